This is an optimization exercise on Yosys and OpenROAD, whose aim is small area, not a production implementation.
At most, simulation tests tie the RTL to the original design; equivalence was not proved.
The runs stand in the order in which they began. Some may have run side by side, so a run need not build on the results above it, and the first need not be the original design.
Not every run is shown, and edits may drop behaviour that the tests do not exercise.
For run 10, only the layout was checked, not whether the RTL still works.
No driver is modelled on the clock port, so clocking that relies on it looks cheaper here than on a real chip.
Power figures rest on the tool's default switching activity, not on a simulated workload.

**run.sh**
```bash
#!/bin/bash
# synth_recipe.tcl (not shown) runs the flow's synth.tcl, then flattens the netlist and writes it again
# the make line also repeats each setting of config.mk as NAME=value (left out here)
make -C /OpenROAD-flow-scripts/flow DESIGN_CONFIG=/design/flow/config.mk WORK_HOME=/design/flow/orfs CLKGATE_MAP_FILE= SYNTH_SCRIPT=/design/flow/synth_recipe.tcl finish
```
**config.mk**
```make
export PLATFORM = sky130hd
export DESIGN_NAME = top
export DESIGN_NICKNAME = top
export VERILOG_FILES = /design/flow/design.v
export SDC_FILE = /design/flow/constraint.sdc
export NUM_CORES = 4
export LEC_CHECK = 0
export CAP_MARGIN = 20
export CORE_MARGIN = 2
export CORE_UTILIZATION = 40
export SLEW_MARGIN = 20
```
**constraint.sdc**
```tcl
create_clock -name core_clock -period 10.0 [get_ports {CLK100MHZ}]
set_input_delay 2.0000 -clock core_clock [delete_from_list [all_inputs] [get_ports {CLK100MHZ}]]
set_output_delay 2.0000 -clock core_clock [all_outputs]
set_load 0.01 [all_outputs]
```
**design.v**
```verilog
`timescale 1ns / 1ps
module iclk_genr (
    input  wire CLK100MHZ,         
    input  wire rst,               
    output wire iclk_rise,         
    output wire iclk_fall          
);
    reg [4:0] counter;            
    always @(posedge CLK100MHZ) begin
        if (rst)
            counter <= 5'b0;
        else if (counter == 24)               
            counter <= 5'b0;
        else
            counter <= counter + 1;           
    end
    assign iclk_fall = (counter == 12);
    assign iclk_rise = (counter == 24);
endmodule
`timescale 1ns / 1ps
module spi_master (
    input  wire clk,              
    input  wire rst,              
    input  wire iclk_rise,        
    input  wire iclk_fall,        
    input  wire miso,             
    output wire sclk,             
    output reg  mosi,             
    output reg  cs,               
    output wire [14:0] acl_data   
);
    reg sclk_control;
    reg clk_counter;
    reg clk_reg;
    always @(posedge clk) begin
        if (rst) begin
            clk_counter <= 1'b0;
            clk_reg     <= 1'b1;
        end else if (iclk_rise) begin
            clk_counter <= clk_counter + 1;
            if (clk_counter == 1'b1)
                clk_reg <= ~clk_reg;     
        end
    end
    localparam [7:0] write_instr   = 8'h0A;     
    localparam [7:0] mode_reg_addr = 8'h2D;     
    localparam [7:0] mode_wr_data  = 8'h02;     
    localparam [7:0] read_instr    = 8'h0B;     
    localparam [7:0] x_LSB_addr    = 8'h0E;     
    reg [14:0] temp_DATA;                
    reg [15:0] X;                        
    reg [15:0] Y;                        
    reg [15:0] Z;                        
    reg [31:0] counter;                  
    wire latch_data;
    localparam [6:0] POWER_UP    = 7'h00,   
                     BEGIN_SPIW  = 7'h01,    
                     SEND_WCMD7  = 7'h02,    
                     SEND_WCMD6  = 7'h03,    
                     SEND_WCMD5  = 7'h04,    
                     SEND_WCMD4  = 7'h05,    
                     SEND_WCMD3  = 7'h06,    
                     SEND_WCMD2  = 7'h07,    
                     SEND_WCMD1  = 7'h08,    
                     SEND_WCMD0  = 7'h09,    
                     SEND_WADDR7 = 7'h0A,    
                     SEND_WADDR6 = 7'h0B,    
                     SEND_WADDR5 = 7'h0C,    
                     SEND_WADDR4 = 7'h0D,    
                     SEND_WADDR3 = 7'h0E,    
                     SEND_WADDR2 = 7'h0F,    
                     SEND_WADDR1 = 7'h10,    
                     SEND_WADDR0 = 7'h11,    
                     SEND_BYTE7  = 7'h12,    
                     SEND_BYTE6  = 7'h13,    
                     SEND_BYTE5  = 7'h14,    
                     SEND_BYTE4  = 7'h15,    
                     SEND_BYTE3  = 7'h16,    
                     SEND_BYTE2  = 7'h17,    
                     SEND_BYTE1  = 7'h18,    
                     SEND_BYTE0  = 7'h19,    
                     WAIT        = 7'h1A,    
                     BEGIN_SPIR  = 7'h1B,    
                     SEND_RCMD7  = 7'h1C,    
                     SEND_RCMD6  = 7'h1D,    
                     SEND_RCMD5  = 7'h1E,    
                     SEND_RCMD4  = 7'h1F,    
                     SEND_RCMD3  = 7'h20,    
                     SEND_RCMD2  = 7'h21,    
                     SEND_RCMD1  = 7'h22,    
                     SEND_RCMD0  = 7'h23,    
                     SEND_RADDR7 = 7'h24,    
                     SEND_RADDR6 = 7'h25,    
                     SEND_RADDR5 = 7'h26,    
                     SEND_RADDR4 = 7'h27,    
                     SEND_RADDR3 = 7'h28,    
                     SEND_RADDR2 = 7'h29,    
                     SEND_RADDR1 = 7'h2A,    
                     SEND_RADDR0 = 7'h2B,    
                     REC_XLSB7   = 7'h2C,    
                     REC_XLSB6   = 7'h2D,    
                     REC_XLSB5   = 7'h2E,    
                     REC_XLSB4   = 7'h2F,    
                     REC_XLSB3   = 7'h30,    
                     REC_XLSB2   = 7'h31,    
                     REC_XLSB1   = 7'h32,    
                     REC_XLSB0   = 7'h33,    
                     REC_XMSB7   = 7'h34,    
                     REC_XMSB6   = 7'h35,    
                     REC_XMSB5   = 7'h36,    
                     REC_XMSB4   = 7'h37,    
                     REC_XMSB3   = 7'h38,    
                     REC_XMSB2   = 7'h39,    
                     REC_XMSB1   = 7'h3A,    
                     REC_XMSB0   = 7'h3B,    
                     REC_YLSB7   = 7'h3C,    
                     REC_YLSB6   = 7'h3D,    
                     REC_YLSB5   = 7'h3E,    
                     REC_YLSB4   = 7'h3F,    
                     REC_YLSB3   = 7'h40,    
                     REC_YLSB2   = 7'h41,    
                     REC_YLSB1   = 7'h42,    
                     REC_YLSB0   = 7'h43,    
                     REC_YMSB7   = 7'h44,    
                     REC_YMSB6   = 7'h45,    
                     REC_YMSB5   = 7'h46,    
                     REC_YMSB4   = 7'h47,    
                     REC_YMSB3   = 7'h48,    
                     REC_YMSB2   = 7'h49,    
                     REC_YMSB1   = 7'h4A,    
                     REC_YMSB0   = 7'h4B,    
                     REC_ZLSB7   = 7'h4C,    
                     REC_ZLSB6   = 7'h4D,    
                     REC_ZLSB5   = 7'h4E,    
                     REC_ZLSB4   = 7'h4F,    
                     REC_ZLSB3   = 7'h50,    
                     REC_ZLSB2   = 7'h51,    
                     REC_ZLSB1   = 7'h52,    
                     REC_ZLSB0   = 7'h53,    
                     REC_ZMSB7   = 7'h54,    
                     REC_ZMSB6   = 7'h55,    
                     REC_ZMSB5   = 7'h56,    
                     REC_ZMSB4   = 7'h57,    
                     REC_ZMSB3   = 7'h58,    
                     REC_ZMSB2   = 7'h59,    
                     REC_ZMSB1   = 7'h5A,    
                     REC_ZMSB0   = 7'h5B,    
                     END_SPI     = 7'h5C;    
    reg [6:0] state_reg;                
    always @(posedge clk) begin
      if (rst) begin
        state_reg    <= POWER_UP;
        counter      <= 32'b0;
        cs           <= 1'b1;
        mosi         <= 1'b0;
        sclk_control <= 1'b0;
        X            <= 16'b0;
        Y            <= 16'b0;
        Z            <= 16'b0;
      end else if (iclk_rise) begin
        counter <= counter + 1;     
        case (state_reg)
            POWER_UP : begin
                if (counter == 32'd23999)     
                    state_reg <= BEGIN_SPIW;
            end
            BEGIN_SPIW : begin             
                if (counter == 32'd24001) begin
                    state_reg <= SEND_WCMD7;
                    cs <= 1'b0;               
                end
            end
            SEND_WCMD7 : begin             
                sclk_control <= 1'b1;       
                mosi <= write_instr[7];
                if (counter == 32'd24005)
                    state_reg <= SEND_WCMD6;
            end
            SEND_WCMD6 : begin             
                mosi <= write_instr[6];
                if (counter == 32'd24009)
                    state_reg <= SEND_WCMD5;
            end
            SEND_WCMD5 : begin             
                mosi <= write_instr[5];
                if (counter == 32'd24013)
                    state_reg <= SEND_WCMD4;
            end
            SEND_WCMD4 : begin             
                mosi <= write_instr[4];
                if (counter == 32'd24017)
                    state_reg <= SEND_WCMD3;
            end
            SEND_WCMD3 : begin             
                mosi <= write_instr[3];
                if (counter == 32'd24021)
                    state_reg <= SEND_WCMD2;
            end
            SEND_WCMD2 : begin             
                mosi <= write_instr[2];
                if (counter == 32'd24025)
                    state_reg <= SEND_WCMD1;
            end
            SEND_WCMD1 : begin             
                mosi <= write_instr[1];
                if (counter == 32'd24029)
                    state_reg <= SEND_WCMD0;
            end
            SEND_WCMD0 : begin             
                mosi <= write_instr[0];
                if (counter == 32'd24033)
                    state_reg <= SEND_WADDR7;
            end
            SEND_WADDR7 : begin            
                mosi <= mode_reg_addr[7];
                if (counter == 32'd24037)
                    state_reg <= SEND_WADDR6;
            end
            SEND_WADDR6 : begin            
                mosi <= mode_reg_addr[6];
                if (counter == 32'd24041)
                    state_reg <= SEND_WADDR5;
            end
            SEND_WADDR5 : begin            
                mosi <= mode_reg_addr[5];
                if (counter == 32'd24045)
                    state_reg <= SEND_WADDR4;
            end
            SEND_WADDR4 : begin            
                mosi <= mode_reg_addr[4];
                if (counter == 32'd24049)
                    state_reg <= SEND_WADDR3;
            end
            SEND_WADDR3 : begin            
                mosi <= mode_reg_addr[3];
                if (counter == 32'd24053)
                    state_reg <= SEND_WADDR2;
            end
            SEND_WADDR2 : begin            
                mosi <= mode_reg_addr[2];
                if (counter == 32'd24057)
                    state_reg <= SEND_WADDR1;
            end
            SEND_WADDR1 : begin            
                mosi <= mode_reg_addr[1];
                if (counter == 32'd24061)
                    state_reg <= SEND_WADDR0;
            end
            SEND_WADDR0 : begin            
                mosi <= mode_reg_addr[0];
                if (counter == 32'd24065)
                    state_reg <= SEND_BYTE7;
            end
            SEND_BYTE7 : begin             
                mosi <= mode_wr_data[7];
                if (counter == 32'd24069)
                    state_reg <= SEND_BYTE6;
            end
            SEND_BYTE6 : begin             
                mosi <= mode_wr_data[6];
                if (counter == 32'd24073)
                    state_reg <= SEND_BYTE5;
            end
            SEND_BYTE5 : begin             
                mosi <= mode_wr_data[5];
                if (counter == 32'd24077)
                    state_reg <= SEND_BYTE4;
            end
            SEND_BYTE4 : begin             
                mosi <= mode_wr_data[4];
                if (counter == 32'd24081)
                    state_reg <= SEND_BYTE3;
            end
            SEND_BYTE3 : begin             
                mosi <= mode_wr_data[3];
                if (counter == 32'd24085)
                    state_reg <= SEND_BYTE2;
            end
            SEND_BYTE2 : begin             
                mosi <= mode_wr_data[2];
                if (counter == 32'd24089)
                    state_reg <= SEND_BYTE1;
            end
            SEND_BYTE1 : begin             
                mosi <= mode_wr_data[1];
                if (counter == 32'd24093)
                    state_reg <= SEND_BYTE0;
            end
            SEND_BYTE0 : begin             
                mosi <= mode_wr_data[0];
                if (counter == 32'd24097) begin
                    state_reg <= WAIT;
                    counter   <= 32'd0;        
                    cs        <= 1'b1;         
                    sclk_control <= 1'b0;      
                end
            end
            WAIT : begin                    
                if (counter == 32'd160002) begin
                    counter   <= 32'd0;      
                    state_reg <= BEGIN_SPIR;
                end
            end
            BEGIN_SPIR : begin              
                if (counter == 32'd1) begin
                    state_reg    <= SEND_RCMD7;
                    cs           <= 1'b0;     
                    sclk_control <= 1'b1;     
                end
            end
            SEND_RCMD7 : begin              
                mosi <= read_instr[7];
                if (counter == 32'd4)
                    state_reg <= SEND_RCMD6;
            end
            SEND_RCMD6 : begin              
                mosi <= read_instr[6];
                if (counter == 32'd8)
                    state_reg <= SEND_RCMD5;
            end
            SEND_RCMD5 : begin              
                mosi <= read_instr[5];
                if (counter == 32'd12)
                    state_reg <= SEND_RCMD4;
            end
            SEND_RCMD4 : begin              
                mosi <= read_instr[4];
                if (counter == 32'd16)
                    state_reg <= SEND_RCMD3;
            end
            SEND_RCMD3 : begin              
                mosi <= read_instr[3];
                if (counter == 32'd20)
                    state_reg <= SEND_RCMD2;
            end
            SEND_RCMD2 : begin              
                mosi <= read_instr[2];
                if (counter == 32'd24)
                    state_reg <= SEND_RCMD1;
            end
            SEND_RCMD1 : begin              
                mosi <= read_instr[1];
                if (counter == 32'd28)
                    state_reg <= SEND_RCMD0;
            end
            SEND_RCMD0 : begin              
                mosi <= read_instr[0];
                if (counter == 32'd32)
                    state_reg <= SEND_RADDR7;
            end
            SEND_RADDR7 : begin             
                mosi <= x_LSB_addr[7];
                if (counter == 32'd36)
                    state_reg <= SEND_RADDR6;
            end
            SEND_RADDR6 : begin             
                mosi <= x_LSB_addr[6];
                if (counter == 32'd40)
                    state_reg <= SEND_RADDR5;
            end
            SEND_RADDR5 : begin             
                mosi <= x_LSB_addr[5];
                if (counter == 32'd44)
                    state_reg <= SEND_RADDR4;
            end
            SEND_RADDR4 : begin             
                mosi <= x_LSB_addr[4];
                if (counter == 32'd48)
                    state_reg <= SEND_RADDR3;
            end
            SEND_RADDR3 : begin             
                mosi <= x_LSB_addr[3];
                if (counter == 32'd52)
                    state_reg <= SEND_RADDR2;
            end
            SEND_RADDR2 : begin             
                mosi <= x_LSB_addr[2];
                if (counter == 32'd56)
                    state_reg <= SEND_RADDR1;
            end
            SEND_RADDR1 : begin             
                mosi <= x_LSB_addr[1];
                if (counter == 32'd60)
                    state_reg <= SEND_RADDR0;
            end
            SEND_RADDR0 : begin             
                mosi <= x_LSB_addr[0];
                if (counter == 32'd64)
                    state_reg <= REC_XLSB7;
            end
            REC_XLSB7 : begin               
                X[7] <= miso;
                if (counter == 32'd68)
                    state_reg <= REC_XLSB6;
            end
            REC_XLSB6 : begin               
                X[6] <= miso;
                if (counter == 32'd72)
                    state_reg <= REC_XLSB5;
            end
            REC_XLSB5 : begin               
                X[5] <= miso;
                if (counter == 32'd76)
                    state_reg <= REC_XLSB4;
            end
            REC_XLSB4 : begin               
                X[4] <= miso;
                if (counter == 32'd80)
                    state_reg <= REC_XLSB3;
            end
            REC_XLSB3 : begin               
                X[3] <= miso;
                if (counter == 32'd84)
                    state_reg <= REC_XLSB2;
            end
            REC_XLSB2 : begin               
                X[2] <= miso;
                if (counter == 32'd88)
                    state_reg <= REC_XLSB1;
            end
            REC_XLSB1 : begin               
                X[1] <= miso;
                if (counter == 32'd92)
                    state_reg <= REC_XLSB0;
            end
            REC_XLSB0 : begin               
                X[0] <= miso;
                if (counter == 32'd96)
                    state_reg <= REC_XMSB7;
            end
            REC_XMSB7 : begin               
                X[15] <= miso;
                if (counter == 32'd100)
                    state_reg <= REC_XMSB6;
            end
            REC_XMSB6 : begin               
                X[14] <= miso;
                if (counter == 32'd104)
                    state_reg <= REC_XMSB5;
            end
            REC_XMSB5 : begin               
                X[13] <= miso;
                if (counter == 32'd108)
                    state_reg <= REC_XMSB4;
            end
            REC_XMSB4 : begin               
                X[12] <= miso;
                if (counter == 32'd112)
                    state_reg <= REC_XMSB3;
            end
            REC_XMSB3 : begin               
                X[11] <= miso;
                if (counter == 32'd116)
                    state_reg <= REC_XMSB2;
            end
            REC_XMSB2 : begin               
                X[10] <= miso;
                if (counter == 32'd120)
                    state_reg <= REC_XMSB1;
            end
            REC_XMSB1 : begin               
                X[9] <= miso;
                if (counter == 32'd124)
                    state_reg <= REC_XMSB0;
            end
            REC_XMSB0 : begin               
                X[8] <= miso;
                if (counter == 32'd128)
                    state_reg <= REC_YLSB7;
            end
            REC_YLSB7 : begin               
                Y[7] <= miso;
                if (counter == 32'd132)
                    state_reg <= REC_YLSB6;
            end
            REC_YLSB6 : begin               
                Y[6] <= miso;
                if (counter == 32'd136)
                    state_reg <= REC_YLSB5;
            end
            REC_YLSB5 : begin               
                Y[5] <= miso;
                if (counter == 32'd140)
                    state_reg <= REC_YLSB4;
            end
            REC_YLSB4 : begin               
                Y[4] <= miso;
                if (counter == 32'd144)
                    state_reg <= REC_YLSB3;
            end
            REC_YLSB3 : begin               
                Y[3] <= miso;
                if (counter == 32'd148)
                    state_reg <= REC_YLSB2;
            end
            REC_YLSB2 : begin               
                Y[2] <= miso;
                if (counter == 32'd152)
                    state_reg <= REC_YLSB1;
            end
            REC_YLSB1 : begin               
                Y[1] <= miso;
                if (counter == 32'd156)
                    state_reg <= REC_YLSB0;
            end
            REC_YLSB0 : begin               
                Y[0] <= miso;
                if (counter == 32'd160)
                    state_reg <= REC_YMSB7;
            end
            REC_YMSB7 : begin               
                Y[15] <= miso;
                if (counter == 32'd164)
                    state_reg <= REC_YMSB6;
            end
            REC_YMSB6 : begin               
                Y[14] <= miso;
                if (counter == 32'd168)
                    state_reg <= REC_YMSB5;
            end
            REC_YMSB5 : begin               
                Y[13] <= miso;
                if (counter == 32'd172)
                    state_reg <= REC_YMSB4;
            end
            REC_YMSB4 : begin               
                Y[12] <= miso;
                if (counter == 32'd176)
                    state_reg <= REC_YMSB3;
            end
            REC_YMSB3 : begin               
                Y[11] <= miso;
                if (counter == 32'd180)
                    state_reg <= REC_YMSB2;
            end
            REC_YMSB2 : begin               
                Y[10] <= miso;
                if (counter == 32'd184)
                    state_reg <= REC_YMSB1;
            end
            REC_YMSB1 : begin               
                Y[9] <= miso;
                if (counter == 32'd188)
                    state_reg <= REC_YMSB0;
            end
            REC_YMSB0 : begin               
                Y[8] <= miso;
                if (counter == 32'd192)
                    state_reg <= REC_ZLSB7;
            end
            REC_ZLSB7 : begin               
                Z[7] <= miso;
                if (counter == 32'd196)
                    state_reg <= REC_ZLSB6;
            end
            REC_ZLSB6 : begin               
                Z[6] <= miso;
                if (counter == 32'd200)
                    state_reg <= REC_ZLSB5;
            end
            REC_ZLSB5 : begin               
                Z[5] <= miso;
                if (counter == 32'd204)
                    state_reg <= REC_ZLSB4;
            end
            REC_ZLSB4 : begin               
                Z[4] <= miso;
                if (counter == 32'd208)
                    state_reg <= REC_ZLSB3;
            end
            REC_ZLSB3 : begin               
                Z[3] <= miso;
                if (counter == 32'd212)
                    state_reg <= REC_ZLSB2;
            end
            REC_ZLSB2 : begin               
                Z[2] <= miso;
                if (counter == 32'd216)
                    state_reg <= REC_ZLSB1;
            end
            REC_ZLSB1 : begin               
                Z[1] <= miso;
                if (counter == 32'd220)
                    state_reg <= REC_ZLSB0;
            end
            REC_ZLSB0 : begin               
                Z[0] <= miso;
                if (counter == 32'd224)
                    state_reg <= REC_ZMSB7;
            end
            REC_ZMSB7 : begin               
                Z[15] <= miso;
                if (counter == 32'd228)
                    state_reg <= REC_ZMSB6;
            end
            REC_ZMSB6 : begin               
                Z[14] <= miso;
                if (counter == 32'd232)
                    state_reg <= REC_ZMSB5;
            end
            REC_ZMSB5 : begin               
                Z[13] <= miso;
                if (counter == 32'd236)
                    state_reg <= REC_ZMSB4;
            end
            REC_ZMSB4 : begin               
                Z[12] <= miso;
                if (counter == 32'd240)
                    state_reg <= REC_ZMSB3;
            end
            REC_ZMSB3 : begin               
                Z[11] <= miso;
                if (counter == 32'd244)
                    state_reg <= REC_ZMSB2;
            end
            REC_ZMSB2 : begin               
                Z[10] <= miso;
                if (counter == 32'd248)
                    state_reg <= REC_ZMSB1;
            end
            REC_ZMSB1 : begin               
                Z[9] <= miso;
                if (counter == 32'd252)
                    state_reg <= REC_ZMSB0;
            end
            REC_ZMSB0 : begin               
                Z[8] <= miso;
                if (counter == 32'd256) begin
                    cs           <= 1'b1;     
                    sclk_control <= 1'b0;     
                    state_reg    <= END_SPI;
                end
            end
            END_SPI : begin                 
                if (counter == 32'd40259) begin
                    counter   <= 32'd0;      
                    state_reg <= BEGIN_SPIR;  
                end
            end
        endcase
      end
    end
    always @(posedge clk)
        if (rst)
            temp_DATA <= 15'b0;
        else if (iclk_fall && latch_data) begin                     
            temp_DATA <= {X[11:7], Y[11:7], Z[11:7]};  
        end
    assign acl_data = temp_DATA;
    assign latch_data = ((state_reg == END_SPI) && (counter == 32'd258)) ? 1 : 0;
    assign sclk = (sclk_control) ? clk_reg : 0;
endmodule
`timescale 1ns / 1ps
module seg7_control (
    input  wire CLK100MHZ,          
    input  wire rst,                
    input  wire [14:0] acl_data,    
    output reg  [6:0] seg,          
    output reg  dp,                 
    output reg  [7:0] an            
);
    wire x_sign, y_sign, z_sign;
    assign x_sign = acl_data[14];     
    assign y_sign = acl_data[9];      
    assign z_sign = acl_data[4];      
    wire [3:0] x_data, y_data, z_data;
    assign x_data = acl_data[13:10];  
    assign y_data = acl_data[8:5];    
    assign z_data = acl_data[3:0];    
    wire [3:0] x_10, x_1, y_10, y_1, z_10, z_1;
    assign x_10 = x_data / 10;        
    assign x_1  = x_data % 10;        
    assign y_10 = y_data / 10;        
    assign y_1  = y_data % 10;        
    assign z_10 = z_data / 10;        
    assign z_1  = z_data % 10;        
    parameter ZERO  = 7'b000_0001;   
    parameter ONE   = 7'b100_1111;   
    parameter TWO   = 7'b001_0010;   
    parameter THREE = 7'b000_0110;   
    parameter FOUR  = 7'b100_1100;   
    parameter FIVE  = 7'b010_0100;   
    parameter SIX   = 7'b010_0000;   
    parameter SEVEN = 7'b000_1111;   
    parameter EIGHT = 7'b000_0000;   
    parameter NINE  = 7'b000_0100;   
    parameter NULL  = 7'b111_1111;   
    reg [2:0] anode_select;            
    reg [16:0] anode_timer;            
    always @(posedge CLK100MHZ) begin                
        if (rst) begin
            anode_timer  <= 0;
            anode_select <= 0;
        end
        else if (anode_timer == 99_999) begin              
            anode_timer  <= 0;                        
            anode_select <= anode_select + 1;
        end
        else
            anode_timer <= anode_timer + 1;
    end
    always @* begin
        case (anode_select) 
            3'b000 : an = 8'b1111_1110;   
            3'b001 : an = 8'b1111_1101;  
            3'b010 : an = 8'b1111_1011;  
            3'b011 : an = 8'b1111_0111;
            3'b100 : an = 8'b1110_1111;   
            3'b101 : an = 8'b1101_1111;  
            3'b110 : an = 8'b1011_1111;  
            3'b111 : an = 8'b0111_1111; 
        endcase
    end
    always @*
        case (anode_select)
            3'b000 : begin
                        if (z_sign)                   
                            dp = 1'b0;               
                        else
                            dp = 1'b1;               
                        case (z_1)                    
                            4'b0000 : seg = ZERO;
                            4'b0001 : seg = ONE;
                            4'b0010 : seg = TWO;
                            4'b0011 : seg = THREE;
                            4'b0100 : seg = FOUR;
                            4'b0101 : seg = FIVE;
                            4'b0110 : seg = SIX;
                            4'b0111 : seg = SEVEN;
                            4'b1000 : seg = EIGHT;
                            4'b1001 : seg = NINE;
                            default : seg = NULL;     
                        endcase
                    end
            3'b001 : begin  
                        dp = 1'b1;                   
                        case (z_10)                   
                            4'b0000 : seg = ZERO;
                            4'b0001 : seg = ONE;
                            4'b0010 : seg = TWO;
                            4'b0011 : seg = THREE;
                            4'b0100 : seg = FOUR;
                            4'b0101 : seg = FIVE;
                            4'b0110 : seg = SIX;
                            4'b0111 : seg = SEVEN;
                            4'b1000 : seg = EIGHT;
                            4'b1001 : seg = NINE;
                            default : seg = NULL;     
                        endcase
                    end
            3'b010 : begin                           
                        dp = 1'b1;
                        seg = NULL;     
                    end
            3'b011 : begin
                        if (y_sign)                   
                            dp = 1'b0;               
                        else
                            dp = 1'b1;               
                        case (y_1)                    
                            4'b0000 : seg = ZERO;
                            4'b0001 : seg = ONE;
                            4'b0010 : seg = TWO;
                            4'b0011 : seg = THREE;
                            4'b0100 : seg = FOUR;
                            4'b0101 : seg = FIVE;
                            4'b0110 : seg = SIX;
                            4'b0111 : seg = SEVEN;
                            4'b1000 : seg = EIGHT;
                            4'b1001 : seg = NINE;
                            default : seg = NULL;     
                        endcase
                    end
            3'b100 : begin
                        dp = 1'b1;                   
                        case (y_10)                   
                            4'b0000 : seg = ZERO;
                            4'b0001 : seg = ONE;
                            4'b0010 : seg = TWO;
                            4'b0011 : seg = THREE;
                            4'b0100 : seg = FOUR;
                            4'b0101 : seg = FIVE;
                            4'b0110 : seg = SIX;
                            4'b0111 : seg = SEVEN;
                            4'b1000 : seg = EIGHT;
                            4'b1001 : seg = NINE;
                            default : seg = NULL;     
                        endcase
                    end
            3'b101 : begin                           
                        dp = 1'b1;
                        seg = NULL;    
                    end
            3'b110 : begin 
                        if (x_sign)                   
                            dp = 1'b0;               
                        else
                            dp = 1'b1;               
                        case (x_1)                    
                            4'b0000 : seg = ZERO;
                            4'b0001 : seg = ONE;
                            4'b0010 : seg = TWO;
                            4'b0011 : seg = THREE;
                            4'b0100 : seg = FOUR;
                            4'b0101 : seg = FIVE;
                            4'b0110 : seg = SIX;
                            4'b0111 : seg = SEVEN;
                            4'b1000 : seg = EIGHT;
                            4'b1001 : seg = NINE;
                            default : seg = NULL;     
                        endcase
                    end
            3'b111 : begin
                        dp = 1'b1;                   
                        case (x_10)                   
                            4'b0000 : seg = ZERO;
                            4'b0001 : seg = ONE;
                            4'b0010 : seg = TWO;
                            4'b0011 : seg = THREE;
                            4'b0100 : seg = FOUR;
                            4'b0101 : seg = FIVE;
                            4'b0110 : seg = SIX;
                            4'b0111 : seg = SEVEN;
                            4'b1000 : seg = EIGHT;
                            4'b1001 : seg = NINE;
                            default : seg = NULL;     
                        endcase
                    end
        endcase 
endmodule
`timescale 1ns / 1ps
module top (
    input  wire CLK100MHZ,             
    input  wire CPU_RESETN,            
    input  wire ACL_MISO,              
    output wire ACL_MOSI,              
    output wire ACL_SCLK,              
    output wire ACL_CSN,               
    output wire [14:0] LED,            
    output wire [6:0] SEG,             
    output wire DP,                    
    output wire [7:0] AN               
);
    wire rst = ~CPU_RESETN;             
    wire iclk_rise, iclk_fall;          
    wire [14:0] acl_data;               
    iclk_genr clock_generation (
        .CLK100MHZ(CLK100MHZ),
        .rst(rst),
        .iclk_rise(iclk_rise),
        .iclk_fall(iclk_fall)
    );
    spi_master master (
        .clk(CLK100MHZ),
        .rst(rst),
        .iclk_rise(iclk_rise),
        .iclk_fall(iclk_fall),
        .miso(ACL_MISO),
        .sclk(ACL_SCLK),
        .mosi(ACL_MOSI),
        .cs(ACL_CSN),
        .acl_data(acl_data)
    );
    seg7_control display_control (
        .CLK100MHZ(CLK100MHZ),
        .rst(rst),
        .acl_data(acl_data),
        .seg(SEG),
        .dp(DP),
        .an(AN)
    );
    assign LED[14:10] = acl_data[14:10];     
    assign LED[9:5]   = acl_data[9:5];       
    assign LED[4:0]   = acl_data[4:0];       
endmodule
```
==> notes.md, run 1 <==
Bufs on Longest Clock Path 2; layout cells sized above 1 5.375%; origin of the worst setup path master.temp_DATA[6]; f_max 200.1 MHz; I/O pin count 37; top_reg_cell synth dfxtp_1; number of synthesized flops with an enable pin 0; Mapped Cells 1190; Synth area leaders dfxtp_1 25%, nor2_1 7.1%, ha_1 5.0%; All-Layer GR Usage 25.95%; # setup viols final 0; Pins Over Slew Limit 0; Synth async-reset ratio 0%; largest area contributor in the netlist dfxtp_1; maxcap violations 0; # hold bufs at CTS 0; Clock Skews 0.01349 ns; Post-DP HPWL 20980 um; most instantiated cells after synthesis 161 x nor2_1, 109 x nand2_1, 107 x dfxtp_1, 83 x a21oi_1, 72 x o21ai_0; vias in the first global route 8228; sequential area share after synthesis 25.05%; final hold viol count 0; PortBufs 36; via count 9093; min Tclk post-route 4.996 ns; Crit. End Element output port; initial core utilization 40.68%; RD Place Congestion 1.009; clk sinks 107; most common cell in the netlist nor2_1; antenna-violating nets left 0; average footprint of a synthesized cell 7.185 sq um; # H-tree levels 3; nets@finish 1204; Worst Setup Path Type reg -> out; DRT Wirelength 29810 um; FF-to-FF Start master.state_reg[3]; initial DRC count 1045; clock-pin slew on the worst setup and hold paths 0.07 ns; Synth Register Bits 107; Top delay family on crit path compound AO/OA/AOI/OAI gates; hold_sp master.X[11]; startpoint types flip-flop; worst skew pair latency 0.36 ns; Mapped Area 0.008551 sq mm; number of synthesis warnings 3; Critical Path Max Stage Delay 0.57 ns; CORE AREA 0.02102 sq mm; unrepaired setup endpoints after global routing no; area grow syn2layout 9.248%; Worst EP arrival 3.00 ns; CTS tree done; n_diodes 0; clock root cell clkbuf_16; worst-margin pin slew 1.136 ns; Congestion Overflow GR 0; Rows 53; post-CTS setup buffers 0; CTS buffer count 9; TNS Setup 0 ns; worst path bufs/invs 3; path category of the worst min-delay check reg -> reg; max reg flops 32; Final period util 49.96%; vias per cell 6.284; largest net degree at the start of global routing 71; die height 150.2 um; Largest regs master.counter (32), display_control.anode_timer (17), master.temp_DATA (15); Post-route DRC 0; Synth cell types 89; WL/cell 20.60 um; CP Cell Sequence inv_1, o21ai_0, inv_1, a31oi_1, o21ai_0, a41oi_1, clkdlybuf4s50_1; initial antenna violation count 0; status timing/DRC/antenna clean; die area 0.02256 sq mm; share of the synthesized area in the top cell type 25.05%; cts repair resizes 0; Die W 150.2 um; Slew HR 24.00%; Reg with most FFs master.counter; Synthesized Nets 1227; CP required 8.00 ns; first-pass GRT wire length 46010 um; Crit-path slowest cell clkdlybuf4s50_1; crit path max fanout 6; Pre-Repair DR Iteration Count 6
## kinds of logic (layout without fill, tap and decap cells)
family	after synthesis	count (layout)	synth area share [%]
AND/OR/NAND/NOR	553	553	33.95
adder cells (fa/ha/maj)	35	35	5.092
buffers and inverters	119	101	5.677
XOR/XNOR	53	53	5.429
multiplexers	21	21	2.473
AO/OA/AOI/OAI	302	302	22.33
flip-flops	107	107	25.05
## per-stage QoR
stage          hold WS [ns]  util (%)  instances  instance area, sq um  setup WS [ns]
2_1_floorplan        0.4176         -       1190                  8551          6.102
3_5_place_dp         0.4409     43.02       1431                  9044          5.439
6_report             0.4573     44.44       1447                  9341          5.004
5_1_grt              0.4734     44.44       1447                  9341          4.747
3_3_place_gp         0.4293     43.02       1431                  9044          5.516
4_1_cts              0.4602     44.44       1447                  9341          5.040
## worst reg2reg max path, cell delays in order, from the launching register on
cell and delay [ns]:
dfxtp_1 0.31, buf_4 0.45, nand4bb_1 0.67, a22o_1 0.39
a2111oi_1 0.49, a2111oi_0 0.25, a211oi_1 0.28, nand4_1 0.18
nor4_1 0.48, nand2_1 0.24, o311a_1 0.39
## layout by cell type, fill, tap and decap left out, types with 20 or more instances in the layout
master           count
nor2_1             161
nand2_1            109
dfxtp_1            105
a21oi_1             82
o21ai_0             72
nand3_1             65
clkdlybuf4s50_1     36
nor3_1              35
ha_1                34
xor2_1              33
inv_1               28
nand4_1             23
mux2i_1             20
a31oi_1             20
xnor2_1             20
buf_4               20
## metal layers
metal	global-route usage [%]	vias up	wire [um]
met5	0	-	0
met4	9.811	0	1062
met3	6.485	95	2766
met2	38.77	468	12820
met1	35.95	4243	13170
li1	-	4287	-
## final timing paths
check	to	slack (ns)	depth (start not counted)
min	master.X[11]	0.46	2
max	SEG[0]	5.00	7
min reg2reg	master.X[11]	0.46	2
max reg2reg	master.state_reg[0]	5.74	10
## layout make-up
type                            count  area [sq um]
Clock buffer                       10         229.0
Clock inverter                      6         68.82
Fill cell                        2142         11680
Inverter                           29         108.9
Multi-Input combinational cell    964          5936
Sequential cell                   107          2145
Tap cell                          275         344.1
Timing Repair Buffer               56         510.5
Power of run 1 is not shown: the default activity estimate is doubtful for this run.
==> inputs of run 2 (changes only) <==
==> design.v (replaced) <==
`timescale 1ns / 1ps
`timescale 1ns / 1ps
`timescale 1ns / 1ps
`timescale 1ns / 1ps
module top (
    input  wire CLK100MHZ,
    input  wire CPU_RESETN,
    input  wire ACL_MISO,
    output wire ACL_MOSI,
    output wire ACL_SCLK,
    output wire ACL_CSN,
    output wire [14:0] LED,
    output wire [6:0] SEG,
    output wire DP,
    output wire [7:0] AN
);
    wire rst = ~CPU_RESETN;
    reg [4:0]  c;
    reg [1:0]  q;
    reg [2:0]  l;
    reg [7:0]  h;
    reg [2:0]  sel;
    reg [10:0] v;
    reg [2:0]  lap;
    wire tick  = c[4] & c[3];                         
    wire fall  = c[3] & c[2] & ~c[1] & ~c[0];         
    wire q3    = tick & q[1] & q[0];
    wire l4    = q3 & l[2];                           
    wire hwrap = h[7] & h[6] & h[2] & h[1] & h[0];    
    wire vwrap = v[10] & v[9] & v[8] & v[7] & v[6] & v[4] & v[3] & v[2];  
    wire rd    = lap[2] & lap[0];                     
    wire wr    = ~lap[2] & ~lap[1] & lap[0];          
    always @(posedge CLK100MHZ) begin
        if (rst) begin
            c   <= 5'd0;
            q   <= 2'd0;
            l   <= 3'd0;
            h   <= 8'd0;
            sel <= 3'd0;
            v   <= 11'd861;
            lap <= 3'd0;
        end else begin
            c <= tick ? 5'd0 : c + 5'd1;
            if (tick) q <= q + 2'd1;
            if (q3) l <= l[2] ? 3'd0 : l + 3'd1;
            if (l4) begin
                h <= hwrap ? 8'd0 : h + 8'd1;
                if (hwrap) sel <= sel + 3'd1;
                v <= vwrap ? 11'd0 : v + 11'd1;
                if (vwrap && !rd) lap <= lap + 3'd1;
            end
        end
    end
    wire rwin = rd & (v[10:4] == 7'd0);
    wire wwin = wr & (v[10:3] == 8'd6);
    wire r_cs    = (v[1] & ~v[2]) | (v[2] & ~v[3]) | (~l[2] & ~v[1] & v[3]) | (~v[2] & v[3]) | (l[0] & v[0] & ~v[1]) | (~v[0] & ~v[1] & v[2]) | (l[2] & v[0] & ~v[2]) | (l[1] & v[0] & ~v[3]) | (~q[1] & ~v[1] & v[2]) | (q[0] & q[1] & v[0] & ~v[3]);
    wire r_mosi  = (~q[1] & ~l[0] & ~l[1] & ~l[2] & ~v[0] & ~v[1] & v[2] & ~v[3]) | (~q[0] & ~l[0] & ~l[1] & ~l[2] & ~v[0] & ~v[1] & v[2] & ~v[3]) | (q[0] & q[1] & l[2] & v[0] & ~v[2] & ~v[3]) | (~q[1] & ~l[0] & ~l[2] & ~v[0] & v[1] & ~v[2] & ~v[3]) | (~q[0] & ~l[0] & ~l[2] & ~v[0] & v[1] & ~v[2] & ~v[3]) | (q[0] & q[1] & l[0] & ~l[1] & ~v[0] & v[1] & ~v[2] & ~v[3]) | (l[2] & v[0] & v[1] & ~v[2] & ~v[3]) | (~q[0] & l[0] & l[1] & v[1] & ~v[2] & ~v[3]) | (l[0] & l[1] & v[0] & v[1] & ~v[2] & ~v[3]) | (q[0] & q[1] & ~l[0] & l[1] & v[1] & ~v[2] & ~v[3]) | (~q[1] & l[1] & ~v[0] & v[1] & ~v[2] & ~v[3]);
    wire r_samp  = (q[0] & ~q[1] & ~l[2] & v[0] & v[1] & v[2] & ~v[3]) | (q[0] & ~q[1] & ~v[0] & v[1] & ~v[2] & v[3]) | (q[0] & ~q[1] & l[0] & v[0] & ~v[1] & v[2] & v[3]) | (q[0] & ~q[1] & l[2] & v[0] & ~v[1] & v[2] & v[3]) | (q[0] & ~q[1] & ~l[0] & l[1] & ~v[0] & ~v[1] & v[2] & ~v[3]) | (q[0] & ~q[1] & l[1] & v[0] & ~v[1] & v[2] & v[3]) | (q[0] & ~q[1] & l[2] & ~v[0] & v[1] & v[2] & ~v[3]);
    wire r_latch = (q[0] & q[1] & l[2] & v[0] & ~v[1] & v[2] & v[3]);
    wire w_cs    = (v[0] & ~v[2]) | (v[1] & ~v[2]) | (l[0] & ~v[0] & ~v[1]) | (l[1] & ~v[0] & ~v[1]) | (l[2] & ~v[2]) | (q[1] & ~l[2] & ~v[0] & ~v[1]) | (~q[1] & ~v[0] & ~v[1] & v[2]);
    wire w_mosi  = (q[0] & q[1] & ~l[0] & l[1] & ~v[0] & ~v[1] & v[2]) | (~q[1] & l[0] & l[1] & ~v[0] & ~v[1] & v[2]) | (~q[0] & l[0] & l[1] & ~v[0] & ~v[1] & v[2]) | (q[0] & q[1] & l[2] & ~v[0] & ~v[1] & ~v[2]) | (~q[1] & ~l[0] & ~l[2] & v[0] & ~v[1] & ~v[2]) | (~q[0] & ~l[0] & ~l[2] & v[0] & ~v[1] & ~v[2]) | (~q[0] & l[0] & ~l[1] & v[1] & ~v[2]) | (q[0] & q[1] & ~l[0] & ~l[1] & ~l[2] & v[1] & ~v[2]) | (~q[1] & l[0] & ~l[1] & v[1] & ~v[2]) | (q[0] & q[1] & l[0] & ~l[1] & v[0] & ~v[1] & ~v[2]) | (~q[1] & l[2] & ~v[0] & v[1] & ~v[2]) | (~q[0] & l[2] & ~v[0] & v[1] & ~v[2]) | (l[0] & l[1] & ~v[0] & v[1] & ~v[2]) | (q[0] & q[1] & l[1] & ~v[0] & v[1] & ~v[2]);
    wire csl = (rwin & r_cs) | (wwin & w_cs);
    assign ACL_CSN  = ~csl;
    assign ACL_SCLK = csl & ~q[1];
    assign ACL_MOSI = (rwin & r_mosi) | (wwin & w_mosi);
    reg [14:0] sr;
    always @(posedge CLK100MHZ)
        if (tick & rwin & r_samp) sr <= {sr[13:0], ACL_MISO};
    reg [14:0] led;
    always @(posedge CLK100MHZ)
        if (rst)
            led <= 15'd0;
        else if (fall & rwin & r_latch)
            led <= {sr[13:10], sr[14], sr[8:5], sr[9], sr[3:0], sr[4]};
    assign LED = led;
    wire [3:0] nib = (sel[2:1] == 2'b00) ? led[3:0] :
                     (sel[2:1] == 2'b11) ? led[13:10] : led[8:5];
    wire sgn = (sel[2:1] == 2'b00) ? led[4] :
               (sel[2:1] == 2'b11) ? led[14] : led[9];
    wire tens  = (sel == 3'd1) | (sel == 3'd4) | (sel == 3'd7);
    wire blank = (sel == 3'd2) | (sel == 3'd5);
    wire ones  = (sel == 3'd0) | (sel == 3'd3) | (sel == 3'd6);
    wire [6:0] seg;
    assign seg[0] = (~nib[1] & ~nib[2] & ~nib[3]) | (nib[0] & nib[1] & nib[2] & ~nib[3]) | (nib[1] & ~nib[2] & nib[3]) | (tens);
    assign seg[1] = (nib[0] & ~nib[2] & ~nib[3] & ~tens) | (nib[1] & ~nib[2] & ~nib[3] & ~tens) | (nib[0] & nib[1] & ~nib[3] & ~tens) | (~nib[1] & nib[2] & nib[3]) | (nib[1] & nib[3] & tens) | (nib[0] & nib[1] & ~nib[2] & nib[3]);
    assign seg[2] = (nib[0] & ~tens) | (~nib[1] & nib[2] & ~nib[3] & ~tens) | (nib[1] & nib[2] & nib[3]) | (nib[1] & nib[3] & tens) | (nib[2] & nib[3] & tens);
    assign seg[3] = (nib[0] & ~nib[1] & ~nib[2] & ~nib[3] & ~tens) | (~nib[0] & ~nib[1] & nib[2] & ~nib[3] & ~tens) | (nib[0] & nib[1] & nib[2] & ~nib[3] & ~tens) | (nib[0] & nib[1] & ~nib[2] & nib[3]) | (~nib[0] & nib[1] & nib[2] & nib[3]) | (nib[1] & nib[3] & tens) | (nib[2] & nib[3] & tens);
    assign seg[4] = (~nib[0] & nib[1] & ~nib[2] & ~nib[3] & ~tens) | (~nib[0] & ~nib[1] & nib[2] & nib[3] & ~tens);
    assign seg[5] = (nib[0] & ~nib[1] & nib[2] & ~nib[3] & ~tens) | (~nib[0] & nib[1] & nib[2] & ~nib[3] & ~tens) | (nib[0] & nib[1] & nib[2] & nib[3] & ~tens);
    assign seg[6] = (nib[0] & ~nib[1] & ~nib[2] & ~nib[3] & ~tens) | (~nib[0] & ~nib[1] & nib[2] & ~nib[3] & ~tens) | (nib[0] & nib[1] & ~nib[2] & nib[3]) | (~nib[0] & nib[1] & nib[2] & nib[3]) | (nib[1] & nib[3] & tens) | (nib[2] & nib[3] & tens);
    assign SEG = blank ? 7'b111_1111 : seg;
    assign DP  = ~(ones & sgn);
    assign AN  = ~(8'd1 << sel);
endmodule
--- a/config.mk
+++ b/config.mk
@@ -6,4 +6,5 @@
 export NUM_CORES = 4
 export LEC_CHECK = 0
+export ABC_AREA = 1
 export CAP_MARGIN = 20
 export CORE_MARGIN = 2
==> run 2 against run 1 <==
  * Still clean
  * Setup slack better by 0.38 ns
  * Clock skew grew 0.0015 ns
  * Synthesized cell count decreased by 59%
  * Critical path depth increased by 3
  * Global-route usage shrank 8.1 points
  * Routed wire length shrank 72%
  * Fmax is 8.2% higher
  * Hold slack got worse by 0.011 ns
==> notes.md, run 2 <==
die area 0.009742 sq mm (-57%); worst skew pair latency 0.34 ns (-0.02 ns); most instantiated cells after synthesis 87 x nand2_1, 84 x nor2_1, 52 x inv_1, 50 x dfxtp_1, 38 x nand3_1; # setup viols final 0 (unchanged); number of synthesis warnings 1 (-2); share of the synthesized area in the top cell type 27.90% (+2.9 points); commonest non-fill, non-tap cell in the layout nand2_1; n_diodes 0 (unchanged); initial antenna violation count 0 (unchanged); die height 98.70 um (-34%); path category of the worst min-delay check reg -> reg; Synthesized Nets 501 (-59%); final core occ 48.18% (+3.7 points); largest area contributor in the netlist dfxtp_1; Die W 98.70 um (-34%); largest net degree at the start of global routing 37 (-48%); Synth area leaders dfxtp_1 28%, edfxtp_1 13%, nand2_1 9.1%; worst-margin pin slew 0.5124 ns (-0.6234 ns); CTS buffer count 9 (unchanged); Post-DP HPWL 6190 um (-70%); TNS Setup 0 ns (unchanged); clk sinks 65 (-39%); Bufs on Longest Clock Path 2 (unchanged); Worst Setup Path Type reg -> out; CP required 8.00 ns (about the same); area grow syn2layout 17.13%; PortBufs 36 (unchanged); CTS tree done; # hold bufs at CTS 0 (unchanged); first-pass GRT wire length 14420 um (-69%); clock-pin slew on the worst setup and hold paths 0.08 ns (about the same); sequential area share after synthesis 40.46% (+15 points); Congestion Overflow GR 0 (unchanged); unrepaired setup endpoints after global routing no; startpoint types flip-flop; clock root cell clkbuf_8; Cells after DPL 615 (-57%); Synth Register Bits 65 (-39%); via count 3267 (-64%); Mapped Area 0.003587 sq mm (-58%); f_max 216.5 MHz (+8.2%); maxcap violations 0 (unchanged); WL/cell 13.19 um (-36%); DRT Wirelength 8320 um (-72%); nets@finish 535 (-56%); All-Layer GR Usage 17.88% (-8.1 points); average footprint of a synthesized cell 7.412 sq um (+3.1%); initial DRC count 166 (-84%); layout cells sized above 1 8.795% (+3.4 points); post-CTS setup buffers 0 (unchanged); number of synthesized flops with an enable pin 15 (+15); Crit. End Element output port; Largest regs led (15), sr (15), v (11); Final period util 46.20% (-3.8 points); min Tclk post-route 4.620 ns (-0.3766 ns); antenna-violating nets left 0 (unchanged); Synth cell types 48 (-46%); crit path max fanout 8 (+2); cts repair resizes 0 (unchanged); top_reg_cell synth dfxtp_1; Post-route DRC 0 (unchanged); Worst EP arrival 2.62 ns (-0.38 ns); final setup margin 5.380 ns (+0.3766 ns); status timing/DRC/antenna clean; Rows 34 (-36%); Pins Over Slew Limit 0 (unchanged); # H-tree levels 3 (unchanged); Layout Cells excl Fill 631 (-56%); initial core utilization 41.13% (+0.46 points); RD Place Congestion 0.9385 (-7.0%); Mapped Cells 484 (-59%); vias in the first global route 3073 (-63%); final hold viol count 0 (unchanged); Synth async-reset ratio 0% (unchanged); I/O pin count 37 (unchanged); pre-CTS WS 5.747 ns (+0.3076 ns); CORE AREA 0.008721 sq mm (-59%); Pre-Repair DR Iteration Count 5 (-1); most common cell in the netlist nand2_1; vias per cell 5.177 (-18%); commonest cells after routing, fill and taps aside 87 x nand2_1, 84 x nor2_1, 52 x inv_1; Clock Skews 0.01503 ns (+0.001548 ns); Slew HR 65.80% (+42 points)
run 2: cell types whose count changed in the layout (fill, tap and decap cells not counted), sizes merged, moves of 26 or more:
cell / before / now
nor2: 161 / 89
a21oi: 84 / 20
dfxtp: 107 / 50
o21ai: 76 / 33
inv: 32 / 61
nor3: 37 / 8
xor2: 33 / 4
nand3: 65 / 39
run 2: final timing paths:
| check | start | endpoint | slack (ns) | depth (start not counted) |
|---|---|---|---|---|
| max | sel[1] | SEG[3] | 5.38 | 10 |
| min | sr[6] | sr[7] | 0.45 | 0 |
| max reg2reg | q[1] | led[5] | 8.00 | 7 |
| min reg2reg | sr[6] | sr[7] | 0.45 | 0 |
run 2: logic make-up after synthesis:
| logic type | count (synthesis) | synth area share [%] |
|---|---|---|
| AOI/OAI and AO/OA | 75 | 12.17 |
| xor gates and xnor gates | 6 | 1.465 |
| adders and majority gates | 14 | 4.883 |
| and+or+nand+nor | 248 | 31.84 |
| buffers and inverters | 76 | 9.173 |
| DFF | 65 | 40.46 |
run 2: critical path, cell delays in order (launching register included):
cell	delay (ns)
dfxtp_1	0.47
inv_2	0.10
ha_1	0.20
nand2_1	0.10
nand3_1	0.24
a21oi_1	0.32
nand3_1	0.13
nand2_1	0.08
nor2_1	0.05
nand3_1	0.07
clkdlybuf4s50_1	0.54
run 2: through the flow:
stage,hold WS (ns),instance area (sq um)
final,0.4459,4202
after global routing,0.4659,4202
after CTS,0.4507,4202
after floorplan,0.4208,3587
after detailed placement,0.4301,4000
after global placement,0.4246,4000
run 2: cell type report:
class | count | area (sq um)
tap | 108 | 135.1
inverter | 61 | 231.5
clock buffer | 9 | 123.9
multi-input combinational | 343 | 1807
clock inverter | 7 | 77.57
sequential | 65 | 1451
fill | 866 | 4519
timing repair buffer | 38 | 375.4
run 2: per-layer routing:
| layer | global-route usage, % | part of all wire (%) |
|---|---|---|
| met4 | 5.479 | 0.85 |
| met2 | 28.31 | 45 |
| met5 | 0 | 0 |
| met1 | 24.38 | 49 |
| met3 | 4.184 | 5.8 |
Power of run 2 is not shown: the default activity estimate is doubtful for this run.
==> inputs of run 3 (changes only) <==
--- a/design.v
+++ b/design.v
@@ -22,5 +22,5 @@
     reg [2:0]  sel;
     reg [10:0] v;
-    reg [2:0]  lap;
+    reg        rd;
     wire tick  = c[4] & c[3];                         
     wire fall  = c[3] & c[2] & ~c[1] & ~c[0];         
@@ -29,28 +29,32 @@
     wire hwrap = h[7] & h[6] & h[2] & h[1] & h[0];    
     wire vwrap = v[10] & v[9] & v[8] & v[7] & v[6] & v[4] & v[3] & v[2];  
-    wire rd    = lap[2] & lap[0];                     
-    wire wr    = ~lap[2] & ~lap[1] & lap[0];          
+    wire vlow  = (v[10:4] == 7'd0);
+    wire rdset = l4 & vlow & (v[3:0] == 4'd0) & sel[2] & sel[1] & ~sel[0];
+    wire wr    = ~rd & sel[2] & sel[1];
+    wire en_q   = tick;
+    wire en_l   = q3;
+    wire en_hv  = l4;
+    wire en_sel = l4 & hwrap;
+    wire clr_c  = tick;
+    wire clr_l  = q3 & l[2];
+    wire clr_h  = l4 & hwrap;
+    wire clr_v  = l4 & vwrap;
+    wire [5:0]  cy_c   = {cy_c[4:0] & c, 1'b1};
+    wire [2:0]  cy_q   = {cy_q[1:0] & q, en_q};
+    wire [3:0]  cy_l   = {cy_l[2:0] & l, en_l};
+    wire [8:0]  cy_h   = {cy_h[7:0] & h, en_hv};
+    wire [3:0]  cy_sel = {cy_sel[2:0] & sel, en_sel};
+    wire [11:0] cy_v   = {cy_v[10:0] & v, en_hv};
+    localparam [10:0] V0 = 11'd861;
     always @(posedge CLK100MHZ) begin
-        if (rst) begin
-            c   <= 5'd0;
-            q   <= 2'd0;
-            l   <= 3'd0;
-            h   <= 8'd0;
-            sel <= 3'd0;
-            v   <= 11'd861;
-            lap <= 3'd0;
-        end else begin
-            c <= tick ? 5'd0 : c + 5'd1;
-            if (tick) q <= q + 2'd1;
-            if (q3) l <= l[2] ? 3'd0 : l + 3'd1;
-            if (l4) begin
-                h <= hwrap ? 8'd0 : h + 8'd1;
-                if (hwrap) sel <= sel + 3'd1;
-                v <= vwrap ? 11'd0 : v + 11'd1;
-                if (vwrap && !rd) lap <= lap + 3'd1;
-            end
-        end
+        c   <= {5{~(rst | clr_c)}} & (c ^ cy_c[4:0]);
+        q   <= {2{~rst}} & (q ^ cy_q[1:0]);
+        l   <= {3{~(rst | clr_l)}} & (l ^ cy_l[2:0]);
+        h   <= {8{~(rst | clr_h)}} & (h ^ cy_h[7:0]);
+        sel <= {3{~rst}} & (sel ^ cy_sel[2:0]);
+        v   <= ({11{rst}} & V0) | ({11{~(rst | clr_v)}} & (v ^ cy_v[10:0]));
+        rd  <= ~rst & (rd | rdset);
     end
-    wire rwin = rd & (v[10:4] == 7'd0);
+    wire rwin = rd & vlow;
     wire wwin = wr & (v[10:3] == 8'd6);
     wire r_cs    = (v[1] & ~v[2]) | (v[2] & ~v[3]) | (~l[2] & ~v[1] & v[3]) | (~v[2] & v[3]) | (l[0] & v[0] & ~v[1]) | (~v[0] & ~v[1] & v[2]) | (l[2] & v[0] & ~v[2]) | (l[1] & v[0] & ~v[3]) | (~q[1] & ~v[1] & v[2]) | (q[0] & q[1] & v[0] & ~v[3]);
@@ -67,10 +71,10 @@
     always @(posedge CLK100MHZ)
         if (tick & rwin & r_samp) sr <= {sr[13:0], ACL_MISO};
+    wire ld   = ~rst & fall & rwin & r_latch;
+    wire hold = ~rst & ~(fall & rwin & r_latch);
     reg [14:0] led;
     always @(posedge CLK100MHZ)
-        if (rst)
-            led <= 15'd0;
-        else if (fall & rwin & r_latch)
-            led <= {sr[13:10], sr[14], sr[8:5], sr[9], sr[3:0], sr[4]};
+        led <= ({15{ld}} & {sr[13:10], sr[14], sr[8:5], sr[9], sr[3:0], sr[4]}) |
+               ({15{hold}} & led);
     assign LED = led;
     wire [3:0] nib = (sel[2:1] == 2'b00) ? led[3:0] :
@@ -81,12 +85,15 @@
     wire blank = (sel == 3'd2) | (sel == 3'd5);
     wire ones  = (sel == 3'd0) | (sel == 3'd3) | (sel == 3'd6);
+    wire ge10 = nib[3] & (nib[2] | nib[1]);
+    wire [3:0] d = tens ? {3'b000, ge10} :
+                   ge10 ? {1'b0, nib[2] & nib[1], ~nib[1], nib[0]} : nib;
     wire [6:0] seg;
-    assign seg[0] = (~nib[1] & ~nib[2] & ~nib[3]) | (nib[0] & nib[1] & nib[2] & ~nib[3]) | (nib[1] & ~nib[2] & nib[3]) | (tens);
-    assign seg[1] = (nib[0] & ~nib[2] & ~nib[3] & ~tens) | (nib[1] & ~nib[2] & ~nib[3] & ~tens) | (nib[0] & nib[1] & ~nib[3] & ~tens) | (~nib[1] & nib[2] & nib[3]) | (nib[1] & nib[3] & tens) | (nib[0] & nib[1] & ~nib[2] & nib[3]);
-    assign seg[2] = (nib[0] & ~tens) | (~nib[1] & nib[2] & ~nib[3] & ~tens) | (nib[1] & nib[2] & nib[3]) | (nib[1] & nib[3] & tens) | (nib[2] & nib[3] & tens);
-    assign seg[3] = (nib[0] & ~nib[1] & ~nib[2] & ~nib[3] & ~tens) | (~nib[0] & ~nib[1] & nib[2] & ~nib[3] & ~tens) | (nib[0] & nib[1] & nib[2] & ~nib[3] & ~tens) | (nib[0] & nib[1] & ~nib[2] & nib[3]) | (~nib[0] & nib[1] & nib[2] & nib[3]) | (nib[1] & nib[3] & tens) | (nib[2] & nib[3] & tens);
-    assign seg[4] = (~nib[0] & nib[1] & ~nib[2] & ~nib[3] & ~tens) | (~nib[0] & ~nib[1] & nib[2] & nib[3] & ~tens);
-    assign seg[5] = (nib[0] & ~nib[1] & nib[2] & ~nib[3] & ~tens) | (~nib[0] & nib[1] & nib[2] & ~nib[3] & ~tens) | (nib[0] & nib[1] & nib[2] & nib[3] & ~tens);
-    assign seg[6] = (nib[0] & ~nib[1] & ~nib[2] & ~nib[3] & ~tens) | (~nib[0] & ~nib[1] & nib[2] & ~nib[3] & ~tens) | (nib[0] & nib[1] & ~nib[2] & nib[3]) | (~nib[0] & nib[1] & nib[2] & nib[3]) | (nib[1] & nib[3] & tens) | (nib[2] & nib[3] & tens);
+    assign seg[0] = (~d[1] & ~d[2] & ~d[3]) | (d[0] & d[1] & d[2]);
+    assign seg[1] = (d[0] & ~d[2] & ~d[3]) | (d[1] & ~d[2]) | (d[0] & d[1]);
+    assign seg[2] = (d[0]) | (~d[1] & d[2]);
+    assign seg[3] = (d[0] & ~d[1] & ~d[2] & ~d[3]) | (~d[0] & ~d[1] & d[2]) | (d[0] & d[1] & d[2]);
+    assign seg[4] = (~d[0] & d[1] & ~d[2]);
+    assign seg[5] = (d[0] & ~d[1] & d[2]) | (~d[0] & d[1] & d[2]);
+    assign seg[6] = (d[0] & ~d[1] & ~d[2] & ~d[3]) | (~d[0] & ~d[1] & d[2]);
     assign SEG = blank ? 7'b111_1111 : seg;
     assign DP  = ~(ones & sgn);
==> flow/run.sh (new file) <==
#!/bin/bash
# Own layout flow: the standard flow, with three changes.
#  - Synthesis maps the logic with an area-only ABC script (flow/abc.script):
#    no gate up-sizing or buffering; the placer's repair adds what timing needs.
#  - Ports are buffered with buf_1 instead of a delay cell.
#  - CTS uses smaller clock buffers and no dummy loads.
# Every make step runs through standard.sh; each step's log is in
# orfs/logs/, and each call's whole output in this folder's *.log files.
set -euo pipefail
W=$(pwd)
rm -rf "$W/own_scripts"
cp -r "$FLOW_HOME/scripts" "$W/own_scripts"
cp "$W/flow/abc.script" "$W/own_scripts/abc_area.script"
cp "$W/flow/abc.script" "$W/own_scripts/abc_speed.script"
bash standard.sh "SCRIPTS_DIR=$W/own_scripts" synth > "$W/synth.log" 2>&1
bash standard.sh "SCRIPTS_DIR=$W/own_scripts" \
    "BUFFER_PORTS_ARGS=-buffer_cell sky130_fd_sc_hd__buf_1" \
    "CTS_ARGS=-sink_clustering_enable -repair_clock_nets -dont_use_dummy_load -buf_list sky130_fd_sc_hd__clkbuf_4 -root_buf sky130_fd_sc_hd__clkbuf_8" \
    finish > "$W/layout.log" 2>&1
==> flow/abc.script (new file) <==
strash
&get -n
&fraig -x
&put
scorr
dc2
dretime
strash
&get -n
&dch -f
&nf -a
&put
topo
==> standard.sh (new file) <==
#!/bin/bash
# synth_recipe.tcl (not shown) runs the flow's synth.tcl, then flattens the netlist and writes it again
# the make line also repeats each setting of config.mk as NAME=value (left out here)
make -C /OpenROAD-flow-scripts/flow DESIGN_CONFIG=/design/flow/config.mk WORK_HOME=/design/flow/orfs CLKGATE_MAP_FILE= SYNTH_SCRIPT=/design/flow/synth_recipe.tcl "${@:-finish}"
removed: run.sh
==> run 3 against run 2 <==
  * Fmax down 3.7%
  * Critical endpoint unchanged
  * Design area is 21% lower
  * Highest routed layer unchanged
  * Sequential share of layout area up 8.1 points
  * First-iteration DRC count is 37% lower
  * Hold slack got worse by 0.019 ns
  * Still clean on timing, DRC and antenna
  * Via count down 30%
  * Global-route usage is 1.8 points lower
  * Final cell count down 32%
==> notes.md, run 3 <==
hold_sp sr[12]; via count 2287 (-30%); Layout Cells excl Fill 432 (-32%); most instantiated cells after synthesis 48 x dfxtp_1, 33 x nand2_1, 25 x ha_1, 21 x and3_1, 16 x nor2_1; initial core utilization 40.67% (-0.46 points); clk sinks 63 (-3.1%); number of synthesis warnings 1 (unchanged); CTS tree done; PortBufs 36 (unchanged); antenna-violating nets left 0 (unchanged); clock root cell clkbuf_8; Bufs on Longest Clock Path 2 (unchanged); Mapped Cells 286 (-41%); Top delay family on crit path compound AO/OA/AOI/OAI gates; hold endpoint sr[13]; startpoint types flip-flop; hold slack 0.4268 ns (-0.01913 ns); average footprint of a synthesized cell 10.15 sq um (+37%); unrepaired setup endpoints after global routing no; WL/cell 13.76 um (+4.3%); min Tclk post-route 4.796 ns (+0.1765 ns); status timing/DRC/antenna clean; worst-margin pin slew 0.8245 ns (+0.3121 ns); crit path max fanout 17 (+9); Critical Path Max Stage Delay 0.48 ns (-0.06 ns); Synth cell types 42 (-13%); CP Cell Sequence xnor2_1, o221ai_1, o21ai_0, a211oi_1, a211oi_1, o21ai_0, buf_1; Clock Skews 0.03622 ns (+0.02118 ns); Post-DP HPWL 4217 um (-32%); n_diodes 0 (unchanged); Crit-path slowest cell xnor2_1; Post-route DRC 0 (unchanged); Post-Synth Adder-Cell Area 10.78% (+5.9 points); Synth async-reset ratio 0% (unchanged); # hold bufs at CTS 0 (unchanged); Largest regs led (15), sr (15), v (11); CTS buffer count 9 (unchanged); # H-tree levels 3 (unchanged); Synthesized Nets 314 (-37%); All-Layer GR Usage 16.06% (-1.8 points); mux contribution to synthesized area 0.3879% (+0.39 points); share of the synthesized area in the top cell type 33.10% (+5.2 points); Pre-Repair DR Iteration Count 4 (-1); Post-Synth Simple-Gate Area 22.24% (-9.6 points); CORE AREA 0.007137 sq mm (-18%); worst reg2reg path depth 16 (+9); path category of the worst min-delay check reg -> reg; cts repair resizes 0 (unchanged); commonest non-fill, non-tap cell in the layout dfxtp_1; Cells after DPL 423 (-31%); Pins Over Slew Limit 0 (unchanged); final setup margin 5.204 ns (-0.1765 ns); most common cell in the netlist dfxtp_1; Mapped Area 0.002903 sq mm (-19%); final hold viol count 0 (unchanged); f_max 208.5 MHz (-3.7%); initial DRC count 105 (-37%); vias per cell 5.294 (+2.2%); largest net degree at the start of global routing 35 (-5.4%); post-CTS setup buffers 0 (unchanged); commonest cells after routing, fill and taps aside 48 x dfxtp_1, 36 x buf_1, 33 x nand2_1; worst skew pair latency 0.34 ns (about the same); Worst EP arrival 2.80 ns (+0.18 ns); Die W 89.19 um (-9.6%); layout cells sized above 1 3.904% (-4.9 points); Final period util 47.96% (+1.8 points); Synth area leaders dfxtp_1 33%, edfxtp_1 16%, ha_1 11%; clock-pin slew on the worst setup and hold paths 0.08 ns (about the same); Rows 31 (-8.8%); DRT Wirelength 5943 um (-29%); top_reg_cell synth dfxtp_1; Synth Register Bits 63 (-3.1%); nets@finish 363 (-32%); vias in the first global route 1975 (-36%); largest family of logic cells by synthesized area simple AND/OR/NAND/NOR gates; worst hold path depth 0 (unchanged); Reg2Reg Capture Point v[10]; post-synthesis xor/xnor area fraction 1.810% (+0.35 points); first-pass GRT wire length 9653 um (-33%); Crit. End Element output port; reg-to-reg slack, setup 6.70 ns (-1.30 ns); Worst Setup Path Type reg -> out; complex-gate fraction of the synthesized area 15.13% (+3.0 points); die area 0.007954 sq mm (-18%); worst path bufs/invs 1 (-1); pre-CTS WS 5.586 ns (-0.1607 ns); maxcap violations 0 (unchanged); origin of the worst setup path sel[2]; sequential area share after synthesis 48.62% (+8.2 points); CP required 8.00 ns (about the same); number of synthesized flops with an enable pin 15 (unchanged); FF-to-FF Start q[1]; die height 89.19 um (-9.6%); Congestion Overflow GR 0 (unchanged); TNS Setup 0 ns (unchanged); RD Place Congestion 0.7996 (-15%); # setup viols final 0 (unchanged); area grow syn2layout 14.01%; initial antenna violation count 0 (unchanged); Slew HR 45.00% (-21 points); I/O pin count 37 (unchanged); largest area contributor in the netlist dfxtp_1
==> run 3: cell count changes in the layout (fill, tap and decap cells not counted), sizes merged, moves of 21 or more <==
cell,change
inv,-61
clkdlybuf4s50,-36
nor2,-73
and3,+21
o21ai,-21
nand3,-27
nand2,-63
buf,+36
==> run 3: stage by stage <==
step / instance area [sq um] / util [%]
5_1_grt: 3309 / 46.37
3_5_place_dp: 3183 / 44.60
4_1_cts: 3307 / 46.34
2_1_floorplan: 2903 / -
3_3_place_gp: 3183 / 44.60
6_report: 3309 / 46.37
==> run 3: how the worst max path moves through the flow <==
| stage | end | slack, ns | cells past startpoint |
|---|---|---|---|
| 6_report | SEG[3] | 5.20 | 7 |
| 5_1_grt | SEG[3] | 4.94 | 7 |
| 4_1_cts | SEG[3] | 5.21 | 7 |
| 3_5_place_dp | SEG[3] | 5.59 | 7 |
| 3_3_place_gp | SEG[3] | 5.76 | 7 |
| 2_1_floorplan | SEG[3] | 6.00 | 6 |
==> run 3: metal layers <==
layer | share of wire (%) | up-vias | wire [um] | track usage (%)
met2 | 46 | 44 | 2734 | 24.51
met5 | 0 | - | 0 | 0
met4 | 0.59 | 0 | 35 | 5.292
met3 | 3.9 | 2 | 233 | 5.263
li1 | - | 1182 | - | -
met1 | 49 | 1059 | 2940 | 21.54
==> run 3: cell families (layout without fill, tap and decap cells) <==
kind of cell / count (synthesis) / after routing
AND/OR/NAND/NOR: 123 / 123
flip-flops: 63 / 63
AO/OA/AOI/OAI: 60 / 60
adder cells (fa/ha/maj): 25 / 25
buffers and inverters: 8 / 55
XOR/XNOR: 6 / 6
multiplexers: 1 / 1
==> run 3: layout make-up <==
class / instances / area [sq um]
Fill cell: 710 / 3827
Multi-Input combinational cell: 215 / 1470
Sequential cell: 63 / 1411
Timing Repair Buffer: 38 / 150.1
Clock buffer: 9 / 123.9
Tap cell: 99 / 123.9
Inverter: 8 / 30.03
==> run 3: worst reg2reg max path, cell delays in order (launching register included) <==
cell	delay (ns)
dfxtp_1	0.40
nand2_1	0.23
nor2_1	0.10
nand2_1	0.19
clkinv_1	0.16
ha_1	0.21
ha_1	0.19
ha_1	0.18
ha_1	0.18
ha_1	0.18
ha_1	0.18
ha_1	0.18
ha_1	0.17
ha_1	0.18
ha_1	0.19
xor2_1	0.14
and3_1	0.17
Power of run 3 is not shown: the default activity estimate is doubtful for this run.
==> inputs of run 4 (changes only) <==
--- a/flow/run.sh
+++ b/flow/run.sh
@@ -16,4 +16,4 @@
 bash standard.sh "SCRIPTS_DIR=$W/own_scripts" \
     "BUFFER_PORTS_ARGS=-buffer_cell sky130_fd_sc_hd__buf_1" \
-    "CTS_ARGS=-sink_clustering_enable -repair_clock_nets -dont_use_dummy_load -buf_list sky130_fd_sc_hd__clkbuf_4 -root_buf sky130_fd_sc_hd__clkbuf_8" \
+    "CTS_ARGS=-sink_clustering_enable -repair_clock_nets -dont_use_dummy_load -buf_list sky130_fd_sc_hd__clkbuf_8 -root_buf sky130_fd_sc_hd__clkbuf_8" \
     finish > "$W/layout.log" 2>&1
==> run 4 against run 3 <==
  * Via count stayed put
  * Final cell count stayed put
  * Die area stayed put
  * Sequential cell count stayed put
  * Routed wire length stayed put
  * Synthesized cell count stayed put
  * Hold slack stayed put
  * Critical path type unchanged
  * Critical path depth stayed put
  * Register-to-register slack hardly changed
  * Area after synthesis stayed put
  * Setup slack stayed put
  * Fmax stayed put
==> notes.md, run 4 <==
min Tclk post-route 4.796 ns (unchanged); Die W 89.19 um (unchanged); Worst Setup Path Type reg -> out; maxcap violations 0 (unchanged); Synthesized Nets 314 (unchanged); final hold viol count 0 (unchanged); Largest regs led (15), sr (15), v (11); sequential area share after synthesis 48.62% (unchanged); FF-to-FF Start q[1]; Final period util 47.96% (unchanged); initial core utilization 40.67% (unchanged); TNS Setup 0 ns (unchanged); Congestion Overflow GR 0 (unchanged); Bufs on Longest Clock Path 2 (unchanged); DRT Wirelength 5943 um (unchanged); complex-gate fraction of the synthesized area 15.13% (unchanged); clock-pin slew on the worst setup and hold paths 0.08 ns (about the same); crit path max fanout 17 (unchanged); vias in the first global route 1975 (unchanged); cts repair resizes 0 (unchanged); Slew HR 45.00% (unchanged); Synth Register Bits 63 (unchanged); startpoint types flip-flop; die area 0.007954 sq mm (unchanged); # hold bufs at CTS 0 (unchanged); instance count on the critical path 7 (unchanged); f_max 208.5 MHz (unchanged); # setup viols final 0 (unchanged); CTS tree done; reg-to-reg slack, setup 6.70 ns (about the same); path category of the worst min-delay check reg -> reg; number of synthesized flops with an enable pin 15 (unchanged); antenna-violating nets left 0 (unchanged); Critical Path Max Stage Delay 0.48 ns (about the same); initial DRC count 105 (unchanged); Crit-path slowest cell xnor2_1; Synth area leaders dfxtp_1 33%, edfxtp_1 16%, ha_1 11%; Reg2Reg Capture Point v[10]; clock root cell clkbuf_8; die height 89.19 um (unchanged); WL/cell 13.76 um (unchanged); worst skew pair latency 0.34 ns (about the same); n_diodes 0 (unchanged); Fillers 710 (unchanged); Pre-Repair DR Iteration Count 4 (unchanged); worst-margin pin slew 0.8245 ns (unchanged); post-synthesis xor/xnor area fraction 1.810% (unchanged); Top delay family on crit path compound AO/OA/AOI/OAI gates; Synth async-reset ratio 0% (unchanged); status timing/DRC/antenna clean; clk sinks 63 (unchanged); Synth cell types 42 (unchanged); largest net degree at the start of global routing 35 (unchanged); Post-Synth Adder-Cell Area 10.78% (unchanged); worst reg2reg path depth 16 (unchanged); hold endpoint sr[13]; Mapped Area 0.002903 sq mm (unchanged); initial antenna violation count 0 (unchanged); area grow syn2layout 14.01% (unchanged); unrepaired setup endpoints after global routing no; Rows 31 (unchanged); share of the synthesized area in the top cell type 33.10% (unchanged); Crit. End Element output port; largest family of logic cells by synthesized area simple AND/OR/NAND/NOR gates; CP Cell Sequence xnor2_1, o221ai_1, o21ai_0, a211oi_1, a211oi_1, o21ai_0, buf_1; commonest cells after routing, fill and taps aside 48 x dfxtp_1, 36 x buf_1, 33 x nand2_1; first-pass GRT wire length 9653 um (unchanged); Pins Over Slew Limit 0 (unchanged); Post-DP HPWL 4217 um (unchanged); All-Layer GR Usage 16.06% (unchanged); Post-Synth Simple-Gate Area 22.24% (unchanged); CORE AREA 0.007137 sq mm (unchanged); CP required 8.00 ns (about the same); PortBufs 36 (unchanged); mux contribution to synthesized area 0.3879% (unchanged); I/O pin count 37 (unchanged); Mapped Cells 286 (unchanged); number of synthesis warnings 1 (unchanged); commonest non-fill, non-tap cell in the layout dfxtp_1; most instantiated cells after synthesis 48 x dfxtp_1, 33 x nand2_1, 25 x ha_1, 21 x and3_1, 16 x nor2_1; layout cells sized above 1 3.904% (unchanged); hold_sp sr[12]; RD Place Congestion 0.7996 (unchanged); via count 2287 (unchanged); post-CTS setup buffers 0 (unchanged); vias per cell 5.294 (unchanged); Post-route DRC 0 (unchanged); nets@finish 363 (unchanged); Clock Skews 0.03622 ns (unchanged); top_reg_cell synth dfxtp_1; average footprint of a synthesized cell 10.15 sq um (unchanged); # H-tree levels 3 (unchanged); worst hold path depth 0 (unchanged); largest area contributor in the netlist dfxtp_1; most common cell in the netlist dfxtp_1; Worst EP arrival 2.80 ns (about the same); worst path bufs/invs 1 (unchanged); CTS buffer count 9 (unchanged)
run 4: stage by stage:
stage	utilization (%)	worst slack [ns]	hold WS [ns]	std cells	instance area [sq um]
global route	46.37	4.937	0.4297	432	3309
floorplan	-	6.004	0.4174	286	2903
global placement	44.60	5.757	0.4311	423	3183
CTS	46.34	5.207	0.4253	432	3307
finish	46.37	5.204	0.4268	432	3309
detailed placement	44.60	5.586	0.4331	423	3183
run 4: logic make-up after synthesis:
| logic type | Yosys count |
|---|---|
| fa+ha+maj | 25 |
| buf+inv | 8 |
| mux | 1 |
| simple gates | 123 |
| flops | 63 |
| xor+xnor | 6 |
| compound gates | 60 |
run 4: cell type report:
type / count / area [sq um] / share of cell area [%]
clock buffer: 9 / 123.9 / 3.743
tap: 99 / 123.9 / 3.743
inverter: 8 / 30.03 / 0.9074
sequential: 63 / 1411 / 42.65
timing repair buffer: 38 / 150.1 / 4.537
multi-input combinational: 215 / 1470 / 44.42
run 4: worst max-delay path by stage:
stage / startpoint / endpoint / slack, ns
after floorplan: sel[1] / SEG[3] / 6.00
after global placement: sel[2] / SEG[3] / 5.76
after detailed placement: sel[2] / SEG[3] / 5.59
after CTS: sel[2] / SEG[3] / 5.21
after global routing: sel[2] / SEG[3] / 4.94
final: sel[2] / SEG[3] / 5.20
run 4: worst register-to-register path: cells and delay by family, from the launching register on:
| kind | cells | cell delay (ns) |
|---|---|---|
| XOR/XNOR | 1 | 0.14 |
| adder cells (fa/ha/maj) | 10 | 1.84 |
| buffers and inverters | 1 | 0.16 |
| flip-flops | 1 | 0.40 |
| AND/OR/NAND/NOR | 4 | 0.69 |
run 4: routing by layer:
metal  GRT usage [%]  vias to the layer above  routed length (um)
met1           21.54                     1059                2940
met5               0                        -                   0
met4           5.292                        0                  35
met3           5.263                        2                 233
met2           24.51                       44                2734
li1                -                     1182                   -
Power of run 4 is not shown: the default activity estimate is doubtful for this run.
==> inputs of run 5 (changes only) <==
==> flow/run.sh (replaced) <==
#!/bin/bash
# Own layout flow: the standard flow (standard.sh, every ORFS step), with
# these changes:
#  - Synthesis maps the logic with an area-only ABC script (flow/abc.script),
#    without gate up-sizing or buffering (the placer's repair adds what timing
#    needs), and leaves adders to ABC instead of half/full-adder cells.
#  - Ports are buffered with buf_1 instead of a delay cell.
#  - CTS uses smaller clock buffers and no dummy loads.
# Each call's whole output goes to this folder's *.log files; each ORFS step
# also keeps its own log in orfs/logs/.
set -euo pipefail
W=$(pwd)
rm -rf "$W/own_scripts"
cp -r "$FLOW_HOME/scripts" "$W/own_scripts"
cp "$W/flow/abc.script" "$W/own_scripts/abc_area.script"
cp "$W/flow/abc.script" "$W/own_scripts/abc_speed.script"
bash standard.sh "SCRIPTS_DIR=$W/own_scripts" "ADDER_MAP_FILE=" synth > "$W/synth.log" 2>&1
bash standard.sh "SCRIPTS_DIR=$W/own_scripts" \
    "BUFFER_PORTS_ARGS=-buffer_cell sky130_fd_sc_hd__buf_1" \
    "CTS_ARGS=-sink_clustering_enable -repair_clock_nets -dont_use_dummy_load -buf_list sky130_fd_sc_hd__clkbuf_4 -root_buf sky130_fd_sc_hd__clkbuf_8" \
    finish > "$W/layout.log" 2>&1
==> flow/abc.script (replaced) <==
strash
dc2
dc2
dc2
strash
&get -n
&dch -f
&nf -R 1000 -p
&put
topo
==> run 5 against run 4 <==
  * Sequential cell count did not move
  * Fmax fell by 1.4%
  * Via count rose by 1.6%
  * Non-clock buffer count did not move
  * Design area fell by 6.4%
  * Highest routed layer unchanged
==> notes.md, run 5 <==
via count 2323 (+1.6%); most instantiated cells after synthesis 48 x dfxtp_1, 46 x nor2_1, 34 x nand2_1, 21 x o21ai_0; Mapped Area 0.002721 sq mm (-6.2%); most common cell in the netlist dfxtp_1; Slew HR 44.55% (-0.45 points); clock root cell clkbuf_8; vias in the first global route 1994 (+0.96%); Pins Over Slew Limit 0 (unchanged); Synth Register Bits 63 (unchanged); maxcap violations 0 (unchanged); CP required 8.00 ns (about the same); hold_sp sr[2]; All-Layer GR Usage 16.52% (+0.46 points); PortBufs 36 (unchanged); Synth area leaders dfxtp_1 35%, edfxtp_1 17%, nor2_1 6.3%; Layout Cells excl Fill 431 (-0.23%); # H-tree levels 3 (unchanged); Largest regs led (15), sr (15), v (11); Worst Setup Path Type reg -> out; Critical Path Max Stage Delay 0.50 ns (+0.02 ns); top_reg_cell synth dfxtp_1; TNS Setup 0 ns (unchanged); most used cell, CP nor2_1; number of synthesis warnings 1 (unchanged); hold endpoint sr[3]; Synth cell types 39 (-7.1%); post-CTS setup buffers 0 (unchanged); final hold viol count 0 (unchanged); Die W 86.48 um (-3.0%); crit path max fanout 11 (-6); largest net degree at the start of global routing 22 (-37%); Reg2Reg Capture Point v[9]; worst reg2reg path depth 8 (-8); worst-margin pin slew 0.8313 ns (+0.006796 ns); worst skew pair latency 0.34 ns (about the same); f_max 205.6 MHz (-1.4%); largest area contributor in the netlist dfxtp_1; path category of the worst min-delay check reg -> reg; nets@finish 356 (-1.9%); cts repair resizes 0 (unchanged); Rows 30 (-3.2%); Worst EP arrival 2.86 ns (+0.06 ns); Cells after DPL 422 (-0.24%); # hold bufs at CTS 0 (unchanged); I/O pin count 37 (unchanged); layout cells sized above 1 3.419% (-0.49 points); Synthesized Nets 307 (-2.2%); average footprint of a synthesized cell 8.952 sq um (-12%); initial core utilization 40.73% (+0.057 points); DRT Wirelength 5932 um (-0.19%); status timing/DRC/antenna clean; WL/cell 13.76 um (about the same); reg-to-reg slack, setup 7.57 ns (+0.87 ns); CTS tree done; final instance area 0.003098 sq mm (-6.4%); Clock Skews 0.02974 ns (-0.006476 ns); Post-DP HPWL 4123 um (-2.2%); startpoint types flip-flop; CORE AREA 0.006681 sq mm (-6.4%); Pre-Repair DR Iteration Count 4 (unchanged); unrepaired setup endpoints after global routing no; first-pass GRT wire length 9756 um (+1.1%); worst hold path depth 0 (unchanged); CTS buffer count 9 (unchanged); share of the synthesized area in the top cell type 35.31% (+2.2 points); min Tclk post-route 4.865 ns (+0.06831 ns); Congestion Overflow GR 0 (unchanged); die height 86.48 um (-3.0%); commonest non-fill, non-tap cell in the layout dfxtp_1; # setup viols final 0 (unchanged); initial DRC count 149 (+42%); clock-pin slew on the worst setup and hold paths 0.08 ns (about the same); Post-DP Area 0.002972 sq mm (-6.6%); commonest cells after routing, fill and taps aside 48 x dfxtp_1, 46 x nor2_1, 36 x buf_1; initial antenna violation count 0 (unchanged); final setup margin 5.135 ns (-0.06831 ns); n_diodes 0 (unchanged); CP Cell Sequence or2_0, nand2_1, o21ai_0, nand2_1, nor2_1, nor2_1, nor2_1, clkinv_1, a21oi_1, a21boi_0, o21bai_1, buf_1; clk sinks 63 (unchanged); Crit-path slowest cell dfxtp_1; Mapped Cells 304 (+6.3%); Crit. End Element output port; Bufs on Longest Clock Path 2 (unchanged); Post-route DRC 0 (unchanged); Final period util 48.65% (+0.68 points); Synth async-reset ratio 0% (unchanged); FF-to-FF Start v[0]; RD Place Congestion 0.8240 (+3.1%); sequential area share after synthesis 51.86% (+3.2 points); antenna-violating nets left 0 (unchanged); vias per cell 5.390 (+1.8%); pre-CTS WS 5.489 ns (-0.09640 ns); die area 0.007479 sq mm (-6.0%); area grow syn2layout 13.84%; number of synthesized flops with an enable pin 15 (unchanged)
run 5: changes by cell type after synthesis, sizes merged, moves of 5 or more:
| cell | change |
|---|---|
| nor2 | +30 |
| ha | -25 |
| nor3 | +16 |
| a21oi | +15 |
| and3 | -12 |
| o21ai | +9 |
| or3 | -5 |
run 5: worst max path at each step:
stage	startpoint	endpoint	slack, ns	cells past startpoint
floorplan	sel[2]	SEG[3]	5.66	8
global route	sel[1]	SEG[3]	4.79	12
global placement	sel[1]	SEG[3]	5.61	12
detailed placement	sel[1]	SEG[3]	5.49	12
CTS	sel[1]	SEG[3]	5.14	12
finish	sel[2]	SEG[3]	5.14	12
run 5: layout make-up:
cell class	instances	area, sq um
inverters	4	15.01
clock buffers	9	123.9
repair buffers	38	150.1
flip-flops and latches	63	1411
multi-input cells	237	1297
well taps	80	100.1
fillers	671	3583
run 5: cells by family (layout without fill, tap and decap cells):
kind of cell,Yosys count,count (layout),share of synthesized area (%)
buffers and inverters,4,51,0.5516
XOR/XNOR,4,4,1.288
AND/OR/NAND/NOR,154,154,27.22
flip-flops,63,63,51.86
AO/OA/AOI/OAI,79,79,19.08
run 5: worst max-delay path, delay by kind of cell (launching register included):
| kind | cells | cell delay (ns) |
|---|---|---|
| simple gates | 6 | 1.00 |
| compound gates | 4 | 0.82 |
| flops | 1 | 0.50 |
| buf+inv | 2 | 0.22 |
run 5: per-stage QoR:
stage,util (%),hold WS (ns)
global route,46.37,0.4457
detailed placement,44.48,0.4377
floorplan,-,0.4179
finish,46.37,0.4401
CTS,46.33,0.4345
global placement,44.48,0.4299
run 5: per-layer routing:
layer,part of all wire (%),global-route usage (%),vias up,wire length (um)
met5,0,0,-,0
met4,0.89,7.670,0,53
met3,4.1,3.810,4,246
met2,42,22.10,53,2483
met1,53,24.91,1050,3149
li1,-,-,1216,-
Power of run 5 is not shown: the default activity estimate is doubtful for this run.
==> inputs of run 6 (changes only) <==
--- a/flow/run.sh
+++ b/flow/run.sh
@@ -18,4 +18,4 @@
 bash standard.sh "SCRIPTS_DIR=$W/own_scripts" \
     "BUFFER_PORTS_ARGS=-buffer_cell sky130_fd_sc_hd__buf_1" \
-    "CTS_ARGS=-sink_clustering_enable -repair_clock_nets -dont_use_dummy_load -buf_list sky130_fd_sc_hd__clkbuf_4 -root_buf sky130_fd_sc_hd__clkbuf_8" \
+    "CTS_ARGS=-sink_clustering_enable -repair_clock_nets -dont_use_dummy_load -buf_list sky130_fd_sc_hd__clkbuf_8 -root_buf sky130_fd_sc_hd__clkbuf_8 -sink_clustering_size 30 -sink_clustering_max_diameter 100" \
     finish > "$W/layout.log" 2>&1
==> run 6 against run 5 <==
  * Still clean on timing, DRC and antenna
  * Critical path depth unchanged
  * Clock-buffer cell count stayed put
  * Core utilization unchanged
  * Area after synthesis is the same
==> notes.md, run 6 <==
grt met2 use 22.10% (unchanged); Synth cell types 39 (unchanged); clock-pin slew on the worst setup and hold paths 0.08 ns (about the same); path category of the worst min-delay check reg -> reg; Mapped Area 0.002721 sq mm (unchanged); largest area contributor in the netlist dfxtp_1; die area 0.007479 sq mm (unchanged); I/O pin count 37 (unchanged); maxcap violations 0 (unchanged); All-Layer GR Usage 16.52% (unchanged); most common cell in the netlist dfxtp_1; Post-route DRC 0 (unchanged); initial DRC count 149 (unchanged); commonest cells after routing, fill and taps aside 48 x dfxtp_1, 46 x nor2_1, 36 x buf_1; worst-margin pin slew 0.8313 ns (unchanged); most instantiated cells after synthesis 48 x dfxtp_1, 46 x nor2_1, 34 x nand2_1, 21 x o21ai_0; Crit. End Element output port; initial core utilization 40.73% (unchanged); met3 usage 3.810% (unchanged); status timing/DRC/antenna clean; Mapped Cells 304 (unchanged); Worst EP arrival 2.86 ns (about the same); via count 2323 (unchanged); vias in the first global route 1994 (unchanged); Reg2Reg Capture Point v[9]; CTS buffer count 9 (unchanged); Clock Skews 0.02974 ns (unchanged); Synth area leaders dfxtp_1 35%, edfxtp_1 17%, nor2_1 6.3%; FF-to-FF Start v[0]; # hold bufs at CTS 0 (unchanged); DRT Wirelength 5932 um (unchanged); CORE AREA 0.006681 sq mm (unchanged); unrepaired setup endpoints after global routing no; first-pass GRT wire length 9756 um (unchanged); n_diodes 0 (unchanged); clk sinks 63 (unchanged); share of the synthesized area in the top cell type 35.31% (unchanged); clock root cell clkbuf_8; largest net degree at the start of global routing 22 (unchanged); number of synthesized flops with an enable pin 15 (unchanged); worst reg2reg path depth 8 (unchanged); layout cells sized above 1 3.419% (unchanged); final hold viol count 0 (unchanged); Slew HR 44.55% (unchanged); most used routing layer met1; antenna-violating nets left 0 (unchanged); PortBufs 36 (unchanged); vias per cell 5.390 (unchanged); post-CTS setup buffers 0 (unchanged); WL/cell 13.76 um (unchanged); Pins Over Slew Limit 0 (unchanged); # setup viols final 0 (unchanged); CP required 8.00 ns (about the same); cts repair resizes 0 (unchanged); sequential area share after synthesis 51.86% (unchanged); Synthesized Nets 307 (unchanged); Worst Setup Path Type reg -> out; reg-to-reg slack, setup 7.57 ns (about the same); CTS tree done; average footprint of a synthesized cell 8.952 sq um (unchanged); Synth Register Bits 63 (unchanged); Fillers 671 (unchanged); Congestion Overflow GR 0 (unchanged); min Tclk post-route 4.865 ns (unchanged); met1 Usage GRT 24.91% (unchanged); crit path max fanout 11 (unchanged); nets@finish 356 (unchanged); Post-DP HPWL 4123 um (unchanged); worst hold path depth 0 (unchanged); hold endpoint sr[3]; number of synthesis warnings 1 (unchanged); Final period util 48.65% (unchanged); f_max 205.6 MHz (unchanged); TNS Setup 0 ns (unchanged); Bufs on Longest Clock Path 2 (unchanged); initial antenna violation count 0 (unchanged); worst skew pair latency 0.34 ns (about the same); die height 86.48 um (unchanged); hold_sp sr[2]; top_reg_cell synth dfxtp_1; startpoint types flip-flop; Rows 30 (unchanged); # H-tree levels 3 (unchanged); area grow syn2layout 13.84% (unchanged); commonest non-fill, non-tap cell in the layout dfxtp_1; Die W 86.48 um (unchanged); Largest regs led (15), sr (15), v (11); Synth async-reset ratio 0% (unchanged); Pre-Repair DR Iteration Count 4 (unchanged); RD Place Congestion 0.8240 (unchanged)
-- run 6: final cells by class --
class	count	area [sq um]	area share, %
Clock buffer	9	123.9	3.998
Inverter	4	15.01	0.4847
Multi-Input combinational cell	237	1297	41.88
Sequential cell	63	1411	45.56
Tap cell	80	100.1	3.231
Timing Repair Buffer	38	150.1	4.847
-- run 6: stage by stage --
step                util [%]  area, sq um  worst slack, ns  hold WS [ns]  std cells
finish                 46.37         3098            5.135        0.4401        431
global route           46.37         3098            4.788        0.4457        431
CTS                    46.33         3095            5.138        0.4345        431
detailed placement     44.48         2972            5.489        0.4377        422
global placement       44.48         2972            5.611        0.4299        422
floorplan                  -         2721            5.660        0.4179        304
-- run 6: routing by layer --
metal | vias to the layer above | wire length (um)
met3 | 4 | 246
li1 | 1216 | -
met1 | 1050 | 3149
met4 | 0 | 53
met5 | - | 0
met2 | 53 | 2483
-- run 6: critical path, cell delays in order, from the launching register on --
cell	delay, ns
dfxtp_1	0.50
or2_0	0.34
nand2_1	0.16
o21ai_0	0.35
nand2_1	0.12
nor2_1	0.13
nor2_1	0.05
nor2_1	0.20
clkinv_1	0.10
a21oi_1	0.16
a21boi_0	0.13
o21bai_1	0.18
buf_1	0.12
-- run 6: cells by family (layout without fill, tap and decap cells) --
kind of cell / Yosys count / in the layout / synth area share [%]
XOR/XNOR: 4 / 4 / 1.288
buffers and inverters: 4 / 51 / 0.5516
AO/OA/AOI/OAI: 79 / 79 / 19.08
AND/OR/NAND/NOR: 154 / 154 / 27.22
flip-flops: 63 / 63 / 51.86
-- run 6: worst max path at each step --
stage / startpoint / to / slack, ns / cells past startpoint
after global placement: sel[1] / SEG[3] / 5.61 / 12
final: sel[2] / SEG[3] / 5.14 / 12
after detailed placement: sel[1] / SEG[3] / 5.49 / 12
after global routing: sel[1] / SEG[3] / 4.79 / 12
after CTS: sel[1] / SEG[3] / 5.14 / 12
after floorplan: sel[2] / SEG[3] / 5.66 / 8
Power of run 6 is not shown: the default activity estimate is doubtful for this run.
==> inputs of run 7 (changes only) <==
--- a/flow/run.sh
+++ b/flow/run.sh
@@ -18,4 +18,4 @@
 bash standard.sh "SCRIPTS_DIR=$W/own_scripts" \
     "BUFFER_PORTS_ARGS=-buffer_cell sky130_fd_sc_hd__buf_1" \
-    "CTS_ARGS=-sink_clustering_enable -repair_clock_nets -dont_use_dummy_load -buf_list sky130_fd_sc_hd__clkbuf_8 -root_buf sky130_fd_sc_hd__clkbuf_8 -sink_clustering_size 30 -sink_clustering_max_diameter 100" \
+    "CTS_ARGS=-sink_clustering_enable -repair_clock_nets -dont_use_dummy_load -buf_list sky130_fd_sc_hd__clkbuf_4 -root_buf sky130_fd_sc_hd__clkbuf_8 -tree_buf sky130_fd_sc_hd__clkbuf_4" \
     finish > "$W/layout.log" 2>&1
==> run 7 against run 6 <==
  * Register-to-register slack is essentially flat
  * Clock-buffer cell count did not move
  * Core utilization unchanged
  * Non-clock buffer count unchanged
  * Final cell count is the same
  * Critical path type unchanged
  * Critical endpoint unchanged
==> notes.md, run 7 <==
Synth cell types 39 (unchanged); maxcap violations 0 (unchanged); final core occ 46.37% (unchanged); commonest cells after routing, fill and taps aside 48 x dfxtp_1, 46 x nor2_1, 36 x buf_1; layout cells sized above 1 3.419% (unchanged); min Tclk post-route 4.865 ns (unchanged); Routed met2 length 2483 um (unchanged); Synth area leaders dfxtp_1 35%, edfxtp_1 17%, nor2_1 6.3%; clock-pin slew on the worst setup and hold paths 0.08 ns (about the same); die area 0.007479 sq mm (unchanged); Die W 86.48 um (unchanged); via count 2323 (unchanged); average footprint of a synthesized cell 8.952 sq um (unchanged); path category of the worst min-delay check reg -> reg; # hold bufs at CTS 0 (unchanged); largest net degree at the start of global routing 22 (unchanged); Largest regs led (15), sr (15), v (11); Layout Cells excl Fill 431 (unchanged); antenna-violating nets left 0 (unchanged); Synth async-reset ratio 0% (unchanged); DRT Wirelength 5932 um (unchanged); largest area contributor in the netlist dfxtp_1; Congestion Overflow GR 0 (unchanged); Top delay family on crit path simple AND/OR/NAND/NOR gates; reg-to-reg slack, setup 7.57 ns (about the same); Crit. End Element output port; WL/cell 13.76 um (unchanged); crit path max fanout 11 (unchanged); TNS Setup 0 ns (unchanged); unrepaired setup endpoints after global routing no; vias per cell 5.390 (unchanged); Post-DP HPWL 4123 um (unchanged); Crit-path slowest cell dfxtp_1; CP Cell Sequence or2_0, nand2_1, o21ai_0, nand2_1, nor2_1, nor2_1, nor2_1, clkinv_1, a21oi_1, a21boi_0, o21bai_1, buf_1; initial DRC count 149 (unchanged); initial core utilization 40.73% (unchanged); f_max 205.6 MHz (unchanged); Pins Over Slew Limit 0 (unchanged); number of synthesized flops with an enable pin 15 (unchanged); Clock Skews 0.02974 ns (unchanged); Critical Path Max Stage Delay 0.50 ns (about the same); commonest non-fill, non-tap cell in the layout dfxtp_1; most instantiated cells after synthesis 48 x dfxtp_1, 46 x nor2_1, 34 x nand2_1, 21 x o21ai_0; Rows 30 (unchanged); cts repair resizes 0 (unchanged); final instance area 0.003098 sq mm (unchanged); clk sinks 63 (unchanged); worst path bufs/invs 2 (unchanged); CTS tree done; Bufs on Longest Clock Path 2 (unchanged); Post-DP Area 0.002972 sq mm (unchanged); wire length on met3 246 um (unchanged); PortBufs 36 (unchanged); Mapped Cells 304 (unchanged); CP required 8.00 ns (about the same); number of synthesis warnings 1 (unchanged); Post-route DRC 0 (unchanged); CORE AREA 0.006681 sq mm (unchanged); most common cell in the netlist dfxtp_1; CTS buffer count 9 (unchanged); clock root cell clkbuf_8; sequential area share after synthesis 51.86% (unchanged); Slew HR 44.55% (unchanged); die height 86.48 um (unchanged); I/O pin count 37 (unchanged); # setup viols final 0 (unchanged); post-CTS setup buffers 0 (unchanged); vias in the first global route 1994 (unchanged); n_diodes 0 (unchanged); most used cell, CP nor2_1; Synthesized Nets 307 (unchanged); first-pass GRT wire length 9756 um (unchanged); nets@finish 356 (unchanged); initial antenna violation count 0 (unchanged); area grow syn2layout 13.84% (unchanged); Synth Register Bits 63 (unchanged); Max Used Layer met4; # H-tree levels 3 (unchanged); worst skew pair latency 0.34 ns (about the same); Worst Setup Path Type reg -> out; top_reg_cell synth dfxtp_1; All-Layer GR Usage 16.52% (unchanged); Mapped Area 0.002721 sq mm (unchanged); final hold viol count 0 (unchanged); Pre-Repair DR Iteration Count 4 (unchanged); met1 WL 3149 um (unchanged); Worst EP arrival 2.86 ns (about the same); Cells after DPL 422 (unchanged); RD Place Congestion 0.8240 (unchanged); status timing/DRC/antenna clean; startpoint types flip-flop; Final period util 48.65% (unchanged); share of the synthesized area in the top cell type 35.31% (unchanged); worst-margin pin slew 0.8313 ns (unchanged)
## run 7: cell counts after synthesis
Identical to the previous run, type by type.
## run 7: path summary, 6_finish.rpt
check | start | to | cells past startpoint
max | sel[2] | SEG[3] | 12
min | sr[2] | sr[3] | 0
max reg2reg | v[0] | v[9] | 8
min reg2reg | sr[2] | sr[3] | 0
## run 7: cell families (layout without fill, tap and decap cells)
kind of cell              Yosys count  after routing  share of synthesized area (%)
and+or+nand+nor                   154            154                          27.22
AOI/OAI and AO/OA                  79             79                          19.08
DFF                                63             63                          51.86
xor gates and xnor gates            4              4                          1.288
buffers and inverters               4             51                         0.5516
## run 7: metal layers
layer | vias up | track usage, %
li1 | 1216 | -
met1 | 1050 | 24.91
met2 | 53 | 22.10
met3 | 4 | 3.810
met4 | 0 | 7.670
met5 | - | 0
## run 7: layout make-up
cell class                      count  area (sq um)
Fill cell                         671          3583
Clock buffer                        9         123.9
Inverter                            4         15.01
Tap cell                           80         100.1
Timing Repair Buffer               38         150.1
Sequential cell                    63          1411
Multi-Input combinational cell    237          1297
## run 7: stage by stage
step	hold slack [ns]	setup WS, ns
3_5_place_dp	0.4377	5.489
2_1_floorplan	0.4179	5.660
3_3_place_gp	0.4299	5.611
5_1_grt	0.4457	4.788
4_1_cts	0.4345	5.138
6_report	0.4401	5.135
Power of run 7 is not shown: the default activity estimate is doubtful for this run.
==> inputs of run 8 (changes only) <==
--- a/flow/run.sh
+++ b/flow/run.sh
@@ -18,4 +18,5 @@
 bash standard.sh "SCRIPTS_DIR=$W/own_scripts" \
     "BUFFER_PORTS_ARGS=-buffer_cell sky130_fd_sc_hd__buf_1" \
-    "CTS_ARGS=-sink_clustering_enable -repair_clock_nets -dont_use_dummy_load -buf_list sky130_fd_sc_hd__clkbuf_4 -root_buf sky130_fd_sc_hd__clkbuf_8 -tree_buf sky130_fd_sc_hd__clkbuf_4" \
+    "CTS_ARGS=-sink_clustering_enable -repair_clock_nets -dont_use_dummy_load -buf_list sky130_fd_sc_hd__clkbuf_4 -root_buf sky130_fd_sc_hd__clkbuf_4" \
+    "POST_CTS_TCL=$W/flow/post_cts.tcl" \
     finish > "$W/layout.log" 2>&1
==> flow/post_cts.tcl (new file) <==
# After CTS: give the clock root (the buffer the clock port drives) a
# stronger cell, so the small leaf buffers see a sharp input edge.
foreach it [[[[ord::get_db_block] findBTerm CLK100MHZ] getNet] getITerms] {
  set inst [$it getInst]
  if {[string match *clkbuf* [[$inst getMaster] getName]]} {
    replace_cell [get_cells [$inst getName]] sky130_fd_sc_hd__clkbuf_16
  }
}
detailed_placement
check_placement -verbose
estimate_parasitics -placement
==> run 8 against run 7 <==
  * Sequential share of layout area up 0.58 points
  * Sequential cell count unchanged
  * Fmax up 0.47%
  * First-iteration DRC count down 2.7%
  * Global-route usage down 0.10 points
  * Design area down 1.3%
  * Die area unchanged
==> notes.md, run 8 <==
commonest non-fill, non-tap cell in the layout dfxtp_1; antenna-violating nets left 0 (unchanged); Rows 30 (unchanged); min Tclk post-route 4.842 ns (-0.02290 ns); most instantiated cells after synthesis 48 x dfxtp_1, 46 x nor2_1, 34 x nand2_1, 21 x o21ai_0; most common cell in the netlist dfxtp_1; Synth Register Bits 63 (unchanged); Synth area leaders dfxtp_1 35%, edfxtp_1 17%, nor2_1 6.3%; initial core utilization 40.73% (unchanged); number of synthesized flops with an enable pin 15 (unchanged); RD Place Congestion 0.8240 (unchanged); Synth cell types 39 (unchanged); DRT Wirelength 5912 um (-0.34%); Congestion Overflow GR 0 (unchanged); Fillers 676 (+0.75%); Reg2Reg Capture Point sr[14]; sequential area share after synthesis 51.86% (unchanged); nets@finish 356 (unchanged); Worst EP arrival 2.84 ns (-0.02 ns); first-pass GRT wire length 9639 um (-1.2%); unrepaired setup endpoints after global routing no; initial antenna violation count 0 (unchanged); via count 2330 (+0.30%); Final period util 48.42% (-0.23 points); Post-route DRC 0 (unchanged); I/O pin count 37 (unchanged); All-Layer GR Usage 16.42% (-0.10 points); number of synthesis warnings 1 (unchanged); worst reg2reg path depth 6 (-2); final hold viol count 0 (unchanged); clock-pin slew on the worst setup and hold paths 0.12 ns (+0.04 ns); worst-margin pin slew 0.8073 ns (-0.02401 ns); CTS tree done; share of the synthesized area in the top cell type 35.31% (unchanged); vias per cell 5.406 (+0.30%); commonest cells after routing, fill and taps aside 48 x dfxtp_1, 46 x nor2_1, 36 x buf_1; PortBufs 36 (unchanged); path category of the worst min-delay check reg -> reg; n_diodes 0 (unchanged); TNS Setup 0 ns (unchanged); Pre-Repair DR Iteration Count 5 (+1); # setup viols final 0 (unchanged); WL/cell 13.72 um (-0.34%); clk sinks 63 (unchanged); die area 0.007479 sq mm (unchanged); crit path max fanout 11 (unchanged); top_reg_cell synth dfxtp_1; CP required 8.00 ns (about the same); status timing/DRC/antenna clean; Clock Skews 0.04470 ns (+0.01496 ns); hold_sp sr[7]; f_max 206.5 MHz (+0.47%); initial DRC count 145 (-2.7%); maxcap violations 0 (unchanged); Cells after DPL 422 (unchanged); Die W 86.48 um (unchanged); hold endpoint sr[8]; reg-to-reg slack, setup 7.56 ns (about the same); Mapped Area 0.002721 sq mm (unchanged); Crit. End Element output port; average footprint of a synthesized cell 8.952 sq um (unchanged); Layout Cells excl Fill 431 (unchanged); layout cells sized above 1 3.419% (unchanged); vias in the first global route 1990 (-0.20%); startpoint types flip-flop; Pins Over Slew Limit 0 (unchanged); Slew HR 46.15% (+1.6 points); largest area contributor in the netlist dfxtp_1; hold slack 0.4336 ns (-0.006525 ns); Mapped Cells 304 (unchanged); largest net degree at the start of global routing 22 (unchanged); Worst Setup Path Type reg -> out; FF-to-FF Start v[8]; worst skew pair latency 0.32 ns (-0.02 ns); Post-DP HPWL 4123 um (unchanged); area grow syn2layout 12.41%; die height 86.48 um (unchanged); Largest regs led (15), sr (15), v (11); CORE AREA 0.006681 sq mm (unchanged); Synth async-reset ratio 0% (unchanged); Synthesized Nets 307 (unchanged); worst hold path depth 0 (unchanged)
run 8: worst max path at each step:
stage	from	slack, ns	depth (start not counted)	endpoint
3_5_place_dp	sel[1]	5.49	12	SEG[3]
5_1_grt	sel[2]	4.81	12	SEG[3]
6_report	sel[2]	5.16	12	SEG[3]
2_1_floorplan	sel[2]	5.66	8	SEG[3]
3_3_place_gp	sel[1]	5.61	12	SEG[3]
run 8: cell type report:
class                           count  area, sq um  share of cell area, %
Clock buffer                        9        85.08                  2.781
Multi-Input combinational cell    237         1297                  42.41
Timing Repair Buffer               38        150.1                  4.908
Sequential cell                    63         1411                  46.13
Tap cell                           80        100.1                  3.272
Inverter                            4        15.01                 0.4908
run 8: per-stage QoR:
stage / util, % / worst slack (ns) / cell area (sq um)
after floorplan: - / 5.660 / 2721
after global placement: 44.48 / 5.611 / 2972
after detailed placement: 44.48 / 5.489 / 2972
after global routing: 45.79 / 4.811 / 3059
final: 45.79 / 5.158 / 3059
run 8: worst max-delay path: stages (launching register included):
cell,delay (ns)
dfxtp_1,0.51
or2_0,0.35
nand2_1,0.16
o21ai_0,0.34
nand2_1,0.11
nor2_1,0.13
nor2_1,0.05
nor2_1,0.20
clkinv_1,0.10
a21oi_1,0.16
a21boi_0,0.12
o21bai_1,0.18
buf_1,0.12
run 8: metal layers:
layer | track usage (%) | part of all wire, %
met1 | 24.43 | 52
met5 | 0 | 0
met2 | 22.10 | 42
met3 | 5.238 | 5.2
met4 | 5.966 | 1.1
run 8: logic make-up (layout without fill, tap and decap cells):
kind of cell / Yosys count / in the layout / synth area share (%)
XOR/XNOR: 4 / 4 / 1.288
flip-flops: 63 / 63 / 51.86
AO/OA/AOI/OAI: 79 / 79 / 19.08
AND/OR/NAND/NOR: 154 / 154 / 27.22
buffers and inverters: 4 / 51 / 0.5516
Power of run 8 is not shown: the default activity estimate is doubtful for this run.
==> inputs of run 9 (changes only) <==
--- a/design.v
+++ b/design.v
@@ -29,6 +29,5 @@
     wire hwrap = h[7] & h[6] & h[2] & h[1] & h[0];    
     wire vwrap = v[10] & v[9] & v[8] & v[7] & v[6] & v[4] & v[3] & v[2];  
-    wire vlow  = (v[10:4] == 7'd0);
-    wire rdset = l4 & vlow & (v[3:0] == 4'd0) & sel[2] & sel[1] & ~sel[0];
+    wire rdset = l4 & ((~v[0] & ~v[1] & ~v[2] & ~v[3] & ~v[4] & ~v[5] & ~v[6] & ~v[7] & ~v[8] & ~v[9] & ~v[10])) & sel[2] & sel[1] & ~sel[0];    
     wire wr    = ~rd & sel[2] & sel[1];
     wire en_q   = tick;
@@ -56,16 +55,20 @@
         rd  <= ~rst & (rd | rdset);
     end
-    wire rwin = rd & vlow;
+    wire rwin = rd & (v[10:4] == 7'd0);
     wire wwin = wr & (v[10:3] == 8'd6);
     wire r_cs    = (v[1] & ~v[2]) | (v[2] & ~v[3]) | (~l[2] & ~v[1] & v[3]) | (~v[2] & v[3]) | (l[0] & v[0] & ~v[1]) | (~v[0] & ~v[1] & v[2]) | (l[2] & v[0] & ~v[2]) | (l[1] & v[0] & ~v[3]) | (~q[1] & ~v[1] & v[2]) | (q[0] & q[1] & v[0] & ~v[3]);
-    wire r_mosi  = (~q[1] & ~l[0] & ~l[1] & ~l[2] & ~v[0] & ~v[1] & v[2] & ~v[3]) | (~q[0] & ~l[0] & ~l[1] & ~l[2] & ~v[0] & ~v[1] & v[2] & ~v[3]) | (q[0] & q[1] & l[2] & v[0] & ~v[2] & ~v[3]) | (~q[1] & ~l[0] & ~l[2] & ~v[0] & v[1] & ~v[2] & ~v[3]) | (~q[0] & ~l[0] & ~l[2] & ~v[0] & v[1] & ~v[2] & ~v[3]) | (q[0] & q[1] & l[0] & ~l[1] & ~v[0] & v[1] & ~v[2] & ~v[3]) | (l[2] & v[0] & v[1] & ~v[2] & ~v[3]) | (~q[0] & l[0] & l[1] & v[1] & ~v[2] & ~v[3]) | (l[0] & l[1] & v[0] & v[1] & ~v[2] & ~v[3]) | (q[0] & q[1] & ~l[0] & l[1] & v[1] & ~v[2] & ~v[3]) | (~q[1] & l[1] & ~v[0] & v[1] & ~v[2] & ~v[3]);
+    wire r_mosi  = (l[2] & v[0] & ~v[2] & ~v[3]) | (l[1] & v[0] & v[1] & ~v[2] & ~v[3]) | (~l[0] & l[1] & v[1] & ~v[2] & ~v[3]) | (l[0] & ~l[1] & ~v[0] & v[1] & ~v[2] & ~v[3]);    
     wire r_samp  = (q[0] & ~q[1] & ~l[2] & v[0] & v[1] & v[2] & ~v[3]) | (q[0] & ~q[1] & ~v[0] & v[1] & ~v[2] & v[3]) | (q[0] & ~q[1] & l[0] & v[0] & ~v[1] & v[2] & v[3]) | (q[0] & ~q[1] & l[2] & v[0] & ~v[1] & v[2] & v[3]) | (q[0] & ~q[1] & ~l[0] & l[1] & ~v[0] & ~v[1] & v[2] & ~v[3]) | (q[0] & ~q[1] & l[1] & v[0] & ~v[1] & v[2] & v[3]) | (q[0] & ~q[1] & l[2] & ~v[0] & v[1] & v[2] & ~v[3]);
     wire r_latch = (q[0] & q[1] & l[2] & v[0] & ~v[1] & v[2] & v[3]);
     wire w_cs    = (v[0] & ~v[2]) | (v[1] & ~v[2]) | (l[0] & ~v[0] & ~v[1]) | (l[1] & ~v[0] & ~v[1]) | (l[2] & ~v[2]) | (q[1] & ~l[2] & ~v[0] & ~v[1]) | (~q[1] & ~v[0] & ~v[1] & v[2]);
-    wire w_mosi  = (q[0] & q[1] & ~l[0] & l[1] & ~v[0] & ~v[1] & v[2]) | (~q[1] & l[0] & l[1] & ~v[0] & ~v[1] & v[2]) | (~q[0] & l[0] & l[1] & ~v[0] & ~v[1] & v[2]) | (q[0] & q[1] & l[2] & ~v[0] & ~v[1] & ~v[2]) | (~q[1] & ~l[0] & ~l[2] & v[0] & ~v[1] & ~v[2]) | (~q[0] & ~l[0] & ~l[2] & v[0] & ~v[1] & ~v[2]) | (~q[0] & l[0] & ~l[1] & v[1] & ~v[2]) | (q[0] & q[1] & ~l[0] & ~l[1] & ~l[2] & v[1] & ~v[2]) | (~q[1] & l[0] & ~l[1] & v[1] & ~v[2]) | (q[0] & q[1] & l[0] & ~l[1] & v[0] & ~v[1] & ~v[2]) | (~q[1] & l[2] & ~v[0] & v[1] & ~v[2]) | (~q[0] & l[2] & ~v[0] & v[1] & ~v[2]) | (l[0] & l[1] & ~v[0] & v[1] & ~v[2]) | (q[0] & q[1] & l[1] & ~v[0] & v[1] & ~v[2]);
+    wire w_mosi  = (~l[0] & ~l[1] & ~l[2] & v[1] & ~v[2]) | (l[0] & ~l[1] & v[0] & ~v[1] & ~v[2]) | (l[2] & ~v[0] & ~v[1] & ~v[2]) | (l[1] & ~v[0] & v[1] & ~v[2]) | (~l[0] & l[1] & ~v[0] & ~v[1] & v[2]);
+    reg mosi;
+    always @(posedge CLK100MHZ)
+        if (rst | (tick & q[1] & ~q[0]))
+            mosi <= ~rst & ((rwin & r_mosi) | (wwin & w_mosi));
     wire csl = (rwin & r_cs) | (wwin & w_cs);
     assign ACL_CSN  = ~csl;
     assign ACL_SCLK = csl & ~q[1];
-    assign ACL_MOSI = (rwin & r_mosi) | (wwin & w_mosi);
+    assign ACL_MOSI = mosi;
     reg [14:0] sr;
     always @(posedge CLK100MHZ)
--- a/flow/run.sh
+++ b/flow/run.sh
@@ -6,5 +6,6 @@
 #    needs), and leaves adders to ABC instead of half/full-adder cells.
 #  - Ports are buffered with buf_1 instead of a delay cell.
-#  - CTS uses smaller clock buffers and no dummy loads.
+#  - CTS uses clkbuf_4 buffers and no dummy loads; afterwards the clock root
+#    (the buffer the clock port drives) is made a clkbuf_16 (flow/post_cts.tcl).
 # Each call's whole output goes to this folder's *.log files; each ORFS step
 # also keeps its own log in orfs/logs/.
==> run 9 against run 8 <==
  * Sequential cell count up 1
  * Global-route usage rose by 0.26 points
  * Routed wire length is 0.27% lower
  * Synthesized cell count fell by 2.6%
  * Still clean
  * Sequential share of layout area grew 0.94 points
  * Hold slack improved by 0.0024 ns
  * Critical path type unchanged
==> notes.md, run 9 <==
sequential area share after synthesis 53.04% (+1.2 points); Slew HR 35.46% (-11 points); f_max 207.8 MHz (+0.63%); most used cell, CP nor2_1; All-Layer GR Usage 16.68% (+0.26 points); die area 0.007469 sq mm (-0.13%); hold slack 0.4360 ns (+0.002438 ns); Die W 86.43 um (about the same); Clock Skews 0.02553 ns (-0.01916 ns); multi-input logic area 0.001266 sq mm (-2.4%); Rows 30 (unchanged); Congestion Overflow GR 0 (unchanged); Synth Register Bits 64 (+1.6%); Pins Over Slew Limit 0 (unchanged); Synth cell types 35 (-10%); Worst EP arrival 2.81 ns (-0.03 ns); Pre-Repair DR Iteration Count 4 (-1); average footprint of a synthesized cell 9.181 sq um (+2.6%); worst-margin pin slew 0.9593 ns (+0.1520 ns); worst path bufs/invs 1 (-1); clock-pin slew on the worst setup and hold paths 0.09 ns (-0.03 ns); pwr dens 132.5 mW/mm^2; unrepaired setup endpoints after global routing no; Critical Path Max Stage Delay 0.50 ns (about the same); top_reg_cell synth dfxtp_1; Fillers 680 (+0.59%); PortBufs 36 (unchanged); I/O pin count 37 (unchanged); DRT Wirelength 5896 um (-0.27%); die height 86.43 um (about the same); min Tclk post-route 4.812 ns (-0.03031 ns); antenna-violating nets left 0 (unchanged); first-pass GRT wire length 9756 um (+1.2%); path category of the worst min-delay check reg -> reg; initial antenna violation count 0 (unchanged); WL/cell 13.94 um (+1.6%); # setup viols final 0 (unchanged); RD Place Congestion 0.8249 (+0.11%); most common cell in the netlist dfxtp_1; largest area contributor in the netlist dfxtp_1; met1 Usage GRT 24.40% (-0.032 points); met3 usage 3.619% (-1.6 points); commonest non-fill, non-tap cell in the layout dfxtp_1; maxcap violations 0 (unchanged); initial core utilization 40.67% (-0.056 points); TNS Setup 0 ns (unchanged); Synth area leaders dfxtp_1 35%, edfxtp_1 18%, nor2_1 5.1%; share of the synthesized area in the top cell type 35.36% (+0.049 points); via count 2322 (-0.34%); largest net degree at the start of global routing 23 (+4.5%); worst vdd ir 0.00005113 V; vias per cell 5.489 (+1.5%); Worst Setup Path Type reg -> out; Largest regs led (15), sr (15), v (11); Top delay family on crit path simple AND/OR/NAND/NOR gates; n_diodes 0 (unchanged); CTS tree done; area grow syn2layout 12.66%; grt met2 use 23.22% (+1.1 points); leakage 0.001051 uW; Mapped Cells 296 (-2.6%); Post-DP Area 0.002974 sq mm (about the same); number of synthesized flops with an enable pin 16 (+1); Crit-path slowest cell dfxtp_1; startpoint types flip-flop; nets@finish 348 (-2.2%); number of synthesis warnings 1 (unchanged); vias in the first global route 1998 (+0.40%); Synth async-reset ratio 0% (unchanged); clk sinks 64 (+1.6%); most instantiated cells after synthesis 48 x dfxtp_1, 37 x nor2_1, 30 x nand2_1, 27 x a21oi_1, 20 x o21ai_0; Mapped Area 0.002718 sq mm (-0.14%); register area 0.001441 sq mm (+2.1%); layout cells sized above 1 3.790% (+0.37 points); final hold viol count 0 (unchanged); CP Cell Sequence or2_0, nand2_1, o21ai_0, nand2_1, nor2_1, nor2_1, nor2_1, o21ai_0, o21a_1, o21bai_1, buf_1; commonest cells after routing, fill and taps aside 48 x dfxtp_1, 37 x nor2_1, 36 x buf_1; Post-DP HPWL 4091 um (-0.78%); Post-route DRC 0 (unchanged); Final period util 48.12% (-0.30 points); crit path max fanout 11 (unchanged); initial DRC count 172 (+19%); worst skew pair latency 0.31 ns (about the same); Synthesized Nets 299 (-2.6%); CORE AREA 0.006681 sq mm (unchanged); Crit. End Element output port; CP required 8.00 ns (about the same); status timing/DRC/antenna clean; final instance area 0.003062 sq mm (about the same); most used routing layer met1
-- run 9: area by class of cell --
type / count / share of cell area (%)
Tap cell: 80 / 3.269
Timing Repair Buffer: 38 / 4.904
Inverter: 5 / 0.6130
Multi-Input combinational cell: 227 / 41.36
Sequential cell: 64 / 47.08
Clock buffer: 9 / 2.779
-- run 9: path summary, 6_finish.rpt --
check | from | endpoint | slack, ns | depth (start not counted)
min | sr[2] | sr[3] | 0.44 | 0
max reg2reg | l[2] | v[9] | 6.91 | 10
max | sel[2] | SEG[3] | 5.19 | 11
min reg2reg | sr[2] | sr[3] | 0.44 | 0
-- run 9: kinds of logic after synthesis --
group / after synthesis / synth area share (%)
xor+xnor: 5 / 1.611
flops: 64 / 53.04
simple gates: 140 / 25.55
buf+inv: 5 / 0.6907
compound gates: 82 / 19.11
-- run 9: per-layer routing --
layer | part of all wire, % | wire length, um
met1 | 51 | 3026
met2 | 43 | 2528
met3 | 4.2 | 249
met4 | 1.6 | 92
met5 | 0 | 0
-- run 9: per-stage QoR --
step           cells  total power, uW  util [%]  setup WS (ns)
6_report         423            405.6     45.82          5.188
5_1_grt          423            422.2     45.82          4.908
3_5_place_dp     414            279.4     44.51          5.551
3_3_place_gp     414            279.2     44.51          5.653
2_1_floorplan    296            276.0         -          5.879
-- run 9: worst reg2reg max path: stages, from the launching register on --
cell      delay, ns
dfxtp_1        0.51
clkinv_1       0.21
nor3_1         0.63
and3_1         0.33
nor2b_1        0.30
and3_1         0.28
and3_1         0.23
and2_0         0.23
a21oi_1        0.09
o21ai_0        0.12
nand2_1        0.06
-- run 9: where the power goes --
group / leakage [uW] / switching (uW) / total (uW) / internal [uW]
combinational: 0.000468 / 4.47 / 6.62 / 2.15
clock: 0.0000491 / 76.9 / 132 / 55.3
sequential: 0.000533 / 1.69 / 267 / 265
total: 0.00105 / 83.1 / 406 / 322
==> inputs of run 10 (changes only) <==
--- a/design.v
+++ b/design.v
@@ -29,6 +29,6 @@
     wire hwrap = h[7] & h[6] & h[2] & h[1] & h[0];    
     wire vwrap = v[10] & v[9] & v[8] & v[7] & v[6] & v[4] & v[3] & v[2];  
-    wire rdset = l4 & ((~v[0] & ~v[1] & ~v[2] & ~v[3] & ~v[4] & ~v[5] & ~v[6] & ~v[7] & ~v[8] & ~v[9] & ~v[10])) & sel[2] & sel[1] & ~sel[0];    
-    wire wr    = ~rd & sel[2] & sel[1];
+    wire rdset = l4 & ((~v[0] & ~v[1] & ~v[2] & ~v[3] & ~v[4] & ~v[5] & ~v[6] & ~v[7] & ~v[8] & ~v[9] & ~v[10])) & ((~sel[0] & ~sel[1] & sel[2]));    
+    wire wr    = ~rd & ((~sel[1] & sel[2]));             
     wire en_q   = tick;
     wire en_l   = q3;
@@ -43,5 +43,5 @@
     wire [3:0]  cy_l   = {cy_l[2:0] & l, en_l};
     wire [8:0]  cy_h   = {cy_h[7:0] & h, en_hv};
-    wire [3:0]  cy_sel = {cy_sel[2:0] & sel, en_sel};
+    wire [2:0]  tg_sel = {(sel[0]), (sel[0] & ~sel[2]), 1'b1};
     wire [11:0] cy_v   = {cy_v[10:0] & v, en_hv};
     localparam [10:0] V0 = 11'd861;
@@ -51,5 +51,5 @@
         l   <= {3{~(rst | clr_l)}} & (l ^ cy_l[2:0]);
         h   <= {8{~(rst | clr_h)}} & (h ^ cy_h[7:0]);
-        sel <= {3{~rst}} & (sel ^ cy_sel[2:0]);
+        sel <= {3{~rst}} & (sel ^ ({3{en_sel}} & tg_sel));
         v   <= ({11{rst}} & V0) | ({11{~(rst | clr_v)}} & (v ^ cy_v[10:0]));
         rd  <= ~rst & (rd | rdset);
@@ -81,11 +81,12 @@
                ({15{hold}} & led);
     assign LED = led;
-    wire [3:0] nib = (sel[2:1] == 2'b00) ? led[3:0] :
-                     (sel[2:1] == 2'b11) ? led[13:10] : led[8:5];
-    wire sgn = (sel[2:1] == 2'b00) ? led[4] :
-               (sel[2:1] == 2'b11) ? led[14] : led[9];
-    wire tens  = (sel == 3'd1) | (sel == 3'd4) | (sel == 3'd7);
-    wire blank = (sel == 3'd2) | (sel == 3'd5);
-    wire ones  = (sel == 3'd0) | (sel == 3'd3) | (sel == 3'd6);
+    wire zs = (~sel[1] & ~sel[2]);     
+    wire ys = (sel[1]);     
+    wire xs = (~sel[1] & sel[2]);     
+    wire [3:0] nib = ({4{zs}} & led[3:0]) | ({4{ys}} & led[8:5]) | ({4{xs}} & led[13:10]);
+    wire sgn = (zs & led[4]) | (ys & led[9]) | (xs & led[14]);
+    wire tens  = (sel[0] & ~sel[1]) | (~sel[0] & sel[1] & ~sel[2]);
+    wire blank = (sel[0] & sel[1] & ~sel[2]) | (~sel[0] & sel[1] & sel[2]);
+    wire ones  = (~sel[0] & ~sel[1]) | (sel[0] & sel[1] & sel[2]);
     wire ge10 = nib[3] & (nib[2] | nib[1]);
     wire [3:0] d = tens ? {3'b000, ge10} :
@@ -101,4 +102,4 @@
     assign SEG = blank ? 7'b111_1111 : seg;
     assign DP  = ~(ones & sgn);
-    assign AN  = ~(8'd1 << sel);
+    assign AN  = ~{(sel[0] & ~sel[1] & sel[2]), (~sel[0] & ~sel[1] & sel[2]), (sel[0] & sel[1] & ~sel[2]), (~sel[0] & sel[1] & ~sel[2]), (sel[0] & sel[1] & sel[2]), (~sel[0] & sel[1] & sel[2]), (sel[0] & ~sel[1] & ~sel[2]), (~sel[0] & ~sel[1] & ~sel[2])};
 endmodule
==> run 10 against run 9 <==
  * Still clean on timing, DRC and antenna
  * Die area decreased by 1.2%
  * Hold slack gained 0.011 ns
  * Clock-buffer cell count unchanged
  * Design area is 1.5% lower
  * Synthesized cell count down 5.1%
  * Core utilization rose by 1.1 points
  * Clock power is essentially flat
  * Fmax decreased by 6.5%
  * First-iteration DRC count is 12% lower
  * Clock skew down 0.0080 ns
  * Routed wire length hardly changed
==> notes.md, run 10 <==
WL/cell 14.56 um (+4.4%); sequential area share after synthesis 53.73% (+0.69 points); nets@finish 333 (-4.3%); clk sinks 64 (unchanged); Crit. End Element output port; Pre-Repair DR Iteration Count 20 (+16); f_max 194.4 MHz (-6.5%); Die W 85.89 um (-0.62%); clock-pin slew on the worst setup and hold paths 0.09 ns (about the same); average footprint of a synthesized cell 9.547 sq um (+4.0%); Mapped Cells 281 (-5.1%); worst path bufs/invs 2 (+1); initial core utilization 41.77% (+1.1 points); Synthesized Nets 284 (-5.0%); Congestion Overflow GR 0 (unchanged); Rows 29 (-3.3%); largest area contributor in the netlist dfxtp_1; unrepaired setup endpoints after global routing no; Largest regs led (15), sr (15), v (11); Worst Setup Path Type reg -> out; Clock Skews 0.01756 ns (-0.007976 ns); min Tclk post-route 5.143 ns (+0.3319 ns); vias per cell 5.625 (+2.5%); most instantiated cells after synthesis 48 x dfxtp_1, 36 x nor2_1, 30 x nand2_1, 18 x a21oi_1; I/O pin count 37 (unchanged); initial DRC count 151 (-12%); DRT Wirelength 5895 um (about the same); Post-DP Area 0.002929 sq mm (-1.5%); crit path max fanout 14 (+3); startpoint types flip-flop; via count 2278 (-1.9%); commonest cells after routing, fill and taps aside 48 x dfxtp_1, 36 x nor2_1, 36 x buf_1; CP Cell Sequence nor2b_1, a222oi_1, and2_0, nor2_1, nor3b_1, clkinv_1, a21oi_1, a21boi_0, nand2b_1, buf_1; All-Layer GR Usage 16.82% (+0.15 points); Slew HR 44.64% (+9.2 points); PortBufs 36 (unchanged); initial antenna violation count 0 (unchanged); Post-route DRC 0 (unchanged); first-pass GRT wire length 9687 um (-0.71%); vias in the first global route 2010 (+0.60%); number of synthesized flops with an enable pin 16 (unchanged); Critical Path Max Stage Delay 0.58 ns (+0.08 ns); CORE AREA 0.006422 sq mm (-3.9%); status timing/DRC/antenna clean; Final period util 51.43% (+3.3 points); die height 85.89 um (-0.62%); antenna-violating nets left 0 (unchanged); worst vdd ir 0.00005895 V (+15%); instance count on the critical path 10 (-1); die area 0.007377 sq mm (-1.2%); largest net degree at the start of global routing 23 (unchanged); CTS tree done; Synth area leaders dfxtp_1 36%, edfxtp_1 18%, a22o_1 5.2%; most common cell in the netlist dfxtp_1; top_reg_cell synth dfxtp_1; pwr dens 134.6 mW/mm^2 (+1.6%); commonest non-fill, non-tap cell in the layout dfxtp_1; final core occ 46.97% (+1.1 points); share of the synthesized area in the top cell type 35.82% (+0.46 points); Synth cell types 35 (unchanged); path category of the worst min-delay check reg -> reg; RD Place Congestion 0.8294 (+0.55%); worst skew pair latency 0.31 ns (about the same); worst-margin pin slew 0.8300 ns (-0.1293 ns); final instance area 0.003017 sq mm (-1.5%); final hold viol count 0 (unchanged); number of synthesis warnings 1 (unchanged); TNS Setup 0 ns (unchanged); Worst EP arrival 3.14 ns (+0.33 ns); # setup viols final 0 (unchanged); Post-DP HPWL 4172 um (+2.0%); Synth Register Bits 64 (unchanged); worst hold path depth 0 (unchanged); n_diodes 0 (unchanged); layout cells sized above 1 3.659% (-0.13 points); Crit-path slowest cell dfxtp_1; Mapped Area 0.002683 sq mm (-1.3%); maxcap violations 0 (unchanged); Synth async-reset ratio 0% (unchanged); hold slack 0.4467 ns (+0.01070 ns); leakage 0.001074 uW (+2.2%); worst reg2reg path depth 9 (-1); Pins Over Slew Limit 0 (unchanged); CP required 8.00 ns (about the same); area grow syn2layout 12.45%; Top delay family on crit path simple AND/OR/NAND/NOR gates
-- run 10: cell count changes after synthesis, moves of 3 or more --
cell / previous run / this run
a21oi_1: 27 / 18
nand3_1: 11 / 5
o21ai_0: 20 / 15
clkinv_1: 5 / 2
o31ai_1: 2 / 5
-- run 10: layout make-up --
| class | instances | area [sq um] |
|---|---|---|
| multi-input cells | 215 | 1236 |
| fillers | 629 | 3406 |
| well taps | 77 | 96.34 |
| clock buffers | 9 | 85.08 |
| inverters | 2 | 7.507 |
| repair buffers | 38 | 150.1 |
| flip-flops and latches | 64 | 1441 |
-- run 10: final timing paths --
| kind | start | to | slack, ns |
|---|---|---|---|
| max reg2reg | v[0] | v[10] | 7.37 |
| min reg2reg | sr[6] | sr[7] | 0.45 |
| min | sr[6] | sr[7] | 0.45 |
| max | sel[1] | SEG[3] | 4.86 |
-- run 10: through the flow --
| step | total power [uW] | std cells | setup slack [ns] |
|---|---|---|---|
| floorplan | 276.6 | 281 | 5.517 |
| global placement | 280.0 | 396 | 5.406 |
| detailed placement | 280.3 | 396 | 5.249 |
| global route | 426.8 | 405 | 4.507 |
| finish | 406.0 | 405 | 4.857 |
-- run 10: power by group --
part           switching [uW]  internal, uW  leakage [uW]
Clock                    76.6          55.3     0.0000491
Combinational            4.88          2.43      0.000493
Sequential               1.67           265      0.000532
Total                    83.2           323       0.00107
-- run 10: logic make-up after synthesis --
group	Yosys count	share of synthesized area, %
buffers and inverters	2	0.2800
flip-flops	64	53.73
AND/OR/NAND/NOR	136	25.51
AO/OA/AOI/OAI	72	18.19
XOR/XNOR	7	2.285
-- run 10: routing by layer --
metal  global-route usage, %  vias up  part of all wire (%)
li1                        -     1144                     -
met3                   5.775        7                   4.8
met5                       0        -                     0
met2                   24.52       65                    44
met1                   22.96     1062                    49
met4                   6.494        0                   1.8
==> inputs of run 11 (changes only) <==
--- a/design.v
+++ b/design.v
@@ -25,6 +25,6 @@
     wire tick  = c[4] & c[3];                         
     wire fall  = c[3] & c[2] & ~c[1] & ~c[0];         
-    wire q3    = tick & q[1] & q[0];
-    wire l4    = q3 & l[2];                           
+    wire q3    = tick & ((q[0] & q[1]));                     
+    wire l4    = q3 & ((l[2]));                       
     wire hwrap = h[7] & h[6] & h[2] & h[1] & h[0];    
     wire vwrap = v[10] & v[9] & v[8] & v[7] & v[6] & v[4] & v[3] & v[2];  
@@ -36,10 +36,9 @@
     wire en_sel = l4 & hwrap;
     wire clr_c  = tick;
-    wire clr_l  = q3 & l[2];
     wire clr_h  = l4 & hwrap;
     wire clr_v  = l4 & vwrap;
     wire [5:0]  cy_c   = {cy_c[4:0] & c, 1'b1};
-    wire [2:0]  cy_q   = {cy_q[1:0] & q, en_q};
-    wire [3:0]  cy_l   = {cy_l[2:0] & l, en_l};
+    wire [1:0]  tg_q   = {(q[0]), 1'b1};
+    wire [2:0]  tg_l   = {(l[0] & l[1]) | (l[2]), (l[0]), (~l[2])};
     wire [8:0]  cy_h   = {cy_h[7:0] & h, en_hv};
     wire [2:0]  tg_sel = {(sel[0]), (sel[0] & ~sel[2]), 1'b1};
@@ -48,6 +47,6 @@
     always @(posedge CLK100MHZ) begin
         c   <= {5{~(rst | clr_c)}} & (c ^ cy_c[4:0]);
-        q   <= {2{~rst}} & (q ^ cy_q[1:0]);
-        l   <= {3{~(rst | clr_l)}} & (l ^ cy_l[2:0]);
+        q   <= {2{~rst}} & (q ^ ({2{en_q}} & tg_q));
+        l   <= {3{~rst}} & (l ^ ({3{en_l}} & tg_l));
         h   <= {8{~(rst | clr_h)}} & (h ^ cy_h[7:0]);
         sel <= {3{~rst}} & (sel ^ ({3{en_sel}} & tg_sel));
@@ -65,18 +64,18 @@
     reg mosi;
     always @(posedge CLK100MHZ)
-        if (rst | (tick & q[1] & ~q[0]))
+        if (rst | (tick & ((~q[0] & q[1]))))
             mosi <= ~rst & ((rwin & r_mosi) | (wwin & w_mosi));
     wire csl = (rwin & r_cs) | (wwin & w_cs);
     assign ACL_CSN  = ~csl;
-    assign ACL_SCLK = csl & ~q[1];
+    assign ACL_SCLK = csl & ((~q[1]));    
     assign ACL_MOSI = mosi;
-    reg [14:0] sr;
+    reg [20:0] ring;
     always @(posedge CLK100MHZ)
-        if (tick & rwin & r_samp) sr <= {sr[13:0], ACL_MISO};
+        ring <= {ring[19:0], (tick & rwin & r_samp) ? ACL_MISO : ring[20]};
     wire ld   = ~rst & fall & rwin & r_latch;
     wire hold = ~rst & ~(fall & rwin & r_latch);
     reg [14:0] led;
     always @(posedge CLK100MHZ)
-        led <= ({15{ld}} & {sr[13:10], sr[14], sr[8:5], sr[9], sr[3:0], sr[4]}) |
+        led <= ({15{ld}} & {ring[9], ring[14], ring[19], ring[3], ring[12], ring[5], ring[10], ring[15], ring[20], ring[8], ring[1], ring[6], ring[11], ring[16], ring[4]}) |
                ({15{hold}} & led);
     assign LED = led;
==> run 11 against run 10 <==
  * Global-route usage shrank 0.11 points
  * Total power grew 5.2%
  * Via count shrank 2.6%
  * First-iteration DRC count grew 11%
  * Critical path type unchanged
  * Highest routed layer unchanged
  * Die area shrank 0.76%
  * Critical path depth shrank 1
  * Largest cell class unchanged
  * Fmax is essentially flat
  * Hold slack lost 0.12 ns
==> notes.md, run 11 <==
# setup viols final 0 (unchanged); Synth async-reset ratio 0% (unchanged); f_max 194.4 MHz (about the same); most common cell in the netlist dfxtp_1; Largest regs ring (21), led (15), v (11); P_sw 89.00 uW (+7.0%); I/O pin count 37 (unchanged); timing endpoint of the critical path SEG[3]; Synth cell types 36 (+2.9%); Worst EP arrival 3.14 ns (about the same); Rows 29 (unchanged); worst skew pair latency 0.32 ns (about the same); pwr dens 143.0 mW/mm^2 (+6.3%); clk sinks 70 (+9.4%); Synth area leaders dfxtp_1 52%, a22o_1 4.9%, nor2_1 4.7%; worst-margin pin slew 0.8128 ns (-0.01722 ns); CP required 8.00 ns (about the same); Fillers 641 (+1.9%); via count 2219 (-2.6%); All-Layer GR Usage 16.71% (-0.11 points); leakage 0.001102 uW (+2.6%); Pre-Repair DR Iteration Count 4 (-80%); Clock power frac 32.3% (-0.2 points); most instantiated cells after synthesis 69 x dfxtp_1, 33 x nor2_1, 31 x nand2_1, 23 x o21ai_0, 21 x a21oi_1; vias in the first global route 1963 (-2.3%); worst reg2reg path depth 9 (unchanged); number of synthesized flops with an enable pin 1 (-15); number of synthesis warnings 1 (unchanged); Reg power frac 66.1% (+0.4 points); Worst Setup Path Type reg -> out; worst vdd ir 0.00007471 V (+27%); CORE AREA 0.006386 sq mm (-0.57%); path category of the worst min-delay check reg -> reg; Post-route DRC 0 (unchanged); clock-pin slew on the worst setup and hold paths 0.10 ns (about the same); status timing/DRC/antenna clean; Reg with most FFs ring; FF-to-FF Start c[3]; RD Place Congestion 0.8965 (+8.1%); initial antenna violation count 0 (unchanged); initial core utilization 41.67% (-0.096 points); WL/cell 13.93 um (-4.3%); Synthesized Nets 295 (+3.9%); area grow syn2layout 12.27%; layout cells sized above 1 3.254% (-0.40 points); die height 85.57 um (-0.38%); DRT Wirelength 5781 um (-1.9%); Gate power share 1.6% (-0.2 points); final hold viol count 0 (unchanged); Crit. End Element output port; top_reg_cell synth dfxtp_1; Mapped Area 0.002661 sq mm (-0.79%); share of the synthesized area in the top cell type 51.90% (+16 points); Clock Skews 0.03325 ns (+0.01569 ns); origin of the worst setup path sel[1]; Die W 85.57 um (-0.38%); sequential area share after synthesis 53.03% (-0.70 points); largest area contributor in the netlist dfxtp_1; Slew HR 45.79% (+1.1 points); first-pass GRT wire length 9570 um (-1.2%); TNS Setup 0 ns (unchanged); reg-to-reg slack, setup 7.49 ns (+0.12 ns); Reg2Reg Capture Point v[9]; crit path max fanout 14 (unchanged); unrepaired setup endpoints after global routing no; max reg flops 21; Final period util 51.43% (about the same); commonest cells after routing, fill and taps aside 69 x dfxtp_1, 36 x buf_1, 33 x nor2_1; Synth Register Bits 70 (+9.4%); average footprint of a synthesized cell 9.114 sq um (-4.5%); initial DRC count 167 (+11%); nets@finish 343 (+3.0%); PortBufs 36 (unchanged); Congestion Overflow GR 0 (unchanged); antenna-violating nets left 0 (unchanged); largest net degree at the start of global routing 25 (+8.7%); sw frac 20.83% (+0.34 points); vias per cell 5.347 (-4.9%); Mapped Cells 292 (+3.9%); n_diodes 0 (unchanged); maxcap violations 0 (unchanged); die area 0.007321 sq mm (-0.76%); hold slack 0.3244 ns (-0.1223 ns); min Tclk post-route 5.143 ns (-0.00005000 ns); commonest non-fill, non-tap cell in the layout dfxtp_1; Final Power 427.3 uW (+5.2%); Int Power 338.3 uW (+4.8%); Post-DP HPWL 4171 um (about the same); final setup margin 4.857 ns (+0.00005000 ns); startpoint types flip-flop; pre-CTS WS 5.180 ns (-0.06870 ns); CTS tree done; Pins Over Slew Limit 0 (unchanged)
run 11: changes by cell type in the layout (fill, tap and decap cells not counted), moves of 3 or more:
cell,change
nor2b_1,+4
nor2_1,-3
o31ai_1,-4
nor4_1,-3
edfxtp_1,-15
o21ai_0,+8
dfxtp_1,+21
a21oi_1,+3
run 11: cells by family after synthesis:
logic type,Yosys count,synth area share [%]
mux,2,0.7992
flops,70,53.03
xor+xnor,7,2.304
buf+inv,3,0.4231
simple gates,134,25.25
compound gates,76,18.19
run 11: worst min path at each step:
stage | startpoint | to | slack, ns | cells past startpoint
floorplan | ring[13] | ring[14] | 0.31 | 0
global placement | ring[0] | ring[1] | 0.31 | 0
detailed placement | ring[13] | ring[14] | 0.31 | 0
global route | ring[2] | ring[3] | 0.34 | 0
finish | ring[2] | ring[3] | 0.32 | 0
run 11: stage by stage:
step / util, % / cell area [sq um] / cells
finish: 46.79 / 2988 / 415
detailed placement: 45.42 / 2900 / 406
floorplan: - / 2661 / 292
global route: 46.79 / 2988 / 415
global placement: 45.42 / 2900 / 406
run 11: critical path, stage by stage, from the launching register on:
cell and delay [ns]:
dfxtp_1 0.57, nor2b_1 0.22, a222oi_1 0.52, nand2_1 0.18
nor2b_1 0.16, nor3b_1 0.49, o21ai_0 0.22, o21a_1 0.22
nand2b_1 0.13, buf_1 0.12
run 11: layer usage:
| layer | GRT usage (%) | wire length, um | vias to the layer above |
|---|---|---|---|
| met2 | 23.22 | 2376 | 56 |
| met5 | 0 | 0 | - |
| met4 | 8.658 | 81 | 0 |
| li1 | - | - | 1154 |
| met3 | 3.561 | 305 | 9 |
| met1 | 24.24 | 3017 | 1000 |
run 11: cell type report:
class / instances / area, sq um / share of cell area (%)
tap: 77 / 96.34 / 3.224
timing repair buffer: 37 / 142.6 / 4.774
inverter: 3 / 11.26 / 0.3769
clock buffer: 9 / 85.08 / 2.848
sequential: 70 / 1411 / 47.24
multi-input combinational: 219 / 1241 / 41.54
run 11: power by group through the flow:
stage / sequential, uW / clock, uW / combinational (uW)
after floorplan: 289 / 0 / 3.71
after detailed placement: 289 / 0 / 6.74
after global routing: 283 / 157 / 7.76
final: 282 / 138 / 6.74
after global placement: 289 / 0 / 6.70
==> inputs of run 12 (changes only) <==
--- a/config.mk
+++ b/config.mk
@@ -10,3 +10,4 @@
 export CORE_MARGIN = 2
 export CORE_UTILIZATION = 40
+export GPL_TIMING_DRIVEN = 0
 export SLEW_MARGIN = 20
==> run 12 against run 11 <==
  * Global-route usage fell by 0.16 points
  * Final cell count fell by 0.24%
  * Largest power group unchanged
  * Highest routed layer unchanged
  * Critical path depth is the same
  * Still clean
  * Largest cell class unchanged
==> notes.md, run 12 <==
top_reg_cell synth dfxtp_1; die height 85.57 um (unchanged); initial antenna violation count 0 (unchanged); first-pass GRT wire length 9542 um (-0.29%); Congestion Overflow GR 0 (unchanged); PortBufs 36 (unchanged); final setup margin 4.729 ns (-0.1277 ns); clock-pin slew on the worst setup and hold paths 0.12 ns (+0.02 ns); min Tclk post-route 5.271 ns (+0.1277 ns); sequential area share after synthesis 53.03% (unchanged); maxcap violations 0 (unchanged); register area 0.001411 sq mm (unchanged); Rows 29 (unchanged); Final Power 427.2 uW (about the same); Synth area leaders dfxtp_1 52%, a22o_1 4.9%, nor2_1 4.7%; max reg flops 21 (unchanged); pre-CTS WS 5.123 ns (-0.05690 ns); number of synthesized flops with an enable pin 1 (unchanged); startpoint types flip-flop; clk sinks 70 (unchanged); Post-route DRC 0 (unchanged); hold slack 0.2904 ns (-0.03406 ns); # setup viols final 0 (unchanged); Fillers 646 (+0.78%); initial core utilization 41.67% (unchanged); Final period util 52.71% (+1.3 points); f_max 189.7 MHz (-2.4%); most instantiated cells after synthesis 69 x dfxtp_1, 33 x nor2_1, 31 x nand2_1, 23 x o21ai_0, 21 x a21oi_1; RD Place Congestion 0.8536 (-4.8%); Post-DP Area 0.002893 sq mm (-0.26%); die area 0.007321 sq mm (unchanged); share of the synthesized area in the top cell type 51.90% (unchanged); commonest non-fill, non-tap cell in the layout dfxtp_1; status timing/DRC/antenna clean; Worst EP arrival 3.27 ns (+0.13 ns); Synth async-reset ratio 0% (unchanged); worst reg2reg path depth 9 (unchanged); CP required 8.00 ns (about the same); most common cell in the netlist dfxtp_1; FF-to-FF Start c[3]; Die W 85.57 um (unchanged); Reg2Reg Capture Point v[9]; CTS tree done; final hold viol count 0 (unchanged); nets@finish 342 (-0.29%); multi-input logic area 0.001239 sq mm (-0.20%); Reg with most FFs ring; Clock Skews 0.03530 ns (+0.002046 ns); n_diodes 0 (unchanged); average footprint of a synthesized cell 9.114 sq um (unchanged); pwr dens 143.5 mW/mm^2 (+0.31%); reg-to-reg slack, setup 7.42 ns (-0.07 ns); timing endpoint of the critical path SEG[3]; I/O pin count 37 (unchanged); Synthesized Nets 295 (unchanged); Synth Register Bits 70 (unchanged); crit path max fanout 14 (unchanged); leakage 0.001097 uW (-0.52%); commonest cells after routing, fill and taps aside 69 x dfxtp_1, 36 x buf_1, 33 x nor2_1; Pre-Repair DR Iteration Count 5 (+1); WL/cell 13.54 um (-2.8%); Crit. End Element output port; layout cells sized above 1 2.671% (-0.58 points); largest area contributor in the netlist dfxtp_1; worst vdd ir 0.00006350 V (-15%); number of synthesis warnings 1 (unchanged); Mapped Area 0.002661 sq mm (unchanged); vias in the first global route 1988 (+1.3%); Synth cell types 36 (unchanged); path category of the worst min-delay check reg -> reg; antenna-violating nets left 0 (unchanged); worst-margin pin slew 1.025 ns (+0.2125 ns); worst skew pair latency 0.33 ns (about the same); vias per cell 5.333 (-0.26%); area grow syn2layout 11.89%; origin of the worst setup path sel[1]; initial DRC count 171 (+2.4%); unrepaired setup endpoints after global routing no; Mapped Cells 292 (unchanged); All-Layer GR Usage 16.55% (-0.16 points); final instance area 0.002978 sq mm (-0.34%); CORE AREA 0.006386 sq mm (unchanged); Worst Setup Path Type reg -> out; via count 2208 (-0.50%); Post-DP HPWL 3999 um (-4.1%); Slew HR 31.51% (-14 points); Pins Over Slew Limit 0 (unchanged); TNS Setup 0 ns (unchanged); Largest regs ring (21), led (15), v (11); DRT Wirelength 5607 um (-3.0%); largest net degree at the start of global routing 25 (unchanged)
-- run 12: cell counts after synthesis --
Identical to the previous run, type by type.
-- run 12: cells by family after synthesis --
group,count (synthesis),share of synthesized area [%]
DFF,70,53.03
xor gates and xnor gates,7,2.304
muxes,2,0.7992
and+or+nand+nor,134,25.25
buffers and inverters,3,0.4231
AOI/OAI and AO/OA,76,18.19
-- run 12: metal layers --
| metal | GRT usage (%) | vias to the layer above | routed length (um) |
|---|---|---|---|
| li1 | - | 1152 | - |
| met1 | 22.14 | 1005 | 2842 |
| met2 | 25.28 | 42 | 2395 |
| met3 | 5.582 | 9 | 291 |
| met4 | 5.339 | 0 | 77 |
| met5 | 0 | - | 0 |
-- run 12: how the worst min path moves through the flow --
stage | from | to | cells past startpoint
after global placement | ring[0] | ring[1] | 0
final | ring[7] | ring[8] | 0
after global routing | ring[7] | ring[8] | 0
after floorplan | ring[13] | ring[14] | 0
after detailed placement | ring[13] | ring[14] | 0
-- run 12: critical path, stage by stage (launching register included) --
cell and delay, ns:
dfxtp_1 0.59, nor2b_1 0.27, a222oi_1 0.56, nand2_1 0.19, nor2b_1 0.17, nor3b_1 0.52
o21ai_0 0.21, o21a_1 0.21, nand2b_1 0.13, buf_1 0.12
-- run 12: area by class of cell --
| class | count | share of cell area [%] |
|---|---|---|
| clock buffers | 9 | 2.857 |
| inverters | 3 | 0.3782 |
| multi-input cells | 219 | 41.60 |
| flip-flops and latches | 70 | 47.39 |
| well taps | 77 | 3.235 |
| repair buffers | 36 | 4.538 |
-- run 12: metrics by stage --
step                utilization, %  cells
floorplan                        -    292
global placement             45.30    405
detailed placement           45.30    405
global route                 46.63    414
finish                       46.63    414
-- run 12: power breakdown --
part	internal, uW	switching, uW	leakage, uW
combinational	1.90	4.66	0.000479
sequential	281	1.57	0.000568
clock	55.4	82.9	0.0000491
total	338	89.2	0.00110
==> inputs of run 13 (changes only) <==
--- a/flow/run.sh
+++ b/flow/run.sh
@@ -7,5 +7,5 @@
 #  - Ports are buffered with buf_1 instead of a delay cell.
 #  - CTS uses clkbuf_4 buffers and no dummy loads; afterwards the clock root
-#    (the buffer the clock port drives) is made a clkbuf_16 (flow/post_cts.tcl).
+#    (the buffer the clock port drives) is made a clkbuf_8 (flow/post_cts.tcl).
 # Each call's whole output goes to this folder's *.log files; each ORFS step
 # also keeps its own log in orfs/logs/.
--- a/flow/post_cts.tcl
+++ b/flow/post_cts.tcl
@@ -4,5 +4,5 @@
   set inst [$it getInst]
   if {[string match *clkbuf* [[$inst getMaster] getName]]} {
-    replace_cell [get_cells [$inst getName]] sky130_fd_sc_hd__clkbuf_16
+    replace_cell [get_cells [$inst getName]] sky130_fd_sc_hd__clkbuf_8
   }
 }
==> run 13 against run 12 <==
  * Highest routed layer unchanged
  * Sequential power hardly changed
  * Still clean
  * Die area stayed put
  * Core utilization is 0.18 points lower
  * Clock power is 7% lower
  * Global-route usage is 0.057 points lower
  * Critical endpoint unchanged
  * Total power is 2.1% lower
  * Hold slack better by 0.00095 ns
  * Non-clock buffer count stayed put
  * Routed wire length is 0.21% lower
  * Fmax is 0.42% lower
==> notes.md, run 13 <==
Mapped Cells 292 (unchanged); antenna-violating nets left 0 (unchanged); Mapped Area 0.002661 sq mm (unchanged); maxcap violations 0 (unchanged); final hold viol count 0 (unchanged); worst skew pair latency 0.35 ns (+0.02 ns); Reg2Reg Capture Point v[9]; Post-DP HPWL 3999 um (unchanged); Post-Synth Adder-Cell Area 0% (unchanged); CORE AREA 0.006386 sq mm (unchanged); average footprint of a synthesized cell 9.114 sq um (unchanged); top_reg_cell synth dfxtp_1; commonest cells after routing, fill and taps aside 69 x dfxtp_1, 36 x buf_1, 33 x nor2_1; post-synthesis xor/xnor area fraction 2.304% (unchanged); worst-margin pin slew 1.025 ns (-0.0007434 ns); Synth cell types 36 (unchanged); largest area contributor in the netlist dfxtp_1; vias per cell 5.341 (+0.14%); Crit. End Element output port; Worst Setup Path Type reg -> out; clk sinks 70 (unchanged); Layout Cells excl Fill 414 (unchanged); number of synthesis warnings 1 (unchanged); most used cell, CP nor2b_1; RD Place Congestion 0.8536 (unchanged); nets@finish 342 (unchanged); reg-to-reg slack, setup 7.41 ns (about the same); Final period util 52.93% (+0.22 points); Cells after DPL 405 (unchanged); Post-Synth Simple-Gate Area 25.25% (unchanged); f_max 188.9 MHz (-0.42%); DRT Wirelength 5595 um (-0.21%); Clock Skews 0.03439 ns (-0.0009056 ns); worst reg2reg path depth 9 (unchanged); largest net degree at the start of global routing 25 (unchanged); area grow syn2layout 11.47%; sequential area share after synthesis 53.03% (unchanged); # setup viols final 0 (unchanged); Congestion Overflow GR 0 (unchanged); min Tclk post-route 5.293 ns (+0.02243 ns); Post-route DRC 0 (unchanged); CP Cell Sequence nor2b_1, a222oi_1, nand2_1, nor2b_1, nor3b_1, o21ai_0, o21a_1, nand2b_1, buf_1; die height 85.57 um (unchanged); Fillers 645 (-0.15%); Pre-Repair DR Iteration Count 4 (-1); initial antenna violation count 0 (unchanged); Synth async-reset ratio 0% (unchanged); CTS tree done; PortBufs 36 (unchanged); first-pass GRT wire length 9501 um (-0.43%); Crit-path slowest cell dfxtp_1; TNS Setup 0 ns (unchanged); Critical Path Max Stage Delay 0.58 ns (about the same); vias in the first global route 1981 (-0.35%); via count 2211 (+0.14%); largest family of logic cells by synthesized area simple AND/OR/NAND/NOR gates; Post-DP Area 0.002893 sq mm (unchanged); startpoint types flip-flop; Slew HR 31.56% (+0.050 points); Synthesized Nets 295 (unchanged); Synth Register Bits 70 (unchanged); initial DRC count 171 (unchanged); clock-pin slew on the worst setup and hold paths 0.12 ns (about the same); Pins Over Slew Limit 0 (unchanged); mux contribution to synthesized area 0.7992% (unchanged); pwr dens 141.0 mW/mm^2 (-1.7%); layout cells sized above 1 2.671% (unchanged); crit path max fanout 14 (unchanged); status timing/DRC/antenna clean; FF-to-FF Start c[3]; n_diodes 0 (unchanged); origin of the worst setup path sel[1]; Rows 29 (unchanged); Synth area leaders dfxtp_1 52%, a22o_1 4.9%, nor2_1 4.7%; path category of the worst min-delay check reg -> reg; initial core utilization 41.67% (unchanged); Worst EP arrival 3.29 ns (+0.02 ns); commonest non-fill, non-tap cell in the layout dfxtp_1; All-Layer GR Usage 16.49% (-0.057 points); max reg flops 21 (unchanged); number of synthesized flops with an enable pin 1 (unchanged); Die W 85.57 um (unchanged); unrepaired setup endpoints after global routing no; timing endpoint of the critical path SEG[3]; most common cell in the netlist dfxtp_1; CP required 8.00 ns (about the same); final instance area 0.002967 sq mm (-0.38%); share of the synthesized area in the top cell type 51.90% (unchanged); complex-gate fraction of the synthesized area 18.19% (unchanged); worst vdd ir 0.00006238 V (-1.8%); leakage 0.001092 uW (-0.47%); Reg with most FFs ring; most instantiated cells after synthesis 69 x dfxtp_1, 33 x nor2_1, 31 x nand2_1, 23 x o21ai_0, 21 x a21oi_1; WL/cell 13.51 um (-0.21%); I/O pin count 37 (unchanged); die area 0.007321 sq mm (unchanged); Largest regs ring (21), led (15), v (11)
-- run 13: cell families after synthesis --
| group | count (synthesis) |
|---|---|
| AND/OR/NAND/NOR | 134 |
| AO/OA/AOI/OAI | 76 |
| flip-flops | 70 |
| XOR/XNOR | 7 |
| buffers and inverters | 3 |
| multiplexers | 2 |
-- run 13: report_power, final --
part	total (uW)	switching [uW]	internal, uW
Clock	129	82.8	46.6
Combinational	6.56	4.66	1.90
Sequential	282	1.57	281
Total	418	89.0	329
-- run 13: through the flow --
| step | hold slack [ns] | util [%] | setup slack (ns) | power [uW] |
|---|---|---|---|---|
| after floorplan | 0.3096 | - | 5.635 | 292.2 |
| after global placement | 0.3115 | 45.30 | 5.163 | 295.2 |
| after detailed placement | 0.3121 | 45.30 | 5.123 | 295.5 |
| after global routing | 0.2867 | 46.45 | 4.318 | 437.6 |
| final | 0.2913 | 46.45 | 4.707 | 418.3 |
-- run 13: area by class of cell --
| cell class | instances | area (sq um) | area share, % |
|---|---|---|---|
| flip-flops and latches | 70 | 1411 | 47.57 |
| multi-input cells | 219 | 1239 | 41.75 |
| repair buffers | 36 | 135.1 | 4.555 |
| well taps | 77 | 96.34 | 3.248 |
| clock buffers | 9 | 73.82 | 2.488 |
| inverters | 3 | 11.26 | 0.3796 |
-- run 13: worst min path at each step --
stage | end | start | cells past startpoint | slack [ns]
floorplan | ring[14] | ring[13] | 0 | 0.31
global placement | ring[1] | ring[0] | 0 | 0.31
detailed placement | ring[14] | ring[13] | 0 | 0.31
global route | ring[8] | ring[7] | 0 | 0.29
finish | ring[8] | ring[7] | 0 | 0.29
-- run 13: routing by layer --
layer  up-vias  part of all wire [%]  global-route usage [%]
met2        44                    43                   25.21
li1       1152                     -                       -
met4         0                   1.4                   5.339
met3         9                   5.3                   5.582
met5         -                     0                       0
met1      1006                    51                   22.03
-- run 13: worst max-delay path, delay by kind of cell (launching register included) --
family / cells / cell delay (ns)
flops: 1 / 0.58
buf+inv: 1 / 0.12
simple gates: 5 / 1.28
compound gates: 3 / 0.98
==> inputs of run 14 (changes only) <==
--- a/flow/post_cts.tcl
+++ b/flow/post_cts.tcl
@@ -10,2 +10,29 @@
 check_placement -verbose
 estimate_parasitics -placement
+
+proc leaf_worst_slew {inst} {
+  set worst 0
+  foreach s [[[$inst findITerm X] getNet] getITerms] {
+    if {[$s getInst] == $inst} { continue }
+    set pin [get_pins "[[$s getInst] getName]/[[$s getMTerm] getName]"]
+    foreach p {slew_max_rise slew_max_fall} {
+      set v [sta::time_sta_ui [get_property $pin $p]]
+      if {$v > $worst} { set worst $v }
+    }
+  }
+  return $worst
+}
+foreach inst [[ord::get_db_block] getInsts] {
+  if {[[$inst getMaster] getName] ne "sky130_fd_sc_hd__clkbuf_4"} { continue }
+  replace_cell [get_cells [$inst getName]] sky130_fd_sc_hd__clkbuf_2
+  estimate_parasitics -placement
+  set w [leaf_worst_slew $inst]
+  puts "leaf [$inst getName]: clkbuf_2 worst sink slew $w"
+  if {$w > 0.095} {
+    replace_cell [get_cells [$inst getName]] sky130_fd_sc_hd__clkbuf_4
+    estimate_parasitics -placement
+  }
+}
+detailed_placement
+check_placement -verbose
+estimate_parasitics -placement
==> run 14 against run 13 <==
  * Still clean on timing, DRC and antenna
  * First-iteration DRC count stayed put
  * Register-to-register slack is essentially flat
  * Clock skew is the same
  * Routed wire length unchanged
  * Largest cell class unchanged
==> notes.md, run 14 <==
Reg with most FFs ring; most used cell, CP nor2b_1; most instantiated cells after synthesis 69 x dfxtp_1, 33 x nor2_1, 31 x nand2_1, 23 x o21ai_0, 21 x a21oi_1; Reg power frac 67.5% (about the same); Largest regs ring (21), led (15), v (11); antenna-violating nets left 0 (unchanged); Post-route DRC 0 (unchanged); sw frac 21.28% (unchanged); Synth area leaders dfxtp_1 52%, a22o_1 4.9%, nor2_1 4.7%; die height 85.57 um (unchanged); Synthesized Nets 295 (unchanged); worst skew pair latency 0.35 ns (about the same); origin of the worst setup path sel[1]; worst-margin pin slew 1.025 ns (unchanged); crit path max fanout 14 (unchanged); Int Power 329.2 uW (unchanged); initial core utilization 41.67% (unchanged); Critical Path Max Stage Delay 0.58 ns (about the same); largest net degree at the start of global routing 25 (unchanged); WL/cell 13.51 um (unchanged); PortBufs 36 (unchanged); TNS Setup 0 ns (unchanged); clock-pin slew on the worst setup and hold paths 0.12 ns (about the same); Mapped Area 0.002661 sq mm (unchanged); worst vdd ir 0.00006238 V (unchanged); maxcap violations 0 (unchanged); Crit. End Element output port; clk sinks 70 (unchanged); Pre-Repair DR Iteration Count 4 (unchanged); area grow syn2layout 11.47% (unchanged); CP required 8.00 ns (about the same); FF-to-FF Start c[3]; number of synthesized flops with an enable pin 1 (unchanged); vias per cell 5.341 (unchanged); # setup viols final 0 (unchanged); commonest cells after routing, fill and taps aside 69 x dfxtp_1, 36 x buf_1, 33 x nor2_1; worst reg2reg path depth 9 (unchanged); number of synthesis warnings 1 (unchanged); Worst Setup Path Type reg -> out; vias in the first global route 1981 (unchanged); hold_sp ring[7]; Crit-path slowest cell dfxtp_1; Synth async-reset ratio 0% (unchanged); commonest non-fill, non-tap cell in the layout dfxtp_1; average footprint of a synthesized cell 9.114 sq um (unchanged); All-Layer GR Usage 16.49% (unchanged); first-pass GRT wire length 9501 um (unchanged); die area 0.007321 sq mm (unchanged); final core occ 46.45% (unchanged); min Tclk post-route 5.293 ns (unchanged); largest area contributor in the netlist dfxtp_1; Final period util 52.93% (unchanged); nets@finish 342 (unchanged); P_sw 89.02 uW (unchanged); CTS tree done; startpoint types flip-flop; Fillers 645 (unchanged); status timing/DRC/antenna clean; Gate power share 1.6% (about the same); pwr dens 141.0 mW/mm^2 (unchanged); initial DRC count 171 (unchanged); Pins Over Slew Limit 0 (unchanged); Mapped Cells 292 (unchanged); most common cell in the netlist dfxtp_1; unrepaired setup endpoints after global routing no; leakage 0.001092 uW (unchanged); Slew HR 31.56% (unchanged); layout cells sized above 1 2.671% (unchanged); Post-DP HPWL 3999 um (unchanged); CORE AREA 0.006386 sq mm (unchanged); sequential area share after synthesis 53.03% (unchanged); share of the synthesized area in the top cell type 51.90% (unchanged); Synth cell types 36 (unchanged); Synth Register Bits 70 (unchanged); Clock Skews 0.03439 ns (unchanged); max reg flops 21 (unchanged); Worst EP arrival 3.29 ns (about the same); f_max 188.9 MHz (unchanged); RD Place Congestion 0.8536 (unchanged); DRT Wirelength 5595 um (unchanged); I/O pin count 37 (unchanged); Die W 85.57 um (unchanged); Clock power frac 30.9% (about the same); final hold viol count 0 (unchanged); Rows 29 (unchanged); top_reg_cell synth dfxtp_1; via count 2211 (unchanged); worst hold path depth 0 (unchanged); CP Cell Sequence nor2b_1, a222oi_1, nand2_1, nor2b_1, nor3b_1, o21ai_0, o21a_1, nand2b_1, buf_1; Congestion Overflow GR 0 (unchanged); path category of the worst min-delay check reg -> reg; n_diodes 0 (unchanged); initial antenna violation count 0 (unchanged)
[run 14: power by group through the flow]
stage | combinational, uW | sequential [uW] | clock [uW]
after global routing | 7.31 | 283 | 147
after detailed placement | 6.64 | 289 | 0
after global placement | 6.44 | 289 | 0
after floorplan | 3.71 | 289 | 0
final | 6.56 | 282 | 129
[run 14: worst paths after layout]
path	to	slack, ns
max	SEG[3]	4.71
min	ring[8]	0.29
max reg2reg	v[9]	7.41
min reg2reg	ring[8]	0.29
[run 14: per-layer routing]
layer | track usage, % | wire length (um) | vias to the layer above
met1 | 22.03 | 2832 | 1006
met2 | 25.21 | 2390 | 44
met3 | 5.582 | 295 | 9
li1 | - | - | 1152
met5 | 0 | 0 | -
met4 | 5.339 | 77 | 0
[run 14: cell families after synthesis]
logic type | count (synthesis) | share of synthesized area (%)
AND/OR/NAND/NOR | 134 | 25.25
buffers and inverters | 3 | 0.4231
AO/OA/AOI/OAI | 76 | 18.19
flip-flops | 70 | 53.03
XOR/XNOR | 7 | 2.304
multiplexers | 2 | 0.7992
[run 14: cell type report]
type / instances / area, sq um / area share [%]
inverters: 3 / 11.26 / 0.3796
well taps: 77 / 96.34 / 3.248
multi-input cells: 219 / 1239 / 41.75
flip-flops and latches: 70 / 1411 / 47.57
repair buffers: 36 / 135.1 / 4.555
clock buffers: 9 / 73.82 / 2.488
[run 14: stage by stage]
stage	hold slack, ns	power, uW	setup slack (ns)	instances	area, sq um
floorplan	0.3096	292.2	5.635	292	2661
global placement	0.3115	295.2	5.163	405	2893
detailed placement	0.3121	295.5	5.123	405	2893
global route	0.2867	437.6	4.318	414	2967
finish	0.2913	418.3	4.707	414	2967
[run 14: worst max-delay path: cells and delay by family, from the launching register on]
family	cells	cell delay, ns
buffers and inverters	1	0.12
AO/OA/AOI/OAI	3	0.98
flip-flops	1	0.58
AND/OR/NAND/NOR	5	1.28

-- port drivers added, routing unchanged --
Ports are ideal in the flow. The routed layouts listed here were re-timed in OpenROAD. Step 1, drivers: a clkbuf_16 drives CLK100MHZ and a buf_2 each remaining input, both assumed. Step 2 moves the port delays by t, midway between the first and last clock arrival at a register: inputs arrive t later, outputs are due t later. That takes back most of the time a late clock gives input paths. Slacks: ideal / step 1 / step 2; pairs: ideal / step 1.
run | t, ns | setup slack, ns | hold WS [ns] | cell pins on the clock port's net
run 1 | 0.390 | 5.004 / 4.963 / 5.353 | 0.457 / 0.457 / 0.457 | 1
run 2 | 0.361 | 5.380 / 5.348 / 5.710 | 0.446 / 0.446 / 0.446 | 1
run 3 | 0.354 | 5.204 / 5.173 / 5.527 | 0.427 / 0.427 / 0.427 | 1
run 4 | 0.354 | 5.204 / 5.173 / 5.527 | 0.427 / 0.427 / 0.427 | 1
run 5 | 0.351 | 5.135 / 5.106 / 5.457 | 0.440 / 0.440 / 0.440 | 1
run 6 | 0.351 | 5.135 / 5.106 / 5.457 | 0.440 / 0.440 / 0.440 | 1
run 7 | 0.351 | 5.135 / 5.106 / 5.457 | 0.440 / 0.440 / 0.440 | 1
run 8 | 0.337 | 5.158 / 5.123 / 5.459 | 0.434 / 0.434 / 0.434 | 1
run 9 | 0.336 | 5.188 / 5.152 / 5.488 | 0.436 / 0.436 / 0.436 | 1
run 10 | 0.334 | 4.857 / 4.821 / 5.155 | 0.447 / 0.447 / 0.447 | 1
run 11 | 0.340 | 4.857 / 4.823 / 5.162 | 0.324 / 0.324 / 0.324 | 1
run 12 | 0.341 | 4.729 / 4.699 / 5.040 | 0.290 / 0.290 / 0.290 | 1
run 13 | 0.361 | 4.707 / 4.681 / 5.043 | 0.291 / 0.291 / 0.291 | 1
run 14 | 0.361 | 4.707 / 4.681 / 5.043 | 0.291 / 0.291 / 0.291 | 1
After both steps setup and hold are still met in every run listed.
